Background: an optimization exercise with open tools, aiming at small area. Do not read the settings as production practice.
Where RTL was checked, it was by simulation tests only, not by an equivalence proof against the original.
Runs are listed by start time; runs that overlapped did not see each other's results, and the first one shown may already differ from the original design.
Some runs may be left out. An edit can pass the tests and still lose a function that they never use.
Only the layout flow was run in runs 1 and 10 to 12; the RTL was not checked for function there.

$ cat flow/config.mk
export PLATFORM = sky130hd
export DESIGN_NAME = FFT_top
export DESIGN_NICKNAME = FFT_top
export VERILOG_FILES = /design/flow/design.v
export SDC_FILE = /design/flow/constraint.sdc
export NUM_CORES = 4
export LEC_CHECK = 0
export CAP_MARGIN = 20
export CORE_MARGIN = 2
export CORE_UTILIZATION = 40
export SLEW_MARGIN = 20
$ cat flow/constraint.sdc
create_clock -name core_clock -period 12.0 [get_ports {clk}]
set_input_delay 2.4000 -clock core_clock [delete_from_list [all_inputs] [get_ports {clk}]]
set_output_delay 2.4000 -clock core_clock [all_outputs]
set_load 0.01 [all_outputs]
$ cat flow/design.v
module BF1 (
input	wire				clk,reset_n,en,
input	wire	[15:0]		x_0_re,			 
							x_1_re,			 
output	reg		[15:0]		g_0_re,			 
							g_1_re           
);
always@(posedge clk,negedge reset_n)
begin
	if(!reset_n)
	begin
		g_0_re <= 16'b0;
		g_1_re <= 16'b0;
	end
	else if(en)
	begin
		g_0_re <= x_0_re + x_1_re;
		g_1_re <= x_0_re - x_1_re;
	end
end
endmodule
module BF2 (
input	wire				clk,reset_n,en,
input	wire	[15:0]		C_0_re,
							C_1_re,
							D_0_re,
							D_1_re,
output	reg		[15:0]		A_0_re,
							A_1_re,A_1_im,
							A_2_re,
							A_3_re,A_3_im
);
always@(posedge clk,negedge reset_n)
begin
	if(!reset_n)
	begin
		A_0_re <= 16'b0;	 
		A_1_re <= 16'b0;	A_1_im <= 16'b0;
		A_2_re <= 16'b0;	 
		A_3_re <= 16'b0;	A_3_im <= 16'b0;
	end
	else if (en)
	begin
		A_0_re <= C_0_re + D_0_re;
		A_1_re <= C_1_re;	A_1_im <= (~D_1_re) + 1'b1;	
		A_2_re <= C_0_re - D_0_re;
		A_3_re <= C_1_re;	A_3_im <= D_1_re;				
	end
end
endmodule
module BF4 (
input	wire				clk,reset_n,en,
input	wire		[15:0]	A_0_re, 
							A_1_re,A_1_im,
							A_2_re, 
							A_3_re,A_3_im,
							B_0_re, 
							B_2_re, 
input wire	signed	[15:0]	B_3_re,B_3_im,	 
							B_1_re,B_1_im,
output	reg		[15:0]		X_0_re,X_0_im,
							X_1_re,X_1_im,
							X_2_re,X_2_im,
							X_3_re,X_3_im,
							X_4_re,X_4_im,
							X_5_re,X_5_im,
							X_6_re,X_6_im,
							X_7_re,X_7_im
);
localparam signed [15:0]	W8_1_re =  16'h5A82, W8_1_im = -16'h5A82,
						W8_3_re = -16'h5A82, W8_3_im = -16'h5A82;
	wire signed [31:0]	x1_x5_re_res_32,x1_x5_im_res_32,
                        x3_x7_re_res_32,x3_x7_im_res_32;
	wire signed [15:0]	x1_x5_re_res,x1_x5_im_res,
                        x3_x7_re_res,x3_x7_im_res;
	assign x1_x5_re_res_32 = ((B_1_re) * (W8_1_re)) - ((B_1_im) * (W8_1_im));
	assign x1_x5_im_res_32 = ((B_1_re) * (W8_1_im)) + ((B_1_im) * (W8_1_re));
	assign x3_x7_re_res_32 = ((B_3_re) * (W8_3_re)) - ((B_3_im) * (W8_3_im));
	assign x3_x7_im_res_32 = ((B_3_re) * (W8_3_im)) + ((B_3_im) * (W8_3_re));
	assign x1_x5_re_res = x1_x5_re_res_32 >>> 15;
	assign x1_x5_im_res = x1_x5_im_res_32 >>> 15;
	assign x3_x7_re_res = x3_x7_re_res_32 >>> 15;
	assign x3_x7_im_res = x3_x7_im_res_32 >>> 15;
always@(posedge clk,negedge reset_n)
begin
	if(!reset_n)
	begin
		X_0_re <= 32'b0;	X_0_im <= 32'b0;
		X_1_re <= 32'b0;	X_1_im <= 32'b0;
		X_2_re <= 32'b0;	X_2_im <= 32'b0;
		X_3_re <= 32'b0;	X_3_im <= 32'b0;
		X_4_re <= 32'b0;	X_4_im <= 32'b0;
		X_5_re <= 32'b0;	X_5_im <= 32'b0;
		X_6_re <= 32'b0;	X_6_im <= 32'b0;
		X_7_re <= 32'b0;	X_7_im <= 32'b0;
	end
	else if(en)		 
	begin
		X_0_re <= A_0_re + B_0_re;	X_0_im <= 0;		
		X_1_re <= A_1_re + x1_x5_re_res;	 
		X_1_im <= A_1_im + x1_x5_im_res;	 
		X_2_re <= A_2_re ;		X_2_im <= - B_2_re;	 
		X_3_re <= A_3_re + x3_x7_re_res;	
		X_3_im <= A_3_im + x3_x7_im_res;
		X_4_re <= A_0_re - B_0_re;	X_4_im <= 0;		
		X_5_re <= A_1_re - x1_x5_re_res;	 
		X_5_im <= A_1_im - x1_x5_im_res;     
		X_6_re <= A_2_re;		X_6_im <= B_2_re;  
		X_7_re <= A_3_re - x3_x7_re_res;	 
		X_7_im <= A_3_im - x3_x7_im_res;     
	end
end		
endmodule
module s2p (
input	wire				clk,reset_n,
input	wire				en,
input	wire	[15:0]		s_in,
output	wire	[15:0]		p_out0,p_out1,p_out2,p_out3,
							p_out4,p_out5,p_out6,p_out7
);                          
reg [15:0]	reg_x_out [7:0];
reg [2:0]	index;
integer i;		 
always@(posedge clk,negedge reset_n)
begin
	if(!reset_n)
	begin
		for (i = 0; i<8;i = i+1)
			reg_x_out[i] <= 16'b0;
		index <= 3'b0;
	end
	else if(en)
	begin
		reg_x_out[index] <= s_in;	
		index <= index + 1'b1;		 
	end
end
assign p_out0 = reg_x_out [0];
assign p_out1 = reg_x_out [1];
assign p_out2 = reg_x_out [2];
assign p_out3 = reg_x_out [3];
assign p_out4 = reg_x_out [4];
assign p_out5 = reg_x_out [5];
assign p_out6 = reg_x_out [6];
assign p_out7 = reg_x_out [7];
endmodule
module FFT_3stage (
input	wire			clk,reset_n,
input	wire			en_bf1_1,en_bf1_2,en_bf1_3,en_bf1_4,
input	wire			en_bf2_1,en_bf2_2,
input	wire			en_bf3,
input	wire	[15:0]	x0,x1,x2,x3,	
						x4,x5,x6,x7,	
output	wire	[15:0]	X_0_re,X_1_re,X_2_re,X_3_re,
                        X_4_re,X_5_re,X_6_re,X_7_re,
						X_0_im,X_1_im,X_2_im,X_3_im,
						X_4_im,X_5_im,X_6_im,X_7_im
);
wire	[15:0]		C_0_re,C_1_re,D_0_re,D_1_re,	 
					E_0_re,E_1_re,F_0_re,F_1_re,	 
					A_0_re,A_1_re,A_1_im,			 
					A_2_re,A_3_re,A_3_im,			 
					B_0_re,B_1_re,B_1_im,			 
					B_2_re,B_3_re,B_3_im;			 
BF1 U1 (
	.clk	(clk),
	.reset_n(reset_n),
	.x_0_re	(x0),
	.x_1_re	(x1),
	.en 	(en_bf1_1),
	.g_0_re	(C_0_re),
	.g_1_re	(C_1_re)
);
BF1 U2 (
	.clk	(clk),
	.reset_n(reset_n),
	.x_0_re	(x2),
	.x_1_re	(x3),
	.en 	(en_bf1_2),
	.g_0_re	(D_0_re),
	.g_1_re	(D_1_re)
);
BF1 U3 (
	.clk	(clk),
	.reset_n(reset_n),
	.x_0_re	(x4	),
	.x_1_re	(x5	),
	.en 	(en_bf1_3),
	.g_0_re	(E_0_re),
	.g_1_re	(E_1_re)
);
BF1 U4 (
	.clk	(clk),
	.reset_n(reset_n),
	.x_0_re	(x6),
	.x_1_re	(x7),
	.en 	(en_bf1_4),
	.g_0_re	(F_0_re	),
	.g_1_re	(F_1_re	)
);
BF2 U5 (
	.clk	(clk),		 
	.reset_n(reset_n),	.A_0_re	(A_0_re),
	.C_0_re	(C_0_re),	.A_1_re	(A_1_re),
	.C_1_re	(C_1_re),	.A_1_im (A_1_im),
	.D_0_re	(D_0_re),	.A_2_re	(A_2_re),
	.D_1_re	(D_1_re),	.A_3_re	(A_3_re),
	.en 	(en_bf2_1),	.A_3_im (A_3_im)
);
BF2 U6 (
	.clk	(clk),		 
	.reset_n(reset_n),	.A_0_re	(B_0_re),
	.C_0_re	(E_0_re),	.A_1_re	(B_1_re),
	.C_1_re	(E_1_re),	.A_1_im (B_1_im),
	.D_0_re	(F_0_re),	.A_2_re	(B_2_re),
	.D_1_re	(F_1_re),	.A_3_re	(B_3_re),
	.en 	(en_bf2_2),	.A_3_im (B_3_im)
);
BF4 U7 (
.clk	(clk),
.reset_n(reset_n),
.en		(en_bf3),
.A_0_re(A_0_re),
.A_1_re(A_1_re),.A_1_im(A_1_im),
.A_2_re(A_2_re),
.A_3_re(A_3_re),.A_3_im(A_3_im),
.B_0_re(B_0_re),
.B_1_re(B_1_re),.B_1_im(B_1_im),
.B_2_re(B_2_re),
.B_3_re(B_3_re),.B_3_im(B_3_im),
.X_0_re(X_0_re),.X_0_im(X_0_im),
.X_1_re(X_1_re),.X_1_im(X_1_im),
.X_2_re(X_2_re),.X_2_im(X_2_im),
.X_3_re(X_3_re),.X_3_im(X_3_im),
.X_4_re(X_4_re),.X_4_im(X_4_im),
.X_5_re(X_5_re),.X_5_im(X_5_im),
.X_6_re(X_6_re),.X_6_im(X_6_im),
.X_7_re(X_7_re),.X_7_im(X_7_im)
);
endmodule
module FFT_8p_control_2 (
input  wire        clk,
input  wire        reset_n,
input  wire        start,
output reg         en_s2p,
output reg         en_bf1_1,
output reg         en_bf1_2,
output reg         en_bf1_3,
output reg         en_bf1_4,
output reg         en_bf2_1,
output reg         en_bf2_2,
output reg         en_bf3
);
reg [2:0] 	cycle_count;
reg			toggle_start;	 
always @(posedge clk, negedge reset_n) begin
    if (!reset_n) 
	begin
        cycle_count <= 0;
		en_s2p <= 0;
		toggle_start <= 0;
    end 
	else if(start)	 
	begin
        cycle_count <= 0;
		en_s2p <= 0;
		toggle_start <= ~toggle_start;
	end
	else if(toggle_start)	 
	begin
        cycle_count <= cycle_count + 1;
		en_s2p <= 1;
    end
	else
	begin
		cycle_count <= 0;
		en_s2p <= 0;
	end
end
always@(*)
begin
	en_bf1_1 = 0;
	en_bf1_2 = 0;
	en_bf1_3 = 0;
	en_bf1_4 = 0;
	en_bf2_1 = 0;
	en_bf2_2 = 0;
	en_bf3	 = 0;
	case(cycle_count)
		3'd1: begin 
			en_bf1_4 = 1;	
		end
		3'd2: begin 
			en_bf2_2 = 1;
		end
		3'd3: begin 
			en_bf1_1 = 1;	
			en_bf3 = 1;	
		end
		3'd5: begin
			en_bf1_2 = 1;
		end
		3'd6: begin
			en_bf2_1 = 1;
		end
		3'd7: begin
			en_bf1_3 = 1;
		end
	endcase
end
endmodule
module FFT_datapath (
input	wire			clk,reset_n,
input	wire	[15:0]	s_in,
input	wire			en_s2p,			 
input	wire			en_bf1_1,en_bf1_2,en_bf1_3,			 
						en_bf1_4,en_bf2_1,en_bf2_2,en_bf3,   
output	wire	[15:0]	X_0_re,X_1_re,
						X_4_re,X_5_re,
						X_0_im,X_1_im,
						X_4_im,X_5_im,
						X_2_re,X_3_re,
						X_6_re,X_7_re,
						X_2_im,X_3_im,
						X_6_im,X_7_im
);
	wire	[15:0]	x0,x1,x2,x3,
					x4,x5,x6,x7;
s2p DUT (
.clk	(clk),
.reset_n(reset_n),
.en		(en_s2p),
.s_in	(s_in),
.p_out0	(x0),
.p_out1	(x1),
.p_out2	(x2),
.p_out3	(x3),
.p_out4	(x4),
.p_out5	(x5),
.p_out6	(x6),
.p_out7 (x7)
);
FFT_3stage FFT_stages (
.clk		(clk),
.reset_n	(reset_n),
.en_bf1_1	(en_bf1_1),
.en_bf1_2	(en_bf1_2),
.en_bf1_3	(en_bf1_3),
.en_bf1_4	(en_bf1_4),
.en_bf2_1	(en_bf2_1),
.en_bf2_2	(en_bf2_2),
.en_bf3		(en_bf3),
.x0(x0),
.x1(x1),
.x2(x2),
.x3(x3),	
.x4(x4),
.x5(x5),
.x6(x6),
.x7(x7),	
.X_0_re(X_0_re),.X_1_re(X_1_re),
.X_4_re(X_4_re),.X_5_re(X_5_re),
.X_0_im(X_0_im),.X_1_im(X_1_im),
.X_4_im(X_4_im),.X_5_im(X_5_im),
.X_2_re(X_2_re),.X_3_re(X_3_re),
.X_6_re(X_6_re),.X_7_re(X_7_re),
.X_2_im(X_2_im),.X_3_im(X_3_im),
.X_6_im(X_6_im),.X_7_im(X_7_im)
);
endmodule
module FFT_top (
input	wire 			clk,reset_n,
input	wire			start,
input	wire 	[15:0]	s_in,	 
output	wire 			s2p_en,
output	wire[15:0]		X_0_re,X_1_re,
						X_4_re,X_5_re,
						X_0_im,X_1_im,
						X_4_im,X_5_im,
						X_2_re,X_3_re,
						X_6_re,X_7_re,
						X_2_im,X_3_im,
						X_6_im,X_7_im			
);
wire		en_s2p,
			en_bf1_1,en_bf1_2,en_bf1_3,	
			en_bf1_4,en_bf2_1,en_bf2_2,en_bf3;
FFT_datapath DP (
	.clk		(clk	),
	.reset_n	(reset_n),
	.s_in(s_in),	
	.en_s2p		(en_s2p),
	.en_bf1_1	(en_bf1_1), .en_bf1_2	(en_bf1_2),
	.en_bf1_3	(en_bf1_3), .en_bf1_4	(en_bf1_4),
	.en_bf2_1	(en_bf2_1), .en_bf2_2	(en_bf2_2),
	.en_bf3		(en_bf3	),
	.X_0_re(X_0_re),.X_1_re(X_1_re),
	.X_4_re(X_4_re),.X_5_re(X_5_re),
	.X_0_im(X_0_im),.X_1_im(X_1_im),
	.X_4_im(X_4_im),.X_5_im(X_5_im),
	.X_2_re(X_2_re),.X_3_re(X_3_re),
	.X_6_re(X_6_re),.X_7_re(X_7_re),
	.X_2_im(X_2_im),.X_3_im(X_3_im),
	.X_6_im(X_6_im),.X_7_im(X_7_im)
);
FFT_8p_control_2 ctrl (
.clk	 	(clk	 ),
.reset_n	(reset_n),
.start		(start),
.en_s2p		(en_s2p	),
.en_bf1_1	(en_bf1_1),
.en_bf1_2	(en_bf1_2),
.en_bf1_3	(en_bf1_3),
.en_bf1_4	(en_bf1_4),
.en_bf2_1	(en_bf2_1),
.en_bf2_2	(en_bf2_2),
.en_bf3     (en_bf3)
);
assign s2p_en = en_s2p;
endmodule
$ cat flow/run.sh
#!/bin/bash
# synth_recipe.tcl (not shown) runs the flow's synth.tcl, then flattens the netlist and writes it again
# the make line also repeats each setting of config.mk as NAME=value (left out here)
make -C /OpenROAD-flow-scripts/flow DESIGN_CONFIG=/design/flow/config.mk WORK_HOME=/design/flow/orfs CLKGATE_MAP_FILE= SYNTH_SCRIPT=/design/flow/synth_recipe.tcl finish
==> out/results.tsv, run 1 <==
stage	metric	value	unit
logic_synthesis	top cell type by total area after synthesis	dfrtp_1	
sta	final setup vio count	0	
logic_synthesis	Synth Cell Area	64040	sq um
die	IO Pins	276	
sta	min cycle time layout	10.42	ns
grt	Congestion Overflow GR	0	
clock_tree	Clock Latency Late Sink	0.74	ns
setup_path	CP Launch Type	flop	
route	DR vias/cell	5.172	
die	die area	163300	sq um
finish	share of layout cells above drive strength 1	6.896	%
setup_path	crit path max fanout	9	
grt	Total GRT Usage	22.56	%
logic_synthesis	register area share after synthesis	24.15	%
place	gp weighted congestion	0.9141	
clock_tree	TritonCTS Buffers	79	
place	Detailed Place HPWL	150.5	mm
sta	Period Utilization, post-route	86.83	%
finish	Layout Nets	8471	
run_status	status	complete, no violations	
die	Chip Width	404.1	um
logic_synthesis	Async SR Flop Fraction	100.0	%
grt	largest net degree at the start of global routing	147	
logic_synthesis	most area-consuming cells after synthesis	dfrtp_1, ha_1, fa_1	
route	drt initial violations	2690	
logic_synthesis	Netlist cell types	83	
die	die height	404.1	um
sta	Final Hold Vio Count	0	
route	via count	47020	
clock_tree	Sink Count	618	
sta	measured slew at the worst slew-check pin	1.106	ns
sta	RSZ-0062 raised after global routing	no	
die	Starting Density	40.34	%
route	First-pass DRT Iterations	5	
setup_path	critical path data arrival time	11.04	ns
setup_path	CP max stage delay	0.60	ns
die	row count	146	
clock_tree	clk slew on worst S/H paths	0.06	ns
logic_synthesis	Synth warnings	6	
logic_synthesis	FF+latch count, synth	618	
grt	initial antenna violation count	9	
finish	Fill cells	15190	
finish	Area Growth Syn to Fin	11.36	%
clock_tree	CTS root buf	clkbuf_16	
sta	Max Slew Vio Count	0	
logic_synthesis	Synth top area share	24.15	%
route	DRT Wirelength	183.1	mm
finish	commonest non-fill, non-tap cell in the layout	inv_1	
setup_path	CP Class	flop to flop	
route	DRC	0	
clock_tree	Max Root-Sink Buffers	3	
setup_path	most frequent CP cell	inv_1	
sta	fmax	95.97	MHz
route	Post-DRT Antenna Nets	0	
place	I/O Buffers	243	
die	Core Footprint	158700	sq um
clock_tree	# Post-CTS Setup Buffers	0	
clock_tree	H-Tree Depth	3	
sta	Max transition margin	26.07	%
job	Max Cap Viol	0	
clock_tree	Resize count post-CTS	0	
setup_path	CP max stage cell	dfrtp_1	
min_path	Hold Crit Class	flop to flop	
setup_path	Critical Path RT	12.62	ns
finish	most frequent cells in the layout	inv_1, ha_1, dfrtp_1, fa_1, nand2_1	
logic_synthesis	Most used DFF post-synth	dfrtp_1	
grt	number of global-route vias before repair	47790	
sta	clock skew	0.06232	ns
sta	setup total negative slack	0	ns
clock_tree	CTS tree	built	
route	wire length per cell	20.14	um
logic_synthesis	EDFF count, synth	0	
setup_path	kind of end point of the critical path	flop	
clock_tree	Hold Buf Count CTS	0	
logic_synthesis	Post-Syn Instances	6788	
logic_synthesis	Avg Synthesized Cell Area	9.434	sq um
grt	first-pass GRT wire length	283.5	mm
registers in the layout, summed over array words and instances, names as in the netlist, 16 cells and up:
signal and count:
DP.FFT_stages.U1.g_0_re 16, DP.FFT_stages.U7.X_6_re 16, DP.FFT_stages.U5.A_1_im 16, DP.FFT_stages.U4.g_0_re 16, DP.FFT_stages.U3.g_0_re 16, DP.FFT_stages.U7.X_1_re 16, DP.FFT_stages.U7.X_5_im 16, DP.FFT_stages.U5.A_1_re 16
DP.FFT_stages.U6.A_2_re 16, DP.DUT.reg_x_out 128, DP.FFT_stages.U7.X_2_im 16, DP.FFT_stages.U6.A_1_im 16, DP.FFT_stages.U6.A_1_re 16, DP.FFT_stages.U7.X_7_im 16, DP.FFT_stages.U2.g_0_re 16, DP.FFT_stages.U7.X_4_re 16
DP.FFT_stages.U5.A_2_re 16, DP.FFT_stages.U7.X_7_re 16
final timing paths:
path,end,start,slack (ns),cells after the start
worst min register to register,DP.FFT_stages.U5.A_1_re[12],DP.FFT_stages.U1.g_1_re[12],0.47,2
worst max register to register,DP.FFT_stages.U7.X_1_im[15],DP.FFT_stages.U6.A_1_re[6],1.58,40
worst max-delay path,DP.FFT_stages.U7.X_1_im[15],DP.FFT_stages.U6.A_1_re[6],1.58,40
worst min-delay path,DP.FFT_stages.U5.A_1_re[12],DP.FFT_stages.U1.g_1_re[12],0.47,2
min in group asynchronous,DP.FFT_stages.U7.X_2_im[9],reset_n,1.76,1
max in group asynchronous,DP.FFT_stages.U7.X_1_im[5],reset_n,7.89,3
layer usage:
| metal | part of all wire, % | vias to the layer above | global-route usage [%] |
|---|---|---|---|
| met3 | 5.6 | 185 | 4.023 |
| met4 | 2.5 | 6 | 5.957 |
| met1 | 47 | 23210 | 31.57 |
| met2 | 45 | 943 | 35.89 |
| met5 | 0.027 | - | 0 |
| li1 | - | 22680 | - |
Yosys cell counts (10+ instances only):
master     count
a211oi_1      20
or3_1         32
xor2_1       135
buf_1         16
buf_4         54
nor2b_1       48
nor3b_1       11
a21oi_1      405
a21o_1        95
nand2b_1      49
nor4_1        17
o21bai_1      89
xnor2_1      362
ha_1        1043
nor2_1       350
and2_1        12
mux2_2       249
a31oi_1       56
o211ai_1      19
clkbuf_1     146
o31ai_1       59
dfrtp_1      618
nand4_1       20
or2_2         22
o21a_1        33
a21boi_0      16
nor3_1       108
fa_1         454
nand3b_1      10
mux2i_1       12
nand2_1      434
a2111oi_0     13
o21ai_0      345
inv_1       1173
and3_1        47
o21ba_2       10
nand3_1       48
stage by stage:
| step | worst slack, ns | instances | utilization, % | cell area, sq um | hold WS [ns] |
|---|---|---|---|---|---|
| 2_1_floorplan | 2.398 | 6819 | - | 64150 | 0.4331 |
| 3_3_place_gp | 1.708 | 8946 | 43.12 | 68440 | 0.4499 |
| 3_5_place_dp | 1.598 | 8946 | 43.12 | 68450 | 0.4539 |
| 4_1_cts | 1.627 | 9091 | 44.92 | 71310 | 0.4653 |
| 5_1_grt | 1.019 | 9091 | 44.92 | 71310 | 0.4841 |
| 6_report | 1.581 | 9092 | 44.92 | 71310 | 0.4653 |
cells by family (layout without fill, tap and decap cells):
family | count (synthesis) | after routing | share of synthesized area, %
mux | 261 | 261 | 4.566
fa+ha+maj | 1497 | 1497 | 34.57
simple gates | 1233 | 1233 | 8.857
flops | 618 | 618 | 24.15
other cells | 1 | 33 | 0.005856
buf+inv | 1392 | 1592 | 8.478
xor+xnor | 500 | 500 | 6.893
compound gates | 1286 | 1286 | 12.48
worst max-delay path, delay by kind of cell (launching register included):
family,cells,cell delay (ns)
xor+xnor,2,0.25
mux,1,0.27
simple gates,6,0.93
buf+inv,7,0.61
flops,1,0.60
fa+ha+maj,9,3.87
compound gates,15,3.81
cell type report:
cell class / instances / area [sq um] / area share, %
Antenna cell: 1 / 2.502 / 0.003509
Clock buffer: 98 / 2178 / 3.055
Clock inverter: 47 / 679.4 / 0.9527
Inverter: 1175 / 4410 / 6.185
Multi-Input combinational cell: 4809 / 43300 / 60.72
Sequential cell: 618 / 15470 / 21.69
Tap cell: 2072 / 2592 / 3.636
Timing Repair Buffer: 272 / 2680 / 3.758
Power of run 1 is not shown: default switching activity piles up to over one toggle a cycle in this logic, so the estimate is an artifact.
==> run 2, diff against run 1 <==
==> flow/design.v (replaced) <==
module rca #(parameter W = 16) (
  input  wire [W-1:0] a, b,
  input  wire         ci,
  output wire [W-1:0] s
);
  wire [W:0] c;
  assign c[0] = ci;
  genvar i;
  generate for (i = 0; i < W; i = i + 1) begin : g
    assign s[i]   = a[i] ^ b[i] ^ c[i];
    assign c[i+1] = (a[i] & b[i]) | (a[i] & c[i]) | (b[i] & c[i]);
  end endgenerate
endmodule
module mulw (
  input  wire [16:0] u,
  output wire [15:0] y
);
  wire [19:0] u20 = {{3{u[16]}}, u};
  wire [22:0] u23 = {{6{u[16]}}, u};
  wire [23:0] u24 = {{7{u[16]}}, u};
  wire [19:0] a;             
  wire [22:0] a23 = {{3{a[19]}}, a};
  wire [22:0] b;             
  wire [23:0] c;             
  wire [29:0] b30 = {{7{b[22]}}, b};
  wire [29:0] c30 = {{6{c[23]}}, c};
  wire [29:0] r;             
  assign a[1:0] = u[1:0];
  rca #(18) ra (.a(u20[19:2]), .b(u20[17:0]), .ci(1'b0), .s(a[19:2]));
  assign b[2:0] = a[2:0];
  rca #(20) rb (.a(a23[22:3]), .b(a23[19:0]), .ci(1'b0), .s(b[22:3]));
  assign c[5:0] = u[5:0];
  rca #(18) rc (.a(u24[23:6]), .b(u24[17:0]), .ci(1'b0), .s(c[23:6]));
  assign r[7:0] = c[7:0];
  rca #(22) rr (.a(b30[21:0]), .b(c30[29:8]), .ci(1'b0), .s(r[29:8]));
  assign y = r[29:14];
endmodule
module FFT_top (
input	wire 			clk,reset_n,
input	wire			start,
input	wire 	[15:0]	s_in,
output	wire 			s2p_en,
output	wire[15:0]		X_0_re,X_1_re,
						X_4_re,X_5_re,
						X_0_im,X_1_im,
						X_4_im,X_5_im,
						X_2_re,X_3_re,
						X_6_re,X_7_re,
						X_2_im,X_3_im,
						X_6_im,X_7_im
);
reg       toggle, en, primed;
reg [2:0] p;                  
always @(posedge clk, negedge reset_n) begin
  if (!reset_n) begin
    toggle <= 1'b0; en <= 1'b0; p <= 3'd0; primed <= 1'b0;
  end else begin
    if (start) toggle <= ~toggle;
    en <= toggle & ~start;
    if (en) p <= p + 3'd1;
    if (en && p == 3'd7) primed <= 1'b1;
  end
end
assign s2p_en = en;
wire p0 = (p == 3'd0), p1 = (p == 3'd1), p2 = (p == 3'd2), p3 = (p == 3'd3);
wire p4 = (p == 3'd4), p5 = (p == 3'd5), p6 = (p == 3'd6), p7 = (p == 3'd7);
reg [15:0] d1, d2;             
always @(posedge clk) if (en) begin d1 <= s_in; d2 <= d1; end
reg [15:0] X0a, X4a, ABa, A2p;
wire [15:0] xg = en ? d2 : 16'd0;
wire        sub4  = en & (p6 | p7 | p0 | p1);
wire        subab = en & (p4 | p5 | p0 | p1);
wire        init0 = en & p2;
wire        initab = en & (p2 | p6);
wire [15:0] x0s, x4s, abs_;
rca #(16) ax0 (.a(init0  ? 16'd0 : X0a), .b(xg),                 .ci(1'b0),  .s(x0s));
rca #(16) ax4 (.a(init0  ? 16'd0 : X4a), .b(xg ^ {16{sub4}}),    .ci(sub4),  .s(x4s));
rca #(16) aab (.a(initab ? 16'd0 : ABa), .b(xg ^ {16{subab}}),   .ci(subab), .s(abs_));
always @(posedge clk) begin
  X0a <= x0s; X4a <= x4s; ABa <= abs_;
  if (en && p6) A2p <= ABa;
end
wire [15:0] da = p7 ? d1 : d2;
wire [15:0] db = p7 ? s_in : d1;
wire [15:0] df;
rca #(16) adf (.a(da), .b(~db), .ci(1'b1), .s(df));
reg  [15:0] C, D;
reg  [16:0] E, F;
reg         m_p, nz_p, nzv_p;
wire [16:0] es = {E[15], E[15:0]};
wire [16:0] fs = {df[15], df};
wire [16:0] dif, sum;
rca #(17) aum (.a(es), .b(~fs), .ci(1'b1), .s(dif));    
rca #(17) aup (.a(es), .b(fs),  .ci(1'b0), .s(sum));    
wire        m_n = (df == 16'h8000);
wire [16:0] u1r = {dif[16] ^ m_n, dif[15:0]};           
wire [15:0] my;
mulw umul (.u(p0 ? F : E), .y(my));
always @(posedge clk) if (en) begin
  if (p2) C <= df;
  if (p4) D <= df;
  if (p6) E <= {1'b0, df};
  if (p7) begin
    E <= sum; F <= u1r;
    m_p <= m_n; nz_p <= |u1r[13:0]; nzv_p <= |sum[13:0];
  end
  if (p0) F[15:0] <= my;
  if (p1) E[15:0] <= my;
end
wire [15:0] P, Q, R, S;
rca #(16) aP (.a(C), .b(F[15:0]),  .ci(1'b0),   .s(P));     
rca #(16) aQ (.a(C), .b(~F[15:0]), .ci(1'b1),   .s(Q));     
rca #(16) aR (.a(D), .b(~E[15:0]), .ci(~nzv_p), .s(R));     
rca #(16) aS (.a(D), .b(E[15:0]),  .ci(nzv_p),  .s(S));     
reg [15:0] H0, H4, HA2, HB2, HP, HQ, HR, HS;
reg        Hm, Hnz;
always @(posedge clk, negedge reset_n) begin
  if (!reset_n) begin
    H0 <= 16'd0; H4 <= 16'd0; HA2 <= 16'd0; HB2 <= 16'd0;
    HP <= 16'd0; HQ <= 16'd0; HR <= 16'd0; HS <= 16'd0;
    Hm <= 1'b0; Hnz <= 1'b0;
  end else if (en && p2 && primed) begin
    H0 <= X0a; H4 <= X4a; HA2 <= A2p; HB2 <= ABa;
    HP <= P; HQ <= Q; HR <= R; HS <= S;
    Hm <= m_p; Hnz <= nz_p;
  end
end
wire [15:0] K  = Hm ? 16'hB504 : 16'd0;
wire [15:0] nK = Hm ? 16'h4AFC : 16'd0;       
wire [15:0] x7r, x3r, x1i, x5i, x2i;
rca #(16) o7r (.a(HP),  .b(K),   .ci(Hnz),  .s(x7r));   
rca #(16) o3r (.a(HQ),  .b(~K),  .ci(~Hnz), .s(x3r));   
rca #(16) o1i (.a(~HS), .b(nK),  .ci(1'b1), .s(x1i));   
rca #(16) o5i (.a(~HR), .b(K),   .ci(1'b1), .s(x5i));   
rca #(16) o2i (.a(~HB2), .b(16'd0), .ci(1'b1), .s(x2i));  
assign X_0_re = H0;   assign X_0_im = 16'd0;
assign X_4_re = H4;   assign X_4_im = 16'd0;
assign X_2_re = HA2;  assign X_2_im = x2i;
assign X_6_re = HA2;  assign X_6_im = HB2;
assign X_1_re = HP;   assign X_1_im = x1i;
assign X_5_re = HQ;   assign X_5_im = x5i;
assign X_3_re = x3r;  assign X_3_im = HR;
assign X_7_re = x7r;  assign X_7_im = HS;
endmodule
==> run 2 against run 1 <==
  * Wire length decreased by 76%
  * Cell area decreased by 69%
  * Critical path depth decreased by 5
  * Clock-buffer cell count decreased by 53
  * Global-route usage decreased by 3.7 points
  * Sequential share of layout area increased by 13 points
  * Die area decreased by 71%
  * Utilization increased by 4.3 points
  * Clock skew decreased by 0.033 ns
  * Worst hold slack got worse by 0.0089 ns
  * Cell count decreased by 75%
  * Critical path type unchanged
  * Largest cell class unchanged
==> out/results.tsv, run 2 <==
stage	metric	value	unit
clock_tree	clk slew on worst S/H paths	0.06	ns
place	Detailed Place HPWL	34.38	mm
route	First-pass DRT Iterations	5	
clock_tree	Hold Buf Count CTS	0	
route	DRT Wirelength	43.34	mm
clock_tree	TritonCTS Buffers	34	
setup_path	critical path data arrival time	11.47	ns
setup_path	CP Class	flop to flop	
setup_path	kind of end point of the critical path	flop	
sta	final setup vio count	0	
clock_tree	Max Root-Sink Buffers	3	
grt	Total GRT Usage	18.88	%
clock_tree	# Post-CTS Setup Buffers	0	
finish	Layout Nets	1981	
route	Post-DRT Antenna Nets	0	
finish	Final Util	49.18	%
min_path	Hold Crit Class	flop to flop	
sta	clock skew	0.02901	ns
sta	fmax	89.35	MHz
setup_path	CP max stage delay	0.50	ns
sta	Final Hold Vio Count	0	
route	DRC	0	
grt	first-pass GRT wire length	67.68	mm
place	gp weighted congestion	0.8784	
logic_synthesis	top cell type by total area after synthesis	fa_1	
die	Starting Density	40.54	%
setup_path	CP max stage cell	mux2i_2	
logic_synthesis	Post-Syn Instances	1450	
die	row count	78	
logic_synthesis	most area-consuming cells after synthesis	fa_1, edfxtp_1, dfrtp_1	
clock_tree	Clock Latency Late Sink	0.56	ns
sta	measured slew at the worst slew-check pin	0.8859	ns
setup_path	most frequent CP cell	fa_1	
logic_synthesis	Synth warnings	1	
route	drt initial violations	731	
run_status	status	complete, no violations	
logic_synthesis	Avg Synthesized Cell Area	12.71	sq um
die	die area	47830	sq um
sta	setup total negative slack	0	ns
logic_synthesis	Netlist cell types	44	
logic_synthesis	Async SR Flop Fraction	44.82	%
finish	# diodes	0	
clock_tree	Sink Count	299	
setup_path	Reg2Reg Setup Slack	0.81	ns
job	Max Cap Viol	0	
place	I/O Buffers	243	
logic_synthesis	Most used DFF post-synth	dfrtp_1	
logic_synthesis	Synth top area share	24.76	%
route	wire length per cell	18.85	um
finish	most frequent cells in the layout	inv_1, clkdlybuf4s50_1, fa_1, dfrtp_1, nand2_1	
logic_synthesis	most frequent cell after synthesis	inv_1	
die	die height	218.7	um
grt	number of global-route vias before repair	11270	
clock_tree	CTS tree	built	
sta	Max transition margin	40.94	%
clock_tree	H-Tree Depth	2	
logic_synthesis	register area share after synthesis	42.46	%
setup_path	Critical Path RT	12.28	ns
setup_path	crit path max fanout	8	
sta	Period Utilization, post-route	93.27	%
sta	Max Slew Vio Count	0	
die	Chip Width	218.7	um
setup_path	CP Launch Type	flop	
sta	RSZ-0062 raised after global routing	no	
die	IO Pins	276	
grt	largest net degree at the start of global routing	98	
die	Core Footprint	45480	sq um
logic_synthesis	EDFF count, synth	117	
finish	Area Growth Syn to Fin	21.32	%
grt	Congestion Overflow GR	0	
finish	Regs by FF count	E: 17 flops, F: 17 flops	
clock_tree	Resize count post-CTS	0	
clock_tree	CTS root buf	clkbuf_16	
finish	commonest non-fill, non-tap cell in the layout	inv_1	
sta	min cycle time layout	11.19	ns
route	via count	10770	
grt	initial antenna violation count	0	
logic_synthesis	FF+latch count, synth	299	
logic_synthesis	most instantiated cells after synthesis	inv_1, fa_1, dfrtp_1, nand2_1, mux2_2	
logic_synthesis	Synth Cell Area	18440	sq um
route	DR vias/cell	4.684	
finish	share of layout cells above drive strength 1	12.36	%
[run 2: cell count changes in the layout (fill, tap and decap cells not counted), sizes merged, moves of 226 or more]
cell / delta
a21oi: -389
dfrtp: -484
fa: -226
ha: -982
inv: -925
nand2: -307
nor2: -331
o21ai: -274
xnor2: -317
[run 2: kinds of logic (layout without fill, tap and decap cells)]
group,after synthesis,in the layout,share of synthesized area (%)
buffers and inverters,351,569,8.537
DFF,299,299,42.46
xor gates and xnor gates,55,55,2.613
muxes,158,158,9.752
AOI/OAI and AO/OA,95,95,2.681
other,1,32,0.02034
and+or+nand+nor,199,199,4.880
adders and majority gates,292,292,29.06
[run 2: path summary, 6_finish.rpt]
path / startpoint / to / depth (start not counted)
setup / recovery: p[0] / F[15] / 35
hold / removal: ABa[3] / A2p[3] / 0
setup reg to reg: p[0] / F[15] / 35
hold reg to reg: ABa[3] / A2p[3] / 0
max in group asynchronous: reset_n / HR[1] / 2
min in group asynchronous: reset_n / H4[6] / 1
[run 2: layer usage]
metal | vias up | share of wire [%] | global-route usage [%]
met2 | 270 | 47 | 30.54
met4 | 0 | 1.7 | 4.189
met5 | - | 0 | 0
li1 | 4946 | - | -
met3 | 45 | 5.3 | 2.825
met1 | 5507 | 46 | 26.98
[run 2: final cells by class]
class                   instances  area [sq um]
well taps                     600         750.7
fillers                      4012         23110
inverters                     252         947.2
clock inverters                17         209.0
clock buffers                  45         943.4
repair buffers                255          2524
multi-input cells             831          9165
flip-flops and latches        299          7829
[run 2: critical path, delay by kind of cell, from the launching register on]
family	cells	cell delay (ns)
flip-flops	1	0.41
XOR/XNOR	2	0.35
adder cells (fa/ha/maj)	22	8.49
AND/OR/NAND/NOR	4	0.53
AO/OA/AOI/OAI	5	0.55
multiplexers	1	0.50
buffers and inverters	1	0.09
[run 2: stage by stage]
stage / instances / setup slack (ns) / area (sq um) / hold WS, ns
after CTS: 2299 / 0.8186 / 22370 / 0.4590
after detailed placement: 2237 / 0.8252 / 21220 / 0.4519
after floorplan: 1481 / 0.9563 / 18550 / 0.4261
after global placement: 2237 / 0.9965 / 21220 / 0.4475
after global routing: 2299 / 0.3336 / 22370 / 0.4766
final: 2299 / 0.8075 / 22370 / 0.4564
Power of run 2 is left out for the same reason.
==> run 3, diff against run 2 <==
--- a/flow/config.mk
+++ b/flow/config.mk
@@ -7,5 +7,7 @@
 export LEC_CHECK = 0
 export CAP_MARGIN = 20
 export CORE_MARGIN = 2
-export CORE_UTILIZATION = 40
+export CORE_UTILIZATION = 70
+export CTS_BUF_LIST = sky130_fd_sc_hd__clkbuf_4
+export CTS_CLUSTER_SIZE = 30
 export SLEW_MARGIN = 20
==> run 3 against run 2 <==
  * Still clean on timing, DRC and antenna
  * Via count grew 7.7%
  * Wire length grew 0.35%
  * Utilization is 35 points higher
  * Flip-flop and latch count unchanged
  * Fmax fell by 2.0%
  * Cell count decreased by 7.8%
==> out/results.tsv, run 3 <==
stage	metric	value	unit
finish	Area Growth Syn to Fin	19.10	%
min_path	Hold Crit Class	flop to flop	
min_path	HP Start	d1[10]	
clock_tree	Clock Latency Late Sink	0.75	ns
sta	Max transition margin	36.83	%
place	Detailed Place HPWL	33.71	mm
setup_path	most frequent CP cell	fa_1	
clock_tree	clk slew on worst S/H paths	0.07	ns
logic_synthesis	most frequent cell after synthesis	inv_1	
route	First-pass DRT Iterations	8	
clock_tree	Max Root-Sink Buffers	3	
sta	Final Hold Vio Count	0	
setup_path	Reg2Reg Setup Slack	0.58	ns
setup_path	CP Class	flop to flop	
sta	setup total negative slack	0	ns
logic_synthesis	top cell type by total area after synthesis	fa_1	
grt	Congestion Overflow GR	0	
finish	most frequent cells in the layout	inv_1, clkdlybuf4s50_1, fa_1, dfrtp_1, nand2_1	
grt	initial antenna violation count	2	
clock_tree	CTS root buf	clkbuf_4	
sta	fmax	87.56	MHz
die	Starting Density	70.95	%
sta	min cycle time layout	11.42	ns
setup_path	critical path data arrival time	11.86	ns
sta	clock skew	0.05130	ns
logic_synthesis	most area-consuming cells after synthesis	fa_1, edfxtp_1, dfrtp_1	
sta	Max Slew Vio Count	0	
setup_path	kind of end point of the critical path	flop	
logic_synthesis	Synth Area in XOR/XNOR	2.613	%
finish	share of layout cells above drive strength 1	15.84	%
setup_path	Critical Path RT	12.44	ns
die	die area	27650	sq um
clock_tree	TritonCTS Buffers	79	
place	gp weighted congestion	0.9805	
logic_synthesis	simple-gate share of the synthesized area	4.880	%
die	IO Pins	276	
setup_path	worst r2r src	p[0]	
route	DRC	0	
logic_synthesis	mux share of post-synthesis cell area	9.752	%
run_status	status	complete, no violations	
logic_synthesis	most instantiated cells after synthesis	inv_1, fa_1, dfrtp_1, nand2_1, mux2_2	
setup_path	CP max stage cell	mux2i_2	
logic_synthesis	Async SR Flop Fraction	44.82	%
logic_synthesis	Synth Cell Area	18440	sq um
logic_synthesis	FF+latch count, synth	299	
die	Core Footprint	25980	sq um
die	Chip Width	166.3	um
route	Post-DRT Antenna Nets	0	
sta	Period Utilization, post-route	95.17	%
setup_path	crit path max fanout	18	
finish	Layout Nets	2025	
grt	first-pass GRT wire length	69.62	mm
logic_synthesis	largest family of logic cells by synthesized area	adder cells	
logic_synthesis	Netlist cell types	44	
sta	measured slew at the worst slew-check pin	0.9475	ns
clock_tree	CTS tree	built	
grt	Total GRT Usage	33.32	%
route	DRT Wirelength	43.50	mm
logic_synthesis	Most used DFF post-synth	dfrtp_1	
logic_synthesis	Synth top area share	24.76	%
grt	largest net degree at the start of global routing	163	
route	wire length per cell	20.53	um
die	row count	59	
finish	commonest non-fill, non-tap cell in the layout	inv_1	
logic_synthesis	register area share after synthesis	42.46	%
clock_tree	# Post-CTS Setup Buffers	0	
sta	final setup vio count	0	
min_path	depth of the worst hold-timing path	0	
clock_tree	Resize count post-CTS	0	
clock_tree	Sink Count	299	
route	drt initial violations	958	
place	I/O Buffers	243	
setup_path	R2R depth	35	
route	via count	11600	
logic_synthesis	Avg Synthesized Cell Area	12.71	sq um
setup_path	Crit Reg-Reg Endpoint	F[15]	
route	DR vias/cell	5.473	
min_path	Endpoint, Worst Hold	d2[10]	
logic_synthesis	EDFF count, synth	117	
finish	Regs by FF count	E: 17 flops, F: 17 flops	
die	die height	166.3	um
logic_synthesis	Post-Syn Instances	1450	
clock_tree	H-Tree Depth	3	
clock_tree	Hold Buf Count CTS	0	
setup_path	CP max stage delay	0.52	ns
setup_path	CP Launch Type	flop	
finish	Fill cells	1390	
logic_synthesis	Synth warnings	1	
sta	RSZ-0062 raised after global routing	no	
logic_synthesis	post-synthesis adder-cell area fraction	29.06	%
job	Max Cap Viol	0	
logic_synthesis	complex-gate fraction of the synthesized area	2.681	%
grt	number of global-route vias before repair	12620	
-- run 3: cell types whose count changed in the layout (fill, tap and decap cells not counted), sizes merged --
cell	before	now
clkinvlp	1	0
clkbuf	45	118
diode	0	4
inv	253	254
clkinv	12	22
bufinv	3	2
buf	13	12
-- run 3: layer usage --
layer / wire (um) / GRT usage [%] / share of wire [%] / vias to the layer above
met3: 3713 / 7.912 / 8.5 / 91
met4: 1590 / 13.42 / 3.7 / 0
met5: 0 / 0 / 0 / -
li1: - / - / - / 5094
met2: 21540 / 53.78 / 50 / 573
met1: 16650 / 44.53 / 38 / 5840
-- run 3: cells by family (layout without fill, tap and decap cells) --
family,Yosys count,in the layout
and+or+nand+nor,199,199
adders and majority gates,292,292
muxes,158,158
DFF,299,299
other,1,36
AOI/OAI and AO/OA,95,95
buffers and inverters,351,650
xor gates and xnor gates,55,55
-- run 3: worst max-delay path: cells and delay by family (launching register included) --
family | cells | cell delay, ns
adder cells (fa/ha/maj) | 22 | 8.58
AND/OR/NAND/NOR | 4 | 0.60
AO/OA/AOI/OAI | 5 | 0.55
multiplexers | 1 | 0.52
flip-flops | 1 | 0.42
XOR/XNOR | 2 | 0.35
buffers and inverters | 1 | 0.10
-- run 3: stage by stage --
stage | setup slack [ns] | util, % | cell area [sq um] | hold slack (ns) | cells
after floorplan | 0.9563 | - | 18550 | 0.4261 | 1481
after global placement | 1.032 | 80.30 | 20870 | 0.4473 | 1970
final | 0.5793 | 84.51 | 21960 | 0.4732 | 2119
after global routing | 0.1614 | 84.51 | 21960 | 0.4732 | 2119
after detailed placement | 0.6397 | 80.30 | 20870 | 0.4574 | 1970
after CTS | 0.6172 | 84.36 | 21920 | 0.4760 | 2114
-- run 3: worst max-delay path by stage --
stage | startpoint | slack, ns | to | cells past startpoint
6_report | p[0] | 0.58 | F[15] | 35
4_1_cts | p[0] | 0.62 | F[15] | 35
2_1_floorplan | p[1] | 0.96 | F[15] | 37
5_1_grt | p[0] | 0.16 | E[15] | 35
3_3_place_gp | p[0] | 1.03 | F[15] | 35
3_5_place_dp | p[0] | 0.64 | F[15] | 35
-- run 3: final cells by class --
cell class,count,area [sq um],area share [%]
flip-flops and latches,299,7829,35.65
well taps,335,419.2,1.909
multi-input cells,831,9163,41.73
diodes,4,10.01,0.04558
inverters,252,947.2,4.313
clock inverters,26,168.9,0.7692
clock buffers,118,885.9,4.034
repair buffers,254,2536,11.55
Power of run 3 is left out for the same reason.
==> run 4, diff against run 3 <==
--- a/flow/config.mk
+++ b/flow/config.mk
@@ -8,6 +8,7 @@
 export CAP_MARGIN = 20
 export CORE_MARGIN = 2
 export CORE_UTILIZATION = 70
-export CTS_BUF_LIST = sky130_fd_sc_hd__clkbuf_4
+export CTS_BUF_LIST = sky130_fd_sc_hd__clkbuf_16
+export CTS_CLUSTER_DIAMETER = 100
 export CTS_CLUSTER_SIZE = 30
 export SLEW_MARGIN = 20
==> run 4 against run 3 <==
  * Non-clock buffer count unchanged
  * Global-route usage decreased by 1.4 points
  * Fmax decreased by 0.34%
  * Area after synthesis unchanged
  * Critical path type unchanged
  * Largest cell class unchanged
==> out/results.tsv, run 4 <==
stage	metric	value	unit
setup_path	critical path data arrival time	11.71	ns
clock_tree	CTS root buf	clkbuf_16	
die	Core Footprint	25980	sq um
route	DR vias/cell	5.581	
setup_path	crit path max fanout	18	
logic_synthesis	Synth top area share	24.76	%
job	Max Cap Viol	0	
logic_synthesis	Post-Syn Instances	1450	
die	Chip Width	166.3	um
setup_path	most frequent CP cell	fa_1	
route	DRC	0	
clock_tree	Hold Buf Count CTS	0	
sta	measured slew at the worst slew-check pin	0.9620	ns
sta	Max Slew Vio Count	0	
logic_synthesis	register area share after synthesis	42.46	%
finish	commonest non-fill, non-tap cell in the layout	inv_1	
die	die area	27650	sq um
finish	most frequent cells in the layout	inv_1, clkdlybuf4s50_1, fa_1, dfrtp_1, nand2_1	
grt	Total GRT Usage	31.92	%
setup_path	CP Launch Type	flop	
min_path	HP Start	d1[7]	
grt	initial antenna violation count	0	
route	drt initial violations	984	
clock_tree	Max Root-Sink Buffers	3	
clock_tree	Clock Latency Late Sink	0.50	ns
place	gp weighted congestion	0.9805	
clock_tree	# Post-CTS Setup Buffers	0	
grt	Congestion Overflow GR	0	
setup_path	CP max stage cell	mux2i_2	
route	DRT Wirelength	41.86	mm
sta	Final Hold Vio Count	0	
clock_tree	CTS tree	built	
logic_synthesis	most instantiated cells after synthesis	inv_1, fa_1, dfrtp_1, nand2_1, mux2_2	
die	IO Pins	276	
setup_path	Reg2Reg Setup Slack	0.54	ns
grt	number of global-route vias before repair	12000	
setup_path	CP Class	flop to flop	
logic_synthesis	Synth warnings	1	
setup_path	Crit Reg-Reg Endpoint	F[15]	
die	row count	59	
logic_synthesis	top cell type by total area after synthesis	fa_1	
sta	Period Utilization, post-route	95.50	%
sta	Hold Slack	0.4774	ns
logic_synthesis	most area-consuming cells after synthesis	fa_1, edfxtp_1, dfrtp_1	
sta	min cycle time layout	11.46	ns
min_path	depth of the worst hold-timing path	0	
setup_path	Critical Path RT	12.25	ns
logic_synthesis	Async SR Flop Fraction	44.82	%
place	Detailed Place HPWL	33.71	mm
setup_path	worst r2r src	p[0]	
logic_synthesis	FF+latch count, synth	299	
route	Post-DRT Antenna Nets	0	
logic_synthesis	most frequent cell after synthesis	inv_1	
sta	final setup vio count	0	
finish	# diodes	0	
logic_synthesis	Synth Cell Area	18440	sq um
logic_synthesis	Avg Synthesized Cell Area	12.71	sq um
setup_path	kind of end point of the critical path	flop	
logic_synthesis	Netlist cell types	44	
clock_tree	Resize count post-CTS	0	
place	I/O Buffers	243	
finish	share of layout cells above drive strength 1	10.08	%
logic_synthesis	Most used DFF post-synth	dfrtp_1	
clock_tree	clk slew on worst S/H paths	0.12	ns
sta	Max transition margin	35.87	%
sta	setup total negative slack	0	ns
setup_path	R2R depth	35	
grt	largest net degree at the start of global routing	163	
sta	fmax	87.26	MHz
finish	Area Growth Syn to Fin	15.26	%
min_path	Hold Crit Class	flop to flop	
logic_synthesis	EDFF count, synth	117	
min_path	Endpoint, Worst Hold	d2[7]	
finish	Regs by FF count	E: 17 flops, F: 17 flops	
run_status	status	complete, no violations	
die	die height	166.3	um
route	via count	11120	
setup_path	CP max stage delay	0.53	ns
sta	RSZ-0062 raised after global routing	no	
route	wire length per cell	21.02	um
finish	Layout Nets	1959	
route	First-pass DRT Iterations	6	
clock_tree	TritonCTS Buffers	13	
die	Starting Density	70.95	%
grt	first-pass GRT wire length	67.42	mm
clock_tree	H-Tree Depth	1	
sta	clock skew	0.02143	ns
clock_tree	Sink Count	299	
run 4: cell types whose count changed in the layout (fill, tap and decap cells not counted), sizes merged:
cell / previous run / this run
bufinv: 2 / 0
clkbuf: 118 / 13
clkinv: 22 / 1
diode: 4 / 0
inv: 254 / 259
run 4: metal layers:
metal,share of wire [%],track usage [%]
met5,0,0
met4,3.5,9.670
met2,49,52.50
met3,8.2,5.315
met1,39,44.85
run 4: worst max-delay path by stage:
stage / start / end / cells past startpoint
finish: p[0] / F[15] / 35
global route: p[0] / F[15] / 35
CTS: p[0] / F[15] / 35
detailed placement: p[0] / F[15] / 35
global placement: p[0] / F[15] / 35
floorplan: p[1] / F[15] / 37
run 4: cell type report:
type	count	area, sq um
flip-flops and latches	299	7829
multi-input cells	831	9163
fillers	1500	4736
clock inverters	8	30.03
inverters	252	947.2
clock buffers	13	325.3
repair buffers	254	2536
well taps	335	419.2
run 4: critical path, delay by kind of cell (launching register included):
kind	cells	cell delay (ns)
compound gates	5	0.57
xor+xnor	2	0.35
fa+ha+maj	22	8.57
buf+inv	1	0.11
flops	1	0.43
mux	1	0.53
simple gates	4	0.63
run 4: logic make-up after synthesis:
logic type / count (synthesis) / synth area share (%)
simple gates: 199 / 4.880
compound gates: 95 / 2.681
fa+ha+maj: 292 / 29.06
xor+xnor: 55 / 2.613
mux: 158 / 9.752
other cells: 1 / 0.02034
buf+inv: 351 / 8.537
flops: 299 / 42.46
run 4: through the flow:
stage                     util, %  setup slack [ns]  instance area [sq um]  cells
final                       81.77            0.5401                  21250   1992
after global routing        81.77            0.1551                  21250   1992
after CTS                   81.67            0.6237                  21220   1991
after detailed placement    80.30            0.6397                  20870   1970
after global placement      80.30             1.032                  20870   1970
after floorplan                 -            0.9563                  18550   1481
Power of run 4 is left out for the same reason.
==> run 5, diff against run 4 <==
==> flow/flow/run.sh (new file) <==
#!/bin/bash
# Standard layout, except that the port buffers the standard flow's flow adds are the
# smallest buffer (buf_1) instead of the default choice.
set -euo pipefail
bash standard.sh "BUFFER_PORTS_ARGS=-buffer_cell sky130_fd_sc_hd__buf_1" finish > standard_flow.log 2>&1
==> flow/standard.sh (new file) <==
#!/bin/bash
# synth_recipe.tcl (not shown) runs the flow's synth.tcl, then flattens the netlist and writes it again
# the make line also repeats each setting of config.mk as NAME=value (left out here)
make -C /OpenROAD-flow-scripts/flow DESIGN_CONFIG=/design/flow/config.mk WORK_HOME=/design/flow/orfs CLKGATE_MAP_FILE= SYNTH_SCRIPT=/design/flow/synth_recipe.tcl "${@:-finish}"
removed: flow/run.sh
==> run 5 against run 4 <==
  * Utilization down 5.6 points
  * Synthesized cell count did not move
  * Sequential share of layout area increased by 2.7 points
  * Cell count rose by 0.10%
  * Clock skew rose by 0.018 ns
  * Worst hold slack worse by 0.020 ns
  * Highest routed layer unchanged
  * Flip-flop and latch count unchanged
  * Die area did not move
  * Clock-buffer cell count increased by 2
  * Setup slack improved by 0.31 ns
  * Cell area is 6.9% lower
  * Area after synthesis is the same
==> out/results.tsv, run 5 <==
stage	metric	value	unit
logic_synthesis	Async SR Flop Fraction	44.82	%
logic_synthesis	EDFF count, synth	117	
finish	# diodes	0	
sta	final setup vio count	0	
setup_path	CP max stage cell	mux2i_2	
sta	fmax	89.69	MHz
setup_path	CP Launch Type	flop	
logic_synthesis	mux share of post-synthesis cell area	9.752	%
min_path	HP Start	d1[0]	
setup_path	CP Class	flop to flop	
finish	Regs by FF count	E: 17 flops, F: 17 flops	
setup_path	Critical Path RT	12.25	ns
logic_synthesis	post-synthesis adder-cell area fraction	29.06	%
finish	Final Util	76.17	%
route	First-pass DRT Iterations	5	
route	wire length per cell	19.94	um
logic_synthesis	most instantiated cells after synthesis	inv_1, fa_1, dfrtp_1, nand2_1, mux2_2	
finish	share of layout cells above drive strength 1	10.25	%
setup_path	Critical Path Source	p[0]	
logic_synthesis	register area share after synthesis	42.46	%
route	via count	10890	
clock_tree	Max Root-Sink Buffers	3	
grt	Total GRT Usage	29.80	%
place	Detailed Place HPWL	31.98	mm
sta	worst setup margin	0.8499	ns
die	Core Footprint	25980	sq um
clock_tree	clk slew on worst S/H paths	0.12	ns
place	I/O Buffers	243	
sta	Max Slew Vio Count	0	
route	DR vias/cell	5.461	
die	Starting Density	70.95	%
place	gp weighted congestion	0.9488	
setup_path	most frequent CP cell	fa_1	
logic_synthesis	top cell type by total area after synthesis	fa_1	
logic_synthesis	Synth top area share	24.76	%
sta	Final Hold Vio Count	0	
sta	Max transition margin	27.33	%
finish	commonest non-fill, non-tap cell in the layout	inv_1	
setup_path	CP max stage delay	0.52	ns
sta	Period Utilization, post-route	92.92	%
grt	largest net degree at the start of global routing	163	
route	drt initial violations	969	
finish	most frequent cells in the layout	inv_1, buf_1, fa_1, dfrtp_1, nand2_1	
die	die height	166.3	um
grt	initial antenna violation count	0	
finish	FF/Latch Area	7829	sq um
sta	RSZ-0062 raised after global routing	no	
logic_synthesis	Most used DFF post-synth	dfrtp_1	
finish	area of the multi-input gates	9163	sq um
route	DRT Wirelength	39.76	mm
logic_synthesis	simple-gate share of the synthesized area	4.880	%
route	DRC	0	
job	Max Cap Viol	0	
clock_tree	CTS tree	built	
setup_path	kind of end point of the critical path	flop	
logic_synthesis	complex-gate fraction of the synthesized area	2.681	%
die	IO Pins	276	
clock_tree	H-Tree Depth	1	
clock_tree	Sink Count	299	
sta	measured slew at the worst slew-check pin	1.090	ns
sta	min cycle time layout	11.15	ns
setup_path	critical path's top delay family	adder cells	
die	die area	27650	sq um
die	row count	59	
finish	Fill cells	1750	
logic_synthesis	Synth Area in XOR/XNOR	2.613	%
die	Chip Width	166.3	um
finish	Layout Nets	1959	
logic_synthesis	Synth warnings	1	
clock_tree	Resize count post-CTS	0	
sta	setup total negative slack	0	ns
grt	Congestion Overflow GR	0	
logic_synthesis	most area-consuming cells after synthesis	fa_1, edfxtp_1, dfrtp_1	
run_status	status	complete, no violations	
grt	first-pass GRT wire length	63.20	mm
clock_tree	# Post-CTS Setup Buffers	0	
min_path	Hold Crit Class	flop to flop	
logic_synthesis	Avg Synthesized Cell Area	12.71	sq um
logic_synthesis	most frequent cell after synthesis	inv_1	
logic_synthesis	Synth Cell Area	18440	sq um
clock_tree	CTS root buf	clkbuf_16	
setup_path	worst r2r src	p[0]	
clock_tree	Clock Latency Late Sink	0.51	ns
sta	clock skew	0.03930	ns
logic_synthesis	FF+latch count, synth	299	
place	pre-CTS WS	0.9200	ns
logic_synthesis	largest family of logic cells by synthesized area	adder cells	
clock_tree	TritonCTS Buffers	14	
setup_path	critical path data arrival time	11.40	ns
logic_synthesis	Netlist cell types	44	
finish	Area Growth Syn to Fin	7.356	%
grt	number of global-route vias before repair	11290	
setup_path	crit path max fanout	11	
clock_tree	Hold Buf Count CTS	0	
route	Post-DRT Antenna Nets	0	
setup_path	crit path buf inv count	1	
logic_synthesis	Post-Syn Instances	1450	
[run 5: through the flow]
stage	hold WS [ns]	cell area, sq um	cells
after floorplan	0.4261	18550	1481
after global placement	0.4473	19350	1970
after detailed placement	0.4511	19350	1970
after CTS	0.4567	19790	1994
after global routing	0.4690	19790	1994
final	0.4574	19790	1994
[run 5: cell type report]
class | count | share of cell area (%)
multi-input cells | 831 | 46.29
flip-flops and latches | 299 | 39.55
repair buffers | 253 | 5.026
inverters | 252 | 4.785
well taps | 335 | 2.118
clock buffers | 15 | 1.896
clock inverters | 9 | 0.3287
[run 5: layer usage]
metal  track usage (%)  vias up  wire (um)
li1                  -     4887          -
met1             44.57     5532      16860
met2             47.47      423      19080
met3             4.171       47       2837
met4             7.421        0        980
met5                 0        -          0
[run 5: logic make-up (layout without fill, tap and decap cells)]
family,after synthesis,in the layout
AOI/OAI and AO/OA,95,95
other,1,32
buffers and inverters,351,529
adders and majority gates,292,292
muxes,158,158
xor gates and xnor gates,55,55
DFF,299,299
and+or+nand+nor,199,199
[run 5: final timing paths]
| kind | depth (start not counted) | slack, ns | end |
|---|---|---|---|
| min in group asynchronous | 1 | 1.98 | toggle |
| worst min register to register | 0 | 0.46 | d2[0] |
| worst max register to register | 35 | 0.85 | F[15] |
| max in group asynchronous | 2 | 8.80 | HQ[7] |
| worst min-delay path | 0 | 0.46 | d2[0] |
| worst max-delay path | 35 | 0.85 | F[15] |
[run 5: worst register-to-register path, delay by kind of cell (launching register included)]
kind	cells	cell delay (ns)
AOI/OAI and AO/OA	5	0.55
and+or+nand+nor	4	0.51
adders and majority gates	22	8.44
muxes	1	0.52
DFF	1	0.43
xor gates and xnor gates	2	0.35
buffers and inverters	1	0.08
Power of run 5 is left out for the same reason.
==> run 6, diff against run 5 <==
--- a/flow/design.v
+++ b/flow/design.v
@@ -66,7 +66,8 @@
 wire p4 = (p == 3'd4), p5 = (p == 3'd5), p6 = (p == 3'd6), p7 = (p == 3'd7);
 reg [15:0] d1, d2;             
 always @(posedge clk) if (en) begin d1 <= s_in; d2 <= d1; end
-reg [15:0] X0a, X4a, ABa, A2p;
+reg [15:0] X0a, ABa, A2p;
+reg [15:1] X4a;
 wire [15:0] xg = en ? d2 : 16'd0;
 wire        sub4  = en & (p6 | p7 | p0 | p1);
 wire        subab = en & (p4 | p5 | p0 | p1);
@@ -74,10 +75,10 @@
 wire        initab = en & (p2 | p6);
 wire [15:0] x0s, x4s, abs_;
 rca #(16) ax0 (.a(init0  ? 16'd0 : X0a), .b(xg),                 .ci(1'b0),  .s(x0s));
-rca #(16) ax4 (.a(init0  ? 16'd0 : X4a), .b(xg ^ {16{sub4}}),    .ci(sub4),  .s(x4s));
+rca #(16) ax4 (.a(init0  ? 16'd0 : {X4a[15:1], X0a[0]}), .b(xg ^ {16{sub4}}), .ci(sub4), .s(x4s));
 rca #(16) aab (.a(initab ? 16'd0 : ABa), .b(xg ^ {16{subab}}),   .ci(subab), .s(abs_));
 always @(posedge clk) begin
-  X0a <= x0s; X4a <= x4s; ABa <= abs_;
+  X0a <= x0s; X4a <= x4s[15:1]; ABa <= abs_;
   if (en && p6) A2p <= ABa;
 end
 wire [15:0] da = p7 ? d1 : d2;
@@ -112,33 +113,40 @@
 rca #(16) aQ (.a(C), .b(~F[15:0]), .ci(1'b1),   .s(Q));     
 rca #(16) aR (.a(D), .b(~E[15:0]), .ci(~nzv_p), .s(R));     
 rca #(16) aS (.a(D), .b(E[15:0]),  .ci(nzv_p),  .s(S));     
-reg [15:0] H0, H4, HA2, HB2, HP, HQ, HR, HS;
+reg [15:0] H0, HP, HR;
+reg [15:1] H4, HA2, HB2, HQ, HS;
 reg        Hm, Hnz;
 always @(posedge clk, negedge reset_n) begin
   if (!reset_n) begin
-    H0 <= 16'd0; H4 <= 16'd0; HA2 <= 16'd0; HB2 <= 16'd0;
-    HP <= 16'd0; HQ <= 16'd0; HR <= 16'd0; HS <= 16'd0;
+    H0 <= 16'd0; H4 <= 15'd0; HA2 <= 15'd0; HB2 <= 15'd0;
+    HP <= 16'd0; HQ <= 15'd0; HR <= 16'd0; HS <= 15'd0;
     Hm <= 1'b0; Hnz <= 1'b0;
   end else if (en && p2 && primed) begin
-    H0 <= X0a; H4 <= X4a; HA2 <= A2p; HB2 <= ABa;
-    HP <= P; HQ <= Q; HR <= R; HS <= S;
+    H0 <= X0a; H4 <= X4a; HA2 <= A2p[15:1]; HB2 <= ABa[15:1];
+    HP <= P; HQ <= Q[15:1]; HR <= R; HS <= S[15:1];
     Hm <= m_p; Hnz <= nz_p;
   end
 end
+wire        b2lsb = H0[1] ^ H4[1];
+wire [15:0] fX4 = {H4, H0[0]};
+wire [15:0] fA2 = {HA2, b2lsb ^ H0[0]};
+wire [15:0] fB2 = {HB2, b2lsb};
+wire [15:0] fQ  = {HQ, HP[0]};
+wire [15:0] fS  = {HS, HR[0]};
 wire [15:0] K  = Hm ? 16'hB504 : 16'd0;
 wire [15:0] nK = Hm ? 16'h4AFC : 16'd0;       
 wire [15:0] x7r, x3r, x1i, x5i, x2i;
 rca #(16) o7r (.a(HP),  .b(K),   .ci(Hnz),  .s(x7r));   
-rca #(16) o3r (.a(HQ),  .b(~K),  .ci(~Hnz), .s(x3r));   
-rca #(16) o1i (.a(~HS), .b(nK),  .ci(1'b1), .s(x1i));   
+rca #(16) o3r (.a(fQ),  .b(~K),  .ci(~Hnz), .s(x3r));   
+rca #(16) o1i (.a(~fS), .b(nK),  .ci(1'b1), .s(x1i));   
 rca #(16) o5i (.a(~HR), .b(K),   .ci(1'b1), .s(x5i));   
-rca #(16) o2i (.a(~HB2), .b(16'd0), .ci(1'b1), .s(x2i));  
+rca #(16) o2i (.a(~fB2), .b(16'd0), .ci(1'b1), .s(x2i));  
 assign X_0_re = H0;   assign X_0_im = 16'd0;
-assign X_4_re = H4;   assign X_4_im = 16'd0;
-assign X_2_re = HA2;  assign X_2_im = x2i;
-assign X_6_re = HA2;  assign X_6_im = HB2;
+assign X_4_re = fX4;   assign X_4_im = 16'd0;
+assign X_2_re = fA2;  assign X_2_im = x2i;
+assign X_6_re = fA2;  assign X_6_im = fB2;
 assign X_1_re = HP;   assign X_1_im = x1i;
-assign X_5_re = HQ;   assign X_5_im = x5i;
+assign X_5_re = fQ;   assign X_5_im = x5i;
 assign X_3_re = x3r;  assign X_3_im = HR;
-assign X_7_re = x7r;  assign X_7_im = HS;
+assign X_7_re = x7r;  assign X_7_im = fS;
 endmodule
--- a/flow/config.mk
+++ b/flow/config.mk
@@ -5,10 +5,11 @@
 export SDC_FILE = /design/flow/constraint.sdc
 export NUM_CORES = 4
 export LEC_CHECK = 0
+export ABC_AREA = 1
 export CAP_MARGIN = 20
 export CORE_MARGIN = 2
 export CORE_UTILIZATION = 70
 export CTS_BUF_LIST = sky130_fd_sc_hd__clkbuf_16
 export CTS_CLUSTER_DIAMETER = 100
-export CTS_CLUSTER_SIZE = 30
+export CTS_CLUSTER_SIZE = 25
 export SLEW_MARGIN = 20
==> run 6 against run 5 <==
  * Fmax decreased by 0.52%
  * Worst hold slack about the same
  * Global-route usage increased by 0.35 points
  * First-iteration DRC count increased by 25%
  * Still clean on timing, DRC and antenna
  * Utilization decreased by 0.31 points
  * Cell count increased by 9.2%
  * Setup slack got worse by 0.058 ns
==> out/results.tsv, run 6 <==
stage	metric	value	unit
logic_synthesis	Synth top area share	24.97	%
clock_tree	clk slew on worst S/H paths	0.11	ns
setup_path	Reg2Reg Setup Slack	0.79	ns
sta	RSZ-0062 raised after global routing	no	
logic_synthesis	top cell type by total area after synthesis	fa_1	
setup_path	most frequent CP cell	fa_1	
grt	largest net degree at the start of global routing	109	
grt	first-pass GRT wire length	61.15	mm
logic_synthesis	most area-consuming cells after synthesis	fa_1, edfxtp_1, dfrtp_1	
place	I/O Buffers	243	
logic_synthesis	Synth Area in XOR/XNOR	1.814	%
sta	clock skew	0.02119	ns
finish	share of layout cells above drive strength 1	5.429	%
route	DRT Wirelength	40.27	mm
setup_path	CP max stage cell	dfrtp_1	
route	drt initial violations	1211	
clock_tree	H-Tree Depth	1	
grt	number of global-route vias before repair	11230	
die	die height	165.6	um
logic_synthesis	EDFF count, synth	116	
finish	Fill cells	1808	
run_status	status	complete, no violations	
finish	Area Growth Syn to Fin	7.243	%
finish	most frequent cells in the layout	inv_1, buf_1, fa_1, nand2_1, dfrtp_1	
die	Chip Width	165.6	um
route	wire length per cell	18.50	um
setup_path	CP Launch Type	flop	
finish	Layout Nets	2141	
die	die area	27420	sq um
finish	area of the multi-input gates	8761	sq um
logic_synthesis	Avg Synthesized Cell Area	11.18	sq um
sta	fmax	89.22	MHz
setup_path	Crit Reg-Reg Endpoint	E[15]	
clock_tree	Clock Latency Late Sink	0.51	ns
setup_path	Worst Setup EP	E[15]	
logic_synthesis	FF+latch count, synth	294	
die	Core Footprint	25840	sq um
sta	Period Utilization, post-route	93.40	%
die	row count	59	
min_path	Hold Crit Class	flop to flop	
finish	# diodes	0	
setup_path	Critical Path Source	p[1]	
sta	measured slew at the worst slew-check pin	0.9419	ns
die	Starting Density	70.74	%
logic_synthesis	mux share of post-synthesis cell area	3.656	%
logic_synthesis	Post-Syn Instances	1634	
clock_tree	CTS root buf	clkbuf_16	
sta	setup total negative slack	0	ns
sta	min cycle time layout	11.21	ns
logic_synthesis	most instantiated cells after synthesis	inv_1, fa_1, nand2_1, dfrtp_1, o21ai_0	
grt	Congestion Overflow GR	0	
finish	commonest non-fill, non-tap cell in the layout	inv_1	
setup_path	R2R depth	36	
sta	final setup vio count	0	
logic_synthesis	complex-gate fraction of the synthesized area	5.901	%
route	First-pass DRT Iterations	5	
logic_synthesis	Synth warnings	1	
route	Post-DRT Antenna Nets	0	
clock_tree	Sink Count	294	
setup_path	Critical Path RT	12.36	ns
sta	Final Hold Vio Count	0	
logic_synthesis	register area share after synthesis	42.14	%
route	via count	11720	
logic_synthesis	Netlist cell types	42	
logic_synthesis	Synth Cell Area	18280	sq um
sta	Max Slew Vio Count	0	
setup_path	kind of end point of the critical path	flop	
grt	initial antenna violation count	0	
sta	Max transition margin	37.21	%
job	Max Cap Viol	0	
route	DR vias/cell	5.384	
setup_path	CP Class	flop to flop	
grt	Total GRT Usage	30.15	%
finish	Regs by FF count	E: 17 flops, F: 17 flops	
place	Detailed Place HPWL	32.05	mm
setup_path	CP max stage delay	0.55	ns
clock_tree	CTS tree	built	
logic_synthesis	most frequent cell after synthesis	inv_1	
logic_synthesis	Async SR Flop Fraction	44.56	%
clock_tree	TritonCTS Buffers	15	
logic_synthesis	post-synthesis adder-cell area fraction	29.15	%
setup_path	worst r2r src	p[1]	
place	gp weighted congestion	0.8978	
setup_path	crit path max fanout	37	
die	IO Pins	276	
logic_synthesis	Most used DFF post-synth	dfrtp_1	
finish	FF/Latch Area	7704	sq um
logic_synthesis	largest family of logic cells by synthesized area	adder cells	
route	DRC	0	
setup_path	critical path data arrival time	11.56	ns
logic_synthesis	simple-gate share of the synthesized area	6.668	%
clock_tree	Max Root-Sink Buffers	3	
clock_tree	Hold Buf Count CTS	0	
[run 6: cell count changes after synthesis, sizes merged, moves of 4 or more]
cell | previous run | this run
xor2 | 10 | 19
nand3 | 1 | 5
xnor2 | 45 | 18
mux2 | 134 | 47
nand2 | 127 | 205
and2 | 29 | 1
o21ai | 72 | 138
buf | 76 | 83
nor2 | 19 | 76
mux2i | 24 | 12
inv | 251 | 335
a21oi | 17 | 66
[run 6: worst min-delay path by stage]
stage | from | end | slack, ns | cells past startpoint
floorplan | ABa[15] | A2p[15] | 0.42 | 0
global placement | d1[0] | d2[0] | 0.43 | 0
detailed placement | d1[8] | d2[8] | 0.43 | 0
CTS | d1[8] | d2[8] | 0.46 | 0
global route | d1[8] | d2[8] | 0.46 | 0
finish | d1[8] | d2[8] | 0.46 | 0
[run 6: critical path, delay by kind of cell (launching register included)]
kind | cells | cell delay (ns)
fa+ha+maj | 22 | 8.50
flops | 1 | 0.55
xor+xnor | 2 | 0.38
simple gates | 3 | 0.47
buf+inv | 5 | 0.55
compound gates | 4 | 0.58
[run 6: cell families (layout without fill, tap and decap cells)]
kind of cell             after synthesis  in the layout
XOR/XNOR                              37             37
AO/OA/AOI/OAI                        208            208
adder cells (fa/ha/maj)              289            289
other                                  1             32
flip-flops                           294            294
multiplexers                          59             59
buffers and inverters                442            619
AND/OR/NAND/NOR                      304            304
[run 6: area by class of cell]
| type | instances | area share (%) |
|---|---|---|
| clock inverters | 11 | 0.2617 |
| clock buffers | 15 | 1.915 |
| well taps | 335 | 2.139 |
| flip-flops and latches | 294 | 39.30 |
| multi-input cells | 929 | 44.70 |
| inverters | 335 | 6.435 |
| repair buffers | 258 | 5.247 |
[run 6: what timing repair did]
item / CTS / global route
buffers inserted: 0 / 2
gates resized for setup: 0 / 1
setup endpoints to repair: 0 / 1
[run 6: through the flow]
step	utilization, %	hold WS [ns]	setup WS [ns]	std cells	instance area, sq um
2_1_floorplan	-	0.4234	0.9726	1665	18390
3_3_place_gp	74.14	0.4298	0.9029	2149	19150
3_5_place_dp	74.14	0.4348	0.6449	2149	19150
4_1_cts	75.79	0.4573	0.5944	2175	19580
5_1_grt	75.86	0.4611	0.1271	2177	19600
6_report	75.86	0.4571	0.7919	2177	19600
[run 6: layer usage]
layer / vias to the layer above / wire length, um / track usage, %
met3: 57 / 3241 / 3.696
li1: 5348 / - / -
met1: 5817 / 16980 / 45.71
met5: - / 0 / 0
met2: 499 / 19220 / 47.83
met4: 0 / 835 / 6.857
Power of run 6 is left out for the same reason.
==> run 7, diff against run 6 <==
==> flow/run.sh (new file) <==
#!/bin/bash
# synth_recipe.tcl (not shown) runs the flow's synth.tcl, then flattens the netlist and writes it again
# the make line also repeats each setting of config.mk as NAME=value (left out here)
make -C /OpenROAD-flow-scripts/flow DESIGN_CONFIG=/design/flow/config.mk WORK_HOME=/design/flow/orfs CLKGATE_MAP_FILE= SYNTH_SCRIPT=/design/flow/synth_recipe.tcl finish
removed: flow/flow/run.sh
removed: flow/standard.sh
==> run 7 against run 6 <==
  * Via count up 2.7%
  * Register-to-register slack worse by 0.26 ns
  * Area after synthesis unchanged
  * Sequential share of layout area down 2.8 points
  * Cell area up 7.8%
  * Critical path depth down 1
  * Synthesized cell count unchanged
  * Largest cell class unchanged
==> out/results.tsv, run 7 <==
stage	metric	value	unit
run_status	status	complete, no violations	
finish	Regs by FF count	E: 17 flops, F: 17 flops	
job	Max Cap Viol	0	
die	Core Footprint	25840	sq um
setup_path	kind of end point of the critical path	flop	
grt	Total GRT Usage	33.12	%
logic_synthesis	EDFF count, synth	116	
logic_synthesis	register area share after synthesis	42.14	%
route	DRT Wirelength	43.49	mm
min_path	Hold Crit Class	flop to flop	
logic_synthesis	Synth warnings	1	
clock_tree	H-Tree Depth	1	
route	First-pass DRT Iterations	5	
grt	largest net degree at the start of global routing	116	
finish	Area Growth Syn to Fin	15.59	%
grt	number of global-route vias before repair	12360	
setup_path	CP Class	flop to flop	
sta	clock skew	0.03035	ns
place	Detailed Place HPWL	34.07	mm
setup_path	CP max stage cell	dfrtp_1	
finish	Layout Nets	2141	
route	Post-DRT Antenna Nets	0	
setup_path	most frequent CP cell	fa_1	
logic_synthesis	most instantiated cells after synthesis	inv_1, fa_1, nand2_1, dfrtp_1, o21ai_0	
finish	Fill cells	1526	
logic_synthesis	Most used DFF post-synth	dfrtp_1	
setup_path	critical path data arrival time	11.82	ns
die	die area	27420	sq um
logic_synthesis	Synth top area share	24.97	%
route	DR vias/cell	5.531	
clock_tree	clk slew on worst S/H paths	0.11	ns
logic_synthesis	top cell type by total area after synthesis	fa_1	
logic_synthesis	FF+latch count, synth	294	
setup_path	crit path buf inv count	4	
clock_tree	TritonCTS Buffers	15	
sta	min cycle time layout	11.47	ns
sta	Final Hold Vio Count	0	
setup_path	crit path max fanout	51	
grt	initial antenna violation count	0	
die	Chip Width	165.6	um
sta	Max transition margin	43.23	%
finish	most frequent cells in the layout	inv_1, clkdlybuf4s50_1, fa_1, nand2_1, dfrtp_1	
logic_synthesis	Synth Cell Area	18280	sq um
sta	fmax	87.19	MHz
clock_tree	Clock Latency Late Sink	0.51	ns
sta	Max Slew Vio Count	0	
sta	Period Utilization, post-route	95.57	%
clock_tree	Hold Buf Count CTS	0	
clock_tree	CTS tree	built	
finish	share of layout cells above drive strength 1	5.483	%
grt	first-pass GRT wire length	66.87	mm
die	Starting Density	70.74	%
setup_path	Critical Path RT	12.35	ns
sta	setup total negative slack	0	ns
die	die height	165.6	um
clock_tree	CTS root buf	clkbuf_16	
die	IO Pins	276	
logic_synthesis	Netlist cell types	42	
place	I/O Buffers	243	
logic_synthesis	Avg Synthesized Cell Area	11.18	sq um
sta	measured slew at the worst slew-check pin	0.8516	ns
logic_synthesis	Post-Syn Instances	1634	
logic_synthesis	Async SR Flop Fraction	44.56	%
clock_tree	Sink Count	294	
route	drt initial violations	1265	
sta	RSZ-0062 raised after global routing	no	
logic_synthesis	most frequent cell after synthesis	inv_1	
finish	commonest non-fill, non-tap cell in the layout	inv_1	
route	via count	12040	
grt	Congestion Overflow GR	0	
clock_tree	Max Root-Sink Buffers	3	
logic_synthesis	most area-consuming cells after synthesis	fa_1, edfxtp_1, dfrtp_1	
route	DRC	0	
place	gp weighted congestion	0.9089	
die	row count	59	
setup_path	critical path's top delay family	adder cells	
setup_path	CP max stage delay	0.58	ns
route	wire length per cell	19.98	um
sta	final setup vio count	0	
setup_path	CP Launch Type	flop	
finish	# diodes	0	
==> run 7: repair_timing <==
action | in CTS | in global routing
gates resized for setup | 0 | 4
setup buffers | 0 | 2
hold endpoints to repair | 0 | 0
setup endpoints to repair | 0 | 2
==> run 7: path summary, 6_finish.rpt <==
check / from / end / slack, ns / depth (start not counted)
setup reg to reg: p[1] / F[15] / 0.53 / 35
max in group asynchronous: reset_n / HQ[1] / 8.83 / 2
hold / removal: d1[8] / d2[8] / 0.47 / 0
setup / recovery: p[1] / F[15] / 0.53 / 35
hold reg to reg: d1[8] / d2[8] / 0.47 / 0
min in group asynchronous: reset_n / p[0] / 1.87 / 1
==> run 7: worst register-to-register path: cells and delay by family, from the launching register on <==
kind | cells | cell delay [ns]
buf+inv | 4 | 0.72
simple gates | 4 | 0.63
compound gates | 3 | 0.48
flops | 1 | 0.58
fa+ha+maj | 22 | 8.53
xor+xnor | 2 | 0.39
==> run 7: cell families (layout without fill, tap and decap cells) <==
| family | after synthesis | count (layout) | share of synthesized area, % |
|---|---|---|---|
| adder cells (fa/ha/maj) | 289 | 289 | 29.15 |
| buffers and inverters | 442 | 619 | 10.65 |
| AND/OR/NAND/NOR | 304 | 304 | 6.668 |
| AO/OA/AOI/OAI | 208 | 208 | 5.901 |
| XOR/XNOR | 37 | 37 | 1.814 |
| multiplexers | 59 | 59 | 3.656 |
| flip-flops | 294 | 294 | 42.14 |
| other | 1 | 32 | 0.02052 |
==> run 7: layer usage <==
metal,part of all wire (%),GRT usage [%],vias to the layer above
li1,-,-,5335
met1,38,45.03,6079
met2,51,56.17,547
met3,7.7,5.470,80
met4,2.9,9.326,0
met5,0,0,-
==> run 7: cell type report <==
class	instances	area, sq um	area share, %
multi-input cells	929	8765	41.49
repair buffers	258	2550	12.07
clock buffers	15	375.4	1.777
well taps	335	419.2	1.984
flip-flops and latches	294	7704	36.47
inverters	335	1261	5.970
clock inverters	11	51.30	0.2428
==> run 7: metrics by stage <==
stage          hold WS, ns  cell area (sq um)  utilization, %  worst slack [ns]  cells
2_1_floorplan       0.4234              18390               -            0.9726   1665
3_3_place_gp        0.4309              20670           80.01            0.7176   2149
3_5_place_dp        0.4386              20670           80.01            0.3528   2149
4_1_cts             0.4633              21100           81.66            0.3272   2175
5_1_grt             0.4801              21130           81.76           0.02250   2177
6_report            0.4659              21130           81.76            0.5314   2177
Power of run 7 is left out for the same reason.
==> run 8, diff against run 7 <==
==> flow/flow/run.sh (new file) <==
#!/bin/bash
# Standard layout, except that the port buffers the standard flow's flow adds are the
# smallest buffer (buf_1) instead of the default choice.
set -euo pipefail
bash standard.sh "BUFFER_PORTS_ARGS=-buffer_cell sky130_fd_sc_hd__buf_1" finish > standard_flow.log 2>&1
==> flow/standard.sh (new file) <==
#!/bin/bash
# synth_recipe.tcl (not shown) runs the flow's synth.tcl, then flattens the netlist and writes it again
# the make line also repeats each setting of config.mk as NAME=value (left out here)
make -C /OpenROAD-flow-scripts/flow DESIGN_CONFIG=/design/flow/config.mk WORK_HOME=/design/flow/orfs CLKGATE_MAP_FILE= SYNTH_SCRIPT=/design/flow/synth_recipe.tcl "${@:-finish}"
--- a/flow/config.mk
+++ b/flow/config.mk
@@ -5,7 +5,6 @@
 export SDC_FILE = /design/flow/constraint.sdc
 export NUM_CORES = 4
 export LEC_CHECK = 0
-export ABC_AREA = 1
 export CAP_MARGIN = 20
 export CORE_MARGIN = 2
 export CORE_UTILIZATION = 70
removed: flow/run.sh
==> run 8 against run 7 <==
  * Still clean
  * Cell count shrank 6.6%
  * Critical path depth down 2
  * Flip-flop and latch count stayed put
  * Register-to-register slack improved by 0.04 ns
  * First-iteration DRC count fell by 19%
  * Clock-buffer cell count is the same
  * Wire length decreased by 8.4%
  * Cell area decreased by 6.3%
  * Sequential share of layout area up 2.4 points
  * Fmax rose by 0.33%
  * Critical path type unchanged
  * Highest routed layer unchanged
==> out/results.tsv, run 8 <==
stage	metric	value	unit
run_status	status	complete, no violations	
setup_path	kind of end point of the critical path	flop	
logic_synthesis	Synth Cell Area	18460	sq um
finish	commonest non-fill, non-tap cell in the layout	inv_1	
grt	Congestion Overflow GR	0	
clock_tree	TritonCTS Buffers	15	
route	DRT Wirelength	39.84	mm
sta	final setup vio count	0	
setup_path	CP max stage cell	fa_1	
sta	clock skew	0.01954	ns
setup_path	crit path buf inv count	3	
logic_synthesis	Post-Syn Instances	1492	
logic_synthesis	register area share after synthesis	41.73	%
die	Core Footprint	25980	sq um
setup_path	CP Class	flop to flop	
place	gp weighted congestion	0.9069	
place	I/O Buffers	243	
logic_synthesis	EDFF count, synth	116	
sta	Hold Slack	0.4773	ns
logic_synthesis	most instantiated cells after synthesis	inv_1, fa_1, nand2_1, dfrtp_1, edfxtp_1	
logic_synthesis	FF+latch count, synth	294	
sta	Final Hold Vio Count	0	
route	First-pass DRT Iterations	5	
sta	measured slew at the worst slew-check pin	0.8929	ns
logic_synthesis	top cell type by total area after synthesis	fa_1	
setup_path	critical path data arrival time	11.69	ns
sta	RSZ-0062 raised after global routing	no	
clock_tree	Clock Latency Late Sink	0.50	ns
route	DRC	0	
logic_synthesis	Avg Synthesized Cell Area	12.37	sq um
logic_synthesis	Synth warnings	1	
route	drt initial violations	1027	
setup_path	Critical Path RT	12.26	ns
route	wire length per cell	19.60	um
die	die height	166.4	um
die	row count	59	
setup_path	critical path's top delay family	adder cells	
finish	share of layout cells above drive strength 1	8.834	%
setup_path	CP max stage delay	0.47	ns
clock_tree	CTS tree	built	
die	die area	27690	sq um
finish	Regs by FF count	E: 17 flops, F: 17 flops	
die	Chip Width	166.4	um
route	Post-DRT Antenna Nets	0	
route	DR vias/cell	5.435	
sta	min cycle time layout	11.43	ns
logic_synthesis	most area-consuming cells after synthesis	fa_1, edfxtp_1, dfrtp_1	
clock_tree	Resize count post-CTS	0	
setup_path	crit path max fanout	23	
grt	Total GRT Usage	29.43	%
grt	first-pass GRT wire length	63.03	mm
job	Max Cap Viol	0	
sta	Max Slew Vio Count	0	
setup_path	most frequent CP cell	fa_1	
clock_tree	CTS root buf	clkbuf_16	
logic_synthesis	Synth top area share	24.73	%
logic_synthesis	Most used DFF post-synth	dfrtp_1	
place	Detailed Place HPWL	30.91	mm
clock_tree	Max Root-Sink Buffers	3	
clock_tree	Sink Count	294	
grt	initial antenna violation count	0	
sta	Period Utilization, post-route	95.26	%
finish	Layout Nets	1998	
finish	Area Growth Syn to Fin	7.246	%
logic_synthesis	most frequent cell after synthesis	inv_1	
logic_synthesis	Async SR Flop Fraction	44.56	%
grt	number of global-route vias before repair	11230	
min_path	Hold Crit Class	flop to flop	
finish	most frequent cells in the layout	inv_1, buf_1, fa_1, nand2_1, dfrtp_1	
logic_synthesis	Netlist cell types	49	
sta	Max transition margin	40.33	%
clock_tree	Hold Buf Count CTS	0	
finish	# diodes	0	
sta	setup total negative slack	0	ns
clock_tree	H-Tree Depth	1	
die	Starting Density	71.04	%
die	IO Pins	276	
clock_tree	# Post-CTS Setup Buffers	0	
setup_path	CP Launch Type	flop	
grt	largest net degree at the start of global routing	160	
sta	fmax	87.48	MHz
clock_tree	clk slew on worst S/H paths	0.11	ns
route	via count	11050	
## run 8: cells by family after synthesis
kind of cell | count (synthesis) | share of synthesized area [%]
other cells | 1 | 0.02032
fa+ha+maj | 290 | 28.92
mux | 127 | 8.500
buf+inv | 358 | 8.852
compound gates | 114 | 3.348
flops | 294 | 41.73
xor+xnor | 55 | 2.610
simple gates | 253 | 6.019
## run 8: final timing paths
| kind | startpoint | end | slack, ns | cells after the start |
|---|---|---|---|---|
| max reg2reg | p[0] | F[15] | 0.57 | 33 |
| min in group asynchronous | reset_n | toggle | 2.00 | 1 |
| max in group asynchronous | reset_n | HP[11] | 8.81 | 3 |
| max | p[0] | F[15] | 0.57 | 33 |
| min reg2reg | d1[3] | d2[3] | 0.48 | 0 |
| min | d1[3] | d2[3] | 0.48 | 0 |
## run 8: routing by layer
layer | vias up | GRT usage, % | share of wire (%) | wire length (um)
met5 | - | 0 | 0 | 0
met4 | 0 | 7.909 | 2.9 | 1159
met3 | 68 | 4.695 | 7.5 | 2992
met2 | 452 | 46.46 | 47 | 18890
met1 | 5555 | 43.64 | 42 | 16800
li1 | 4974 | - | - | -
## run 8: through the flow
stage,utilization (%),instances,cell area [sq um],worst slack [ns]
floorplan,-,1523,18580,0.8747
global placement,74.33,2005,19310,0.7760
detailed placement,74.33,2005,19310,0.5584
CTS,75.94,2030,19730,0.5414
global route,76.18,2033,19800,0.05596
finish,76.18,2033,19800,0.5690
## run 8: final cells by class
class | instances | area, sq um
Clock inverter | 10 | 42.54
Sequential cell | 294 | 7704
Multi-Input combinational cell | 872 | 9264
Tap cell | 335 | 419.2
Inverter | 252 | 945.9
Clock buffer | 15 | 375.4
Timing Repair Buffer | 255 | 1046
Fill cell | 1769 | 6188
## run 8: worst reg2reg max path, delay by kind of cell (launching register included)
kind	cells	cell delay, ns
AO/OA/AOI/OAI	5	0.99
XOR/XNOR	2	0.37
adder cells (fa/ha/maj)	21	8.27
buffers and inverters	3	0.64
flip-flops	1	0.44
AND/OR/NAND/NOR	2	0.49
Power of run 8 is left out for the same reason.
==> run 9, diff against run 8 <==
==> flow/flow/run.sh (replaced) <==
#!/bin/bash
# Standard layout, except that the port buffers the standard flow's flow adds are the
# smallest buffer (buf_1) instead of the default choice, and one tie cell
# drives the constant outputs.
set -euo pipefail
bash standard.sh "BUFFER_PORTS_ARGS=-buffer_cell sky130_fd_sc_hd__buf_1" SKIP_REPAIR_TIE_FANOUT=1 finish > standard_flow.log 2>&1
--- a/flow/config.mk
+++ b/flow/config.mk
@@ -5,6 +5,7 @@
 export SDC_FILE = /design/flow/constraint.sdc
 export NUM_CORES = 4
 export LEC_CHECK = 0
+export ABC_AREA = 1
 export CAP_MARGIN = 20
 export CORE_MARGIN = 2
 export CORE_UTILIZATION = 70
==> run 9 against run 8 <==
  * Still clean
  * Register-to-register slack gained 0.12 ns
  * Cell count up 5.6%
  * Synthesized cell count rose by 9.5%
  * Sequential share of layout area increased by 0.59 points
  * Fmax is 1.1% higher
  * Cell area down 1.5%
  * Largest cell class unchanged
  * Critical path depth grew 2
  * Die area shrank 0.97%
==> out/results.tsv, run 9 <==
stage	metric	value	unit
logic_synthesis	register area share after synthesis	42.14	%
setup_path	CP Class	flop to flop	
die	Chip Width	165.6	um
finish	area of the multi-input gates	8645	sq um
finish	Area Growth Syn to Fin	6.702	%
route	Post-DRT Antenna Nets	0	
sta	fmax	88.45	MHz
logic_synthesis	EDFF count, synth	116	
die	die height	165.6	um
place	I/O Buffers	243	
route	DRC	0	
min_path	HP Start	X0a[3]	
finish	FF/Latch Area	7704	sq um
grt	Total GRT Usage	30.92	%
route	DRT Wirelength	41.84	mm
setup_path	most frequent CP cell	fa_1	
clock_tree	CTS root buf	clkbuf_16	
clock_tree	Hold Buf Count CTS	0	
min_path	Hold Crit Class	flop to flop	
logic_synthesis	FF+latch count, synth	294	
logic_synthesis	Synth warnings	1	
logic_synthesis	Netlist cell types	42	
finish	Layout Nets	2110	
grt	Congestion Overflow GR	0	
setup_path	Critical Path RT	12.36	ns
grt	first-pass GRT wire length	62.56	mm
setup_path	worst r2r src	p[1]	
logic_synthesis	most instantiated cells after synthesis	inv_1, fa_1, nand2_1, dfrtp_1, o21ai_0	
route	drt initial violations	1265	
setup_path	crit path max fanout	20	
sta	Period Utilization, post-route	94.22	%
logic_synthesis	Post-Syn Instances	1634	
clock_tree	Resize count post-CTS	0	
place	Detailed Place HPWL	33.55	mm
finish	commonest non-fill, non-tap cell in the layout	inv_1	
finish	most frequent cells in the layout	inv_1, buf_1, fa_1, nand2_1, dfrtp_1	
clock_tree	# Post-CTS Setup Buffers	0	
logic_synthesis	Most used DFF post-synth	dfrtp_1	
route	DR vias/cell	5.423	
sta	measured slew at the worst slew-check pin	1.007	ns
setup_path	kind of end point of the critical path	flop	
sta	min cycle time layout	11.31	ns
finish	share of layout cells above drive strength 1	5.522	%
setup_path	Reg2Reg Setup Slack	0.69	ns
job	Max Cap Viol	0	
die	Core Footprint	25840	sq um
grt	number of global-route vias before repair	11320	
die	die area	27420	sq um
die	Starting Density	70.74	%
clock_tree	TritonCTS Buffers	15	
route	via count	11640	
min_path	depth of the worst hold-timing path	2	
logic_synthesis	most area-consuming cells after synthesis	fa_1, edfxtp_1, dfrtp_1	
sta	final setup vio count	0	
sta	Final Hold Vio Count	0	
finish	Regs by FF count	E: 17 flops, F: 17 flops	
logic_synthesis	Async SR Flop Fraction	44.56	%
die	row count	59	
sta	RSZ-0062 raised after global routing	no	
finish	Fill cells	1817	
route	First-pass DRT Iterations	6	
clock_tree	clk slew on worst S/H paths	0.11	ns
logic_synthesis	Avg Synthesized Cell Area	11.18	sq um
route	wire length per cell	19.50	um
clock_tree	Clock Latency Late Sink	0.51	ns
finish	# diodes	0	
logic_synthesis	top cell type by total area after synthesis	fa_1	
setup_path	critical path data arrival time	11.67	ns
sta	clock skew	0.01887	ns
setup_path	CP max stage cell	dfrtp_1	
setup_path	R2R depth	35	
clock_tree	CTS tree	built	
setup_path	Crit Reg-Reg Endpoint	E[15]	
grt	largest net degree at the start of global routing	112	
clock_tree	Max Root-Sink Buffers	3	
run_status	status	complete, no violations	
setup_path	CP Launch Type	flop	
logic_synthesis	Synth top area share	24.97	%
logic_synthesis	most frequent cell after synthesis	inv_1	
sta	Max transition margin	32.90	%
sta	setup total negative slack	0	ns
place	gp weighted congestion	0.8953	
die	IO Pins	276	
grt	initial antenna violation count	0	
setup_path	CP max stage delay	0.50	ns
min_path	Endpoint, Worst Hold	H0[3]	
sta	Max Slew Vio Count	0	
clock_tree	Sink Count	294	
clock_tree	H-Tree Depth	1	
logic_synthesis	Synth Cell Area	18280	sq um
==> run 9: area by class of cell <==
class	count	share of cell area (%)
Clock buffer	15	1.925
Tap cell	335	2.149
Timing Repair Buffer	258	5.274
Clock inverter	11	0.3721
Inverter	335	6.448
Multi-Input combinational cell	898	44.33
Sequential cell	294	39.50
==> run 9: per-layer routing <==
| metal | global-route usage [%] | vias up | wire length [um] | part of all wire, % |
|---|---|---|---|---|
| li1 | - | 5301 | - | - |
| met1 | 43.64 | 5804 | 17360 | 41 |
| met2 | 51.94 | 463 | 20620 | 49 |
| met3 | 4.845 | 67 | 3051 | 7.3 |
| met4 | 6.113 | 2 | 751 | 1.8 |
| met5 | 1.894 | - | 65 | 0.16 |
==> run 9: worst max path at each step <==
stage               cells after the start  from  slack, ns    end
floorplan                              37  p[1]       0.97  E[15]
global placement                       35  p[1]       0.99  F[15]
detailed placement                     35  p[1]       0.74  E[15]
CTS                                    35  p[1]       0.70  E[15]
global route                           35  p[1]       0.08  E[15]
finish                                 35  p[1]       0.69  E[15]
==> run 9: kinds of logic (layout without fill, tap and decap cells) <==
logic type	after synthesis	in the layout	synth area share [%]
compound gates	208	208	5.901
flops	294	294	42.14
xor+xnor	37	37	1.814
simple gates	304	304	6.668
other cells	1	1	0.02052
mux	59	59	3.656
fa+ha+maj	289	289	29.15
buf+inv	442	619	10.65
==> run 9: stage by stage <==
| stage | hold WS, ns | cells | utilization, % | setup slack (ns) | cell area (sq um) |
|---|---|---|---|---|---|
| after CTS | 0.4701 | 2146 | 75.48 | 0.7047 | 19500 |
| after global placement | 0.4297 | 2120 | 73.74 | 0.9888 | 19050 |
| final | 0.4691 | 2146 | 75.48 | 0.6939 | 19500 |
| after global routing | 0.4801 | 2146 | 75.48 | 0.07825 | 19500 |
| after floorplan | 0.4234 | 1634 | - | 0.9726 | 18280 |
| after detailed placement | 0.4516 | 2120 | 73.74 | 0.7371 | 19050 |
==> run 9: worst max-delay path, delay by kind of cell, from the launching register on <==
family | cells | cell delay [ns]
AO/OA/AOI/OAI | 4 | 0.70
XOR/XNOR | 2 | 0.35
adder cells (fa/ha/maj) | 22 | 8.67
buffers and inverters | 5 | 0.70
flip-flops | 1 | 0.50
AND/OR/NAND/NOR | 2 | 0.25
Power of run 9 is left out for the same reason.
==> run 10, diff against run 9 <==
--- a/flow/design.v
+++ b/flow/design.v
@@ -86,9 +86,9 @@
 wire [15:0] df;
 rca #(16) adf (.a(da), .b(~db), .ci(1'b1), .s(df));
 reg  [15:0] C, D;
-reg  [16:0] E, F;
+reg  [16:0] R1, R2;           
 reg         m_p, nz_p, nzv_p;
-wire [16:0] es = {E[15], E[15:0]};
+wire [16:0] es = {R2[15], R2[15:0]};
 wire [16:0] fs = {df[15], df};
 wire [16:0] dif, sum;
 rca #(17) aum (.a(es), .b(~fs), .ci(1'b1), .s(dif));    
@@ -96,23 +96,23 @@
 wire        m_n = (df == 16'h8000);
 wire [16:0] u1r = {dif[16] ^ m_n, dif[15:0]};           
 wire [15:0] my;
-mulw umul (.u(p0 ? F : E), .y(my));
+mulw umul (.u(R1), .y(my));
 always @(posedge clk) if (en) begin
   if (p2) C <= df;
   if (p4) D <= df;
-  if (p6) E <= {1'b0, df};
+  if (p6) R2 <= {1'b0, df};
   if (p7) begin
-    E <= sum; F <= u1r;
+    R1 <= u1r; R2 <= sum;
     m_p <= m_n; nz_p <= |u1r[13:0]; nzv_p <= |sum[13:0];
   end
-  if (p0) F[15:0] <= my;
-  if (p1) E[15:0] <= my;
+  if (p0) begin R1 <= R2; R2[15:0] <= my; end
+  if (p1) R1[15:0] <= my;
 end
 wire [15:0] P, Q, R, S;
-rca #(16) aP (.a(C), .b(F[15:0]),  .ci(1'b0),   .s(P));     
-rca #(16) aQ (.a(C), .b(~F[15:0]), .ci(1'b1),   .s(Q));     
-rca #(16) aR (.a(D), .b(~E[15:0]), .ci(~nzv_p), .s(R));     
-rca #(16) aS (.a(D), .b(E[15:0]),  .ci(nzv_p),  .s(S));     
+rca #(16) aP (.a(C), .b(R2[15:0]),  .ci(1'b0),   .s(P));     
+rca #(16) aQ (.a(C), .b(~R2[15:0]), .ci(1'b1),   .s(Q));     
+rca #(16) aR (.a(D), .b(~R1[15:0]), .ci(~nzv_p), .s(R));     
+rca #(16) aS (.a(D), .b(R1[15:0]),  .ci(nzv_p),  .s(S));     
 reg [15:0] H0, HP, HR;
 reg [15:1] H4, HA2, HB2, HQ, HS;
 reg        Hm, Hnz;
==> run 10 against run 9 <==
  * Worst hold slack worse by 0.010 ns
  * Cell area is 0.32% lower
  * Synthesized cell count is 1.7% lower
  * Wire length is 4.9% lower
  * Die area is 0.25% lower
  * Clock skew hardly changed
  * Global-route usage is 0.50 points lower
  * Register-to-register slack better by 0.79 ns
  * Highest routed layer is now met4
==> out/results.tsv, run 10 <==
stage	metric	value	unit
run_status	status	complete, no violations	
die	Core Footprint	25840	sq um
finish	share of layout cells above drive strength 1	5.104	%
grt	Total GRT Usage	30.42	%
setup_path	CP Launch Type	flop	
sta	Max Slew Vio Count	0	
die	die area	27350	sq um
setup_path	Worst path depth	27	
finish	Layout Nets	2086	
clock_tree	Max Root-Sink Buffers	3	
clock_tree	Clock Latency Late Sink	0.51	ns
sta	Period Utilization, post-route	87.67	%
grt	number of global-route vias before repair	11340	
clock_tree	TritonCTS Buffers	15	
clock_tree	Sink Count	294	
sta	min cycle time layout	10.52	ns
route	DRT Wirelength	39.80	mm
sta	clock skew	0.01864	ns
sta	final setup vio count	0	
logic_synthesis	top cell type by total area after synthesis	fa_1	
logic_synthesis	Synth top area share	25.26	%
die	IO Pins	276	
route	Post-DRT Antenna Nets	0	
finish	most frequent cells in the layout	inv_1, buf_1, fa_1, nand2_1, dfrtp_1	
sta	Final Hold Vio Count	0	
logic_synthesis	most frequent cell after synthesis	inv_1	
setup_path	CP max stage delay	0.56	ns
logic_synthesis	Post-Syn Instances	1607	
place	gp weighted congestion	0.9533	
setup_path	Critical Path Source	R1[2]	
logic_synthesis	Async SR Flop Fraction	44.56	%
die	die height	165.4	um
setup_path	R2R depth	27	
setup_path	most frequent CP cell	fa_1	
route	wire length per cell	18.79	um
setup_path	critical path's top delay family	adder cells	
setup_path	crit path buf inv count	2	
route	drt initial violations	877	
clock_tree	CTS tree	built	
logic_synthesis	most area-consuming cells after synthesis	fa_1, edfxtp_1, dfrtp_1	
setup_path	CP Class	flop to flop	
die	Starting Density	70.56	%
die	Chip Width	165.4	um
route	DR vias/cell	5.358	
sta	fmax	95.05	MHz
grt	first-pass GRT wire length	61.33	mm
setup_path	worst r2r src	R1[2]	
route	First-pass DRT Iterations	5	
clock_tree	clk slew on worst S/H paths	0.11	ns
setup_path	Crit Reg-Reg Endpoint	R1[15]	
finish	Area Growth Syn to Fin	6.630	%
finish	commonest non-fill, non-tap cell in the layout	inv_1	
place	Detailed Place HPWL	31.79	mm
logic_synthesis	Synth Cell Area	18230	sq um
sta	Max transition margin	34.18	%
clock_tree	Hold Buf Count CTS	0	
clock_tree	H-Tree Depth	1	
clock_tree	# Post-CTS Setup Buffers	0	
sta	worst setup margin	1.479	ns
setup_path	Critical Path RT	12.24	ns
sta	measured slew at the worst slew-check pin	0.9862	ns
finish	Regs by FF count	R1: 17 flops, R2: 17 flops	
sta	RSZ-0062 raised after global routing	no	
sta	setup total negative slack	0	ns
setup_path	CP max stage cell	fa_1	
clock_tree	Resize count post-CTS	0	
route	DRC	0	
die	row count	59	
finish	# diodes	0	
setup_path	crit path max fanout	5	
logic_synthesis	register area share after synthesis	42.25	%
logic_synthesis	EDFF count, synth	116	
logic_synthesis	FF+latch count, synth	294	
grt	Congestion Overflow GR	0	
setup_path	kind of end point of the critical path	flop	
setup_path	Reg2Reg Setup Slack	1.48	ns
setup_path	critical path data arrival time	10.76	ns
logic_synthesis	Synth warnings	1	
setup_path	Worst Setup EP	R1[15]	
place	I/O Buffers	243	
min_path	Hold Crit Class	flop to flop	
place	pre-CTS WS	1.463	ns
logic_synthesis	most instantiated cells after synthesis	inv_1, fa_1, nand2_1, dfrtp_1, edfxtp_1	
grt	largest net degree at the start of global routing	134	
logic_synthesis	Netlist cell types	38	
logic_synthesis	Most used DFF post-synth	dfrtp_1	
grt	initial antenna violation count	0	
job	Max Cap Viol	0	
clock_tree	CTS root buf	clkbuf_16	
route	via count	11350	
logic_synthesis	Avg Synthesized Cell Area	11.34	sq um
==> run 10: cell count changes after synthesis, moves of 7 or more <==
cell | before | now
xor2_2 | 1 | 8
nand2_1 | 201 | 185
o21ai_0 | 124 | 95
a21oi_1 | 66 | 73
o21ai_1 | 10 | 36
==> run 10: logic make-up after synthesis <==
group,after synthesis,synth area share (%)
xor+xnor,44,2.443
buf+inv,434,10.39
mux,59,3.562
flops,294,42.25
compound gates,209,5.800
fa+ha+maj,293,29.58
simple gates,273,5.951
other cells,1,0.02057
==> run 10: stage by stage <==
stage	utilization (%)	cell area [sq um]	std cells	hold WS, ns
6_report	75.23	19440	2118	0.4588
5_1_grt	75.23	19440	2118	0.4682
4_1_cts	75.23	19440	2118	0.4626
3_5_place_dp	73.58	19010	2092	0.4386
3_3_place_gp	73.58	19010	2092	0.4291
2_1_floorplan	-	18230	1607	0.4234
==> run 10: layer usage <==
layer	part of all wire [%]	vias to the layer above	GRT usage, %
met5	0	-	0
met4	2.2	0	7.680
met1	42	5660	44.19
met2	48	421	48.37
li1	-	5220	-
met3	8.3	48	5.969
==> run 10: layout make-up <==
type | count | area, sq um
Timing Repair Buffer | 254 | 998.5
Inverter | 330 | 1239
Fill cell | 1840 | 6399
Sequential cell | 294 | 7704
Multi-Input combinational cell | 879 | 8652
Tap cell | 335 | 419.2
Clock inverter | 11 | 51.30
Clock buffer | 15 | 375.4
==> run 10: worst min path at each step <==
stage | from | endpoint | cells past startpoint
floorplan | ABa[15] | A2p[15] | 0
global placement | d1[13] | d2[13] | 0
detailed placement | d1[8] | d2[8] | 0
CTS | d1[13] | d2[13] | 0
global route | d1[13] | d2[13] | 0
finish | d1[8] | d2[8] | 0
Power of run 10 is left out for the same reason.
==> run 11, diff against run 10 <==
--- a/flow/config.mk
+++ b/flow/config.mk
@@ -8,7 +8,7 @@
 export ABC_AREA = 1
 export CAP_MARGIN = 20
 export CORE_MARGIN = 2
-export CORE_UTILIZATION = 70
+export CORE_UTILIZATION = 80
 export CTS_BUF_LIST = sky130_fd_sc_hd__clkbuf_16
 export CTS_CLUSTER_DIAMETER = 100
 export CTS_CLUSTER_SIZE = 25
==> run 11 against run 10 <==
  * Synthesized cell count unchanged
  * Sequential share of layout area increased by 0.14 points
  * Worst hold slack improved by 0.012 ns
  * Utilization increased by 11 points
  * Flip-flop and latch count unchanged
  * Critical endpoint unchanged
  * Highest routed layer unchanged
==> out/results.tsv, run 11 <==
stage	metric	value	unit
run_status	status	complete, no violations	
setup_path	CP Class	flop to flop	
sta	final setup vio count	0	
setup_path	R2R depth	27	
place	I/O Buffers	243	
finish	commonest non-fill, non-tap cell in the layout	inv_1	
setup_path	Critical Path Source	R1[2]	
sta	RSZ-0062 raised after global routing	no	
clock_tree	CTS tree	built	
grt	first-pass GRT wire length	71.75	mm
logic_synthesis	top cell type by total area after synthesis	fa_1	
grt	number of global-route vias before repair	13150	
setup_path	Critical Path RT	12.25	ns
route	via count	12530	
route	Post-DRT Antenna Nets	0	
setup_path	critical path's top delay family	adder cells	
clock_tree	H-Tree Depth	1	
die	Chip Width	155.0	um
route	DR vias/cell	6.064	
logic_synthesis	simple-gate share of the synthesized area	5.951	%
logic_synthesis	FF+latch count, synth	294	
sta	Period Utilization, post-route	89.99	%
route	drt initial violations	1281	
sta	fmax	92.60	MHz
sta	measured slew at the worst slew-check pin	1.033	ns
route	wire length per cell	23.00	um
logic_synthesis	EDFF count, synth	116	
die	Starting Density	81.01	%
logic_synthesis	register area share after synthesis	42.25	%
logic_synthesis	largest family of logic cells by synthesized area	adder cells	
setup_path	most frequent CP cell	fa_1	
logic_synthesis	Avg Synthesized Cell Area	11.34	sq um
sta	min cycle time layout	10.80	ns
route	First-pass DRT Iterations	6	
sta	clock skew	0.04831	ns
finish	share of layout cells above drive strength 1	5.051	%
finish	Regs by FF count	R1: 17 flops, R2: 17 flops	
clock_tree	Max Root-Sink Buffers	3	
logic_synthesis	post-synthesis adder-cell area fraction	29.58	%
clock_tree	Hold Buf Count CTS	0	
setup_path	worst r2r src	R1[2]	
job	Max Cap Viol	0	
setup_path	Reg2Reg Setup Slack	1.20	ns
route	DRT Wirelength	47.53	mm
clock_tree	clk slew on worst S/H paths	0.11	ns
die	IO Pins	276	
sta	Max Slew Vio Count	0	
finish	# diodes	0	
place	gp weighted congestion	0.9682	
grt	Congestion Overflow GR	0	
setup_path	CP max stage cell	fa_1	
clock_tree	# Post-CTS Setup Buffers	0	
clock_tree	Resize count post-CTS	0	
logic_synthesis	Synth top area share	25.26	%
die	Core Footprint	22500	sq um
setup_path	CP max stage delay	0.59	ns
setup_path	kind of end point of the critical path	flop	
finish	Layout Nets	2085	
min_path	Hold Crit Class	flop to flop	
finish	most frequent cells in the layout	inv_1, buf_1, fa_1, nand2_1, dfrtp_1	
grt	Total GRT Usage	40.00	%
logic_synthesis	complex-gate fraction of the synthesized area	5.800	%
die	die height	155.0	um
clock_tree	Sink Count	294	
die	row count	55	
logic_synthesis	Synth warnings	1	
logic_synthesis	most frequent cell after synthesis	inv_1	
logic_synthesis	mux share of post-synthesis cell area	3.562	%
setup_path	crit path max fanout	5	
grt	initial antenna violation count	0	
logic_synthesis	Post-Syn Instances	1607	
finish	Area Growth Syn to Fin	6.266	%
logic_synthesis	Most used DFF post-synth	dfrtp_1	
route	DRC	0	
setup_path	Crit Reg-Reg Endpoint	R1[15]	
logic_synthesis	Async SR Flop Fraction	44.56	%
sta	setup total negative slack	0	ns
place	Detailed Place HPWL	35.17	mm
logic_synthesis	Netlist cell types	38	
setup_path	Worst path depth	27	
logic_synthesis	most area-consuming cells after synthesis	fa_1, edfxtp_1, dfrtp_1	
sta	Final Hold Vio Count	0	
logic_synthesis	Synth Cell Area	18230	sq um
die	die area	24010	sq um
setup_path	crit path buf inv count	2	
setup_path	CP Launch Type	flop	
setup_path	critical path data arrival time	11.05	ns
setup_path	Worst Setup EP	R1[15]	
logic_synthesis	Synth Area in XOR/XNOR	2.443	%
clock_tree	Clock Latency Late Sink	0.53	ns
sta	Max transition margin	31.09	%
grt	largest net degree at the start of global routing	108	
logic_synthesis	most instantiated cells after synthesis	inv_1, fa_1, nand2_1, dfrtp_1, edfxtp_1	
clock_tree	TritonCTS Buffers	15	
clock_tree	CTS root buf	clkbuf_16	
==> run 11: worst reg2reg max path, cell delays in order, from the launching register on <==
cell	delay (ns)
edfxtp_1	0.52
ha_1	0.23
fa_1	0.18
inv_1	0.06
fa_1	0.45
fa_1	0.46
fa_1	0.46
fa_1	0.46
fa_1	0.46
fa_1	0.47
fa_1	0.46
fa_1	0.48
fa_1	0.48
fa_1	0.47
fa_1	0.48
fa_1	0.59
fa_1	0.48
fa_1	0.41
fa_1	0.43
fa_1	0.55
inv_1	0.08
fa_1	0.42
fa_1	0.40
fa_1	0.39
xnor2_1	0.16
or2_2	0.34
nand3_1	0.07
o21ai_0	0.10
==> run 11: cell type report <==
cell class / count / area, sq um
clock buffer: 15 / 375.4
clock inverter: 11 / 51.30
fill: 1081 / 3131
inverter: 330 / 1239
multi-input combinational: 879 / 8652
sequential: 294 / 7704
tap: 285 / 356.6
timing repair buffer: 253 / 994.7
==> run 11: how the worst min path moves through the flow <==
stage                     endpoint  cells past startpoint  startpoint  slack (ns)
after floorplan            A2p[15]                      0     ABa[15]        0.42
after global placement      d2[13]                      0      d1[13]        0.43
after detailed placement     d2[8]                      0       d1[8]        0.45
after CTS                  HA2[15]                      1     A2p[15]        0.47
after global routing           Hnz                      1        nz_p        0.48
final                      HA2[15]                      1     A2p[15]        0.47
==> run 11: logic make-up (layout without fill, tap and decap cells) <==
| group | count (synthesis) | count (layout) |
|---|---|---|
| buffers and inverters | 434 | 609 |
| XOR/XNOR | 44 | 44 |
| flip-flops | 294 | 294 |
| adder cells (fa/ha/maj) | 293 | 293 |
| multiplexers | 59 | 59 |
| other | 1 | 1 |
| AO/OA/AOI/OAI | 209 | 209 |
| AND/OR/NAND/NOR | 273 | 273 |
==> run 11: metrics by stage <==
step | util (%) | hold slack, ns | cell area [sq um] | worst slack [ns] | instances
5_1_grt | 86.09 | 0.4773 | 19370 | 0.9316 | 2067
6_report | 86.09 | 0.4709 | 19370 | 1.201 | 2067
2_1_floorplan | - | 0.4234 | 18230 | 1.885 | 1607
3_3_place_gp | 84.18 | 0.4293 | 18940 | 1.682 | 2041
4_1_cts | 86.07 | 0.4710 | 19370 | 1.246 | 2067
3_5_place_dp | 84.18 | 0.4491 | 18940 | 1.274 | 2041
==> run 11: layer usage <==
| layer | track usage, % | wire length, um |
|---|---|---|
| met1 | 52.60 | 17200 |
| met2 | 65.97 | 23400 |
| met3 | 8.886 | 4575 |
| met4 | 16.75 | 2363 |
| met5 | 0 | 0 |
Power of run 11 is left out for the same reason.
==> run 12, diff against run 11 <==
--- a/flow/design.v
+++ b/flow/design.v
@@ -97,6 +97,10 @@
 wire [16:0] u1r = {dif[16] ^ m_n, dif[15:0]};           
 wire [15:0] my;
 mulw umul (.u(R1), .y(my));
+wire [15:0] pa = p0 ? C : D;
+wire [15:0] XS, YS;
+rca #(16) aX (.a(pa), .b(my),  .ci(~p0 & nzv_p), .s(XS));    
+rca #(16) aY (.a(pa), .b(~my), .ci(p0 | ~nzv_p), .s(YS));    
 always @(posedge clk) if (en) begin
   if (p2) C <= df;
   if (p4) D <= df;
@@ -105,14 +109,10 @@
     R1 <= u1r; R2 <= sum;
     m_p <= m_n; nz_p <= |u1r[13:0]; nzv_p <= |sum[13:0];
   end
-  if (p0) begin R1 <= R2; R2[15:0] <= my; end
-  if (p1) R1[15:0] <= my;
+  if (p0) begin R1 <= R2; R2[15:0] <= XS; C <= YS; end
+  if (p1) begin R1[15:0] <= XS; D <= YS; end
 end
-wire [15:0] P, Q, R, S;
-rca #(16) aP (.a(C), .b(R2[15:0]),  .ci(1'b0),   .s(P));     
-rca #(16) aQ (.a(C), .b(~R2[15:0]), .ci(1'b1),   .s(Q));     
-rca #(16) aR (.a(D), .b(~R1[15:0]), .ci(~nzv_p), .s(R));     
-rca #(16) aS (.a(D), .b(R1[15:0]),  .ci(nzv_p),  .s(S));     
+wire [15:0] P = R2[15:0], Q = C, R = D, S = R1[15:0];
 reg [15:0] H0, HP, HR;
 reg [15:1] H4, HA2, HB2, HQ, HS;
 reg        Hm, Hnz;
--- a/flow/config.mk
+++ b/flow/config.mk
@@ -8,7 +8,7 @@
 export ABC_AREA = 1
 export CAP_MARGIN = 20
 export CORE_MARGIN = 2
-export CORE_UTILIZATION = 80
+export CORE_UTILIZATION = 70
 export CTS_BUF_LIST = sky130_fd_sc_hd__clkbuf_16
 export CTS_CLUSTER_DIAMETER = 100
 export CTS_CLUSTER_SIZE = 25
==> run 12 against run 11 <==
  * Largest cell class unchanged
  * Global-route usage fell by 9.4 points
  * Highest routed layer unchanged
  * Critical endpoint is now D[15]
  * Setup slack got worse by 0.071 ns
  * Worst hold slack got worse by 0.0010 ns
  * Register-to-register slack got worse by 0.07 ns
  * Via count fell by 3.8%
==> out/results.tsv, run 12 <==
stage	metric	value	unit
grt	largest net degree at the start of global routing	218	
place	Detailed Place HPWL	31.46	mm
run_status	status	complete, no violations	
clock_tree	# Post-CTS Setup Buffers	0	
clock_tree	Hold Buf Count CTS	0	
finish	area of the multi-input gates	8523	sq um
die	Chip Width	165.3	um
die	Starting Density	70.50	%
setup_path	worst r2r src	R1[1]	
sta	measured slew at the worst slew-check pin	1.051	ns
clock_tree	clk slew on worst S/H paths	0.10	ns
route	DRT Wirelength	40.64	mm
setup_path	Crit Reg-Reg Endpoint	D[15]	
logic_synthesis	FF+latch count, synth	294	
sta	clock skew	0.01603	ns
job	Max Cap Viol	0	
sta	final setup vio count	0	
grt	first-pass GRT wire length	62.82	mm
setup_path	Worst Setup EP	D[15]	
setup_path	CP Class	flop to flop	
clock_tree	CTS root buf	clkbuf_16	
route	drt initial violations	880	
logic_synthesis	Async SR Flop Fraction	44.56	%
clock_tree	H-Tree Depth	1	
setup_path	CP Launch Type	flop	
die	IO Pins	276	
logic_synthesis	most area-consuming cells after synthesis	fa_1, edfxtp_1, dfrtp_1	
finish	FF/Latch Area	7704	sq um
sta	min cycle time layout	10.87	ns
logic_synthesis	Synth warnings	1	
clock_tree	TritonCTS Buffers	15	
clock_tree	CTS tree	built	
sta	setup total negative slack	0	ns
finish	Final Util	75.05	%
sta	Final Hold Vio Count	0	
route	DR vias/cell	5.394	
grt	initial antenna violation count	0	
finish	Layout Nets	2172	
finish	share of layout cells above drive strength 1	4.002	%
setup_path	crit path max fanout	6	
logic_synthesis	EDFF count, synth	116	
logic_synthesis	Avg Synthesized Cell Area	10.49	sq um
finish	Fill cells	1920	
route	First-pass DRT Iterations	5	
logic_synthesis	most instantiated cells after synthesis	inv_1, nand2_1, fa_1, o21ai_0, dfrtp_1	
logic_synthesis	top cell type by total area after synthesis	fa_1	
grt	number of global-route vias before repair	11810	
route	via count	12060	
sta	Max transition margin	29.74	%
clock_tree	Clock Latency Late Sink	0.52	ns
finish	Regs by FF count	R1: 17 flops, R2: 17 flops	
logic_synthesis	Most used DFF post-synth	dfrtp_1	
setup_path	CP max stage cell	fa_1	
setup_path	Critical Path Source	R1[1]	
die	row count	59	
place	I/O Buffers	243	
clock_tree	Max Root-Sink Buffers	3	
logic_synthesis	most frequent cell after synthesis	inv_1	
grt	Congestion Overflow GR	0	
route	Post-DRT Antenna Nets	0	
setup_path	CP max stage delay	0.54	ns
min_path	Hold Crit Class	flop to flop	
die	Core Footprint	25840	sq um
finish	commonest non-fill, non-tap cell in the layout	inv_1	
place	Post-Place Cells	2207	
finish	most frequent cells in the layout	inv_1, nand2_1, buf_1, fa_1, o21ai_0	
sta	fmax	91.99	MHz
finish	Area Growth Syn to Fin	6.450	%
die	die height	165.3	um
setup_path	Reg2Reg Setup Slack	1.13	ns
clock_tree	Resize count post-CTS	0	
setup_path	most frequent CP cell	fa_1	
sta	RSZ-0062 raised after global routing	no	
sta	Period Utilization, post-route	90.59	%
setup_path	kind of end point of the critical path	flop	
route	wire length per cell	18.18	um
logic_synthesis	register area share after synthesis	42.28	%
min_path	HP Start	d1[13]	
clock_tree	Sink Count	294	
setup_path	critical path data arrival time	11.25	ns
grt	Total GRT Usage	30.58	%
logic_synthesis	Netlist cell types	41	
route	DRC	0	
finish	Cell Count, Final, Fillers Out	2235	
setup_path	R2R depth	35	
logic_synthesis	Synth top area share	21.98	%
logic_synthesis	Post-Syn Instances	1737	
die	die area	27330	sq um
sta	Max Slew Vio Count	0	
place	gp weighted congestion	0.9273	
setup_path	Critical Path RT	12.38	ns
logic_synthesis	Synth Cell Area	18220	sq um
-- run 12: logic make-up after synthesis --
group           count (synthesis)  synth area share [%]
fa+ha+maj                     263                 26.31
compound gates                255                 7.301
mux                            45                 2.699
other cells                     1               0.02059
flops                         294                 42.28
buf+inv                       465                 11.07
xor+xnor                       41                 1.971
simple gates                  373                 8.352
-- run 12: worst max-delay path, delay by kind of cell (launching register included) --
| family | cells | cell delay, ns |
|---|---|---|
| buf+inv | 3 | 0.25 |
| simple gates | 8 | 0.70 |
| flops | 1 | 0.50 |
| fa+ha+maj | 21 | 8.85 |
| compound gates | 3 | 0.43 |
-- run 12: final cells by class --
class | instances | area share (%)
diodes | 1 | 0.01290
inverters | 349 | 6.769
flip-flops and latches | 294 | 39.73
repair buffers | 252 | 5.175
multi-input cells | 978 | 43.95
clock inverters | 11 | 0.2646
well taps | 335 | 2.162
clock buffers | 15 | 1.936
-- run 12: how the worst min path moves through the flow --
stage	endpoint	slack (ns)	cells after the start
floorplan	d2[0]	0.43	0
global placement	d2[8]	0.44	0
detailed placement	d2[13]	0.44	0
CTS	d2[13]	0.47	0
global route	A2p[12]	0.49	0
finish	d2[13]	0.47	0
-- run 12: layer usage --
layer	global-route usage, %	up-vias	wire length [um]
met5	0	-	0
met4	12.97	0	1892
met3	3.996	94	2227
met2	51.57	411	20710
met1	40.52	5925	15810
li1	-	5625	-
-- run 12: through the flow --
stage | hold slack, ns | setup slack, ns | instance area, sq um
floorplan | 0.4264 | 1.824 | 18220
global placement | 0.4361 | 1.537 | 18930
detailed placement | 0.4433 | 1.231 | 18930
CTS | 0.4740 | 1.188 | 19360
global route | 0.4864 | 0.7702 | 19390
finish | 0.4699 | 1.130 | 19390
Power of run 12 is left out for the same reason.
==> run 13, diff against run 12 <==
--- a/flow/design.v
+++ b/flow/design.v
@@ -81,10 +81,8 @@
   X0a <= x0s; X4a <= x4s[15:1]; ABa <= abs_;
   if (en && p6) A2p <= ABa;
 end
-wire [15:0] da = p7 ? d1 : d2;
-wire [15:0] db = p7 ? s_in : d1;
 wire [15:0] df;
-rca #(16) adf (.a(da), .b(~db), .ci(1'b1), .s(df));
+rca #(16) adf (.a(d2), .b(~d1), .ci(1'b1), .s(df));
 reg  [15:0] C, D;
 reg  [16:0] R1, R2;           
 reg         m_p, nz_p, nzv_p;
@@ -97,22 +95,21 @@
 wire [16:0] u1r = {dif[16] ^ m_n, dif[15:0]};           
 wire [15:0] my;
 mulw umul (.u(R1), .y(my));
-wire [15:0] pa = p0 ? C : D;
+wire [15:0] pa = p1 ? C : D;
 wire [15:0] XS, YS;
-rca #(16) aX (.a(pa), .b(my),  .ci(~p0 & nzv_p), .s(XS));    
-rca #(16) aY (.a(pa), .b(~my), .ci(p0 | ~nzv_p), .s(YS));    
+rca #(16) aX (.a(pa), .b(my),  .ci(~p1 & nzv_p), .s(XS));    
+rca #(16) aY (.a(pa), .b(~my), .ci(p1 | ~nzv_p), .s(YS));    
 always @(posedge clk) if (en) begin
   if (p2) C <= df;
   if (p4) D <= df;
   if (p6) R2 <= {1'b0, df};
-  if (p7) begin
+  if (p0) begin
     R1 <= u1r; R2 <= sum;
     m_p <= m_n; nz_p <= |u1r[13:0]; nzv_p <= |sum[13:0];
   end
-  if (p0) begin R1 <= R2; R2[15:0] <= XS; C <= YS; end
-  if (p1) begin R1[15:0] <= XS; D <= YS; end
+  if (p1) begin R1 <= R2; R2[15:0] <= XS; C <= YS; end
 end
-wire [15:0] P = R2[15:0], Q = C, R = D, S = R1[15:0];
+wire [15:0] P = R2[15:0], Q = C, R = YS, S = XS;
 reg [15:0] H0, HP, HR;
 reg [15:1] H4, HA2, HB2, HQ, HS;
 reg        Hm, Hnz;
==> run 13 against run 12 <==
  * Still clean
  * Critical path depth did not move
  * First-iteration DRC count rose by 6.6%
  * Cell area fell by 3.5%
  * Global-route usage rose by 0.95 points
  * Clock-buffer cell count did not move
  * Synthesized cell count fell by 4.7%
==> out/results.tsv, run 13 <==
stage	metric	value	unit
sta	min cycle time layout	10.40	ns
setup_path	most frequent CP cell	fa_1	
setup_path	CP Class	flop to flop	
finish	most frequent cells in the layout	nand2_1, inv_1, buf_1, fa_1, dfrtp_1	
clock_tree	TritonCTS Buffers	15	
finish	Regs by FF count	R1: 17 flops, R2: 17 flops	
finish	area of the multi-input gates	7971	sq um
sta	RSZ-0062 raised after global routing	no	
min_path	Hold Crit Class	flop to flop	
clock_tree	H-Tree Depth	1	
clock_tree	CTS tree	built	
setup_path	CP max stage delay	0.50	ns
sta	Max transition margin	22.42	%
logic_synthesis	Netlist cell types	33	
die	die area	26390	sq um
finish	Area Growth Syn to Fin	6.473	%
logic_synthesis	register area share after synthesis	43.83	%
logic_synthesis	Synth Cell Area	17570	sq um
grt	met3 usage	6.443	%
clock_tree	clk slew on worst S/H paths	0.10	ns
die	die height	162.4	um
clock_tree	# Post-CTS Setup Buffers	0	
logic_synthesis	FF+latch count, synth	294	
sta	setup total negative slack	0	ns
die	Chip Width	162.4	um
grt	met1 usage	43.61	%
logic_synthesis	most frequent cell after synthesis	nand2_1	
setup_path	CP Launch Type	flop	
die	row count	57	
logic_synthesis	most area-consuming cells after synthesis	fa_1, edfxtp_1, dfrtp_1	
setup_path	Critical Path RT	12.38	ns
route	DRT Wirelength	39.53	mm
finish	share of layout cells above drive strength 1	3.279	%
sta	Final Hold Vio Count	0	
place	Detailed Place HPWL	30.27	mm
die	Core Footprint	24460	sq um
place	gp weighted congestion	0.9105	
setup_path	critical path data arrival time	10.77	ns
route	DR vias/cell	5.349	
run_status	status	complete, no violations	
grt	met2 Use GR	51.62	%
logic_synthesis	EDFF count, synth	116	
die	Starting Density	71.83	%
logic_synthesis	Synth top area share	22.67	%
clock_tree	Max Root-Sink Buffers	3	
logic_synthesis	Async SR Flop Fraction	44.56	%
clock_tree	Resize count post-CTS	0	
finish	Fill cells	1746	
finish	commonest non-fill, non-tap cell in the layout	nand2_1	
sta	Max Slew Vio Count	0	
clock_tree	CTS root buf	clkbuf_16	
grt	largest net degree at the start of global routing	90	
grt	Total GRT Usage	31.52	%
setup_path	CP max stage cell	edfxtp_1	
finish	Layout Nets	2102	
grt	initial antenna violation count	1	
grt	first-pass GRT wire length	63.38	mm
logic_synthesis	top cell type by total area after synthesis	fa_1	
setup_path	kind of end point of the critical path	flop	
logic_synthesis	Synth warnings	1	
grt	number of global-route vias before repair	11840	
route	First-pass DRT Iterations	5	
clock_tree	Hold Buf Count CTS	0	
sta	Period Utilization, post-route	86.63	%
place	I/O Buffers	243	
sta	final setup vio count	0	
logic_synthesis	Most used DFF post-synth	dfrtp_1	
finish	FF/Latch Area	7704	sq um
finish	# diodes	0	
route	Post-DRT Antenna Nets	0	
logic_synthesis	most instantiated cells after synthesis	nand2_1, inv_1, fa_1, dfrtp_1, o21ai_0	
setup_path	crit path max fanout	6	
sta	fmax	96.20	MHz
job	Max Cap Viol	0	
route	DRC	0	
logic_synthesis	Post-Syn Instances	1656	
clock_tree	Clock Latency Late Sink	0.52	ns
route	drt initial violations	938	
clock_tree	Sink Count	294	
grt	Most Used Layer, Global Route	met2	
sta	measured slew at the worst slew-check pin	1.160	ns
grt	Congestion Overflow GR	0	
route	via count	11520	
route	wire length per cell	18.35	um
logic_synthesis	Avg Synthesized Cell Area	10.61	sq um
sta	clock skew	0.02193	ns
die	IO Pins	276	
[run 13: changes by cell type after synthesis, sizes merged, moves of 4 or more]
cell / previous run / this run
nand2: 271 / 348
a21oi: 63 / 11
mux2: 33 / 0
inv: 348 / 316
nor2: 75 / 48
mux2i: 12 / 0
or2: 1 / 13
o21ai: 170 / 160
buf: 89 / 84
clkbuf: 27 / 23
[run 13: cell type report]
type	count	share of cell area (%)
clock inverter	11	0.2608
inverter	317	6.367
multi-input combinational	938	42.61
tap	324	2.167
clock buffer	15	2.006
timing repair buffer	255	5.417
sequential	294	41.18
[run 13: kinds of logic after synthesis]
kind of cell	share of synthesized area [%]
XOR/XNOR	2.293
buffers and inverters	10.89
adder cells (fa/ha/maj)	27.16
AND/OR/NAND/NOR	10.09
flip-flops	43.83
other	0.02134
AO/OA/AOI/OAI	5.711
[run 13: per-stage QoR]
stage          util [%]  hold WS (ns)  cell area (sq um)  cells  setup WS (ns)
2_1_floorplan         -        0.4245              17570   1656          2.229
3_3_place_gp      74.69        0.4296              18270   2127          1.931
6_report          76.48        0.4534              18710   2154          1.605
3_5_place_dp      74.69        0.4333              18270   2127          1.608
4_1_cts           76.42        0.4560              18690   2153          1.594
5_1_grt           76.48        0.4663              18710   2154          1.130
[run 13: worst paths after layout]
check | start | slack (ns) | to | depth (start not counted)
max in group asynchronous | reset_n | 8.81 | HP[13] | 2
worst max register to register | R1[1] | 1.60 | C[15] | 35
worst max-delay path | R1[1] | 1.60 | C[15] | 35
worst min register to register | A2p[14] | 0.45 | HA2[14] | 2
worst min-delay path | A2p[14] | 0.45 | HA2[14] | 2
min in group asynchronous | reset_n | 1.98 | HR[8] | 1
[run 13: worst max-delay path, delay by kind of cell, from the launching register on]
kind / cells / cell delay [ns]
AOI/OAI and AO/OA: 3 / 0.35
DFF: 1 / 0.50
and+or+nand+nor: 8 / 0.68
buffers and inverters: 3 / 0.23
adders and majority gates: 21 / 8.50
[run 13: per-layer routing]
| metal | vias to the layer above | share of wire (%) |
|---|---|---|
| met5 | - | 0.023 |
| met4 | 2 | 2.9 |
| met3 | 70 | 8.5 |
| met2 | 462 | 48 |
| met1 | 5645 | 41 |
| li1 | 5342 | - |
Power of run 13 is left out for the same reason.
==> run 14, diff against run 13 <==
--- a/flow/design.v
+++ b/flow/design.v
@@ -86,30 +86,26 @@
 reg  [15:0] C, D;
 reg  [16:0] R1, R2;           
 reg         m_p, nz_p, nzv_p;
-wire [16:0] es = {R2[15], R2[15:0]};
-wire [16:0] fs = {df[15], df};
-wire [16:0] dif, sum;
-rca #(17) aum (.a(es), .b(~fs), .ci(1'b1), .s(dif));    
-rca #(17) aup (.a(es), .b(fs),  .ci(1'b0), .s(sum));    
-wire        m_n = (df == 16'h8000);
-wire [16:0] u1r = {dif[16] ^ m_n, dif[15:0]};           
 wire [15:0] my;
 mulw umul (.u(R1), .y(my));
-wire [15:0] pa = p1 ? C : D;
-wire [15:0] XS, YS;
-rca #(16) aX (.a(pa), .b(my),  .ci(~p1 & nzv_p), .s(XS));    
-rca #(16) aY (.a(pa), .b(~my), .ci(p1 | ~nzv_p), .s(YS));    
+wire [15:0] pa = p0 ? R2[15:0] : (p1 ? C : D);
+wire [15:0] pb = p0 ? df : my;
+wire [16:0] XS, YS;
+rca #(17) aX (.a({pa[15], pa}), .b({pb[15], pb}),   .ci(p2 & nzv_p),    .s(XS));
+rca #(17) aY (.a({pa[15], pa}), .b(~{pb[15], pb}),  .ci(~p2 | ~nzv_p),  .s(YS));
+wire        m_n = (df == 16'h8000);
+wire [16:0] u1r = {YS[16] ^ m_n, YS[15:0]};             
 always @(posedge clk) if (en) begin
   if (p2) C <= df;
   if (p4) D <= df;
   if (p6) R2 <= {1'b0, df};
   if (p0) begin
-    R1 <= u1r; R2 <= sum;
-    m_p <= m_n; nz_p <= |u1r[13:0]; nzv_p <= |sum[13:0];
+    R1 <= u1r; R2 <= XS;
+    m_p <= m_n; nz_p <= |u1r[13:0]; nzv_p <= |XS[13:0];
   end
-  if (p1) begin R1 <= R2; R2[15:0] <= XS; C <= YS; end
+  if (p1) begin R1 <= R2; R2[15:0] <= XS[15:0]; C <= YS[15:0]; end
 end
-wire [15:0] P = R2[15:0], Q = C, R = YS, S = XS;
+wire [15:0] P = R2[15:0], Q = C, R = YS[15:0], S = XS[15:0];
 reg [15:0] H0, HP, HR;
 reg [15:1] H4, HA2, HB2, HQ, HS;
 reg        Hm, Hnz;
==> run 14 against run 13 <==
  * Still clean
  * Wire length is 2.8% higher
  * Critical endpoint is now R2[15]
  * Global-route usage is 1.1 points higher
  * Clock skew hardly changed
  * Flip-flop and latch count stayed put
  * Die area is 2.5% lower
==> out/results.tsv, run 14 <==
stage	metric	value	unit
setup_path	CP max stage delay	0.49	ns
setup_path	critical path data arrival time	10.95	ns
sta	setup total negative slack	0	ns
clock_tree	H-Tree Depth	1	
die	IO Pins	276	
logic_synthesis	Synth Cell Area	17120	sq um
logic_synthesis	Synth top area share	20.35	%
die	Starting Density	70.81	%
clock_tree	Resize count post-CTS	0	
die	die area	25730	sq um
place	Detailed Place HPWL	31.80	mm
finish	most frequent cells in the layout	nand2_1, inv_1, buf_1, fa_1, o21ai_0	
logic_synthesis	FF+latch count, synth	294	
clock_tree	Sink Count	294	
logic_synthesis	Most used DFF post-synth	dfrtp_1	
logic_synthesis	top cell type by total area after synthesis	edfxtp_1	
route	drt initial violations	922	
finish	Layout Nets	2074	
sta	Period Utilization, post-route	89.09	%
clock_tree	# Post-CTS Setup Buffers	0	
grt	number of global-route vias before repair	11650	
sta	measured slew at the worst slew-check pin	0.9707	ns
logic_synthesis	most area-consuming cells after synthesis	edfxtp_1, fa_1, dfrtp_1	
setup_path	CP max stage cell	edfxtp_1	
clock_tree	TritonCTS Buffers	15	
setup_path	Critical Path RT	12.26	ns
route	via count	11600	
grt	met2 Use GR	54.62	%
grt	first-pass GRT wire length	64.05	mm
finish	commonest non-fill, non-tap cell in the layout	nand2_1	
logic_synthesis	Async SR Flop Fraction	44.56	%
sta	min cycle time layout	10.69	ns
grt	largest net degree at the start of global routing	104	
finish	Area Growth Syn to Fin	6.921	%
die	Chip Width	160.4	um
sta	RSZ-0062 raised after global routing	no	
finish	area of the multi-input gates	7610	sq um
clock_tree	Hold Buf Count CTS	0	
finish	share of layout cells above drive strength 1	4.044	%
route	wire length per cell	18.86	um
clock_tree	Max Root-Sink Buffers	3	
setup_path	most frequent CP cell	fa_1	
route	DRC	0	
logic_synthesis	most frequent cell after synthesis	nand2_1	
clock_tree	CTS root buf	clkbuf_16	
finish	# diodes	0	
grt	Total GRT Usage	32.58	%
sta	Max Slew Vio Count	0	
route	DRT Wirelength	40.62	mm
logic_synthesis	Avg Synthesized Cell Area	10.33	sq um
clock_tree	CTS tree	built	
finish	Regs by FF count	R1: 17 flops, R2: 17 flops	
setup_path	CP Class	flop to flop	
finish	Fill cells	1752	
logic_synthesis	Netlist cell types	45	
min_path	Hold Crit Class	flop to flop	
grt	met1 usage	44.37	%
setup_path	crit path max fanout	6	
logic_synthesis	register area share after synthesis	44.99	%
setup_path	CP Launch Type	flop	
route	DR vias/cell	5.386	
sta	clock skew	0.02213	ns
sta	fmax	93.53	MHz
clock_tree	clk slew on worst S/H paths	0.11	ns
die	die height	160.4	um
sta	Max transition margin	35.28	%
logic_synthesis	Post-Syn Instances	1657	
grt	Congestion Overflow GR	0	
logic_synthesis	EDFF count, synth	116	
die	Core Footprint	24180	sq um
place	gp weighted congestion	0.9473	
grt	met3 usage	4.313	%
setup_path	kind of end point of the critical path	flop	
sta	Final Hold Vio Count	0	
logic_synthesis	most instantiated cells after synthesis	nand2_1, inv_1, fa_1, o21ai_0, dfrtp_1	
clock_tree	Clock Latency Late Sink	0.51	ns
place	I/O Buffers	243	
route	First-pass DRT Iterations	5	
grt	Most Used Layer, Global Route	met2	
finish	FF/Latch Area	7704	sq um
route	Post-DRT Antenna Nets	0	
job	Max Cap Viol	0	
grt	initial antenna violation count	0	
run_status	status	complete, no violations	
sta	final setup vio count	0	
die	row count	57	
logic_synthesis	Synth warnings	1	
run 14: per-layer routing:
layer	vias to the layer above	routed length (um)
met1	5674	15710
met4	0	1667
met3	84	3134
li1	5356	-
met2	487	20110
met5	-	0
run 14: worst paths after layout:
path / startpoint / end / slack (ns) / cells after the start
setup / recovery: R1[1] / R2[15] / 1.31 / 34
hold / removal: d1[12] / d2[12] / 0.45 / 0
setup reg to reg: R1[1] / R2[15] / 1.31 / 34
hold reg to reg: d1[12] / d2[12] / 0.45 / 0
max in group asynchronous: reset_n / en / 8.41 / 3
min in group asynchronous: reset_n / HP[8] / 1.81 / 1
run 14: final cells by class:
cell class              count  share of cell area (%)
flip-flops and latches    294                   42.08
multi-input cells         950                   41.57
inverters                 304                   6.268
repair buffers            257                   5.578
well taps                 324                   2.215
clock buffers              15                   2.051
clock inverters            10                  0.2324
run 14: per-stage QoR:
| stage | cells | instance area [sq um] | hold slack, ns | setup slack (ns) | util (%) |
|---|---|---|---|---|---|
| floorplan | 1657 | 17120 | 0.4254 | 1.809 | - |
| global placement | 2129 | 17890 | 0.4274 | 1.535 | 73.98 |
| detailed placement | 2129 | 17890 | 0.4317 | 1.309 | 73.98 |
| CTS | 2154 | 18310 | 0.4498 | 1.267 | 75.71 |
| global route | 2154 | 18310 | 0.4707 | 0.7574 | 75.71 |
| finish | 2154 | 18310 | 0.4546 | 1.309 | 75.71 |
run 14: kinds of logic after synthesis:
family	synth area share, %
buf+inv	10.60
simple gates	11.06
other cells	0.02190
fa+ha+maj	24.26
compound gates	6.197
xor+xnor	2.748
mux	0.1169
flops	44.99
run 14: critical path, delay by kind of cell (launching register included):
kind / cells / cell delay [ns]
DFF: 1 / 0.49
adders and majority gates: 23 / 8.82
and+or+nand+nor: 2 / 0.22
AOI/OAI and AO/OA: 5 / 0.63
buffers and inverters: 4 / 0.30
Power of run 14 is left out for the same reason.
==> run 15, diff against run 14 <==
--- a/flow/design.v
+++ b/flow/design.v
@@ -109,15 +109,31 @@
 reg [15:0] H0, HP, HR;
 reg [15:1] H4, HA2, HB2, HQ, HS;
 reg        Hm, Hnz;
+reg        ld, kp;
+always @(posedge clk, negedge reset_n) begin
+  if (!reset_n) begin
+    ld <= 1'b0; kp <= 1'b0;
+  end else begin
+    ld <= en & p1 & primed;
+    kp <= ~(en & p1 & primed);
+  end
+end
 always @(posedge clk, negedge reset_n) begin
   if (!reset_n) begin
     H0 <= 16'd0; H4 <= 15'd0; HA2 <= 15'd0; HB2 <= 15'd0;
     HP <= 16'd0; HQ <= 15'd0; HR <= 16'd0; HS <= 15'd0;
     Hm <= 1'b0; Hnz <= 1'b0;
-  end else if (en && p2 && primed) begin
-    H0 <= X0a; H4 <= X4a; HA2 <= A2p[15:1]; HB2 <= ABa[15:1];
-    HP <= P; HQ <= Q[15:1]; HR <= R; HS <= S[15:1];
-    Hm <= m_p; Hnz <= nz_p;
+  end else begin
+    H0  <= (X0a        & {16{ld}}) | (H0  & {16{kp}});
+    H4  <= (X4a        & {15{ld}}) | (H4  & {15{kp}});
+    HA2 <= (A2p[15:1]  & {15{ld}}) | (HA2 & {15{kp}});
+    HB2 <= (ABa[15:1]  & {15{ld}}) | (HB2 & {15{kp}});
+    HP  <= (P          & {16{ld}}) | (HP  & {16{kp}});
+    HQ  <= (Q[15:1]    & {15{ld}}) | (HQ  & {15{kp}});
+    HR  <= (R          & {16{ld}}) | (HR  & {16{kp}});
+    HS  <= (S[15:1]    & {15{ld}}) | (HS  & {15{kp}});
+    Hm  <= (m_p & ld) | (Hm  & kp);
+    Hnz <= (nz_p & ld) | (Hnz & kp);
   end
 end
 wire        b2lsb = H0[1] ^ H4[1];
==> run 15 against run 14 <==
  * Critical endpoint is now R1[16]
  * Highest routed layer unchanged
  * Die area is 0.82% lower
  * Largest cell class unchanged
  * Clock skew is 0.0056 ns lower
  * First-iteration DRC count is 13% higher
==> out/results.tsv, run 15 <==
stage	metric	value	unit
setup_path	CP max stage delay	0.57	ns
grt	Congestion Overflow GR	0	
setup_path	most frequent CP cell	fa_1	
setup_path	Reg2Reg Setup Slack	0.54	ns
grt	Total GRT Usage	32.64	%
finish	# diodes	0	
place	Detailed Place HPWL	29.73	mm
setup_path	CP Class	flop to flop	
clock_tree	Clock Latency Late Sink	0.51	ns
route	DRT Wirelength	40.19	mm
min_path	HP Start	d1[12]	
clock_tree	H-Tree Depth	1	
place	gp weighted congestion	0.9353	
clock_tree	# Post-CTS Setup Buffers	0	
setup_path	Critical Path RT	12.27	ns
die	Chip Width	159.7	um
finish	most frequent cells in the layout	inv_1, buf_1, nand2_1, fa_1, dfrtp_1	
clock_tree	CTS tree	built	
min_path	Hold Crit Class	flop to flop	
clock_tree	TritonCTS Buffers	15	
route	drt initial violations	1038	
sta	final setup vio count	0	
sta	Period Utilization, post-route	95.49	%
finish	share of layout cells above drive strength 1	5.012	%
setup_path	worst r2r src	R1[2]	
setup_path	critical path data arrival time	11.73	ns
route	via count	11300	
sta	Max Slew Vio Count	0	
die	die height	159.7	um
finish	Regs by FF count	R1: 17 flops, R2: 17 flops	
setup_path	Crit Reg-Reg Endpoint	R1[16]	
logic_synthesis	Synth Cell Area	16980	sq um
clock_tree	Hold Buf Count CTS	0	
finish	Area Growth Syn to Fin	7.134	%
die	Starting Density	71.89	%
setup_path	crit path max fanout	3	
sta	measured slew at the worst slew-check pin	0.9397	ns
logic_synthesis	Synth warnings	1	
sta	min cycle time layout	11.46	ns
sta	clock skew	0.01649	ns
sta	Max transition margin	37.20	%
setup_path	R2R depth	32	
clock_tree	Resize count post-CTS	0	
logic_synthesis	Most used DFF post-synth	dfrtp_1	
grt	largest net degree at the start of global routing	91	
finish	Fill cells	1637	
run_status	status	complete, no violations	
job	Max Cap Viol	0	
sta	setup total negative slack	0	ns
sta	RSZ-0062 raised after global routing	no	
clock_tree	CTS root buf	clkbuf_16	
logic_synthesis	most frequent cell after synthesis	inv_1	
sta	Final Hold Vio Count	0	
sta	fmax	87.27	MHz
place	I/O Buffers	243	
clock_tree	clk slew on worst S/H paths	0.10	ns
route	DR vias/cell	5.606	
grt	first-pass GRT wire length	63.94	mm
setup_path	kind of end point of the critical path	flop	
die	die area	25510	sq um
die	Core Footprint	23610	sq um
die	row count	56	
finish	Layout Nets	1939	
logic_synthesis	top cell type by total area after synthesis	fa_1	
logic_synthesis	most instantiated cells after synthesis	inv_1, nand2_1, fa_1, dfrtp_1, edfxtp_1	
logic_synthesis	most area-consuming cells after synthesis	fa_1, edfxtp_1, dfrtp_1	
setup_path	CP max stage cell	fa_1	
clock_tree	Max Root-Sink Buffers	3	
logic_synthesis	FF+latch count, synth	296	
clock_tree	Sink Count	296	
grt	initial antenna violation count	0	
finish	commonest non-fill, non-tap cell in the layout	inv_1	
logic_synthesis	EDFF count, synth	116	
logic_synthesis	Async SR Flop Fraction	44.93	%
logic_synthesis	Netlist cell types	38	
route	DRC	0	
min_path	depth of the worst hold-timing path	0	
route	First-pass DRT Iterations	5	
setup_path	CP Launch Type	flop	
logic_synthesis	Post-Syn Instances	1525	
min_path	Endpoint, Worst Hold	d2[12]	
route	wire length per cell	19.94	um
grt	number of global-route vias before repair	11290	
logic_synthesis	Synth top area share	20.64	%
die	IO Pins	276	
logic_synthesis	Avg Synthesized Cell Area	11.13	sq um
route	Post-DRT Antenna Nets	0	
logic_synthesis	register area share after synthesis	45.67	%
## run 15: cell count changes after synthesis, moves of 13 or more
cell / previous run / this run
a22o_1: 2 / 33
inv_1: 297 / 311
inv_2: 4 / 17
nand2_1: 364 / 201
o21ai_0: 157 / 111
o21ai_1: 4 / 17
o22ai_1: 3 / 42
xor2_1: 36 / 16
## run 15: metal layers
| layer | vias up | global-route usage [%] | routed length, um |
|---|---|---|---|
| met1 | 5640 | 53.32 | 17920 |
| met2 | 571 | 46.81 | 17690 |
| met3 | 60 | 5.584 | 3787 |
| li1 | 5026 | - | - |
| met5 | - | 0 | 0 |
| met4 | 0 | 6.983 | 786 |
## run 15: cell families after synthesis
group           count (synthesis)  share of synthesized area (%)
flops                         296                          45.67
xor+xnor                       41                          2.513
mux                            10                         0.5896
simple gates                  273                          6.471
buf+inv                       439                          11.28
other cells                     1                        0.02209
compound gates                232                          8.542
fa+ha+maj                     233                          24.91
## run 15: worst max-delay path, delay by kind of cell, from the launching register on
kind                       cells  cell delay, ns
AOI/OAI and AO/OA              1            0.32
xor gates and xnor gates       2            0.31
adders and majority gates     22            9.57
buffers and inverters          4            0.36
DFF                            1            0.42
and+or+nand+nor                3            0.26
## run 15: stage by stage
stage               area, sq um  instances  hold slack [ns]  setup slack [ns]  util [%]
floorplan                 16980       1525           0.4229            0.9078         -
global placement          17700       1987           0.4330            0.6521     74.94
detailed placement        17700       1987           0.4425            0.3612     74.96
CTS                       18150       2013           0.4669            0.3124     76.85
global route              18190       2015           0.4804          0.001282     77.02
finish                    18190       2015           0.4652            0.5409     77.02
## run 15: final cells by class
| type | instances | area, sq um | area share (%) |
|---|---|---|---|
| Clock buffer | 15 | 375.4 | 2.064 |
| Clock inverter | 11 | 72.57 | 0.3990 |
| Inverter | 328 | 1231 | 6.769 |
| Multi-Input combinational cell | 790 | 7316 | 40.22 |
| Sequential cell | 296 | 7756 | 42.65 |
| Tap cell | 319 | 399.1 | 2.195 |
| Timing Repair Buffer | 256 | 1037 | 5.703 |
## run 15: how the worst max path moves through the flow
| stage | start | end | slack, ns | depth (start not counted) |
|---|---|---|---|---|
| 2_1_floorplan | R1[2] | R1[16] | 0.91 | 32 |
| 3_3_place_gp | R1[2] | R1[16] | 0.65 | 32 |
| 3_5_place_dp | R1[2] | R1[16] | 0.36 | 32 |
| 4_1_cts | R1[2] | R1[16] | 0.31 | 32 |
| 5_1_grt | R1[2] | R1[16] | 0.001 | 32 |
| 6_report | R1[2] | R1[16] | 0.54 | 32 |
Power of run 15 is left out for the same reason.
==> run 16, diff against run 15 <==
--- a/flow/config.mk
+++ b/flow/config.mk
@@ -5,7 +5,6 @@
 export SDC_FILE = /design/flow/constraint.sdc
 export NUM_CORES = 4
 export LEC_CHECK = 0
-export ABC_AREA = 1
 export CAP_MARGIN = 20
 export CORE_MARGIN = 2
 export CORE_UTILIZATION = 70
==> run 16 against run 15 <==
  * Still clean
  * Clock-buffer cell count is 1 higher
  * Setup slack better by 0.0088 ns
  * Cell area is 0.43% lower
  * Die area is 0.63% lower
  * Utilization is 0.11 points lower
  * Register-to-register slack hardly changed
  * Sequential share of layout area is 0.21 points higher
  * Wire length is 0.88% lower
  * Largest cell class unchanged
==> out/results.tsv, run 16 <==
stage	metric	value	unit
clock_tree	Resize count post-CTS	0	
sta	RSZ-0062 raised after global routing	no	
grt	Most Used Layer, Global Route	met2	
grt	met1 usage	47.64	%
sta	final setup vio count	0	
logic_synthesis	most area-consuming cells after synthesis	fa_1, edfxtp_1, dfrtp_1	
finish	FF/Latch Area	7761	sq um
sta	Period Utilization, post-route	95.42	%
setup_path	crit path max fanout	5	
clock_tree	Sink Count	296	
finish	share of layout cells above drive strength 1	2.802	%
clock_tree	CTS root buf	clkbuf_16	
place	Detailed Place HPWL	30.44	mm
logic_synthesis	Avg Synthesized Cell Area	11.69	sq um
die	die area	25350	sq um
finish	Fill cells	1610	
finish	Layout Nets	1848	
grt	Congestion Overflow GR	0	
route	DR vias/cell	5.710	
logic_synthesis	Synth Cell Area	16870	sq um
grt	met3 usage	6.668	%
logic_synthesis	Async SR Flop Fraction	44.93	%
setup_path	Critical Path RT	12.23	ns
sta	fmax	87.33	MHz
clock_tree	CTS tree	built	
sta	Max transition margin	29.06	%
finish	# diodes	0	
die	Core Footprint	23540	sq um
finish	Regs by FF count	R1: 17 flops, R2: 17 flops	
die	Chip Width	159.2	um
route	First-pass DRT Iterations	5	
grt	largest net degree at the start of global routing	73	
setup_path	kind of end point of the critical path	flop	
place	I/O Buffers	243	
logic_synthesis	Synth warnings	1	
clock_tree	TritonCTS Buffers	16	
route	via count	10990	
place	pre-CTS WS	0.5617	ns
grt	number of global-route vias before repair	10760	
die	Starting Density	71.64	%
job	Max Cap Viol	0	
die	IO Pins	276	
clock_tree	Hold Buf Count CTS	0	
min_path	Hold Crit Class	flop to flop	
place	gp weighted congestion	0.9202	
die	die height	159.2	um
logic_synthesis	EDFF count, synth	116	
setup_path	CP max stage cell	fa_1	
sta	worst setup margin	0.5497	ns
finish	most frequent cells in the layout	buf_1, inv_1, nand2_1, fa_1, dfrtp_1	
clock_tree	Clock Latency Late Sink	0.52	ns
sta	min cycle time layout	11.45	ns
clock_tree	H-Tree Depth	1	
grt	Total GRT Usage	31.93	%
clock_tree	clk slew on worst S/H paths	0.09	ns
grt	first-pass GRT wire length	61.98	mm
route	wire length per cell	20.69	um
route	Post-DRT Antenna Nets	0	
sta	setup total negative slack	0	ns
grt	met2 Use GR	49.05	%
logic_synthesis	most frequent cell after synthesis	inv_1	
sta	Hold Slack	0.4562	ns
finish	area of the multi-input gates	7657	sq um
sta	clock skew	0.02003	ns
logic_synthesis	Synth top area share	20.77	%
sta	measured slew at the worst slew-check pin	1.064	ns
clock_tree	Max Root-Sink Buffers	3	
clock_tree	# Post-CTS Setup Buffers	0	
finish	Area Growth Syn to Fin	7.366	%
run_status	status	complete, no violations	
finish	Final Util	76.92	%
logic_synthesis	Netlist cell types	45	
logic_synthesis	Post-Syn Instances	1443	
sta	Final Hold Vio Count	0	
grt	initial antenna violation count	0	
route	DRC	0	
logic_synthesis	register area share after synthesis	45.96	%
logic_synthesis	FF+latch count, synth	296	
route	drt initial violations	1037	
finish	commonest non-fill, non-tap cell in the layout	buf_1	
die	row count	56	
setup_path	critical path data arrival time	11.68	ns
setup_path	CP Launch Type	flop	
route	DRT Wirelength	39.83	mm
logic_synthesis	top cell type by total area after synthesis	fa_1	
sta	Max Slew Vio Count	0	
setup_path	most frequent CP cell	fa_1	
setup_path	CP Class	flop to flop	
setup_path	CP max stage delay	0.51	ns
logic_synthesis	Most used DFF post-synth	dfrtp_1	
logic_synthesis	most instantiated cells after synthesis	inv_1, nand2_1, fa_1, dfrtp_1, edfxtp_1	
-- run 16: cell types whose count changed after synthesis, sizes merged, moves of 17 or more --
cell	delta
a21o	+17
a21oi	+60
a22o	+76
and2	+29
inv	-117
nor2	-23
o21ai	-105
o22ai	-40
xnor2	+20
xor2	-22
-- run 16: cells by family after synthesis --
logic type               count (synthesis)  share of synthesized area, %
XOR/XNOR                                39                         2.025
flip-flops                             296                         45.96
adder cells (fa/ha/maj)                233                         25.07
multiplexers                            14                        0.8531
AND/OR/NAND/NOR                        298                         7.789
AO/OA/AOI/OAI                          229                         9.585
buffers and inverters                  333                         8.687
other                                    1                       0.02223
-- run 16: per-stage QoR --
step                      instances  cell area, sq um
after floorplan                1443             16870
after global placement         1897             17630
after detailed placement       1897             17630
after CTS                      1925             18110
after global routing           1925             18110
final                          1925             18110
-- run 16: layer usage --
| layer | vias up | wire length [um] | part of all wire [%] |
|---|---|---|---|
| met5 | - | 0 | 0 |
| met4 | 0 | 1089 | 2.7 |
| met2 | 542 | 18210 | 46 |
| li1 | 4941 | - | - |
| met1 | 5446 | 16770 | 42 |
| met3 | 63 | 3769 | 9.5 |
-- run 16: layout make-up --
class | count | area share [%]
Clock inverter | 12 | 0.4491
Sequential cell | 296 | 42.86
Timing Repair Buffer | 256 | 5.597
Inverter | 212 | 4.394
Clock buffer | 16 | 2.211
Tap cell | 319 | 2.204
Multi-Input combinational cell | 814 | 42.29
-- run 16: final timing paths --
path | startpoint | depth (start not counted) | slack [ns] | to
max | R1[0] | 37 | 0.55 | R2[15]
min | d1[12] | 0 | 0.46 | d2[12]
max reg2reg | R1[0] | 37 | 0.55 | R2[15]
min reg2reg | d1[12] | 0 | 0.46 | d2[12]
max in group asynchronous | reset_n | 3 | 8.34 | kp
min in group asynchronous | reset_n | 1 | 1.79 | HS[13]
-- run 16: critical path: cells and delay by family (launching register included) --
family                     cells  cell delay (ns)
buffers and inverters          6             0.47
and+or+nand+nor                3             0.37
AOI/OAI and AO/OA              5             0.83
DFF                            1             0.47
adders and majority gates     23             9.02
Power of run 16 is left out for the same reason.
==> run 17, diff against run 16 <==
--- a/flow/design.v
+++ b/flow/design.v
@@ -64,6 +64,23 @@
 assign s2p_en = en;
 wire p0 = (p == 3'd0), p1 = (p == 3'd1), p2 = (p == 3'd2), p3 = (p == 3'd3);
 wire p4 = (p == 3'd4), p5 = (p == 3'd5), p6 = (p == 3'd6), p7 = (p == 3'd7);
+wire       en_n = toggle & ~start;            
+wire [2:0] p_n  = en ? p + 3'd1 : p;          
+wire       n0 = en_n & (p_n == 3'd0), n1 = en_n & (p_n == 3'd1);
+wire       n2 = en_n & (p_n == 3'd2), n6 = en_n & (p_n == 3'd6);
+reg        q0, q1, q2, q6, nq0, kC, kR1, kR2;
+always @(posedge clk, negedge reset_n) begin
+  if (!reset_n) begin
+    q0 <= 1'b0; q1 <= 1'b0; q2 <= 1'b0; q6 <= 1'b0;
+    nq0 <= 1'b0; kC <= 1'b0; kR1 <= 1'b0; kR2 <= 1'b0;
+  end else begin
+    q0 <= n0; q1 <= n1; q2 <= n2; q6 <= n6;
+    nq0 <= ~n0;
+    kC  <= ~(n1 | n2);
+    kR1 <= ~(n0 | n1);
+    kR2 <= ~(n6 | n0 | n1);
+  end
+end
 reg [15:0] d1, d2;             
 always @(posedge clk) if (en) begin d1 <= s_in; d2 <= d1; end
 reg [15:0] X0a, ABa, A2p;
@@ -88,22 +105,21 @@
 reg         m_p, nz_p, nzv_p;
 wire [15:0] my;
 mulw umul (.u(R1), .y(my));
-wire [15:0] pa = p0 ? R2[15:0] : (p1 ? C : D);
-wire [15:0] pb = p0 ? df : my;
+wire [15:0] pa = (R2[15:0] & {16{q0}}) | (C & {16{q1}}) | (D & {16{q2}});
+wire [15:0] pb = (df & {16{q0}}) | (my & {16{nq0}});
 wire [16:0] XS, YS;
-rca #(17) aX (.a({pa[15], pa}), .b({pb[15], pb}),   .ci(p2 & nzv_p),    .s(XS));
-rca #(17) aY (.a({pa[15], pa}), .b(~{pb[15], pb}),  .ci(~p2 | ~nzv_p),  .s(YS));
+rca #(17) aX (.a({pa[15], pa}), .b({pb[15], pb}),   .ci(q2 & nzv_p),    .s(XS));
+rca #(17) aY (.a({pa[15], pa}), .b(~{pb[15], pb}),  .ci(~(q2 & nzv_p)), .s(YS));
 wire        m_n = (df == 16'h8000);
 wire [16:0] u1r = {YS[16] ^ m_n, YS[15:0]};             
-always @(posedge clk) if (en) begin
-  if (p2) C <= df;
-  if (p4) D <= df;
-  if (p6) R2 <= {1'b0, df};
-  if (p0) begin
-    R1 <= u1r; R2 <= XS;
+always @(posedge clk) begin
+  C  <= (df & {16{q2}}) | (YS[15:0] & {16{q1}}) | (C & {16{kC}});
+  R1 <= (u1r & {17{q0}}) | (R2 & {17{q1}}) | (R1 & {17{kR1}});
+  R2 <= ({1'b0, df} & {17{q6}}) | (XS & {17{q0 | q1}}) | (R2 & {17{kR2}});
+  if (en && p4) D <= df;
+  if (en && p0) begin
     m_p <= m_n; nz_p <= |u1r[13:0]; nzv_p <= |XS[13:0];
   end
-  if (p1) begin R1 <= R2; R2[15:0] <= XS[15:0]; C <= YS[15:0]; end
 end
 wire [15:0] P = R2[15:0], Q = C, R = YS[15:0], S = XS[15:0];
 reg [15:0] H0, HP, HR;
--- a/flow/config.mk
+++ b/flow/config.mk
@@ -5,6 +5,7 @@
 export SDC_FILE = /design/flow/constraint.sdc
 export NUM_CORES = 4
 export LEC_CHECK = 0
+export ABC_AREA = 1
 export CAP_MARGIN = 20
 export CORE_MARGIN = 2
 export CORE_UTILIZATION = 70
==> run 17 against run 16 <==
  * Still clean on timing, DRC and antenna
  * Area after synthesis is 0.79% lower
  * Global-route usage rose by 2.0 points
  * Clock-buffer cell count up 1
  * Flip-flop and latch count is 8 higher
  * Setup slack better by 0.57 ns
  * Non-clock buffer count up 2
  * Critical endpoint is now R1[15]
  * Largest cell class unchanged
==> out/results.tsv, run 17 <==
stage	metric	value	unit
logic_synthesis	complex-gate fraction of the synthesized area	9.758	%
sta	worst setup margin	1.120	ns
clock_tree	Max Root-Sink Buffers	3	
route	DRC	0	
logic_synthesis	most instantiated cells after synthesis	inv_1, nand2_1, fa_1, dfrtp_1, dfxtp_1	
sta	setup total negative slack	0	ns
run_status	status	complete, no violations	
die	die height	158.6	um
die	IO Pins	276	
setup_path	Critical Path RT	12.39	ns
sta	measured slew at the worst slew-check pin	0.9594	ns
die	Chip Width	158.6	um
logic_synthesis	Netlist cell types	38	
place	pre-CTS WS	1.114	ns
setup_path	critical path data arrival time	11.27	ns
sta	clock skew	0.03790	ns
logic_synthesis	FF+latch count, synth	304	
logic_synthesis	Synth warnings	1	
place	I/O Buffers	243	
route	Post-DRT Antenna Nets	0	
logic_synthesis	EDFF count, synth	66	
setup_path	crit path max fanout	5	
sta	Max transition margin	36.04	%
grt	initial antenna violation count	0	
finish	most frequent cells in the layout	inv_1, nand2_1, buf_1, fa_1, dfrtp_1	
sta	Max Slew Vio Count	0	
place	Detailed Place HPWL	32.26	mm
logic_synthesis	Synth top area share	21.09	%
die	die area	25160	sq um
grt	Total GRT Usage	33.97	%
grt	largest net degree at the start of global routing	82	
logic_synthesis	mux share of post-synthesis cell area	0	%
finish	Area Growth Syn to Fin	7.395	%
logic_synthesis	largest family of logic cells by synthesized area	adder cells	
route	wire length per cell	20.37	um
clock_tree	Clock Latency Late Sink	0.52	ns
setup_path	CP Launch Type	flop	
logic_synthesis	Synth Cell Area	16730	sq um
place	gp weighted congestion	1.021	
logic_synthesis	Async SR Flop Fraction	46.38	%
route	via count	11680	
grt	Congestion Overflow GR	0	
place	Post-Place Cells	2029	
logic_synthesis	Most used DFF post-synth	dfrtp_1	
die	Core Footprint	23470	sq um
setup_path	CP Class	flop to flop	
setup_path	CP max stage delay	0.52	ns
sta	Period Utilization, post-route	90.67	%
clock_tree	Hold Buf Count CTS	0	
job	Max Cap Viol	0	
finish	# diodes	0	
clock_tree	# Post-CTS Setup Buffers	0	
grt	first-pass GRT wire length	63.56	mm
sta	min cycle time layout	10.88	ns
route	drt initial violations	1352	
setup_path	most frequent CP cell	fa_1	
die	Starting Density	71.29	%
finish	Layout Nets	1979	
logic_synthesis	post-synthesis adder-cell area fraction	25.03	%
clock_tree	clk slew on worst S/H paths	0.11	ns
min_path	Hold Crit Class	flop to flop	
clock_tree	Resize count post-CTS	0	
finish	Regs by FF count	R1: 17 flops, R2: 17 flops	
grt	number of global-route vias before repair	11280	
finish	share of layout cells above drive strength 1	2.530	%
clock_tree	TritonCTS Buffers	16	
logic_synthesis	most area-consuming cells after synthesis	dfrtp_1, fa_1, edfxtp_1	
logic_synthesis	Synth Area in XOR/XNOR	1.675	%
logic_synthesis	most frequent cell after synthesis	inv_1	
setup_path	CP max stage cell	fa_1	
sta	final setup vio count	0	
logic_synthesis	top cell type by total area after synthesis	dfrtp_1	
logic_synthesis	Avg Synthesized Cell Area	10.65	sq um
logic_synthesis	register area share after synthesis	44.53	%
die	row count	56	
logic_synthesis	simple-gate share of the synthesized area	7.657	%
finish	area of the multi-input gates	7387	sq um
route	DRT Wirelength	41.93	mm
setup_path	Reg2Reg Setup Slack	1.12	ns
finish	Fill cells	1628	
sta	fmax	91.91	MHz
finish	Cell Count, Final, Fillers Out	2058	
finish	commonest non-fill, non-tap cell in the layout	inv_1	
logic_synthesis	Post-Syn Instances	1571	
clock_tree	Sink Count	304	
finish	FF/Latch Area	7456	sq um
clock_tree	CTS root buf	clkbuf_16	
clock_tree	CTS tree	built	
route	First-pass DRT Iterations	6	
clock_tree	H-Tree Depth	1	
setup_path	kind of end point of the critical path	flop	
sta	Final Hold Vio Count	0	
route	DR vias/cell	5.677	
sta	RSZ-0062 raised after global routing	no	
[run 17: cell types whose count changed in the layout (fill, tap and decap cells not counted), sizes merged, moves of 18 or more]
cell,previous run,this run
a22o,109,57
xor2,3,21
and2,29,0
o22ai,2,41
inv,221,329
o21ai,23,68
dfxtp,47,97
edfxtp,116,66
nor2,26,52
xnor2,36,11
o211ai,1,29
a21oi,72,29
nand2,191,245
[run 17: final cells by class]
class | count | area share (%)
Inverter | 319 | 6.663
Clock inverter | 11 | 0.3203
Sequential cell | 304 | 41.49
Timing Repair Buffer | 258 | 5.834
Multi-Input combinational cell | 830 | 41.11
Tap cell | 319 | 2.221
Clock buffer | 17 | 2.367
[run 17: cell families (layout without fill, tap and decap cells)]
kind of cell	after synthesis	after routing
flip-flops	304	304
buffers and inverters	437	605
AO/OA/AOI/OAI	243	243
adder cells (fa/ha/maj)	231	231
other	1	1
XOR/XNOR	32	32
AND/OR/NAND/NOR	323	323
[run 17: worst paths after layout]
check                           cells after the start     end     from
worst min register to register                      0  d2[12]   d1[12]
worst max register to register                     31  R1[15]    R1[0]
max in group asynchronous                           3   HR[6]  reset_n
worst min-delay path                                0  d2[12]   d1[12]
min in group asynchronous                           1  HS[15]  reset_n
worst max-delay path                               31  R1[15]    R1[0]
[run 17: critical path, delay by kind of cell, from the launching register on]
family	cells	cell delay, ns
adder cells (fa/ha/maj)	23	9.45
buffers and inverters	6	0.48
flip-flops	1	0.43
AO/OA/AOI/OAI	2	0.40
[run 17: metal layers]
layer / share of wire (%) / track usage (%)
met5: 0 / 0
met4: 2.3 / 7.894
met3: 11 / 8.900
met2: 46 / 52.09
met1: 41 / 49.54
[run 17: stage by stage]
step / utilization, % / hold slack [ns] / cell area [sq um]
floorplan: - / 0.4215 / 16730
global placement: 74.39 / 0.4313 / 17460
detailed placement: 74.39 / 0.4323 / 17460
CTS: 76.44 / 0.4313 / 17940
global route: 76.56 / 0.4453 / 17970
finish: 76.56 / 0.4306 / 17970
Power of run 17 is left out for the same reason.
==> run 18, diff against run 17 <==
--- a/flow/config.mk
+++ b/flow/config.mk
@@ -5,7 +5,6 @@
 export SDC_FILE = /design/flow/constraint.sdc
 export NUM_CORES = 4
 export LEC_CHECK = 0
-export ABC_AREA = 1
 export CAP_MARGIN = 20
 export CORE_MARGIN = 2
 export CORE_UTILIZATION = 70
==> run 18 against run 17 <==
  * Highest routed layer unchanged
  * Synthesized cell count decreased by 11%
  * Via count decreased by 6.9%
  * First-iteration DRC count decreased by 7.8%
  * Still clean
  * Critical endpoint is now R2[15]
  * Worst hold slack improved by 0.026 ns
==> out/results.tsv, run 18 <==
stage	metric	value	unit
clock_tree	Sink Count	304	
sta	Max transition margin	26.52	%
place	Area after DPL	17270	sq um
clock_tree	Resize count post-CTS	0	
die	row count	56	
die	die area	24910	sq um
sta	Max Slew Vio Count	0	
logic_synthesis	EDFF count, synth	66	
logic_synthesis	Synth Cell Area	16560	sq um
sta	Final Hold Vio Count	0	
logic_synthesis	most area-consuming cells after synthesis	dfrtp_1, fa_1, edfxtp_1	
sta	worst setup margin	0.8942	ns
die	Starting Density	70.98	%
finish	commonest non-fill, non-tap cell in the layout	inv_1	
clock_tree	H-Tree Depth	1	
grt	number of global-route vias before repair	10600	
logic_synthesis	FF+latch count, synth	304	
route	DRC	0	
logic_synthesis	Synth top area share	21.30	%
route	Post-DRT Antenna Nets	0	
logic_synthesis	most instantiated cells after synthesis	inv_1, fa_1, dfrtp_1, a22o_1, nand2_1	
finish	most frequent cells in the layout	inv_1, buf_1, fa_1, dfrtp_1	
setup_path	kind of end point of the critical path	flop	
finish	Regs by FF count	R1: 17 flops, R2: 17 flops	
logic_synthesis	Netlist cell types	46	
logic_synthesis	Most used DFF post-synth	dfrtp_1	
route	via count	10880	
sta	measured slew at the worst slew-check pin	1.102	ns
finish	Area Growth Syn to Fin	7.184	%
route	DRT Wirelength	40.76	mm
route	First-pass DRT Iterations	8	
finish	# diodes	0	
grt	largest net degree at the start of global routing	102	
sta	setup total negative slack	0	ns
grt	Total GRT Usage	33.68	%
sta	min cycle time layout	11.11	ns
clock_tree	Hold Buf Count CTS	0	
logic_synthesis	top cell type by total area after synthesis	dfrtp_1	
run_status	status	complete, no violations	
clock_tree	Max Root-Sink Buffers	3	
clock_tree	Clock Latency Late Sink	0.52	ns
logic_synthesis	Post-Syn Instances	1396	
job	Max Cap Viol	0	
setup_path	crit path max fanout	5	
setup_path	CP Class	flop to flop	
grt	Congestion Overflow GR	0	
die	Chip Width	157.8	um
place	pre-CTS WS	0.8862	ns
logic_synthesis	Avg Synthesized Cell Area	11.86	sq um
place	gp weighted congestion	0.9188	
die	die height	157.8	um
route	drt initial violations	1246	
setup_path	CP Launch Type	flop	
sta	clock skew	0.02956	ns
setup_path	critical path's top delay family	adder cells	
setup_path	Critical Path RT	12.39	ns
finish	Layout Nets	1795	
setup_path	most frequent CP cell	fa_1	
logic_synthesis	most frequent cell after synthesis	inv_1	
clock_tree	CTS tree	built	
logic_synthesis	Synth warnings	1	
sta	Period Utilization, post-route	92.55	%
route	wire length per cell	21.75	um
clock_tree	CTS root buf	clkbuf_16	
finish	share of layout cells above drive strength 1	2.315	%
sta	final setup vio count	0	
place	I/O Buffers	243	
logic_synthesis	Async SR Flop Fraction	46.38	%
clock_tree	clk slew on worst S/H paths	0.09	ns
grt	first-pass GRT wire length	62.38	mm
sta	RSZ-0062 raised after global routing	no	
clock_tree	TritonCTS Buffers	16	
min_path	Hold Crit Class	flop to flop	
die	Core Footprint	23330	sq um
logic_synthesis	register area share after synthesis	45.00	%
clock_tree	# Post-CTS Setup Buffers	0	
grt	initial antenna violation count	0	
route	DR vias/cell	5.805	
finish	Design Area, Final	17750	sq um
setup_path	CP max stage cell	fa_1	
setup_path	critical path data arrival time	11.50	ns
sta	fmax	90.04	MHz
die	IO Pins	276	
setup_path	crit path buf inv count	5	
place	Detailed Place HPWL	31.33	mm
setup_path	CP max stage delay	0.49	ns
==> run 18: logic make-up after synthesis <==
logic type	count (synthesis)	synth area share [%]
AO/OA/AOI/OAI	258	11.93
buffers and inverters	363	9.632
other	1	0.02264
AND/OR/NAND/NOR	184	5.205
XOR/XNOR	53	2.803
flip-flops	304	45.00
adder cells (fa/ha/maj)	231	25.29
multiplexers	2	0.1209
==> run 18: cell type report <==
| cell class | instances | area, sq um |
|---|---|---|
| multi-input combinational | 729 | 7515 |
| clock inverter | 11 | 58.81 |
| inverter | 241 | 904.6 |
| timing repair buffer | 253 | 991.0 |
| fill | 1589 | 5580 |
| clock buffer | 17 | 425.4 |
| tap | 319 | 399.1 |
| sequential | 304 | 7458 |
==> run 18: path summary, 6_finish.rpt <==
| kind | start | endpoint | slack [ns] | cells after the start |
|---|---|---|---|---|
| max in group asynchronous | reset_n | kp | 8.30 | 3 |
| hold reg to reg | d1[2] | d2[2] | 0.46 | 0 |
| hold / removal | d1[2] | d2[2] | 0.46 | 0 |
| setup / recovery | R1[6] | R2[15] | 0.89 | 34 |
| setup reg to reg | R1[6] | R2[15] | 0.89 | 34 |
| min in group asynchronous | reset_n | HR[7] | 1.91 | 1 |
==> run 18: metrics by stage <==
stage	hold WS (ns)	util [%]	std cells
2_1_floorplan	0.4264	-	1396
3_3_place_gp	0.4291	74.01	1846
3_5_place_dp	0.4340	74.01	1846
4_1_cts	0.4553	76.08	1874
5_1_grt	0.4671	76.08	1874
6_report	0.4565	76.08	1874
==> run 18: per-layer routing <==
metal | GRT usage, % | routed length (um) | vias to the layer above | part of all wire [%]
met2 | 50.02 | 18410 | 511 | 45
met5 | 0 | 0 | - | 0
met1 | 50.50 | 17240 | 5452 | 42
met3 | 7.528 | 3905 | 70 | 9.6
li1 | - | - | 4845 | -
met4 | 10.04 | 1209 | 0 | 3.0
Power of run 18 is left out for the same reason.
==> run 19, diff against run 18 <==
--- a/flow/design.v
+++ b/flow/design.v
@@ -69,17 +69,12 @@
 wire       n0 = en_n & (p_n == 3'd0), n1 = en_n & (p_n == 3'd1);
 wire       n2 = en_n & (p_n == 3'd2), n6 = en_n & (p_n == 3'd6);
 reg        q0, q1, q2, q6, nq0, kC, kR1, kR2;
-always @(posedge clk, negedge reset_n) begin
-  if (!reset_n) begin
-    q0 <= 1'b0; q1 <= 1'b0; q2 <= 1'b0; q6 <= 1'b0;
-    nq0 <= 1'b0; kC <= 1'b0; kR1 <= 1'b0; kR2 <= 1'b0;
-  end else begin
-    q0 <= n0; q1 <= n1; q2 <= n2; q6 <= n6;
-    nq0 <= ~n0;
-    kC  <= ~(n1 | n2);
-    kR1 <= ~(n0 | n1);
-    kR2 <= ~(n6 | n0 | n1);
-  end
+always @(posedge clk) begin
+  q0 <= n0; q1 <= n1; q2 <= n2; q6 <= n6;
+  nq0 <= ~n0;
+  kC  <= ~(n1 | n2);
+  kR1 <= ~(n0 | n1);
+  kR2 <= ~(n6 | n0 | n1);
 end
 reg [15:0] d1, d2;             
 always @(posedge clk) if (en) begin d1 <= s_in; d2 <= d1; end
==> run 19 against run 18 <==
  * First-iteration DRC count grew 2.3%
  * Setup slack worse by 0.090 ns
  * Sequential share of layout area decreased by 0.12 points
  * Non-clock buffer count unchanged
  * Flip-flop and latch count unchanged
  * Wire length down 2.6%
  * Cell count hardly changed
  * Die area shrank 0.24%
  * Critical path depth did not move
  * Critical endpoint unchanged
==> out/results.tsv, run 19 <==
stage	metric	value	unit
setup_path	crit path max fanout	5	
setup_path	CP Launch Type	flop	
finish	commonest non-fill, non-tap cell in the layout	inv_1	
clock_tree	Clock Latency Late Sink	0.52	ns
die	die height	157.6	um
route	met1 wire length	16.93	mm
sta	fmax	89.32	MHz
grt	Total GRT Usage	32.79	%
min_path	Hold Crit Class	flop to flop	
route	via count	11000	
sta	Period Utilization, post-route	93.29	%
place	gp weighted congestion	0.9207	
die	die area	24850	sq um
sta	Max transition margin	28.77	%
grt	largest net degree at the start of global routing	101	
sta	measured slew at the worst slew-check pin	1.068	ns
logic_synthesis	Avg Synthesized Cell Area	11.84	sq um
grt	number of global-route vias before repair	10490	
logic_synthesis	most frequent cell after synthesis	inv_1	
finish	Layout Nets	1795	
logic_synthesis	most instantiated cells after synthesis	inv_1, fa_1, dfrtp_1, a22o_1, nand2_1	
grt	initial antenna violation count	0	
setup_path	CP max stage cell	fa_1	
finish	Regs by FF count	R1: 17 flops, R2: 17 flops	
finish	share of layout cells above drive strength 1	2.317	%
place	I/O Buffers	243	
clock_tree	clk slew on worst S/H paths	0.09	ns
grt	first-pass GRT wire length	61.15	mm
clock_tree	TritonCTS Buffers	16	
finish	most frequent cells in the layout	inv_1, buf_1, fa_1, dfrtp_1	
route	drt initial violations	1275	
clock_tree	Sink Count	304	
clock_tree	CTS root buf	clkbuf_16	
setup_path	worst r2r src	R1[6]	
finish	Design Area, Final	17710	sq um
clock_tree	# Post-CTS Setup Buffers	0	
clock_tree	Hold Buf Count CTS	0	
route	uppermost layer routed	met4	
logic_synthesis	register area share after synthesis	44.86	%
finish	Fill cells	1560	
die	Starting Density	70.81	%
logic_synthesis	Synth top area share	20.96	%
job	Max Cap Viol	0	
setup_path	most frequent CP cell	fa_1	
setup_path	CP Class	flop to flop	
sta	final setup vio count	0	
sta	min cycle time layout	11.20	ns
grt	Congestion Overflow GR	0	
clock_tree	H-Tree Depth	1	
route	DR vias/cell	5.872	
route	metal3 WL	4.252	mm
sta	Final Hold Vio Count	0	
place	Area after DPL	17230	sq um
sta	setup total negative slack	0	ns
logic_synthesis	Synth warnings	1	
setup_path	Critical Path Source	R1[6]	
die	IO Pins	276	
route	DRC	0	
die	row count	56	
place	Detailed Place HPWL	29.95	mm
setup_path	R2R depth	34	
route	First-pass DRT Iterations	7	
route	DRT Wirelength	39.70	mm
logic_synthesis	Async SR Flop Fraction	43.75	%
clock_tree	Resize count post-CTS	0	
setup_path	kind of end point of the critical path	flop	
setup_path	Reg2Reg Setup Slack	0.80	ns
clock_tree	CTS tree	built	
logic_synthesis	Post-Syn Instances	1396	
route	routed length on met2	17.54	mm
clock_tree	Max Root-Sink Buffers	3	
setup_path	Worst Setup EP	R2[15]	
setup_path	critical path data arrival time	11.58	ns
setup_path	CP max stage delay	0.49	ns
die	Core Footprint	23330	sq um
setup_path	Crit Reg-Reg Endpoint	R2[15]	
finish	Area Growth Syn to Fin	7.179	%
sta	RSZ-0062 raised after global routing	no	
logic_synthesis	Synth Cell Area	16520	sq um
run_status	status	complete, no violations	
logic_synthesis	Most used DFF post-synth	dfrtp_1	
setup_path	Critical Path RT	12.39	ns
finish	# diodes	0	
logic_synthesis	most area-consuming cells after synthesis	fa_1, dfrtp_1, dfxtp_1	
sta	Max Slew Vio Count	0	
route	Post-DRT Antenna Nets	0	
logic_synthesis	top cell type by total area after synthesis	fa_1	
route	wire length per cell	21.20	um
logic_synthesis	FF+latch count, synth	304	
logic_synthesis	Netlist cell types	46	
logic_synthesis	EDFF count, synth	66	
die	Chip Width	157.6	um
sta	clock skew	0.02526	ns
[run 19: routing by layer]
| layer | vias up | GRT usage, % |
|---|---|---|
| met1 | 5459 | 50.98 |
| met4 | 0 | 8.701 |
| met3 | 72 | 7.774 |
| li1 | 4837 | - |
| met2 | 630 | 47.06 |
| met5 | - | 0 |
[run 19: kinds of logic after synthesis]
kind of cell	Yosys count	share of synthesized area, %
buf+inv	363	9.655
flops	304	44.86
compound gates	258	11.96
fa+ha+maj	231	25.35
simple gates	184	5.218
xor+xnor	53	2.810
mux	2	0.1212
other cells	1	0.02270
[run 19: final cells by class]
type	instances	area (sq um)	share of cell area, %
clock inverters	10	55.05	0.3109
well taps	319	399.1	2.254
multi-input cells	729	7515	42.44
inverters	241	904.6	5.108
clock buffers	17	425.4	2.402
flip-flops and latches	304	7418	41.89
repair buffers	253	991.0	5.596
[run 19: how the worst min path moves through the flow]
stage | from | end | slack (ns) | cells after the start
after detailed placement | d1[4] | d2[4] | 0.44 | 0
after floorplan | d1[10] | d2[10] | 0.43 | 0
after global routing | d1[4] | d2[4] | 0.47 | 0
after global placement | d1[8] | d2[8] | 0.43 | 0
after CTS | d1[4] | d2[4] | 0.46 | 0
final | d1[3] | d2[3] | 0.45 | 0
[run 19: metrics by stage]
| stage | instances | hold slack, ns | worst slack (ns) | util (%) |
|---|---|---|---|---|
| finish | 1873 | 0.4549 | 0.8047 | 75.90 |
| floorplan | 1396 | 0.4264 | 1.377 | - |
| global route | 1873 | 0.4737 | 0.2360 | 75.90 |
| global placement | 1846 | 0.4319 | 0.9589 | 73.84 |
| CTS | 1873 | 0.4568 | 0.7756 | 75.90 |
| detailed placement | 1846 | 0.4354 | 0.7875 | 73.84 |
[run 19: worst max-delay path, delay by kind of cell, from the launching register on]
kind,cells,cell delay [ns]
AOI/OAI and AO/OA,5,1.04
adders and majority gates,23,9.17
and+or+nand+nor,1,0.15
buffers and inverters,5,0.36
DFF,1,0.38
Power of run 19 is left out for the same reason.
==> run 20, diff against run 19 <==
--- a/flow/config.mk
+++ b/flow/config.mk
@@ -7,7 +7,7 @@
 export LEC_CHECK = 0
 export CAP_MARGIN = 20
 export CORE_MARGIN = 2
-export CORE_UTILIZATION = 70
+export CORE_UTILIZATION = 80
 export CTS_BUF_LIST = sky130_fd_sc_hd__clkbuf_16
 export CTS_CLUSTER_DIAMETER = 100
 export CTS_CLUSTER_SIZE = 25
==> run 20 against run 19 <==
  * Via count grew 4.2%
  * Area after synthesis is the same
  * Register-to-register slack lost 0.10 ns
  * Clock skew shrank 0.0091 ns
  * Fmax shrank 0.89%
  * Synthesized cell count is the same
  * Wire length grew 7.5%
  * Cell area shrank 0.32%
  * Global-route usage grew 7.3 points
  * Cell count shrank 2.6%
==> out/results.tsv, run 20 <==
stage	metric	value	unit
run_status	status	complete, no violations	
route	DRT Wirelength	42.68	mm
setup_path	critical path data arrival time	11.69	ns
grt	Total GRT Usage	40.13	%
logic_synthesis	Synth Cell Area	16520	sq um
logic_synthesis	top cell type by total area after synthesis	fa_1	
sta	clock skew	0.01617	ns
place	Post-Place Cells	1797	
clock_tree	Max Root-Sink Buffers	3	
logic_synthesis	most area-consuming cells after synthesis	fa_1, dfrtp_1, dfxtp_1	
clock_tree	CTS tree	built	
finish	Cell Count, Final, Fillers Out	1825	
sta	Max Slew Vio Count	0	
route	wire length per cell	23.39	um
finish	Final Util	87.23	%
sta	Period Utilization, post-route	94.14	%
sta	min cycle time layout	11.30	ns
setup_path	most frequent CP cell	fa_1	
route	via count	11460	
finish	most frequent cells in the layout	inv_1, buf_1, fa_1, dfrtp_1	
finish	commonest non-fill, non-tap cell in the layout	inv_1	
logic_synthesis	register area share after synthesis	44.86	%
die	Starting Density	81.65	%
grt	first-pass GRT wire length	66.17	mm
logic_synthesis	Most used DFF post-synth	dfrtp_1	
logic_synthesis	Post-Syn Instances	1396	
finish	Area Growth Syn to Fin	6.831	%
place	pre-CTS WS	0.8193	ns
clock_tree	clk slew on worst S/H paths	0.10	ns
clock_tree	CTS root buf	clkbuf_16	
sta	worst setup margin	0.7037	ns
setup_path	R2R depth	34	
min_path	Hold Crit Class	flop to flop	
logic_synthesis	Synth top area share	20.96	%
clock_tree	# Post-CTS Setup Buffers	0	
sta	Max transition margin	25.32	%
die	IO Pins	276	
finish	# diodes	0	
grt	number of global-route vias before repair	11520	
min_path	depth of the worst hold-timing path	0	
setup_path	Critical Path Source	R1[6]	
clock_tree	TritonCTS Buffers	16	
logic_synthesis	most frequent cell after synthesis	inv_1	
finish	Layout Nets	1795	
setup_path	kind of end point of the critical path	flop	
place	gp weighted congestion	0.9696	
sta	Final Hold Vio Count	0	
setup_path	Reg2Reg Setup Slack	0.70	ns
setup_path	CP Class	flop to flop	
min_path	HP Start	d1[11]	
grt	Congestion Overflow GR	0	
sta	fmax	88.52	MHz
setup_path	CP max stage delay	0.50	ns
setup_path	CP max stage cell	fa_1	
finish	Regs by FF count	R1: 17 flops, R2: 17 flops	
clock_tree	Sink Count	304	
route	DR vias/cell	6.281	
setup_path	crit path max fanout	5	
finish	Fill cells	939	
route	First-pass DRT Iterations	10	
logic_synthesis	Synth warnings	1	
clock_tree	H-Tree Depth	1	
min_path	Endpoint, Worst Hold	d2[11]	
place	Detailed Place HPWL	31.31	mm
die	die area	21820	sq um
setup_path	worst r2r src	R1[6]	
clock_tree	Clock Latency Late Sink	0.51	ns
setup_path	Crit Reg-Reg Endpoint	C[15]	
logic_synthesis	Netlist cell types	46	
route	drt initial violations	1637	
logic_synthesis	FF+latch count, synth	304	
sta	final setup vio count	0	
sta	setup total negative slack	0	ns
clock_tree	Resize count post-CTS	0	
setup_path	CP Launch Type	flop	
grt	largest net degree at the start of global routing	101	
setup_path	Critical Path RT	12.39	ns
die	row count	52	
route	Post-DRT Antenna Nets	0	
die	die height	147.7	um
job	Max Cap Viol	0	
logic_synthesis	EDFF count, synth	66	
logic_synthesis	Async SR Flop Fraction	43.75	%
sta	RSZ-0062 raised after global routing	no	
sta	measured slew at the worst slew-check pin	1.120	ns
grt	initial antenna violation count	1	
finish	share of layout cells above drive strength 1	2.315	%
die	Chip Width	147.7	um
clock_tree	Hold Buf Count CTS	0	
logic_synthesis	most instantiated cells after synthesis	inv_1, fa_1, dfrtp_1, a22o_1, nand2_1	
route	DRC	0	
logic_synthesis	Avg Synthesized Cell Area	11.84	sq um
place	I/O Buffers	243	
die	Core Footprint	20230	sq um
[run 20: cell counts after synthesis]
Identical to the previous run, type by type.
[run 20: final cells by class]
class	count	area [sq um]	share of cell area, %
clock buffers	17	425.4	2.410
clock inverters	11	58.81	0.3332
inverters	241	904.6	5.125
multi-input cells	729	7515	42.57
flip-flops and latches	304	7418	42.03
well taps	270	337.8	1.914
repair buffers	253	991.0	5.614
[run 20: how the worst max path moves through the flow]
stage / depth (start not counted) / slack (ns) / to
after floorplan: 35 / 1.38 / C[15]
after global placement: 35 / 1.06 / C[15]
after detailed placement: 30 / 0.82 / R2[15]
after CTS: 35 / 0.76 / C[15]
after global routing: 35 / 0.33 / C[15]
final: 34 / 0.70 / C[15]
[run 20: layer usage]
layer / track usage, % / share of wire (%) / vias to the layer above
met3: 7.994 / 11 / 109
li1: - / - / 4853
met1: 58.73 / 38 / 5666
met5: 0 / 0 / -
met2: 62.86 / 47 / 834
met4: 12.16 / 3.4 / 0
[run 20: worst max-delay path, delay by kind of cell, from the launching register on]
kind                     cells  cell delay [ns]
AND/OR/NAND/NOR              1             0.11
buffers and inverters        5             0.39
flip-flops                   1             0.38
AO/OA/AOI/OAI                6             1.17
adder cells (fa/ha/maj)     22             9.13
[run 20: logic make-up (layout without fill, tap and decap cells)]
group | count (synthesis) | in the layout | synth area share (%)
multiplexers | 2 | 2 | 0.1212
AND/OR/NAND/NOR | 184 | 184 | 5.218
XOR/XNOR | 53 | 53 | 2.810
buffers and inverters | 363 | 522 | 9.655
flip-flops | 304 | 304 | 44.86
AO/OA/AOI/OAI | 258 | 258 | 11.96
adder cells (fa/ha/maj) | 231 | 231 | 25.35
other | 1 | 1 | 0.02270
[run 20: per-stage QoR]
step	area (sq um)	hold WS, ns
floorplan	16520	0.4264
global placement	17170	0.4333
detailed placement	17170	0.4347
CTS	17650	0.4581
global route	17650	0.4674
finish	17650	0.4626
Power of run 20 is left out for the same reason.
==> run 21, diff against run 20 <==
--- a/flow/config.mk
+++ b/flow/config.mk
@@ -7,8 +7,8 @@
 export LEC_CHECK = 0
 export CAP_MARGIN = 20
 export CORE_MARGIN = 2
-export CORE_UTILIZATION = 80
+export CORE_UTILIZATION = 70
 export CTS_BUF_LIST = sky130_fd_sc_hd__clkbuf_16
-export CTS_CLUSTER_DIAMETER = 100
-export CTS_CLUSTER_SIZE = 25
+export CTS_CLUSTER_DIAMETER = 120
+export CTS_CLUSTER_SIZE = 28
 export SLEW_MARGIN = 20
==> run 21 against run 20 <==
  * Still clean
  * Clock-buffer cell count down 1
  * Critical path type unchanged
  * Flip-flop and latch count unchanged
  * Largest cell class unchanged
  * Cell count up 2.5%
==> out/results.tsv, run 21 <==
stage	metric	value	unit
clock_tree	# Post-CTS Setup Buffers	0	
setup_path	CP Class	flop to flop	
logic_synthesis	most frequent cell after synthesis	inv_1	
sta	Max Slew Vio Count	0	
logic_synthesis	most instantiated cells after synthesis	inv_1, fa_1, dfrtp_1, a22o_1, nand2_1	
clock_tree	clk slew on worst S/H paths	0.12	ns
route	DR vias/cell	5.827	
finish	Regs by FF count	R1: 17 flops, R2: 17 flops	
logic_synthesis	Avg Synthesized Cell Area	11.84	sq um
logic_synthesis	EDFF count, synth	66	
clock_tree	Hold Buf Count CTS	0	
logic_synthesis	Post-Syn Instances	1396	
route	DRT Wirelength	39.48	mm
sta	Final Hold Vio Count	0	
route	via count	10900	
sta	RSZ-0062 raised after global routing	no	
place	Detailed Place HPWL	29.95	mm
route	Post-DRT Antenna Nets	0	
logic_synthesis	Synth Cell Area	16520	sq um
place	gp weighted congestion	0.9207	
route	wire length per cell	21.11	um
setup_path	kind of end point of the critical path	flop	
sta	worst setup margin	0.7810	ns
setup_path	Critical Path RT	12.39	ns
run_status	status	complete, no violations	
setup_path	crit path max fanout	5	
setup_path	CP max stage cell	fa_1	
clock_tree	CTS tree	built	
sta	measured slew at the worst slew-check pin	1.052	ns
sta	Max transition margin	29.90	%
die	Starting Density	70.81	%
logic_synthesis	register area share after synthesis	44.86	%
grt	first-pass GRT wire length	60.70	mm
sta	clock skew	0.02254	ns
job	Max Cap Viol	0	
sta	final setup vio count	0	
die	IO Pins	276	
sta	setup total negative slack	0	ns
min_path	Hold Crit Class	flop to flop	
route	First-pass DRT Iterations	7	
setup_path	critical path data arrival time	11.60	ns
grt	largest net degree at the start of global routing	101	
setup_path	most frequent CP cell	fa_1	
sta	fmax	89.13	MHz
grt	initial antenna violation count	0	
logic_synthesis	top cell type by total area after synthesis	fa_1	
setup_path	CP Launch Type	flop	
logic_synthesis	Netlist cell types	46	
finish	Layout Nets	1793	
clock_tree	Sink Count	304	
grt	number of global-route vias before repair	10390	
die	Core Footprint	23330	sq um
setup_path	critical path's top delay family	adder cells	
logic_synthesis	Synth warnings	1	
logic_synthesis	Async SR Flop Fraction	43.75	%
grt	Congestion Overflow GR	0	
sta	Period Utilization, post-route	93.49	%
die	die height	157.6	um
setup_path	CP max stage delay	0.49	ns
logic_synthesis	Most used DFF post-synth	dfrtp_1	
route	DRC	0	
clock_tree	Max Root-Sink Buffers	3	
setup_path	crit path buf inv count	5	
clock_tree	H-Tree Depth	1	
die	die area	24850	sq um
clock_tree	Clock Latency Late Sink	0.50	ns
sta	min cycle time layout	11.22	ns
place	I/O Buffers	243	
logic_synthesis	most area-consuming cells after synthesis	fa_1, dfrtp_1, dfxtp_1	
finish	# diodes	0	
finish	Fill cells	1576	
logic_synthesis	FF+latch count, synth	304	
finish	commonest non-fill, non-tap cell in the layout	inv_1	
clock_tree	Resize count post-CTS	0	
logic_synthesis	Synth top area share	20.96	%
finish	share of layout cells above drive strength 1	2.128	%
place	pre-CTS WS	0.7875	ns
clock_tree	CTS root buf	clkbuf_16	
route	drt initial violations	1115	
finish	Area Growth Syn to Fin	6.876	%
grt	Total GRT Usage	32.64	%
die	row count	56	
clock_tree	TritonCTS Buffers	14	
finish	most frequent cells in the layout	inv_1, buf_1, fa_1, dfrtp_1	
die	Chip Width	157.6	um
## run 21: cell count changes in the layout (fill, tap and decap cells not counted), sizes merged
cell | previous run | this run
inv | 252 | 249
clkbuf | 18 | 17
## run 21: kinds of logic (layout without fill, tap and decap cells)
kind of cell             after synthesis  count (layout)  share of synthesized area [%]
AND/OR/NAND/NOR                      184             184                          5.218
adder cells (fa/ha/maj)              231             231                          25.35
multiplexers                           2               2                         0.1212
AO/OA/AOI/OAI                        258             258                          11.96
other                                  1               1                        0.02270
buffers and inverters                363             518                          9.655
XOR/XNOR                              53              53                          2.810
flip-flops                           304             304                          44.86
## run 21: cell type report
type                    instances  area, sq um  share of cell area [%]
multi-input cells             729         7515                   42.56
flip-flops and latches        304         7418                   42.01
inverters                     241        904.6                   5.123
well taps                     319        399.1                   2.260
clock buffers                  16        400.4                   2.267
repair buffers                253        991.0                   5.612
clock inverters                 8        30.03                  0.1701
## run 21: layer usage
layer / global-route usage, % / vias to the layer above / routed length [um]
met5: 0 / - / 0
met1: 50.40 / 5382 / 16750
met3: 8.240 / 59 / 4328
met4: 8.615 / 0 / 981
met2: 46.85 / 624 / 17420
li1: - / 4832 / -
## run 21: final timing paths
check / start / to / slack, ns / depth (start not counted)
worst max-delay path: R1[6] / R2[15] / 0.78 / 34
worst min-delay path: d1[4] / d2[4] / 0.46 / 0
worst max register to register: R1[6] / R2[15] / 0.78 / 34
worst min register to register: d1[4] / d2[4] / 0.46 / 0
max in group asynchronous: reset_n / kp / 8.43 / 2
min in group asynchronous: reset_n / HR[7] / 2.01 / 1
## run 21: through the flow
step                      area, sq um  std cells  utilization, %  hold WS (ns)
after global placement          17230       1846           73.84        0.4319
after detailed placement        17230       1846           73.84        0.4354
after CTS                       17660       1870           75.68        0.4609
after global routing            17660       1870           75.68        0.4772
after floorplan                 16520       1396               -        0.4264
final                           17660       1870           75.68        0.4633
Power of run 21 is left out for the same reason.
==> run 22, diff against run 21 <==
==> flow/flow/run.sh (replaced) <==
#!/bin/bash
# The standard layout (standard.sh), with three changes:
#  - synthesis is the standard flow's own (synth_recipe.tcl, sourced by area_synth.tcl),
#    except that ABC maps the logic with its area-oriented mapper
#    (abc_amap.script) instead of ORFS's speed script; flip-flop mapping and
#    names are untouched;
#  - the port buffers are the smallest buffer (buf_1);
#  - one tie cell drives the constant outputs.
# Each tool's full output goes to standard_flow.log and ORFS's own logs.
set -euo pipefail
export AREA_SYNTH_DIR="$PWD"
bash standard.sh "SYNTH_SCRIPT=$PWD/flow/area_synth.tcl" \
  "BUFFER_PORTS_ARGS=-buffer_cell sky130_fd_sc_hd__buf_1" \
  SKIP_REPAIR_TIE_FANOUT=1 finish > standard_flow.log 2>&1
==> flow/flow/abc_amap.script (new file) <==
strash
dch
amap
==> flow/flow/area_synth.tcl (new file) <==
# The standard flow's synthesis (synth_recipe.tcl in the work folder), with ABC's
# technology mapping run with flow/abc_amap.script in place of ORFS's script.
proc abc {args} {
  set i [lsearch -exact $args -script]
  if {$i >= 0} {
    lset args [expr {$i + 1}] $::env(AREA_SYNTH_DIR)/flow/abc_amap.script
  }
  yosys abc {*}$args
}
source $::env(AREA_SYNTH_DIR)/synth_recipe.tcl
==> run 22 against run 21 <==
  * Wire length is 0.96% lower
  * Clock skew is 0.0046 ns higher
  * Fmax decreased by 1.0%
  * Critical path type unchanged
==> out/results.tsv, run 22 <==
stage	metric	value	unit
sta	Max Slew Vio Count	0	
sta	Max transition margin	39.38	%
logic_synthesis	most area-consuming cells after synthesis	fa_1, dfrtp_1, dfxtp_1	
run_status	status	complete, no violations	
sta	fmax	88.22	MHz
clock_tree	CTS root buf	clkbuf_16	
clock_tree	CTS tree	built	
logic_synthesis	Synth top area share	21.62	%
grt	largest net degree at the start of global routing	77	
sta	setup total negative slack	0	ns
setup_path	CP Class	flop to flop	
clock_tree	Max Root-Sink Buffers	3	
grt	first-pass GRT wire length	62.58	mm
sta	worst setup margin	0.6652	ns
grt	Total GRT Usage	33.73	%
die	Chip Width	155.3	um
route	wire length per cell	20.59	um
clock_tree	Clock Latency Late Sink	0.52	ns
setup_path	CP max stage cell	fa_1	
route	DR vias/cell	5.949	
job	Max Cap Viol	0	
place	Detailed Place HPWL	29.14	mm
finish	Area Growth Syn to Fin	8.974	%
die	die height	155.3	um
clock_tree	# Post-CTS Setup Buffers	0	
finish	Final Util	77.34	%
setup_path	kind of end point of the critical path	flop	
clock_tree	Sink Count	304	
sta	RSZ-0062 raised after global routing	no	
logic_synthesis	most frequent cell after synthesis	clkinv_1	
clock_tree	TritonCTS Buffers	14	
logic_synthesis	Synth warnings	1	
min_path	Endpoint, Worst Hold	A2p[15]	
clock_tree	Hold Buf Count CTS	0	
setup_path	critical path data arrival time	11.77	ns
logic_synthesis	FF+latch count, synth	304	
sta	measured slew at the worst slew-check pin	0.9092	ns
place	pre-CTS WS	0.7262	ns
setup_path	Crit Reg-Reg Endpoint	R2[15]	
logic_synthesis	Post-Syn Instances	1387	
place	gp weighted congestion	0.9038	
logic_synthesis	Async SR Flop Fraction	43.75	%
sta	Final Hold Vio Count	0	
die	Starting Density	70.97	%
route	via count	11300	
min_path	Hold Crit Class	flop to flop	
sta	clock skew	0.02713	ns
setup_path	CP max stage delay	0.55	ns
min_path	HP Start	ABa[15]	
grt	number of global-route vias before repair	11490	
logic_synthesis	EDFF count, synth	66	
logic_synthesis	top cell type by total area after synthesis	fa_1	
min_path	depth of the worst hold-timing path	0	
die	IO Pins	276	
setup_path	CP Launch Type	flop	
finish	# diodes	0	
die	die area	24110	sq um
route	drt initial violations	1185	
finish	Layout Nets	1856	
setup_path	worst r2r src	R1[1]	
sta	min cycle time layout	11.33	ns
die	Core Footprint	22570	sq um
logic_synthesis	Most used DFF post-synth	dfrtp_1	
logic_synthesis	Synth Cell Area	16020	sq um
setup_path	R2R depth	36	
sta	final setup vio count	0	
die	row count	55	
grt	Congestion Overflow GR	0	
finish	most frequent cells in the layout	clkinv_1, buf_1, fa_1, dfrtp_1, nand2_1	
finish	share of layout cells above drive strength 1	2.416	%
sta	Period Utilization, post-route	94.46	%
route	First-pass DRT Iterations	7	
setup_path	Critical Path RT	12.43	ns
logic_synthesis	Avg Synthesized Cell Area	11.55	sq um
clock_tree	H-Tree Depth	1	
route	DRC	0	
logic_synthesis	most instantiated cells after synthesis	clkinv_1, fa_1, dfrtp_1, nand2_1, o21ai_0	
finish	Regs by FF count	R1: 17 flops, R2: 17 flops	
clock_tree	Resize count post-CTS	0	
grt	initial antenna violation count	1	
place	I/O Buffers	243	
clock_tree	clk slew on worst S/H paths	0.12	ns
logic_synthesis	register area share after synthesis	46.27	%
setup_path	most frequent CP cell	fa_1	
finish	commonest non-fill, non-tap cell in the layout	clkinv_1	
route	Post-DRT Antenna Nets	0	
setup_path	crit path max fanout	5	
setup_path	Reg2Reg Setup Slack	0.67	ns
route	DRT Wirelength	39.10	mm
logic_synthesis	Netlist cell types	33	
[run 22: cell count changes in the layout (fill, tap and decap cells not counted), sizes merged, moves of 13 or more]
cell,before,now
o22ai,3,67
o221ai,2,18
xnor2,36,0
o21ai,64,109
nor2,9,44
inv,249,9
xor2,17,4
clkinv,0,293
a22o,114,47
and2,29,0
[run 22: kinds of logic after synthesis]
group	share of synthesized area, %
AOI/OAI and AO/OA	13.32
buffers and inverters	9.537
other	0.02341
xor gates and xnor gates	0.2187
adders and majority gates	26.15
and+or+nand+nor	4.483
DFF	46.27
[run 22: per-stage QoR]
step                      cell area (sq um)  cells  hold WS, ns
final                                 17460   1899       0.4546
after global routing                  17460   1899       0.4723
after CTS                             17460   1899       0.4549
after detailed placement              17020   1875       0.4363
after global placement                16990   1874       0.4281
after floorplan                       16020   1387       0.4161
[run 22: critical path: cells and delay by family, from the launching register on]
kind	cells	cell delay, ns
buffers and inverters	7	0.67
adders and majority gates	22	8.80
DFF	1	0.39
AOI/OAI and AO/OA	5	1.26
and+or+nand+nor	2	0.13
[run 22: how the worst max path moves through the flow]
| stage | startpoint | to | slack (ns) | cells past startpoint |
|---|---|---|---|---|
| 2_1_floorplan | R1[1] | R2[15] | 1.25 | 36 |
| 3_3_place_gp | R1[6] | R2[15] | 0.92 | 36 |
| 3_5_place_dp | R1[1] | HS[15] | 0.73 | 36 |
| 4_1_cts | R1[1] | R2[15] | 0.69 | 36 |
| 5_1_grt | R1[7] | R2[15] | 0.14 | 36 |
| 6_report | R1[1] | R2[15] | 0.67 | 36 |
[run 22: area by class of cell]
cell class,instances,area [sq um]
clock inverters,9,60.06
well taps,285,356.6
clock buffers,15,375.4
multi-input cells,732,7082
flip-flops and latches,304,7416
fillers,1470,5115
repair buffers,260,1064
inverters,294,1104
[run 22: routing by layer]
metal	up-vias	wire length [um]	GRT usage (%)
li1	5044	-	-
met1	5608	16010	48.71
met2	574	18950	54.98
met3	70	3004	4.986
met4	2	1117	9.043
met5	-	13	0
Power of run 22 is left out for the same reason.
==> run 23, diff against run 22 <==
--- a/flow/config.mk
+++ b/flow/config.mk
@@ -9,6 +9,6 @@
 export CORE_MARGIN = 2
 export CORE_UTILIZATION = 70
 export CTS_BUF_LIST = sky130_fd_sc_hd__clkbuf_16
-export CTS_CLUSTER_DIAMETER = 120
-export CTS_CLUSTER_SIZE = 28
+export CTS_CLUSTER_DIAMETER = 100
+export CTS_CLUSTER_SIZE = 25
 export SLEW_MARGIN = 20
==> run 23 against run 22 <==
  * Worst hold slack lost 0.0078 ns
  * Area after synthesis unchanged
  * Setup slack gained 0.028 ns
  * Via count up 0.79%
  * Critical path depth unchanged
  * Die area stayed put
  * Fmax is 0.25% higher
  * Wire length is 0.51% higher
==> out/results.tsv, run 23 <==
stage	metric	value	unit
clock_tree	# Post-CTS Setup Buffers	0	
grt	first-pass GRT wire length	62.91	mm
sta	measured slew at the worst slew-check pin	0.9240	ns
min_path	Hold Crit Class	flop to flop	
route	DRT Wirelength	39.30	mm
run_status	status	complete, no violations	
clock_tree	Sink Count	304	
grt	met1 usage	48.62	%
logic_synthesis	Async SR Flop Fraction	43.75	%
die	Starting Density	70.97	%
finish	Area Growth Syn to Fin	9.263	%
logic_synthesis	Post-Syn Instances	1387	
logic_synthesis	most area-consuming cells after synthesis	fa_1, dfrtp_1, dfxtp_1	
sta	worst setup margin	0.6932	ns
route	DRC	0	
sta	Final Hold Vio Count	0	
finish	Cell Count, Final, Fillers Out	1903	
finish	Regs by FF count	R1: 17 flops, R2: 17 flops	
sta	Max transition margin	38.40	%
clock_tree	CTS tree	built	
place	Post-Place Cells	1875	
die	Chip Width	155.3	um
job	Max Cap Viol	0	
place	gp weighted congestion	0.9038	
logic_synthesis	most instantiated cells after synthesis	clkinv_1, fa_1, dfrtp_1, nand2_1, o21ai_0	
setup_path	Critical Path RT	12.44	ns
finish	# diodes	0	
clock_tree	TritonCTS Buffers	16	
route	wire length per cell	20.65	um
logic_synthesis	EDFF count, synth	66	
sta	Max Slew Vio Count	0	
clock_tree	Clock Latency Late Sink	0.51	ns
setup_path	critical path data arrival time	11.75	ns
place	pre-CTS WS	0.7262	ns
sta	clock skew	0.02174	ns
grt	Most Used Layer, Global Route	met2	
grt	Total GRT Usage	33.88	%
die	die area	24110	sq um
logic_synthesis	top cell type by total area after synthesis	fa_1	
logic_synthesis	Synth top area share	21.62	%
route	First-pass DRT Iterations	7	
logic_synthesis	Most used DFF post-synth	dfrtp_1	
place	I/O Buffers	243	
route	drt initial violations	1231	
grt	number of global-route vias before repair	11570	
sta	min cycle time layout	11.31	ns
logic_synthesis	register area share after synthesis	46.27	%
route	DR vias/cell	5.984	
sta	setup total negative slack	0	ns
die	row count	55	
grt	Congestion Overflow GR	0	
setup_path	CP Class	flop to flop	
setup_path	most frequent CP cell	fa_1	
route	Post-DRT Antenna Nets	0	
die	Core Footprint	22570	sq um
clock_tree	H-Tree Depth	1	
setup_path	kind of end point of the critical path	flop	
clock_tree	Max Root-Sink Buffers	3	
setup_path	crit path max fanout	4	
sta	final setup vio count	0	
place	Area after DPL	17020	sq um
setup_path	crit path buf inv count	7	
finish	Design Area, Final	17500	sq um
die	die height	155.3	um
clock_tree	CTS root buf	clkbuf_16	
setup_path	critical path's top delay family	adder cells	
route	via count	11390	
logic_synthesis	Synth warnings	1	
finish	commonest non-fill, non-tap cell in the layout	clkinv_1	
setup_path	CP max stage delay	0.54	ns
grt	initial antenna violation count	1	
grt	met2 Use GR	55.47	%
clock_tree	Hold Buf Count CTS	0	
sta	Period Utilization, post-route	94.22	%
logic_synthesis	FF+latch count, synth	304	
logic_synthesis	Netlist cell types	33	
grt	met3 usage	4.875	%
finish	Fill cells	1477	
sta	RSZ-0062 raised after global routing	no	
setup_path	CP max stage cell	fa_1	
logic_synthesis	Synth Cell Area	16020	sq um
clock_tree	Resize count post-CTS	0	
finish	share of layout cells above drive strength 1	2.596	%
finish	most frequent cells in the layout	clkinv_1, buf_1, fa_1, dfrtp_1, nand2_1	
clock_tree	clk slew on worst S/H paths	0.10	ns
grt	largest net degree at the start of global routing	77	
setup_path	R2R depth	36	
logic_synthesis	most frequent cell after synthesis	clkinv_1	
setup_path	CP Launch Type	flop	
die	IO Pins	276	
logic_synthesis	Avg Synthesized Cell Area	11.55	sq um
place	Detailed Place HPWL	29.14	mm
sta	fmax	88.44	MHz
min_path	depth of the worst hold-timing path	2	
setup_path	Worst path depth	36	
finish	Layout Nets	1858	
[run 23: cell counts after synthesis]
No cell type changed its count.
[run 23: tightest hold or removal path, delay by kind of cell, from the launching register on]
family,cells,cell delay (ns)
buf+inv,1,0.05
flops,1,0.32
compound gates,1,0.06
[run 23: final timing paths]
check                      slack, ns    start     end
max                             0.69    R1[6]  R2[15]
min                             0.45  X0a[10]  H0[10]
max reg2reg                     0.69    R1[6]  R2[15]
min reg2reg                     0.45  X0a[10]  H0[10]
max in group asynchronous       8.31  reset_n   HP[0]
min in group asynchronous       1.92  reset_n   HR[6]
[run 23: cell families after synthesis]
family | share of synthesized area, %
compound gates | 13.32
xor+xnor | 0.2187
fa+ha+maj | 26.15
buf+inv | 9.537
flops | 46.27
other cells | 0.02341
simple gates | 4.483
[run 23: cell type report]
| class | count | area, sq um | share of cell area (%) |
|---|---|---|---|
| Inverter | 294 | 1104 | 6.305 |
| Clock buffer | 17 | 425.4 | 2.430 |
| Sequential cell | 304 | 7416 | 42.37 |
| Tap cell | 285 | 356.6 | 2.037 |
| Timing Repair Buffer | 260 | 1064 | 6.076 |
| Multi-Input combinational cell | 732 | 7082 | 40.46 |
| Clock inverter | 11 | 56.30 | 0.3217 |
[run 23: through the flow]
| stage | hold WS [ns] | util [%] |
|---|---|---|
| 3_3_place_gp | 0.4281 | 75.28 |
| 2_1_floorplan | 0.4161 | - |
| 6_report | 0.4468 | 77.54 |
| 5_1_grt | 0.4721 | 77.54 |
| 4_1_cts | 0.4528 | 77.54 |
| 3_5_place_dp | 0.4363 | 75.41 |
[run 23: routing by layer]
| layer | up-vias | wire, um | part of all wire (%) |
|---|---|---|---|
| met5 | - | 10 | 0.025 |
| met4 | 2 | 1183 | 3.0 |
| met3 | 76 | 2964 | 7.5 |
| met2 | 580 | 19140 | 49 |
| met1 | 5673 | 15990 | 41 |
| li1 | 5056 | - | - |
Power of run 23 is left out for the same reason.
==> run 24, diff against run 23 <==
==> flow/flow/run.sh (replaced) <==
#!/bin/bash
# The standard layout (standard.sh), with these changes:
#  - synthesis is the standard flow's own (synth_recipe.tcl, sourced by area_synth.tcl),
#    except that ABC maps the logic with its area-oriented mapper
#    (abc_amap.script) instead of ORFS's speed script, and that fa_flip.py
#    then removes inverters around full-adder cells; flip-flop mapping and
#    names are untouched;
#  - the port buffers are the smallest buffer (buf_1);
#  - one tie cell drives the constant outputs.
# Tool output goes to standard_flow.log, fa_flip.log and ORFS's own logs.
set -euo pipefail
export AREA_SYNTH_DIR="$PWD"
bash standard.sh "SYNTH_SCRIPT=$PWD/flow/area_synth.tcl" \
  "BUFFER_PORTS_ARGS=-buffer_cell sky130_fd_sc_hd__buf_1" \
  SKIP_REPAIR_TIE_FANOUT=1 finish > standard_flow.log 2>&1
==> flow/flow/area_synth.tcl (replaced) <==
# The standard flow's synthesis (synth_recipe.tcl in the work folder), with ABC's
# technology mapping run with flow/abc_amap.script in place of ORFS's script,
# and then flow/fa_flip.py run on the written netlist to remove inverters
# around full-adder cells (flip-flops are untouched). Should fa_flip.py fail,
# the netlist stays as synthesis wrote it.
proc abc {args} {
  set i [lsearch -exact $args -script]
  if {$i >= 0} {
    lset args [expr {$i + 1}] $::env(AREA_SYNTH_DIR)/flow/abc_amap.script
  }
  yosys abc {*}$args
}
source $::env(AREA_SYNTH_DIR)/synth_recipe.tcl
set netlist $::env(RESULTS_DIR)/1_2_yosys.v
if {[catch {exec python3 $::env(AREA_SYNTH_DIR)/flow/fa_flip.py $netlist $netlist.flip \
      >>& $::env(AREA_SYNTH_DIR)/fa_flip.log} err]} {
  puts "fa_flip.py failed, keeping the netlist as written: $err"
} else {
  file rename -force $netlist.flip $netlist
}
==> flow/flow/fa_flip.py (new file) <==
#!/usr/bin/env python3
"""Removes inverters around full-adder cells in a flat Yosys netlist.

A full adder with all three inputs and both outputs inverted computes the
same function: FA(~a,~b,~c) gives ~sum and ~carry. This script flips the
polarity of runs of sky130 fa cells along a carry chain (a single cell is a
run of one) whenever that removes more inverters than it adds, and repeats
until no flip helps. Flip-flops and all other cells are left as they are.

usage: fa_flip.py in.v out.v   (in.v and out.v may be the same file)
"""
import re, sys, collections

OUT_PINS = {'X', 'Y', 'Q', 'Q_N', 'SUM', 'COUT', 'HI', 'LO'}
INV_RE = re.compile(r'sky130_fd_sc_hd__(inv|clkinv)_\d+$')

def norm(net):
    return ' '.join(net.split())

def main(src, dst):
    text = open(src).read()
    m = re.search(r'\bmodule\b.*?;', text, re.S)
    endm = text.rindex('endmodule')
    body = text[m.end():endm]
    # split body into statements ending with ';'
    stmts = []
    pos = 0
    for mm in re.finditer(r';', body):
        stmts.append(body[pos:mm.end()])
        pos = mm.end()
    tail = body[pos:]
    inst_re = re.compile(r'^\s*(sky130_fd_sc_hd__\w+)\s+(\S+)\s*\((.*)\)\s*;\s*$', re.S)
    pin_re = re.compile(r'\.(\w+)\s*\(\s*(.*?)\s*\)\s*(?:,|$)', re.S)
    items = []           # ('raw', text) or ('inst', dict)
    insts = {}
    ports = set()
    assigned_rhs = set()
    for st in stmts:
        mi = inst_re.match(st)
        if mi:
            pins = collections.OrderedDict()
            for pm in pin_re.finditer(mi.group(3)):
                pins[pm.group(1)] = norm(pm.group(2))
            d = {'type': mi.group(1), 'name': mi.group(2), 'pins': pins}
            insts[d['name']] = d
            items.append(('inst', d))
        else:
            items.append(('raw', st))
            s = st.strip()
            if s.startswith('assign'):
                lhs, rhs = s[len('assign'):].rstrip(';').split('=', 1)
                for n in re.findall(r'\\\S+\s|[A-Za-z_][\w$]*(?:\[\d+\])?', rhs):
                    assigned_rhs.add(norm(n))
                for n in re.findall(r'\\\S+\s|[A-Za-z_][\w$]*(?:\[\d+\])?', lhs):
                    ports.add(norm(n))
            elif s.startswith(('input', 'output', 'inout')):
                pass
    # port names (with bit selects) are treated as fixed
    hdr = text[:m.end()]
    portnames = set(re.findall(r'[A-Za-z_][\w$]*', hdr.split('(', 1)[1]))
    def fixed(net):
        base = re.sub(r'\[\d+\]$', '', net.lstrip('\\').strip())
        return net in ports or net in assigned_rhs or base in portnames or "'" in net

    def build():
        drv, loads = {}, collections.defaultdict(list)
        for d in insts.values():
            for p, n in d['pins'].items():
                if p in OUT_PINS:
                    drv[n] = (d['name'], p)
                else:
                    loads[n].append((d['name'], p))
        return drv, loads

    def is_inv(name):
        return name in insts and INV_RE.match(insts[name]['type'])

    counter = [0]
    icount = [0]
    def newinst():
        icount[0] += 1
        return '_faflip_inv%d_' % icount[0]
    def newnet():
        counter[0] += 1
        return '_faflip%d_' % counter[0]

    def set_gain(S, drv, loads):
        """Inverters saved by flipping every fa cell named in S (may be < 0)."""
        added = removed = 0
        need_inv = set()
        for name in sorted(S):
            fa = insts[name]
            for p in ('A', 'B', 'CIN'):
                n = fa['pins'][p]
                if "'" in n:
                    return None
                dv = drv.get(n)
                if dv and dv[0] in S:
                    continue                      # flipped driver: stays consistent
                if dv and is_inv(dv[0]):
                    src = drv.get(insts[dv[0]]['pins']['A'])
                    if src and src[0] in S:
                        return None               # inverter between two flipped cells
                    others = [l for l in loads[n] if not (l[0] in S)]
                    if not others and not fixed(n):
                        removed += 1
                else:
                    if not any(is_inv(l[0]) for l in loads[n]):
                        need_inv.add(n)
            for p in ('SUM', 'COUT'):
                o = fa['pins'][p]
                if fixed(o):
                    added += 1
                    continue
                other = False
                for (ln, lp) in loads.get(o, []):
                    if ln in S:
                        continue
                    if is_inv(ln) and not fixed(insts[ln]['pins']['Y']):
                        removed += 1
                    else:
                        other = True
                if other:
                    added += 1
        return removed - added - len(need_inv)

    def flip_set(S, drv, loads):
        newout = {}
        for name in sorted(S):
            fa = insts[name]
            for p in ('SUM', 'COUT'):
                newout[(name, p)] = newnet()
        inv_of = {}
        for name in sorted(S):
            fa = insts[name]
            for p in ('A', 'B', 'CIN'):
                n = fa['pins'][p]
                dv = drv.get(n)
                if dv and dv[0] in S:
                    fa['pins'][p] = newout[dv]
                    continue
                if dv and is_inv(dv[0]):
                    fa['pins'][p] = insts[dv[0]]['pins']['A'] if dv[0] in insts else fa['pins'][p]
                    continue
                inv = next((l[0] for l in loads[n] if is_inv(l[0]) and l[0] in insts), None)
                if inv:
                    fa['pins'][p] = insts[inv]['pins']['Y']
                else:
                    if n not in inv_of:
                        nn = newnet()
                        nm = newinst()
                        insts[nm] = {'type': 'sky130_fd_sc_hd__inv_1', 'name': nm,
                                     'pins': collections.OrderedDict([('A', n), ('Y', nn)])}
                        inv_of[n] = nn
                    fa['pins'][p] = inv_of[n]
        for name in sorted(S):
            fa = insts[name]
            for p in ('SUM', 'COUT'):
                o = fa['pins'][p]
                on = newout[(name, p)]
                fa['pins'][p] = on
                need_true = fixed(o)
                for (ln, lp) in loads.get(o, []):
                    if ln in S:
                        continue                  # rewired above
                    if ln in insts and is_inv(ln) and not fixed(insts[ln]['pins']['Y']):
                        y = insts[ln]['pins']['Y']
                        del insts[ln]
                        for (mn, mp) in loads.get(y, []):
                            if mn in insts:
                                insts[mn]['pins'][mp] = on
                    else:
                        need_true = True
                if need_true:
                    nm = newinst()
                    insts[nm] = {'type': 'sky130_fd_sc_hd__inv_1', 'name': nm,
                                 'pins': collections.OrderedDict([('A', on), ('Y', o)])}
        # drop inverters left without loads
        drv2, loads2 = build()
        for name in list(insts):
            d = insts[name]
            if is_inv(name) and not loads2.get(d['pins']['Y']) and not fixed(d['pins']['Y']):
                del insts[name]

    def chains(drv, loads):
        fas = [n for n, d in insts.items() if d['type'].startswith('sky130_fd_sc_hd__fa_')]
        nxt = {}
        has_prev = set()
        for n in fas:
            co = insts[n]['pins']['COUT']
            ls = loads.get(co, [])
            if len(ls) == 1 and ls[0][1] == 'CIN' and insts[ls[0][0]]['type'].startswith('sky130_fd_sc_hd__fa_'):
                nxt[n] = ls[0][0]
                has_prev.add(ls[0][0])
        out = []
        for n in fas:
            if n in has_prev:
                continue
            c = [n]
            while c[-1] in nxt:
                c.append(nxt[c[-1]])
            out.append(c)
        return out

    flips = 0
    while True:
        drv, loads = build()
        best = None
        cands = []
        for c in chains(drv, loads):
            for i in range(len(c)):
                for j in range(i + 1, len(c) + 1):
                    cands.append(frozenset(c[i:j]))
        for S in cands:
            g = set_gain(S, drv, loads)
            if g is not None and g > 0 and (best is None or g > best[0]):
                best = (g, S)
        if not best:
            break
        flip_set(best[1], drv, loads)
        flips += 1
    # rewrite
    out = [hdr]
    newnets = sorted({n for d in insts.values() for n in d['pins'].values() if n.startswith('_faflip')})
    for n in newnets:
        out.append('\n  wire %s;' % n)
    seen = set()
    for kind, v in items:
        if kind == 'raw':
            out.append(v)
        else:
            if v['name'] in insts:
                d = insts[v['name']]
                seen.add(d['name'])
                out.append('\n  %s %s (%s);' % (d['type'], d['name'],
                           ', '.join('.%s(%s)' % (p, n + (' ' if n.startswith('\\') else '')) for p, n in d['pins'].items())))
    for name, d in insts.items():
        if name not in seen:
            out.append('\n  %s %s (%s);' % (d['type'], d['name'],
                       ', '.join('.%s(%s)' % (p, n + (' ' if n.startswith('\\') else '')) for p, n in d['pins'].items())))
    out.append(tail)
    out.append(text[endm:])
    open(dst, 'w').write(''.join(out))
    ninv = sum(1 for d in insts.values() if INV_RE.match(d['type']))
    sys.stderr.write('fa_flip: %d flips, %d inverters left\n' % (flips, ninv))

if __name__ == '__main__':
    main(sys.argv[1], sys.argv[2])
==> run 24 against run 23 <==
  * Sequential share of layout area rose by 0.19 points
  * Fmax decreased by 1.2%
  * Utilization is 0.052 points lower
  * Flip-flop and latch count is the same
  * Critical path type unchanged
==> out/results.tsv, run 24 <==
stage	metric	value	unit
finish	Layout Nets	1830	
clock_tree	H-Tree Depth	1	
sta	min cycle time layout	11.44	ns
setup_path	Critical Path RT	12.41	ns
finish	Fill cells	1539	
grt	Total GRT Usage	33.96	%
sta	fmax	87.42	MHz
clock_tree	Sink Count	304	
grt	Most Used Layer, Global Route	met2	
die	die height	154.7	um
die	Chip Width	154.7	um
run_status	status	complete, no violations	
setup_path	critical path data arrival time	11.84	ns
route	DRT Wirelength	39.07	mm
route	First-pass DRT Iterations	5	
min_path	Endpoint, Worst Hold	H0[3]	
min_path	depth of the worst hold-timing path	2	
die	row count	55	
die	Core Footprint	22500	sq um
route	DR vias/cell	6.021	
grt	Congestion Overflow GR	0	
sta	Max Slew Vio Count	0	
finish	Area Growth Syn to Fin	9.628	%
finish	share of layout cells above drive strength 1	3.522	%
setup_path	most frequent CP cell	fa_1	
min_path	HP Start	X0a[3]	
grt	initial antenna violation count	0	
sta	RSZ-0062 raised after global routing	no	
place	Detailed Place HPWL	28.84	mm
min_path	Hold Crit Class	flop to flop	
setup_path	R2R depth	30	
grt	number of global-route vias before repair	11480	
logic_synthesis	Post-Syn Instances	1357	
finish	Regs by FF count	R1: 17 flops, R2: 17 flops	
grt	met1 usage	47.03	%
logic_synthesis	Synth warnings	1	
grt	largest net degree at the start of global routing	77	
grt	first-pass GRT wire length	62.53	mm
setup_path	worst r2r src	R1[6]	
route	Post-DRT Antenna Nets	0	
setup_path	Crit Reg-Reg Endpoint	R1[15]	
sta	measured slew at the worst slew-check pin	0.9710	ns
sta	final setup vio count	0	
sta	setup total negative slack	0	ns
setup_path	CP Launch Type	flop	
setup_path	CP Class	flop to flop	
setup_path	CP max stage delay	0.48	ns
sta	Max transition margin	35.19	%
clock_tree	clk slew on worst S/H paths	0.11	ns
clock_tree	Max Root-Sink Buffers	3	
sta	clock skew	0.03836	ns
place	I/O Buffers	243	
route	drt initial violations	980	
die	Starting Density	70.69	%
job	Max Cap Viol	0	
setup_path	kind of end point of the critical path	flop	
logic_synthesis	Synth Cell Area	15910	sq um
clock_tree	TritonCTS Buffers	16	
grt	met3 usage	6.304	%
setup_path	CP max stage cell	fa_1	
die	die area	23950	sq um
place	gp weighted congestion	0.9384	
sta	Period Utilization, post-route	95.33	%
route	via count	11300	
die	IO Pins	276	
route	DRC	0	
finish	commonest non-fill, non-tap cell in the layout	clkinv_1	
logic_synthesis	Avg Synthesized Cell Area	11.72	sq um
clock_tree	CTS tree	built	
setup_path	Reg2Reg Setup Slack	0.56	ns
finish	most frequent cells in the layout	clkinv_1, buf_1, fa_1, dfrtp_1, nand2_1	
clock_tree	CTS root buf	clkbuf_16	
sta	Final Hold Vio Count	0	
grt	met2 Use GR	54.72	%
route	wire length per cell	20.81	um
clock_tree	Clock Latency Late Sink	0.53	ns
setup_path	crit path max fanout	4	
clock_tree	# Post-CTS Setup Buffers	0	
## run 24: layout make-up
type	instances	area, sq um	area share [%]
tap	285	356.6	2.045
sequential	304	7421	42.56
multi-input combinational	732	7121	40.83
timing repair buffer	262	1059	6.070
inverter	264	992.2	5.690
clock buffer	16	400.4	2.296
clock inverter	12	83.83	0.4807
antenna	2	5.005	0.02870
## run 24: critical path, delay by kind of cell (launching register included)
family / cells / cell delay (ns)
compound gates: 4 / 0.60
fa+ha+maj: 24 / 10.15
buf+inv: 2 / 0.16
flops: 1 / 0.40
## run 24: worst max path at each step
stage | start | to | slack (ns) | depth (start not counted)
after floorplan | R1[1] | R1[15] | 0.61 | 30
after global placement | R1[7] | R1[15] | 0.35 | 30
after detailed placement | R1[7] | R1[15] | 0.23 | 33
after CTS | R1[7] | R1[15] | 0.19 | 33
after global routing | R1[1] | R1[15] | 0.005 | 33
final | R1[6] | R1[15] | 0.56 | 30
## run 24: timing repair
action                     CTS  global route
hold buffers                 0             0
setup endpoints to repair    0             8
gates resized for setup      0            14
## run 24: through the flow
stage	util [%]	cells	setup slack [ns]	hold slack [ns]	cell area (sq um)
after floorplan	-	1357	0.6051	0.4161	15910
after global placement	75.11	1847	0.3466	0.4299	16900
after detailed placement	75.12	1847	0.2274	0.4368	16900
after CTS	77.27	1875	0.1875	0.4575	17390
after global routing	77.47	1875	0.004837	0.4786	17430
final	77.49	1877	0.5605	0.4563	17440
## run 24: routing by layer
layer	vias up	wire, um
met4	0	1758
met1	5622	15540
met2	570	18530
met5	-	0
met3	112	3235
li1	4998	-
Power of run 24 is left out for the same reason.

[port drivers added, routing unchanged]
Ports are ideal in the flow. The routed layouts listed here were re-timed in OpenROAD.
Step 1, drivers: a clkbuf_16 drives clk and a buf_2 each remaining input, both assumed.
Step 2 also shifts input and output timing later by t, the mid clock arrival at the registers, as if the neighbouring blocks saw the same clock.
Three values: no drivers, after step 1, after step 2; two values: the first two.
run | t (ns) | setup slack, ns | hold slack, ns | worst setup path at the end | worst slew at a driven data input, ns
run 1 | 0.782 | 1.581 / 1.581 / 1.581 | 0.465 / 0.465 / 0.465 | register to register | 0.08
run 2 | 0.599 | 0.808 / 0.808 / 0.808 | 0.456 / 0.456 / 0.456 | register to register | 0.04
run 3 | 0.763 | 0.579 / 0.579 / 0.579 | 0.473 / 0.473 / 0.473 | register to register | 0.04
run 4 | 0.540 | 0.540 / 0.540 / 0.540 | 0.477 / 0.477 / 0.477 | register to register | 0.04
run 5 | 0.542 | 0.850 / 0.850 / 0.850 | 0.457 / 0.457 / 0.457 | register to register | 0.03
run 6 | 0.554 | 0.792 / 0.792 / 0.792 | 0.457 / 0.457 / 0.457 | register to register | 0.04
run 7 | 0.551 | 0.531 / 0.531 / 0.531 | 0.466 / 0.466 / 0.466 | register to register | 0.04
run 8 | 0.546 | 0.569 / 0.569 / 0.569 | 0.477 / 0.477 / 0.477 | register to register | 0.03
run 9 | 0.558 | 0.694 / 0.694 / 0.694 | 0.469 / 0.469 / 0.469 | register to register | 0.03
run 10 | 0.558 | 1.479 / 1.479 / 1.479 | 0.459 / 0.459 / 0.459 | register to register | 0.05
run 11 | 0.549 | 1.201 / 1.201 / 1.201 | 0.471 / 0.471 / 0.471 | register to register | 0.06
run 12 | 0.558 | 1.130 / 1.130 / 1.130 | 0.470 / 0.470 / 0.470 | register to register | 0.07
run 13 | 0.561 | 1.605 / 1.605 / 1.605 | 0.453 / 0.453 / 0.453 | register to register | 0.06
run 14 | 0.546 | 1.309 / 1.309 / 1.309 | 0.455 / 0.455 / 0.455 | register to register | 0.04
run 15 | 0.557 | 0.541 / 0.541 / 0.541 | 0.465 / 0.465 / 0.465 | register to register | 0.04
run 16 | 0.555 | 0.550 / 0.550 / 0.550 | 0.456 / 0.456 / 0.456 | register to register | 0.03
run 17 | 0.549 | 1.120 / 1.120 / 1.120 | 0.431 / 0.431 / 0.431 | register to register | 0.03
run 18 | 0.556 | 0.894 / 0.894 / 0.894 | 0.456 / 0.456 / 0.456 | register to register | 0.04
run 19 | 0.555 | 0.805 / 0.805 / 0.805 | 0.455 / 0.455 / 0.455 | register to register | 0.03
run 20 | 0.540 | 0.704 / 0.704 / 0.704 | 0.463 / 0.463 / 0.463 | register to register | 0.04
run 21 | 0.540 | 0.781 / 0.781 / 0.781 | 0.463 / 0.463 / 0.463 | register to register | 0.03
run 22 | 0.555 | 0.665 / 0.665 / 0.665 | 0.455 / 0.455 / 0.455 | register to register | 0.06
run 23 | 0.551 | 0.693 / 0.693 / 0.693 | 0.447 / 0.447 / 0.447 | register to register | 0.06
run 24 | 0.565 | 0.561 / 0.561 / 0.561 | 0.456 / 0.456 / 0.456 | register to register | 0.09
After both steps setup and hold are still met in every run listed.
